This is an optimization exercise on Yosys and OpenROAD, whose aim is small area, not a production implementation.
At most, simulation tests tie the RTL to the original design; equivalence was not proved.
Order is by start time. A run may have started before the one above it ended, and the first run may already hold edits.
Some runs may be left out. An edit can pass the tests and still lose a function that they never use.
Function not checked in runs 3 to 6: the RTL went through the layout flow alone.

==> flow/run.sh <==
#!/bin/bash
# synth_recipe.tcl (not shown) runs the flow's synth.tcl, then flattens the netlist and writes it again
# the make line also repeats each setting of config.mk as NAME=value (left out here)
make -C /OpenROAD-flow-scripts/flow DESIGN_CONFIG=/design/flow/config.mk WORK_HOME=/design/flow/orfs CLKGATE_MAP_FILE= SYNTH_SCRIPT=/design/flow/synth_recipe.tcl finish
==> flow/constraint.sdc <==
create_clock -name core_clock -period 10.0 [get_ports {clk}]
set_input_delay 2.0000 -clock core_clock [delete_from_list [all_inputs] [get_ports {clk}]]
set_output_delay 2.0000 -clock core_clock [all_outputs]
set_load 0.01 [all_outputs]
==> flow/config.mk <==
export PLATFORM = sky130hd
export DESIGN_NAME = UNPARKING
export DESIGN_NICKNAME = UNPARKING
export VERILOG_FILES = /design/flow/design.v
export SDC_FILE = /design/flow/constraint.sdc
export NUM_CORES = 4
export LEC_CHECK = 0
export CAP_MARGIN = 20
export CORE_MARGIN = 2
export CORE_UTILIZATION = 40
export SLEW_MARGIN = 20
==> flow/design.v <==
`timescale 1ns / 1ps
module LCD_Controller ( 
                        iDATA,iRS,
                        iStart,oDone,
                        iCLK,iRST_N,
                        LCD_DATA,
                        LCD_RW,
                        LCD_EN,
                        LCD_RS
								);
parameter CLK_Divide = 16;
input [7:0] iDATA;
input       iRS,iStart;
input       iCLK,iRST_N;
output reg  oDone;
output [7:0] LCD_DATA;
output reg   LCD_EN;
output       LCD_RW;
output       LCD_RS;
reg [4:0]    Cont;
reg [1:0]    ST;
reg preStart,mStart;
assign LCD_DATA= iDATA;
assign LCD_RW= 1'b0;
assign LCD_RS= iRS;
always@(posedge iCLK)
begin
    if(!iRST_N)
    begin
        oDone   <= 1'b0;
        LCD_EN  <= 1'b0;
        preStart<= 1'b0;
        mStart  <= 1'b0;
        Cont    <= 0;
        ST      <= 0;
    end
    else
    begin
        preStart <= iStart;
        if({preStart,iStart}==2'b01)   
        begin
            mStart   <=    1'b1;
            oDone    <=    1'b0;
        end
        if(mStart)   
        begin
            case(ST)
            0:    ST <= 1;  
            1:    begin
                    LCD_EN <= 1'b1;
                    ST     <= 2;
                end
            2:    begin                   
                    if(Cont<CLK_Divide)
                    Cont  <= Cont+1;
                    else
                    ST    <= 3;
                end
            3:    begin
                    LCD_EN  <=    1'b0;
                    mStart  <=    1'b0;
                    oDone   <=    1'b1;
                    Cont    <=    0;
                    ST      <=    0;
                end
            endcase
        end
    end
end
endmodule 
`timescale 1ns / 1ps
module    LCD_TEST (  
                    iCLK,iRST_N,
                    LCD_DATA,LCD_RW,LCD_EN,LCD_RS,
					 Mostrar_10,
					 Mostrar_11,
					 Mostrar_12,
					 Mostrar_13,
					 Mostrar_14,
					 Mostrar_15,
					 Mostrar_16,
					 Mostrar_17,
					 Mostrar_18,
					 Mostrar_19,
					 Mostrar_110,
					 Mostrar_111,
					 Mostrar_112,
					 Mostrar_113,
					 Mostrar_114,
					 Mostrar_115,
					 Mostrar_20,
					 Mostrar_21,
					  Mostrar_22,
					  Mostrar_23,
					  Mostrar_24,
					  Mostrar_25,
					  Mostrar_26,
					  Mostrar_27,
					  Mostrar_28,
					  Mostrar_29,
					  Mostrar_210,
					  Mostrar_211,
					  Mostrar_212,
					  Mostrar_213,
					  Mostrar_214,
					  Mostrar_215
						  );
input  iCLK,iRST_N;
input [8:0] Mostrar_10;
input [8:0] Mostrar_11;
input [8:0] Mostrar_12;
input [8:0] Mostrar_13;
input [8:0] Mostrar_14;
input [8:0] Mostrar_15;
input [8:0] Mostrar_16;
input [8:0] Mostrar_17;
input [8:0] Mostrar_18;
input [8:0] Mostrar_19;
input [8:0] Mostrar_110;
input [8:0] Mostrar_111;
input [8:0] Mostrar_112;
input [8:0] Mostrar_113;
input [8:0] Mostrar_114;
input [8:0] Mostrar_115;
input [8:0] Mostrar_20;
input [8:0] Mostrar_21;
input [8:0] Mostrar_22;
input [8:0] Mostrar_23;
input [8:0] Mostrar_24;
input [8:0] Mostrar_25;
input [8:0] Mostrar_26;
input [8:0] Mostrar_27;
input [8:0] Mostrar_28;
input [8:0] Mostrar_29;
input [8:0] Mostrar_210;
input [8:0] Mostrar_211;
input [8:0] Mostrar_212;
input [8:0] Mostrar_213;
input [8:0] Mostrar_214;
input [8:0] Mostrar_215;
output [7:0] LCD_DATA;
output LCD_RW,LCD_EN,LCD_RS;
reg [5:0]  LUT_INDEX;
reg [10:0]  LUT_DATA;
reg [5:0]  mLCD_ST;
reg [4:0]  mDLY;
reg        mLCD_Start;
reg [7:0]  mLCD_DATA;
reg        mLCD_RS;
wire       mLCD_Done;
parameter    LCD_INTIAL  = 0;
parameter    LCD_LINE1   = 5;
parameter    LCD_CH_LINE = LCD_LINE1+16;
parameter    LCD_LINE2   = LCD_LINE1+16+1;
parameter    LUT_SIZE    = LCD_LINE1+32+30;
always@(posedge iCLK)
begin
    if(!iRST_N)
    begin
        LUT_INDEX  <= 0;
        mLCD_ST    <= 0;
        mDLY       <= 0;
        mLCD_Start <= 0;
        mLCD_DATA  <= 0;
        mLCD_RS    <= 0;
    end
    else
    begin
        if(LUT_INDEX<LUT_SIZE)
        begin
            case(mLCD_ST)
            0:    begin
                    mLCD_DATA  <= LUT_DATA[7:0];
                    mLCD_RS    <= LUT_DATA[8];
                    mLCD_Start <= 1;
                    mLCD_ST    <= 1;
                end
            1:    begin
                    if(mLCD_Done)
                    begin
                    mLCD_Start <= 0;
                    mLCD_ST    <= 2;                    
                    end
                end
            2:    begin
                    if(mDLY<5'h11)  
                    mDLY <= mDLY+1;
                    else
                    begin
                       mDLY    <= 0;
                       mLCD_ST <= 3;
                    end
                end
            3:    begin
                    LUT_INDEX  <= LUT_INDEX+1;
                    mLCD_ST    <= 0;
                end
            endcase
        end else if (LUT_INDEX>=LUT_SIZE)begin
			LUT_INDEX<= 0;
		  end
    end
end
always@(*)
begin
    case(LUT_INDEX)
    LCD_INTIAL+0:    LUT_DATA    <=    9'h038;  
    LCD_INTIAL+1:    LUT_DATA    <=    9'h00C;  
    LCD_INTIAL+2:    LUT_DATA    <=    9'h001;  
    LCD_INTIAL+3:    LUT_DATA    <=    9'h006;  
    LCD_INTIAL+4:    LUT_DATA    <=    9'h080;  
    LCD_LINE1+0:     LUT_DATA    <=    Mostrar_10; 
    LCD_LINE1+1:     LUT_DATA    <=    Mostrar_11; 
    LCD_LINE1+2:     LUT_DATA    <=    Mostrar_12; 
    LCD_LINE1+3:     LUT_DATA    <=    Mostrar_13; 
    LCD_LINE1+4:     LUT_DATA    <=    Mostrar_14; 
    LCD_LINE1+5:     LUT_DATA    <=    Mostrar_15;  
    LCD_LINE1+6:     LUT_DATA    <=    Mostrar_16; 
    LCD_LINE1+7:     LUT_DATA    <=    Mostrar_17; 
    LCD_LINE1+8:     LUT_DATA    <=    Mostrar_18; 
    LCD_LINE1+9:     LUT_DATA    <=    Mostrar_19; 
    LCD_LINE1+10:    LUT_DATA    <=    Mostrar_110; 
    LCD_LINE1+11:    LUT_DATA    <=    Mostrar_111; 
    LCD_LINE1+12:    LUT_DATA    <=    Mostrar_112; 
    LCD_LINE1+13:    LUT_DATA    <=    Mostrar_113; 
    LCD_LINE1+14:    LUT_DATA    <=    Mostrar_114; 
    LCD_LINE1+15:    LUT_DATA    <=    Mostrar_115; 
    LCD_CH_LINE:     LUT_DATA    <=    9'h0C0;
    LCD_LINE2+0:     LUT_DATA    <=    Mostrar_20; 
    LCD_LINE2+1:     LUT_DATA    <=    Mostrar_21; 
    LCD_LINE2+2:     LUT_DATA    <=    Mostrar_22; 
    LCD_LINE2+3:     LUT_DATA    <=    Mostrar_23; 
    LCD_LINE2+4:     LUT_DATA    <=    Mostrar_24; 
    LCD_LINE2+5:     LUT_DATA    <=    Mostrar_25; 
    LCD_LINE2+6:     LUT_DATA    <=    Mostrar_26; 
    LCD_LINE2+7:     LUT_DATA    <=    Mostrar_27; 
    LCD_LINE2+8:     LUT_DATA    <=    Mostrar_28; 
    LCD_LINE2+9:     LUT_DATA    <=    Mostrar_29; 
    LCD_LINE2+10:    LUT_DATA    <=    Mostrar_210; 
    LCD_LINE2+11:    LUT_DATA    <=    Mostrar_211; 
    LCD_LINE2+12:    LUT_DATA    <=    Mostrar_212; 
    LCD_LINE2+13:    LUT_DATA    <=    Mostrar_213; 
    LCD_LINE2+14:    LUT_DATA    <=    Mostrar_214;
    LCD_LINE2+15:    LUT_DATA    <=    Mostrar_215;
    LCD_LINE2+16:    LUT_DATA    <=     9'h000; 
    LCD_LINE2+17:    LUT_DATA    <=    9'h000; 
    LCD_LINE2+18:    LUT_DATA    <=     9'h000; 
    LCD_LINE2+19:    LUT_DATA    <=     9'h000;
    LCD_LINE2+20:    LUT_DATA    <=    9'h000;
    LCD_LINE2+21:    LUT_DATA    <=     9'h000; 
    LCD_LINE2+22:    LUT_DATA    <=    9'h000; 
    LCD_LINE2+23:    LUT_DATA    <=     9'h000; 
    LCD_LINE2+24:    LUT_DATA    <=     9'h000;
    LCD_LINE2+25:    LUT_DATA    <=     9'h000; 
    LCD_LINE2+26:    LUT_DATA    <=    9'h000; 
    LCD_LINE2+27:    LUT_DATA    <=     9'h000; 
    LCD_LINE2+28:    LUT_DATA    <=     9'h000;
    LCD_LINE2+29:    LUT_DATA    <=    9'h000;
    LCD_LINE2+30:    LUT_DATA    <=     9'h000; 
    LCD_LINE2+31:    LUT_DATA    <=    9'h000; 
    LCD_LINE2+32:    LUT_DATA    <=     9'h000; 
    LCD_LINE2+33:    LUT_DATA    <=     9'h000;
    LCD_LINE2+34:    LUT_DATA    <=     9'h000; 
    LCD_LINE2+35:    LUT_DATA    <=    9'h000; 
    LCD_LINE2+36:    LUT_DATA    <=     9'h000; 
    LCD_LINE2+37:    LUT_DATA    <=     9'h000;
    LCD_LINE2+38:    LUT_DATA    <=    9'h000;
    LCD_LINE2+39:    LUT_DATA    <=     9'h000; 
    default:         LUT_DATA    <=    9'h000;
    endcase
end
LCD_Controller u0 (  
                   .iDATA(mLCD_DATA),
                   .iRS(mLCD_RS),
                   .iStart(mLCD_Start),
                   .oDone(mLCD_Done),
                   .iCLK(iCLK),
                   .iRST_N(iRST_N),
                   .LCD_DATA(LCD_DATA),
                   .LCD_RW(LCD_RW),
                   .LCD_EN(LCD_EN),
                   .LCD_RS(LCD_RS)
						 );
endmodule 
`timescale 1ns / 1ps
module convertidorah(caracter, tecla);
input [3:0]caracter;
output reg [8:0]tecla;
always@(*)begin
case (caracter)
		 4'b0000: tecla = 9'h15f; 
		 4'b0001: tecla = 9'h131; 
		 4'b0010: tecla = 9'h132; 
		 4'b0011: tecla = 9'h133; 
		 4'b0100: tecla = 9'h134; 
		 4'b0101: tecla = 9'h135; 
		 4'b0110: tecla = 9'h136; 
		 4'b0111: tecla = 9'h137; 
		 4'b1000: tecla = 9'h138; 
		 4'b1001: tecla = 9'h139; 
		 4'b1010: tecla = 9'h141; 
		 4'b1011: tecla = 9'h142; 
		 4'b1100: tecla = 9'h143; 
		 4'b1101: tecla = 9'h144; 
		 4'b1110: tecla = 9'h12A; 
		 4'b1111: tecla = 9'h123; 
   endcase
end
endmodule
`timescale 1ns / 1ps
module convertidorahcero(caracter, tecla);
input [3:0]caracter;
output reg [8:0]tecla;
always@(*)begin
case (caracter)
		 4'b0000: tecla = 9'h130; 
		 4'b0001: tecla = 9'h131; 
		 4'b0010: tecla = 9'h132; 
		 4'b0011: tecla = 9'h133; 
		 4'b0100: tecla = 9'h134; 
		 4'b0101: tecla = 9'h135; 
		 4'b0110: tecla = 9'h136; 
		 4'b0111: tecla = 9'h137; 
		 4'b1000: tecla = 9'h138; 
		 4'b1001: tecla = 9'h139; 
		 4'b1010: tecla = 9'h141; 
		 4'b1011: tecla = 9'h142; 
		 4'b1100: tecla = 9'h143; 
		 4'b1101: tecla = 9'h144; 
		 4'b1110: tecla = 9'h12A; 
		 4'b1111: tecla = 9'h123; 
   endcase
end
endmodule
`timescale 1ns / 1ps
module    Reset_Delay(iCLK,rst,oRESET);
input        iCLK;
input        rst;
output reg    oRESET;
reg    [3:0]     Cont;
always@(posedge iCLK)
begin
    if(rst)
    begin
        Cont    <=    0;
        oRESET  <=    1'b0;
    end
    else if(Cont!=4'hF)    
    begin
        Cont    <=    Cont+1;
        oRESET    <=    1'b0;
    end
    else
    oRESET    <=    1'b1;
end
endmodule 
`timescale 1ns / 1ps
module LCD_Top(
                CLOCK_50,   
                rst,
                 LCD_RW,    
                 LCD_EN,    
                 LCD_RS,    
                 LCD_DATA,  
						m,
						PL1,
						PL2,
						PL3,
						PL4,
						PL5,
						PL6,
						pasignado,
						dmin,
						umin,
						dseg,
						useg
					  );
reg [8:0] Mostrar_10;
reg [8:0] Mostrar_11;
reg [8:0] Mostrar_12;
reg [8:0] Mostrar_13;
reg [8:0] Mostrar_14;
reg [8:0] Mostrar_15;
reg [8:0] Mostrar_16;
reg [8:0] Mostrar_17;
reg [8:0] Mostrar_18;
reg [8:0] Mostrar_19;
reg [8:0] Mostrar_110;
reg [8:0] Mostrar_111;
reg [8:0] Mostrar_112;
reg [8:0] Mostrar_113;
reg [8:0] Mostrar_114;
reg [8:0] Mostrar_115;
reg [8:0] Mostrar_20;
reg [8:0] Mostrar_21;
reg [8:0] Mostrar_22;
reg [8:0] Mostrar_23;
reg [8:0] Mostrar_24;
reg [8:0] Mostrar_25;
reg [8:0] Mostrar_26;
reg [8:0] Mostrar_27;
reg [8:0] Mostrar_28;
reg [8:0] Mostrar_29;
reg [8:0] Mostrar_210;
reg [8:0] Mostrar_211;
reg [8:0] Mostrar_212;
reg [8:0] Mostrar_213;
reg [8:0] Mostrar_214;
reg [8:0] Mostrar_215;               
input CLOCK_50;        
input rst;             
output [7:0] LCD_DATA;  
input [3:0]m;
input [3:0]PL1;
input [3:0]PL2;
input [3:0]PL3;
input [3:0]PL4;
input [3:0]PL5;
input [3:0]PL6;
input [8:0]pasignado;
input [3:0]dmin;
input [3:0]umin;
input [3:0]dseg;
input [3:0]useg;
output LCD_RW;         
output LCD_EN;         
output LCD_RS;         
reg [8:0]paga;
reg [8:0]zn;
wire [8:0]D1;
wire [8:0]D2;
wire [8:0]D3;
wire [8:0]D4;
wire [8:0]D5;
wire [8:0]D6;
wire [8:0]pa;
wire [8:0]DM;
wire [8:0]UM;
wire [8:0]DS;
wire [8:0]US;
wire DLY_RST;
Reset_Delay r0 ( .iCLK(CLOCK_50),.rst(rst),.oRESET(DLY_RST)    );
wire LCD_RST_N = DLY_RST & ~rst;
convertidorah d1(PL1, D1);
convertidorah d2(PL2, D2);
convertidorah d3(PL3, D3);
convertidorah d4(PL4, D4);
convertidorah d5(PL5, D5);
convertidorah d6(PL6, D6);
convertidorah Pasig(pasignado, pa);
convertidorahcero dm(dmin, DM);
convertidorahcero um(umin, UM);
convertidorahcero ds(dseg, DS);
convertidorahcero us(useg, US);
always @(*)begin
zn = 9'h130;
Mostrar_10 = 9'h120; Mostrar_11 = 9'h120; Mostrar_12 = 9'h120; Mostrar_13 = 9'h120;
Mostrar_14 = 9'h120; Mostrar_15 = 9'h120; Mostrar_16 = 9'h120; Mostrar_17 = 9'h120;
Mostrar_18 = 9'h120; Mostrar_19 = 9'h120; Mostrar_110 = 9'h120; Mostrar_111 = 9'h120;
Mostrar_112 = 9'h120; Mostrar_113 = 9'h120; Mostrar_114 = 9'h120; Mostrar_115 = 9'h120;
Mostrar_20 = 9'h120; Mostrar_21 = 9'h120; Mostrar_22 = 9'h120; Mostrar_23 = 9'h120;
Mostrar_24 = 9'h120; Mostrar_25 = 9'h120; Mostrar_26 = 9'h120; Mostrar_27 = 9'h120;
Mostrar_28 = 9'h120; Mostrar_29 = 9'h120; Mostrar_210 = 9'h120; Mostrar_211 = 9'h120;
Mostrar_212 = 9'h120; Mostrar_213 = 9'h120; Mostrar_214 = 9'h120; Mostrar_215 = 9'h120;
case(pasignado)
		4'b0000: zn = 9'h130;
		4'b0001: zn = 9'h131;
		4'b0010: zn = 9'h131;
		4'b0011: zn = 9'h132;
		4'b0100: zn = 9'h132;
		4'b0101: zn = 9'h133;
		4'b0110: zn = 9'h133;
endcase
case(m)
	4'b0000:begin 
		Mostrar_10 =9'h120; 
      Mostrar_11 =9'h120; 
      Mostrar_12 =9'h142; 
      Mostrar_13 =9'h149; 
      Mostrar_14 =9'h145; 
      Mostrar_15 =9'h14E; 
      Mostrar_16 =9'h156; 
      Mostrar_17 =9'h145; 
      Mostrar_18 =9'h14E; 
      Mostrar_19 =9'h149; 
      Mostrar_110=9'h144; 
      Mostrar_111=9'h14F; 
      Mostrar_112=9'h153; 
      Mostrar_113=9'h120; 
      Mostrar_114=9'h120; 
      Mostrar_115=9'h120; 
      Mostrar_20 =9'h120; 
      Mostrar_21 =9'h120; 
      Mostrar_22 =9'h120; 
      Mostrar_23 =9'h155; 
      Mostrar_24 =9'h14E; 
      Mostrar_25 =9'h120; 
      Mostrar_26 =9'h150; 
      Mostrar_27 =9'h141; 
      Mostrar_28 =9'h152; 
      Mostrar_29 =9'h14B; 
      Mostrar_210=9'h149; 
      Mostrar_211=9'h14E; 
      Mostrar_212=9'h147; 
      Mostrar_213=9'h120; 
      Mostrar_214=9'h120; 
      Mostrar_215=9'h120; 
		end
	4'b0010:begin 
		Mostrar_10 =9'h149; 
      Mostrar_11 =9'h14E; 
      Mostrar_12 =9'h147; 
      Mostrar_13 =9'h152; 
      Mostrar_14 =9'h145; 
      Mostrar_15 =9'h153; 
      Mostrar_16 =9'h145; 
      Mostrar_17 =9'h120; 
      Mostrar_18 =9'h153; 
      Mostrar_19 =9'h155; 
      Mostrar_110=9'h120; 
      Mostrar_111=9'h150; 
      Mostrar_112=9'h14C; 
      Mostrar_113=9'h141; 
      Mostrar_114=9'h143; 
      Mostrar_115=9'h141; 
      Mostrar_20 =9'h13d; 
      Mostrar_21 =9'h13d; 
      Mostrar_22 =9'h13d; 
      Mostrar_23 =9'h13d; 
      Mostrar_24 =9'h13e; 
      Mostrar_25 =    D1; 
      Mostrar_26 =    D2; 
      Mostrar_27 =    D3; 
      Mostrar_28 =    D4; 
      Mostrar_29 =    D5; 
      Mostrar_210=    D6; 
      Mostrar_211=9'h13c; 
      Mostrar_212=9'h13d; 
      Mostrar_213=9'h13d; 
      Mostrar_214=9'h13d; 
      Mostrar_215=9'h13d; 
		end
	4'b0011:begin 
		Mostrar_10 =9'h120; 
      Mostrar_11 =9'h145; 
      Mostrar_12 =9'h14C; 
      Mostrar_13 =9'h149; 
      Mostrar_14 =9'h14A; 
      Mostrar_15 =9'h141; 
      Mostrar_16 =9'h120; 
      Mostrar_17 =9'h14C; 
      Mostrar_18 =9'h141; 
      Mostrar_19 =9'h120; 
      Mostrar_110=9'h15A; 
      Mostrar_111=9'h14F; 
      Mostrar_112=9'h14E; 
      Mostrar_113=9'h141; 
      Mostrar_114=9'h120; 
      Mostrar_115=9'h120; 
      Mostrar_20 =9'h120; 
      Mostrar_21 =9'h15a; 
      Mostrar_22 =9'h131; 
      Mostrar_23 =9'h13e; 
      Mostrar_24 =9'h131; 
      Mostrar_25 =9'h120; 
      Mostrar_26 =9'h15a; 
      Mostrar_27 =9'h132; 
      Mostrar_28 =9'h13e; 
      Mostrar_29 =9'h132; 
      Mostrar_210=9'h120; 
      Mostrar_211=9'h15a; 
      Mostrar_212=9'h133; 
      Mostrar_213=9'h13e; 
      Mostrar_214=9'h133; 
      Mostrar_215=9'h120; 
		end
	4'b0100:begin 
		Mostrar_10 =9'h120; 
      Mostrar_11 =9'h153; 
      Mostrar_12 =9'h155; 
      Mostrar_13 =9'h120; 
      Mostrar_14 =9'h150; 
      Mostrar_15 =9'h141; 
      Mostrar_16 =9'h152; 
      Mostrar_17 =9'h151; 
      Mostrar_18 =9'h155; 
      Mostrar_19 =9'h145; 
      Mostrar_110=9'h141; 
      Mostrar_111=9'h144; 
      Mostrar_112=9'h145; 
      Mostrar_113=9'h152; 
      Mostrar_114=9'h14F; 
      Mostrar_115=9'h120; 
      Mostrar_20 =9'h141; 
      Mostrar_21 =9'h153; 
      Mostrar_22 =9'h149; 
      Mostrar_23 =9'h147; 
      Mostrar_24 =9'h14E; 
      Mostrar_25 =9'h141; 
      Mostrar_26 =9'h144; 
      Mostrar_27 =9'h14F; 
      Mostrar_28 =9'h13e; 
      Mostrar_29 =9'h13e; 
      Mostrar_210=9'h13e; 
      Mostrar_211=9'h15a; 
      Mostrar_212=    zn; 
      Mostrar_213=9'h12c; 
      Mostrar_214=9'h150; 
      Mostrar_215=    pa; 
	end
	4'b0111:begin
		Mostrar_10 =9'h120; 
      Mostrar_11 =9'h120; 
      Mostrar_12 =9'h147; 
      Mostrar_13 =9'h152; 
      Mostrar_14 =9'h141; 
      Mostrar_15 =9'h143; 
      Mostrar_16 =9'h149; 
      Mostrar_17 =9'h141; 
      Mostrar_18 =9'h153; 
      Mostrar_19 =9'h120; 
      Mostrar_110=9'h150; 
      Mostrar_111=9'h14F; 
      Mostrar_112=9'h152; 
      Mostrar_113=9'h120; 
      Mostrar_114=9'h120; 
      Mostrar_115=9'h120; 
      Mostrar_20 =9'h120; 
      Mostrar_21 =9'h120; 
      Mostrar_22 =9'h120; 
      Mostrar_23 =9'h153; 
      Mostrar_24 =9'h155; 
      Mostrar_25 =9'h120; 
      Mostrar_26 =9'h156; 
      Mostrar_27 =9'h149; 
      Mostrar_28 =9'h153; 
      Mostrar_29 =9'h149; 
      Mostrar_210=9'h154; 
      Mostrar_211=9'h141; 
      Mostrar_212=9'h121; 
      Mostrar_213=9'h120; 
      Mostrar_214=9'h120; 
      Mostrar_215=9'h120; 
	end
	4'b1100:begin 
		Mostrar_10 =9'h120; 
      Mostrar_11 =9'h120; 
      Mostrar_12 =9'h150; 
      Mostrar_13 =9'h141; 
      Mostrar_14 =9'h152; 
      Mostrar_15 =9'h151; 
      Mostrar_16 =9'h155; 
      Mostrar_17 =9'h145; 
      Mostrar_18 =9'h141; 
      Mostrar_19 =9'h144; 
      Mostrar_110=9'h145; 
      Mostrar_111=9'h152; 
      Mostrar_112=9'h14f; 
      Mostrar_113=9'h120; 
      Mostrar_114=9'h120; 
      Mostrar_115=9'h120; 
      Mostrar_20 =9'h120; 
      Mostrar_21 =9'h120; 
      Mostrar_22 =9'h120; 
      Mostrar_23 =9'h120; 
      Mostrar_24 =9'h14f; 
      Mostrar_25 =9'h143; 
      Mostrar_26 =9'h155; 
      Mostrar_27 =9'h150; 
      Mostrar_28 =9'h141; 
      Mostrar_29 =9'h144; 
      Mostrar_210=9'h14f; 
      Mostrar_211=9'h120; 
      Mostrar_212=9'h120; 
      Mostrar_213=9'h120; 
      Mostrar_214=9'h120; 
      Mostrar_215=9'h120; 
	end
	4'b1110:begin 
		Mostrar_10 =9'h120; 
      Mostrar_11 =9'h120; 
      Mostrar_12 =9'h120; 
      Mostrar_13 =9'h120; 
      Mostrar_14 =9'h143; 
      Mostrar_15 =9'h145; 
      Mostrar_16 =9'h152; 
      Mostrar_17 =9'h152; 
      Mostrar_18 =9'h141; 
      Mostrar_19 =9'h14e; 
      Mostrar_110=9'h144; 
      Mostrar_111=9'h14f; 
      Mostrar_112=9'h120; 
      Mostrar_113=9'h120; 
      Mostrar_114=9'h120; 
      Mostrar_115=9'h120; 
      Mostrar_20 =9'h120; 
      Mostrar_21 =9'h120; 
      Mostrar_22 =9'h150; 
      Mostrar_23 =9'h141; 
      Mostrar_24 =9'h152; 
      Mostrar_25 =9'h151; 
      Mostrar_26 =9'h155; 
      Mostrar_27 =9'h145; 
      Mostrar_28 =9'h141; 
      Mostrar_29 =9'h144; 
      Mostrar_210=9'h145; 
      Mostrar_211=9'h152; 
      Mostrar_212=9'h14f; 
      Mostrar_213=9'h120; 
      Mostrar_214=9'h120; 
      Mostrar_215=9'h120; 
	end
4'b1111:begin 
		Mostrar_10 =9'h154; 
      Mostrar_11 =9'h149; 
      Mostrar_12 =9'h145; 
      Mostrar_13 =9'h14D; 
      Mostrar_14 =9'h150; 
      Mostrar_15 =9'h14F; 
      Mostrar_16 =9'h120; 
      Mostrar_17 =9'h13D; 
      Mostrar_18 =9'h13D; 
      Mostrar_19 =9'h13E; 
      Mostrar_110=9'h120; 
      Mostrar_111=    DM; 
      Mostrar_112=    UM; 
      Mostrar_113=9'h14D; 
      Mostrar_114=9'h149; 
      Mostrar_115=9'h14E; 
		Mostrar_20 =9'h154; 
      Mostrar_21 =9'h14F; 
      Mostrar_22 =9'h154; 
      Mostrar_23 =9'h141; 
      Mostrar_24 =9'h14C; 
      Mostrar_25 =9'h120; 
      Mostrar_26 =9'h120; 
      Mostrar_27 =9'h13D; 
      Mostrar_28 =9'h13D; 
      Mostrar_29 =9'h13E; 
      Mostrar_210=9'h120; 
      Mostrar_211=9'h124; 
      Mostrar_212=    DS; 
      Mostrar_213=    US; 
      Mostrar_214=9'h120; 
      Mostrar_215=9'h120; 
	end
endcase
end
LCD_TEST u5 ( 
         .iCLK(CLOCK_50),
         .iRST_N(LCD_RST_N),
         .LCD_DATA(LCD_DATA),
         .LCD_RW(LCD_RW),
         .LCD_EN(LCD_EN),
         .LCD_RS(LCD_RS),   
         .Mostrar_10(Mostrar_10),
		   .Mostrar_11(Mostrar_11),
			.Mostrar_12(Mostrar_12),
			.Mostrar_13(Mostrar_13),
			.Mostrar_14(Mostrar_14),
			.Mostrar_15(Mostrar_15),
			.Mostrar_16(Mostrar_16),
			.Mostrar_17(Mostrar_17),
			.Mostrar_18(Mostrar_18),
			.Mostrar_19(Mostrar_19),
			.Mostrar_110(Mostrar_110),
			.Mostrar_111(Mostrar_111),
			.Mostrar_112(Mostrar_112),
			.Mostrar_113(Mostrar_113),
			.Mostrar_114(Mostrar_114),
			.Mostrar_115(Mostrar_115),
			.Mostrar_20(Mostrar_20),
			.Mostrar_21(Mostrar_21),
			.Mostrar_22(Mostrar_22),
			.Mostrar_23(Mostrar_23),
			.Mostrar_24(Mostrar_24),
			.Mostrar_25(Mostrar_25),
			.Mostrar_26(Mostrar_26),
			.Mostrar_27(Mostrar_27),
			.Mostrar_28(Mostrar_28),
			.Mostrar_29(Mostrar_29),
			.Mostrar_210(Mostrar_210),
			.Mostrar_211(Mostrar_211),
			.Mostrar_212(Mostrar_212),
			.Mostrar_213(Mostrar_213),
			.Mostrar_214(Mostrar_214),
			.Mostrar_215(Mostrar_215)
             );
endmodule
`timescale 1ns / 1ps
module divfreq(clk, rst, tick);
input clk;
input rst;
output tick;
reg clk1hz;
reg clk1hz_d;
reg [1:0] count;
always @ (posedge clk)begin
	if(rst)begin
		count <= 0;
		clk1hz <= 0;
		clk1hz_d <= 0;
	end
	else begin
		clk1hz_d <= clk1hz;
		if(count < 'd3)begin
			count <= count + 1;
			end
		else begin
			count <= 0;
			clk1hz <= !clk1hz;
			end
	end
end
assign tick = clk1hz & !clk1hz_d;
endmodule
`timescale 1ns / 1ps
module barrido(clk, rst, en, filas);
input clk;
input rst;
input en;
output reg [3:0] filas;
reg [1:0] selector;
reg [3:0] filas_n;
reg [1:0] selector_n;
always@(*)begin
	filas_n = filas;
	selector_n = selector;
	selector_n = selector_n + 1;
	case(selector_n)
			2'b00: filas_n = 4'b1000;
			2'b01: filas_n = 4'b0100;
			2'b10: filas_n = 4'b0010;
			2'b11: filas_n = 4'b0001;
	endcase
end
always@(posedge clk)begin
	if(rst)begin
		filas <= 0;
		selector <= 0;
	end
	else if(en)begin
		filas <= filas_n;
		selector <= selector_n;
	end
end
endmodule
`timescale 1ns / 1ps
module comparador(filas, columnas, num);
input [3:0] filas;
input [3:0] columnas;
output reg [3:0] num;
always@(*)begin
		num = 4'b0000;
		if (filas == 4'b1000)begin
				case(columnas)
						4'b1000: num = 4'd0001; 
						4'b0100: num = 4'b0010; 
						4'b0010: num = 4'b0011; 
						4'b0001: num = 4'b1010; 
				default: num = 4'b0000;
				endcase
			end
		if (filas == 4'b0100)begin
				case(columnas)
						4'b1000: num = 4'b0100; 
						4'b0100: num = 4'b0101; 
						4'b0010: num = 4'b0110; 
						4'b0001: num = 4'b1011; 
				default: num = 4'b0000;
				endcase
			end
		if (filas == 4'b0010)begin
				case(columnas)
						4'b1000: num = 4'b0111; 
						4'b0100: num = 4'b1000; 
						4'b0010: num = 4'b1001; 
						4'b0001: num = 4'b1100; 
				default: num = 4'b0000;
				endcase
			end
		if (filas == 4'b0001)begin
				case(columnas)
						4'b1000: num = 4'b1110; 
						4'b0100: num = 4'b0000; 
						4'b0010: num = 4'b1111; 
						4'b0001: num = 4'b1101; 
				default: num = 4'b0000;
				endcase
			end
end
endmodule
`timescale 1ns / 1ps
module lecturateclado (clk, rst, filas, columnas, numer);
input [3:0]columnas;
input clk;
input rst;
output [3:0]filas;
output [3:0]numer;
wire clke;
divfreq F1(clk, rst, clke); 
barrido R1(clk, rst, clke, filas);
comparador C1(filas, columnas, numer);
endmodule
`timescale 1ns / 1ps
module switch(clk, rst, led, pasignado, count, swws);
input clk;
input rst;
input swws;
input [3:0]pasignado;
input [5:0]count;
output reg led;
reg led_n;
always@(*)begin
led_n = 1;
if(swws)begin
if(count[0] == 1 && pasignado == 4'b0001)
	led_n = 0;
if(count[1] == 1 && pasignado == 4'b0010)
	led_n = 0;
if(count[2] == 1 && pasignado == 4'b0011)
	led_n = 0;
if(count[3] == 1 && pasignado == 4'b0100)
	led_n = 0;
if(count[4] == 1 && pasignado == 4'b0101)
	led_n = 0;
if(count[5] == 1 && pasignado == 4'b0110)
	led_n = 0;
end
end
always@(posedge clk)begin
	if(rst)
		led <= 1;
	else
		led <= led_n;
end
endmodule
`timescale 1ns / 1ps
module ledparqueadero(clk, rst, en, led, pasignado, l);
input clk;
input rst;
input en;
input led;
input [3:0]pasignado;
output reg [5:0]l;
reg [9:0]counter3;
reg [5:0]l_n;
reg [9:0]counter3_n;
always@(*)begin
l_n = l;
counter3_n = counter3;
if(led)begin
	if(counter3_n< 4)begin
		case(pasignado)
				4'b0000: l_n = 6'b000000;
				4'b0001: l_n = 6'b000001;
				4'b0010: l_n = 6'b000010;
				4'b0011: l_n = 6'b000100;
				4'b0100: l_n = 6'b001000;
				4'b0101: l_n = 6'b010000;
				4'b0110: l_n = 6'b100000;
				default: ;
		endcase
		counter3_n = counter3_n +1;
	end
	else begin
			counter3_n = 0;
		l_n = 6'b000000;
	end
end
else
	l_n = 6'b000000;
end
always@(posedge clk)begin
	if(rst)begin
		l <= 0;
		counter3 <= 0;
	end
	else if(en)begin
		l <= l_n;
		counter3 <= counter3_n;
	end
end
endmodule
`timescale 1ns / 1ps
module placausada(clk, rst, en, ingplaca, teclado, placa, placafake);
input clk;
input rst;
input en;
input ingplaca;
input [3:0]teclado;
output reg [23:0]placa;
output reg [23:0]placafake;
reg [3:0]d1;
reg [3:0]d2;
reg [3:0]d3;
reg [3:0]d4;
reg [3:0]d5;
reg [3:0]d6;
reg [23:0]placa_n;
reg [23:0]placafake_n;
reg [3:0]d1_n;
reg [3:0]d2_n;
reg [3:0]d3_n;
reg [3:0]d4_n;
reg [3:0]d5_n;
reg [3:0]d6_n;
always @(*)begin
placa_n = placa;
placafake_n = placafake;
d1_n = d1;
d2_n = d2;
d3_n = d3;
d4_n = d4;
d5_n = d5;
d6_n = d6;
if(ingplaca)begin
	if(teclado != 0)begin
			if(d1_n == 0)begin
				d1_n = teclado;
				placafake_n[23:20] = teclado;
				end
			else if(d2_n == 0)begin
				d2_n = teclado;
				placafake_n[19:16] = teclado;
				end
			else if(d3_n == 0)begin
				d3_n = teclado;
				placafake_n[15:12] = teclado;
				end
			else if(d4_n == 0)begin
				d4_n = teclado;
				placafake_n[11:8] = teclado;
				end
			else if(d5_n == 0)begin
				d5_n = teclado;
				placafake_n[7:4] = teclado;
				end
			else if(d6_n == 0)begin
				d6_n = teclado;
				placafake_n[3:0] = teclado;
				end
	end
	if(d1_n != 0 && d2_n != 0 && d3_n != 0 && d4_n != 0 && d5_n != 0 && d6_n != 0)begin
			placa_n[23:20] = d1_n;
			placa_n[19:16] = d2_n;
			placa_n[15:12] = d3_n;
			placa_n[11:8] = d4_n;
			placa_n[7:4] = d5_n;
			placa_n[3:0] = d6_n;
	end
end
else begin
	d1_n = 0;
	d2_n = 0;
	d3_n = 0;
	d4_n = 0;
	d5_n = 0;
	d6_n = 0;
	placa_n = 24'b000000000000000000000000;
	placafake_n = 24'b000000000000000000000000;
end
end
always @(posedge clk)begin
	if(rst)begin
		placa <= 0;
		placafake <= 0;
		d1 <= 0;
		d2 <= 0;
		d3 <= 0;
		d4 <= 0;
		d5 <= 0;
		d6 <= 0;
	end
	else if(en)begin
		placa <= placa_n;
		placafake <= placafake_n;
		d1 <= d1_n;
		d2 <= d2_n;
		d3 <= d3_n;
		d4 <= d4_n;
		d5 <= d5_n;
		d6 <= d6_n;
	end
end
endmodule
`timescale 1ns / 1ps
module asignar(clk, rst, en, ingzona, cancelo, decidir, teclado, placa, pasignado, estaba, ocupado, counterp, carros);
input clk;
input rst;
input en;
input ingzona;
input cancelo;
input decidir;
input [3:0]teclado;
input [23:0]placa;
output reg [3:0]pasignado;
output reg estaba;
output reg ocupado;
output reg [20:0]counterp;
output reg [2:0]carros;
reg [23:0]p1;
reg [23:0]p2;
reg [23:0]p3;
reg [23:0]p4;
reg [23:0]p5;
reg [23:0]p6;
reg pu1;
reg pu2;
reg pu3;
reg pu4;
reg pu5;
reg pu6;
reg [20:0]countp1;
reg [20:0]countp2;
reg [20:0]countp3;
reg [20:0]countp4;
reg [20:0]countp5;
reg [20:0]countp6;
reg counter;
reg [3:0]pasignado_n;
reg estaba_n;
reg ocupado_n;
reg [20:0]counterp_n;
reg [2:0]carros_n;
reg [23:0]p1_n;
reg [23:0]p2_n;
reg [23:0]p3_n;
reg [23:0]p4_n;
reg [23:0]p5_n;
reg [23:0]p6_n;
reg pu1_n;
reg pu2_n;
reg pu3_n;
reg pu4_n;
reg pu5_n;
reg pu6_n;
reg [20:0]countp1_n;
reg [20:0]countp2_n;
reg [20:0]countp3_n;
reg [20:0]countp4_n;
reg [20:0]countp5_n;
reg [20:0]countp6_n;
reg counter_n;
always@(*)begin
pasignado_n = pasignado;
estaba_n = estaba;
ocupado_n = ocupado;
counterp_n = counterp;
carros_n = carros;
p1_n = p1;
p2_n = p2;
p3_n = p3;
p4_n = p4;
p5_n = p5;
p6_n = p6;
pu1_n = pu1;
pu2_n = pu2;
pu3_n = pu3;
pu4_n = pu4;
pu5_n = pu5;
pu6_n = pu6;
countp1_n = countp1;
countp2_n = countp2;
countp3_n = countp3;
countp4_n = countp4;
countp5_n = countp5;
countp6_n = countp6;
counter_n = counter;
if(decidir)begin
	case(placa)
		p1_n: begin estaba_n = 1; counterp_n = countp1_n; end
		p2_n: begin estaba_n = 1; counterp_n = countp2_n; end
		p3_n: begin estaba_n = 1; counterp_n = countp3_n; end
		p4_n: begin estaba_n = 1; counterp_n = countp4_n; end
		p5_n: begin estaba_n = 1; counterp_n = countp5_n; end
		p6_n: begin estaba_n = 1; counterp_n = countp6_n; end
		default begin
			estaba_n = 0;  counterp_n = 0; end
	endcase
end
if(ingzona == 1 && teclado != 0 && teclado <= 4'b0011)begin
case(teclado)
	4'b0001:begin
				if(p1_n==0) begin
						pasignado_n = 4'b0001;
						p1_n = placa;
				end
				else if(p2_n==0) begin
						pasignado_n = 4'b0010;
						p2_n = placa;
				end
				else if(p3_n==0) begin
						pasignado_n = 4'b0011;
						p3_n = placa;
				end
				else if(p4_n==0) begin
						pasignado_n = 4'b0100;
						p4_n = placa;
				end
				else if(p5_n==0) begin
						pasignado_n = 4'b0101;
						p5_n = placa;
				end
				else if(p6_n==0) begin
						pasignado_n = 4'b0110;
						p6_n = placa;
				end
		end
		4'b0010:begin
				if(p3_n==0) begin
						pasignado_n = 4'b0011;
						p3_n = placa;
				end
				else if(p4_n==0) begin
						pasignado_n = 4'b0100;
						p4_n = placa;
				end
				else if(p5_n==0) begin
						pasignado_n = 4'b0101;
						p5_n = placa;
				end
				else if(p6_n==0) begin
						pasignado_n = 4'b0110;
						p6_n = placa;
				end
				else if(p1_n==0) begin
						pasignado_n = 4'b0001;
						p1_n = placa;
				end
				else if(p2_n==0) begin
						pasignado_n = 4'b0010;
						p2_n = placa;
				end
		end
		4'b0011:begin
				if(p5_n==0) begin
						pasignado_n = 4'b0101;
						p5_n = placa;
				end
				else if(p6_n==0) begin
						pasignado_n = 4'b0110;
						p6_n = placa;
				end
				else if(p1_n==0) begin
						pasignado_n = 4'b0001;
						p1_n = placa;
				end
				else if(p2_n==0) begin
						pasignado_n = 4'b0010;
						p2_n = placa;
				end
				else if(p3_n==0) begin
						pasignado_n = 4'b0011;
						p3_n = placa;
				end
				else if(p4_n==0) begin
						pasignado_n = 4'b0100;
						p4_n = placa;
				end
		end
endcase
end
else if(ingzona == 0 && placa == 0)
	pasignado_n = 0;
if(p1_n != 0 && p2_n != 0 && p3_n != 0 && p4_n != 0 && p5_n != 0 && p6_n != 0 && pasignado_n != 0)begin
	if(counter_n < 1)
		counter_n = counter_n + 1;
	else if(counter_n == 1)begin
		ocupado_n = 1;
		counter_n = 0;
	end
end
else if(p1_n == 0 || p2_n == 0 || p3_n == 0 || p4_n == 0 || p5_n == 0 || p6_n == 0)
	ocupado_n = 0;
if(cancelo)begin
	case(placa)
		p1_n: begin p1_n = 0; countp1_n = 0;end
		p2_n: begin p2_n = 0; countp2_n = 0;end
		p3_n: begin p3_n = 0; countp3_n = 0;end
		p4_n: begin p4_n = 0; countp4_n = 0;end
		p5_n: begin p5_n = 0; countp5_n = 0;end
		p6_n: begin p6_n = 0; countp6_n = 0;end
	endcase
end
if(p1_n != 0 && countp1_n != 21'h1FFFFF)
		countp1_n = countp1_n + 1;
if(p2_n != 0 && countp2_n != 21'h1FFFFF)
		countp2_n = countp2_n + 1;
if(p3_n != 0 && countp3_n != 21'h1FFFFF)
		countp3_n = countp3_n + 1;
if(p4_n != 0 && countp4_n != 21'h1FFFFF)
		countp4_n = countp4_n + 1;
if(p5_n != 0 && countp5_n != 21'h1FFFFF)
		countp5_n = countp5_n + 1;
if(p6_n != 0 && countp6_n != 21'h1FFFFF)
		countp6_n = countp6_n + 1;
if(p1_n != 0)
		pu1_n = 1;
else
		pu1_n = 0;
if(p2_n != 0)
		pu2_n = 1;
else
		pu2_n = 0;
if(p3_n != 0)
		pu3_n = 1;
else
		pu3_n = 0;
if(p4_n != 0)
		pu4_n = 1;
else
		pu4_n = 0;
if(p5_n != 0)
		pu5_n = 1;
else
		pu5_n = 0;
if(p6_n != 0)
		pu6_n = 1;
else
		pu6_n = 0;
carros_n = pu1_n + pu2_n + pu3_n + pu4_n + pu5_n + pu6_n;
end
always@(posedge clk)begin
	if(rst)begin
		pasignado <= 0;
		estaba <= 0;
		ocupado <= 0;
		counterp <= 0;
		carros <= 0;
		p1 <= 0;
		p2 <= 0;
		p3 <= 0;
		p4 <= 0;
		p5 <= 0;
		p6 <= 0;
		pu1 <= 0;
		pu2 <= 0;
		pu3 <= 0;
		pu4 <= 0;
		pu5 <= 0;
		pu6 <= 0;
		countp1 <= 0;
		countp2 <= 0;
		countp3 <= 0;
		countp4 <= 0;
		countp5 <= 0;
		countp6 <= 0;
		counter <= 0;
	end
	else if(en)begin
		pasignado <= pasignado_n;
		estaba <= estaba_n;
		ocupado <= ocupado_n;
		counterp <= counterp_n;
		carros <= carros_n;
		p1 <= p1_n;
		p2 <= p2_n;
		p3 <= p3_n;
		p4 <= p4_n;
		p5 <= p5_n;
		p6 <= p6_n;
		pu1 <= pu1_n;
		pu2 <= pu2_n;
		pu3 <= pu3_n;
		pu4 <= pu4_n;
		pu5 <= pu5_n;
		pu6 <= pu6_n;
		countp1 <= countp1_n;
		countp2 <= countp2_n;
		countp3 <= countp3_n;
		countp4 <= countp4_n;
		countp5 <= countp5_n;
		countp6 <= countp6_n;
		counter <= counter_n;
	end
end
endmodule
`timescale 1ns / 1ps
module factura(clk, rst, counterp, dmin, umin, dseg, useg);
input clk;
input rst;
input [20:0]counterp;
output reg[3:0]dmin;
output reg[3:0]umin;
output reg[3:0]dseg;
output reg[3:0]useg;
always@(posedge clk)begin
if(rst)begin
		dmin <= 'd0;
		umin <= 'd0;
		dseg <= 'd0;
		useg <= 'd0;
	end
else if(counterp >= 'd00 && counterp < 'd600)begin
		dmin <= 'd0;
		umin <= 'd0;
		dseg <= 'd0;
		useg <= 'd0;
	end
else if(counterp >= 'd600 && counterp < 'd1200)begin
		dmin <= 'd0;
		umin <= 'd1;
		dseg <= 'd0;
		useg <= 'd2;
	end
else if(counterp >= 'd1200 && counterp < 'd1800)begin
		dmin <= 'd0;
		umin <= 'd2;
		dseg <= 'd0;
		useg <= 'd4;
	end
else if(counterp >= 'd1800 && counterp < 'd2400)begin
		dmin <= 'd0;
		umin <= 'd3;
		dseg <= 'd0;
		useg <= 'd6;
	end
else if(counterp >= 'd2400 && counterp < 'd3000)begin
		dmin <= 'd0;
		umin <= 'd4;
		dseg <= 'd0;
		useg <= 'd8;
	end
else if(counterp >= 'd3000 && counterp < 'd3600)begin
		dmin <= 'd0;
		umin <= 'd5;
		dseg <= 'd1;
		useg <= 'd0;
	end
else if(counterp >= 'd3600 && counterp < 'd4200)begin
		dmin <= 'd0;
		umin <= 'd6;
		dseg <= 'd1;
		useg <= 'd2;
	end
else if(counterp >= 'd4200 && counterp < 'd4800)begin
		dmin <= 'd0;
		umin <= 'd7;
		dseg <= 'd1;
		useg <= 'd4;
	end
else if(counterp >= 'd4800 && counterp < 'd5400)begin
		dmin <= 'd0;
		umin <= 'd8;
		dseg <= 'd1;
		useg <= 'd6;
	end
else if(counterp >= 'd5400 && counterp < 'd6000)begin
		dmin <= 'd0;
		umin <= 'd9;
		dseg <= 'd1;
		useg <= 'd8;
	end
else if(counterp >= 'd6000 && counterp < 'd6600)begin
		dmin <= 'd1;
		umin <= 'd0;
		dseg <= 'd2;
		useg <= 'd0;
	end
else if(counterp >= 'd6600 && counterp < 'd7200)begin
		dmin <= 'd1;
		umin <= 'd1;
		dseg <= 'd2;
		useg <= 'd2;
	end
else if(counterp >= 'd7200 && counterp < 'd7800)begin
		dmin <= 'd1;
		umin <= 'd2;
		dseg <= 'd2;
		useg <= 'd4;
	end
else begin
		dmin <= 4'b0000;
		umin <= 4'b0000;
		dseg <= 4'b0000;
		useg <= 4'b0000;
	end
end
endmodule
`timescale 1ns / 1ps
module UNPARKING( clk,                                 
						rst,                                 
						LCD_RW, LCD_EN, LCD_RS, LCD_DATA,    
						filas,columnas,                      
						count,                               
						s,                                   
						m,                                   
						l,                                   
						c                                    
						);
input clk;
input rst;
output [7:0] LCD_DATA;  
output LCD_RW;         
output LCD_EN;         
output LCD_RS;         
input [5:0]count;
input s;
output reg [1:0]m;
output [5:0]l;
input c;
output [3:0]filas;
input [3:0]columnas;
reg [3:0]status;
reg [10:0]counter;
reg [3:0]message;
reg reset;
reg ingplaca;
reg ingzona;
reg abrir;
reg cerrar;
reg fin;
reg cancelo;
reg decidir;
reg swws;
reg [3:0]status_n;
reg [10:0]counter_n;
reg [3:0]message_n;
reg reset_n;
reg ingplaca_n;
reg ingzona_n;
reg abrir_n;
reg cerrar_n;
reg fin_n;
reg cancelo_n;
reg decidir_n;
reg swws_n;
reg [1:0]m_n;
wire clock;
wire led;
wire ocupado;
wire estaba;
wire [23:0]placa;
wire [23:0]pl;
wire [3:0]pasignado;
wire [3:0]teclado;
wire [20:0]counterp;
wire [3:0]dmin;
wire [3:0]umin;
wire [3:0]dseg;
wire [3:0]useg;
wire [2:0]carros;
parameter   START  = 4'b0000, 
				PLACA  = 4'b0001, 
				DECIDE = 4'b0010, 
				ZONE   = 4'b0011, 
				CANCEL = 4'b0100, 
				OPEN   = 4'b0101, 
				CLOSE  = 4'b0110, 
				ASIGNAR= 4'b0111, 
				LED    = 4'b1000, 
				PARK   = 4'b1001, 
				END    = 4'b1010; 
divfreq DF0(clk, rst, clock);
LCD_Top L0(clk, rst, LCD_RW, LCD_EN, LCD_RS, LCD_DATA, message, pl[23:20], pl[19:16], pl[15:12], pl[11:8], pl[7:4], pl[3:0], {5'b00000, pasignado}, dmin, umin, dseg, useg);
switch S00(clk, rst, led, pasignado, count, swws);
ledparqueadero LP0(clk, rst, clock, led, pasignado, l);
placausada PU0(clk, rst, clock, ingplaca, teclado, placa, pl);
lecturateclado T0(clk, rst, filas, columnas, teclado);
asignar A0(clk, rst, clock, ingzona, cancelo, decidir, teclado, placa, pasignado, estaba, ocupado, counterp, carros);
factura F0(clk, rst, counterp, dmin, umin, dseg, useg);
always@(*)begin
status_n = status;
counter_n = counter;
message_n = message;
reset_n = reset;
ingplaca_n = ingplaca;
ingzona_n = ingzona;
abrir_n = abrir;
cerrar_n = cerrar;
fin_n = fin;
cancelo_n = cancelo;
decidir_n = decidir;
swws_n = swws;
m_n = m;
case(status_n)
		START:begin
					reset_n = 1;
					if(ocupado)
						message_n = 4'b1100;
					else
						message_n = 4'b0000;
					if(s == 0)
						status_n = PLACA;
				end
		PLACA:begin
					message_n = 4'b0010;
					ingplaca_n = 1;
					reset_n = 0;
					if(placa != 0)
						status_n = DECIDE;
						decidir_n = 1;
				end
		DECIDE:begin
					if(estaba)
						status_n = CANCEL;
					else
						status_n = ZONE;
				 end
		ZONE:begin
					decidir_n = 0;
					if(ocupado == 0)begin
						ingzona_n = 1;
						message_n = 4'b0011;
						if(pasignado != 0)
							status_n = ASIGNAR;
					end
					else if(ocupado) begin
						message_n = 4'b1100;
						status_n = END;
					end
			 end
		CANCEL:begin
					ingzona_n = 0;
					decidir_n = 0;
					if(cancelo_n)begin
						status_n = OPEN;
						message_n = 4'b0111;
						fin_n = 1;
						end
					else
						message_n = 4'b1111;
				end
		ASIGNAR:begin
					message_n = 4'b0100;
					status_n = OPEN;
					ingzona_n = 0;
				end
				OPEN:begin
					abrir_n = 1;
				end
		CLOSE:begin
					abrir_n = 0;
					cerrar_n = 1;
				end
		LED:begin
					cerrar_n = 0;
					message_n = 4'b0000;
					swws_n = 1;
						status_n = PARK;
				end
		PARK:begin
					if(led == 0)begin
					   swws_n = 0;
						status_n = END;
					end
				end
		END:begin
					cerrar_n = 0;
					fin_n = 0;
					status_n = START;
				end
endcase
if(abrir_n)begin
	if(counter_n < 'd3)begin
		m_n[0] = 1;
		m_n[1] = 0;
		counter_n = counter_n + 1;
	end
	if(counter_n == 'd3)begin
		m_n[0] = 0;
		if(s)begin
			counter_n = 0;
			status_n = CLOSE;
		end
	end
end
if(cerrar_n)begin
	message_n = 4'b1110;
	if(counter_n < 'd3)begin
		m_n[0] = 0;
		m_n[1] = 1;
		counter_n = counter_n + 1;
	end
	if(counter_n == 'd3)begin
		m_n[1] = 0;
		if(fin_n)begin
			counter_n = 0;
			status_n = END;
		end
		else
			status_n = LED;
	end
end
if(reset_n)begin
ingplaca_n = 0;
counter_n = 0;
end
if(c == 0)
	cancelo_n = 1;
else
	cancelo_n = 0;
end
always@(posedge clk)begin
	if(rst)begin
		status <= 0;
		counter <= 0;
		message <= 0;
		reset <= 0;
		ingplaca <= 0;
		ingzona <= 0;
		abrir <= 0;
		cerrar <= 0;
		fin <= 0;
		cancelo <= 0;
		decidir <= 0;
		swws <= 0;
		m <= 0;
	end
	else if(clock)begin
		status <= status_n;
		counter <= counter_n;
		message <= message_n;
		reset <= reset_n;
		ingplaca <= ingplaca_n;
		ingzona <= ingzona_n;
		abrir <= abrir_n;
		cerrar <= cerrar_n;
		fin <= fin_n;
		cancelo <= cancelo_n;
		decidir <= decidir_n;
		swws <= swws_n;
		m <= m_n;
	end
end
endmodule
==> results.cfg, run 1 <==
[outcome]
outcome = finished clean

[global_route]
grt_overflow_total = 0
first_global_vias = 34603
grt_pass1_wl_um = 222000
globalRouteTotalUtil_pct = 33.1
grt_start_max_net_pins = 168
grt_antenna_before_repair = 4

[yosys]
synth.area.mux_share_pct = 2.51
synth-async-reset-ratio_pct = 0
synth.distinct_cells = 105
synth_compound_area_share_pct = 28.7
number_of_enable_type_register_cells_in_the_synthesized_netlist = 0
synthesis.area_per_instance_sq_um = 7.19
number_of_instances_in_the_synthesized_netlist = 4738
post_synth_xor_area_fraction_pct = 2.11
yosys_register_bits = 525
syn_area_sq_um = 34100
share_of_the_yosys_chip_area_belonging_to_registers_pct = 30.8
synth-simple-area-share_pct = 27.3
mappedNetlistNets = 4827
yosysWarningCount = 16
main_combinational_cell_family_by_area_after_synthesis = compound AO/OA/AOI/OAI gates
post_synth_fa_ha_maj_area_fraction_pct = 2.75
ys_dominant_reg_cell = sky130_fd_sc_hd__dfxtp_1

[clocking]
post_cts_resize_count = 0
postCtsHoldBufs = 0
worst_setup_hold_path_clk_slew_ns = 0.06
cts_root_cell = sky130_fd_sc_hd__clkbuf_16
clock_tree.htree_level_count = 2
clkLatencyLatePin_ns = 0.68
clock_sinks = 525
cts_inserted_buffers = 61
ctsLongestPathBuffers = 3
cts_tree = done
post_cts.repair.setup_buffers = 0

[sta]
final.min_clock_period_ns = 8.73
final_total_negative_setup_slack_ns = 0
fmaxAchievable_ghz = 0.115
rsz0062_at_grt = false
worst_clock_skew_ns = 0.0427
timing.final.max_slew_violations = 0
timing.max_slew.rel_slack_pct = 22.6
final.hold.worst_slack_ns = 0.421
timing_worst_slew_pin_value_ns = 1.13
finalSetupViolCount = 0
hold_viol_final = 0
fin_crit_sh_pct = 87.3

[worst_setup_path]
critical-path-max-stage-delay_ns = 0.74
cp_top_family = compound AO/OA/AOI/OAI gates
cp_max_fo = 21
worst_ep_required_time_ns = 10.57
critical_path_class = primary input to flip-flop
critPathArrivalTime_ns = 9.30
worst_path_most_repeated_cell = sky130_fd_sc_hd__and3_1
end_kind = flip-flop
setup.reg_to_reg.worst_slack_ns = 2.77
cp.buffers_inverters = 2
critical_path.cell_chain = clkdlybuf4s50_1, xor2_1, a211o_1, a211o_1, o21ai_2, buf_4, nand3_1, a21oi_1, nand4_1, a2111oi_0, o211a_1, nand2_1, and2_1, ha_1, and3_1, and3_1, and3_1, and3_1, a41o_1, a211oi_2, nand4_1, or2_2, a21oi_1
r2r-end = A0.countp2[19]
worstReg2RegStart = T0.R1.filas[0]
worst-r2r-cell-count = 20
slowest_stage = sky130_fd_sc_hd__clkdlybuf4s50_1
critPathLaunchType = primary input

[placed_design]
numPortBuffers = 35
dp_hpwl_um = 103000
globalplace.congestion = 1.03

[drt]
detail_route.vias_per_cell = 6.47
number_of_vias_after_detailed_routing = 37542
remaining_drc_errors = 0
detail_route.first_pass.iterations = 9
antenna_left = 0
dr.first_iter.drc_count = 5065
routed_wire_length_per_instance_um = 25.8
route.final.wire_length_um = 150000

[floorplan]
die_w_um = 296
core_footprint_sq_um = 84700
floorplan.initialDensity_pct = 40.2
fp-row-count = 107
ios = 37
dieArea_sq_um = 87600
die_height_um = 296

[worst_hold_path]
worstHoldStart = DF0.count[0]
timing.hold.worst_path_depth = 1
hold_path_class = flip-flop to flip-flop
min_to = DF0.count[0]

[layout]
design.final.nets = 4695
final_common_cell = sky130_fd_sc_hd__nor2_1
layout.cells.most_common_list = 638 x sky130_fd_sc_hd__nor2_1, 522 x sky130_fd_sc_hd__dfxtp_1, 473 x sky130_fd_sc_hd__a21oi_1
syn2layout_area_growth_pct = 10.9
final_layout_size_suffix_gt1_share_pct = 7.58
fillerInstances = 8768
antennaDiodeCount = 0

[flow_run]
maximum_capacitance_violations = 0
routing by layer:
metal,share of wire [%],wire length [um],global-route usage [%]
met1,41,61000,43.5
met2,42,62500,49.6
met3,11,16000,7.91
met4,6.7,10000,18.9
met5,0.039,58,0
cells in the mapped netlist, types with 12 or more instances:
cell type | n | share of area [%]
sky130_fd_sc_hd__a211oi_1 | 67 | 1.5
sky130_fd_sc_hd__and4_1 | 17 | 0.44
sky130_fd_sc_hd__a221oi_1 | 18 | 0.46
sky130_fd_sc_hd__clkbuf_1 | 292 | 3.2
sky130_fd_sc_hd__nand3_1 | 167 | 2.5
sky130_fd_sc_hd__nand2b_1 | 50 | 0.92
sky130_fd_sc_hd__o22ai_1 | 87 | 1.6
sky130_fd_sc_hd__ha_1 | 75 | 2.8
sky130_fd_sc_hd__or3_1 | 50 | 0.92
sky130_fd_sc_hd__inv_1 | 129 | 1.4
sky130_fd_sc_hd__and3_1 | 65 | 1.2
sky130_fd_sc_hd__a41oi_1 | 14 | 0.36
sky130_fd_sc_hd__nor4_1 | 85 | 1.6
sky130_fd_sc_hd__a211o_1 | 13 | 0.33
sky130_fd_sc_hd__nor3_1 | 142 | 2.1
sky130_fd_sc_hd__o21ai_0 | 315 | 4.6
sky130_fd_sc_hd__nand2_1 | 433 | 4.8
sky130_fd_sc_hd__and2_1 | 48 | 0.88
sky130_fd_sc_hd__xor2_1 | 33 | 0.85
sky130_fd_sc_hd__or2_2 | 23 | 0.42
sky130_fd_sc_hd__mux2i_1 | 63 | 1.9
sky130_fd_sc_hd__or4_1 | 26 | 0.57
sky130_fd_sc_hd__buf_1 | 40 | 0.44
sky130_fd_sc_hd__a21oi_1 | 473 | 6.9
sky130_fd_sc_hd__o221ai_1 | 18 | 0.46
sky130_fd_sc_hd__nor2b_1 | 48 | 0.88
sky130_fd_sc_hd__nor2_1 | 641 | 7.1
sky130_fd_sc_hd__o21a_1 | 16 | 0.35
sky130_fd_sc_hd__mux2_2 | 18 | 0.59
sky130_fd_sc_hd__nand4_1 | 74 | 1.4
sky130_fd_sc_hd__a2111oi_0 | 21 | 0.54
sky130_fd_sc_hd__o2111ai_1 | 23 | 0.59
sky130_fd_sc_hd__a21o_1 | 12 | 0.26
sky130_fd_sc_hd__xnor2_1 | 49 | 1.3
sky130_fd_sc_hd__o31ai_1 | 27 | 0.59
sky130_fd_sc_hd__dfxtp_1 | 525 | 31
sky130_fd_sc_hd__a31oi_1 | 114 | 2.1
sky130_fd_sc_hd__buf_2 | 25 | 0.37
sky130_fd_sc_hd__o211ai_1 | 66 | 1.5
sky130_fd_sc_hd__a22oi_1 | 61 | 1.3
sky130_fd_sc_hd__a22o_1 | 32 | 0.82
state kept, by name (all words and copies together) (netlist names), 8 cells and up:
signal and count:
PU0.placa 24, A0.p1 24, A0.p6 24, LP0.counter3 10
A0.countp5 21, PU0.placafake 24, A0.countp3 21, A0.counterp 18
A0.countp4 21, A0.countp1 21, A0.countp6 21, A0.p3 24
A0.countp2 21, counter 11, L0.u5.mLCD_DATA 8, A0.p5 24
A0.p4 24, A0.p2 24
through the flow:
step | cell area, sq um | std cells | util (%) | worst slack [ns]
final | 37800 | 5803 | 44.6 | 1.27
after global routing | 37800 | 5803 | 44.6 | 0.920
after CTS | 37800 | 5803 | 44.6 | 1.45
after detailed placement | 35600 | 5687 | 42.0 | 0.773
after global placement | 35600 | 5687 | 42.0 | 0.861
after floorplan | 34100 | 4738 | - | 2.57
worst register-to-register path, stage by stage (launching register included):
cell,delay (ns)
sky130_fd_sc_hd__dfxtp_1,0.61
sky130_fd_sc_hd__nor4b_2,0.66
sky130_fd_sc_hd__nand3_1,0.52
sky130_fd_sc_hd__a21oi_4,0.71
sky130_fd_sc_hd__nand2_1,0.23
sky130_fd_sc_hd__o211ai_1,0.22
sky130_fd_sc_hd__o211ai_1,0.11
sky130_fd_sc_hd__a2111oi_0,0.59
sky130_fd_sc_hd__o211a_1,0.32
sky130_fd_sc_hd__nand2_1,0.24
sky130_fd_sc_hd__and2_1,0.24
sky130_fd_sc_hd__ha_1,0.20
sky130_fd_sc_hd__and3_1,0.19
sky130_fd_sc_hd__and3_1,0.19
sky130_fd_sc_hd__and3_1,0.23
sky130_fd_sc_hd__and3_1,0.23
sky130_fd_sc_hd__a41o_1,0.29
sky130_fd_sc_hd__a211oi_2,0.72
sky130_fd_sc_hd__nand4_1,0.22
sky130_fd_sc_hd__or2_2,0.31
sky130_fd_sc_hd__a21oi_1,0.13
area by class of cell:
| class | count | area, sq um | share of cell area, % |
|---|---|---|---|
| Multi-Input combinational cell | 3707 | 21700 | 57.5 |
| Sequential cell | 525 | 10500 | 27.8 |
| Clock buffer | 82 | 1740 | 4.59 |
| Timing Repair Buffer | 175 | 1430 | 3.79 |
| Tap cell | 1144 | 1430 | 3.79 |
| Inverter | 136 | 510 | 1.35 |
| Clock inverter | 34 | 443 | 1.17 |
how the worst max path moves through the flow:
stage / depth (start not counted) / end / slack (ns) / start
floorplan: 25 / A0.countp4[7] / 2.57 / columnas[1]
global placement: 24 / A0.countp2[15] / 0.86 / columnas[0]
detailed placement: 23 / A0.countp2[19] / 0.77 / columnas[0]
CTS: 23 / A0.countp2[19] / 1.45 / columnas[0]
global route: 23 / A0.countp2[11] / 0.92 / columnas[1]
finish: 23 / A0.countp2[19] / 1.27 / columnas[1]
logic make-up (layout without fill, tap and decap cells):
| family | count (synthesis) | after routing |
|---|---|---|
| muxes | 82 | 82 |
| buffers and inverters | 506 | 427 |
| adders and majority gates | 75 | 75 |
| AOI/OAI and AO/OA | 1533 | 1533 |
| DFF | 525 | 525 |
| xor gates and xnor gates | 82 | 82 |
| other | 1 | 1 |
| and+or+nand+nor | 1934 | 1934 |
Power of run 1 is not shown: the default activity estimate is doubtful for this run.
==> run 2: changes to the inputs <==
==> flow/design.v (replaced) <==
`timescale 1ns / 1ps
module UNPARKING( clk, rst,
                  LCD_RW, LCD_EN, LCD_RS, LCD_DATA,
                  filas, columnas,
                  count, s, m, l, c );
input clk;
input rst;
output [7:0] LCD_DATA;
output LCD_RW;
output LCD_EN;
output LCD_RS;
input [5:0] count;
input s;
output [1:0] m;
output [5:0] l;
input c;
output [3:0] filas;
input [3:0] columnas;
reg [4:0] u;
always @(posedge clk)
	if (rst) u <= 5'd3;
	else     u <= u + 5'd1;
wire tick = (u[2:0] == 3'd7);
reg [4:0] p;
reg [1:0] ist;
reg [5:0] idx;
reg [7:0] dreg;
reg       rsreg;
wire p_end = (p == 5'd20);
always @(posedge clk)
	if (rst) begin
		p <= 5'd4;
		ist <= 2'd0;
	end else begin
		p <= p_end ? 5'd0 : p + 5'd1;
		if (p_end && ist != 2'd3) ist <= ist + 2'd1;
	end
assign LCD_EN = (p >= 5'd3) & ist[0];
assign LCD_RW = 1'b0;
assign LCD_DATA = dreg;
assign LCD_RS = rsreg;
wire started = ~((ist == 2'd0) & (p <= 5'd8));
reg [3:0] filas_w;
always @(*) begin
	case (u[4:3])
		2'd0: filas_w = 4'b1000;
		2'd1: filas_w = 4'b0100;
		2'd2: filas_w = 4'b0010;
		default: filas_w = 4'b0001;
	endcase
	if (!started) filas_w = 4'b0000;
end
assign filas = filas_w;
reg [3:0] teclado;
always @(*) begin
	teclado = 4'd0;
	case (filas)
		4'b1000: case (columnas)
			4'b1000: teclado = 4'd1;
			4'b0100: teclado = 4'd2;
			4'b0010: teclado = 4'd3;
			4'b0001: teclado = 4'd10;
			default: teclado = 4'd0;
		endcase
		4'b0100: case (columnas)
			4'b1000: teclado = 4'd4;
			4'b0100: teclado = 4'd5;
			4'b0010: teclado = 4'd6;
			4'b0001: teclado = 4'd11;
			default: teclado = 4'd0;
		endcase
		4'b0010: case (columnas)
			4'b1000: teclado = 4'd7;
			4'b0100: teclado = 4'd8;
			4'b0010: teclado = 4'd9;
			4'b0001: teclado = 4'd12;
			default: teclado = 4'd0;
		endcase
		4'b0001: case (columnas)
			4'b1000: teclado = 4'd14;
			4'b0010: teclado = 4'd15;
			4'b0001: teclado = 4'd13;
			default: teclado = 4'd0;
		endcase
		default: teclado = 4'd0;
	endcase
end
localparam START=4'd0, PLACA=4'd1, DECIDE=4'd2, ZONE=4'd3, CANCEL=4'd4,
           OPEN=4'd5, CLOSE=4'd6, ASIGNAR=4'd7, LED=4'd8, PARK=4'd9, END=4'd10;
localparam M_BIEN=3'd0, M_PLACA=3'd1, M_ZONA=3'd2, M_ASIG=3'd3,
           M_GRAC=3'd4, M_OCUP=3'd5, M_CERR=3'd6, M_TIEM=3'd7;
reg [3:0] status;
reg [1:0] cnt;
reg [2:0] msg;
reg ingplaca, decidir, ingzona, cancelo, fin;
reg led;
reg [23:0] pf;
wire full = (pf[3:0] != 4'd0);
wire [23:0] placa = full ? pf : 24'd0;
reg [2:0] pasignado;
reg estaba, ocupado, acnt;
reg [3:0] cpb;       
reg [5:0] valid;     
wire [5:0] eq;       
wire [5:0] sat;      
wire [13:0] cval0, cval1, cval2, cval3, cval4, cval5;
wire swws = (status == PARK);
assign m = { (status == CLOSE) & (cnt == 2'd1 || cnt == 2'd2),
             (status == OPEN)  & (cnt == 2'd1 || cnt == 2'd2) };
reg [3:0] status_n;
reg [1:0] cnt_n;
reg [2:0] msg_n;
reg ingplaca_n, decidir_n, ingzona_n, fin_n;
always @(*) begin
	status_n = status;
	cnt_n = 2'd0;
	msg_n = msg;
	ingplaca_n = ingplaca;
	decidir_n = decidir;
	ingzona_n = ingzona;
	fin_n = fin;
	case (status)
		START: begin
			msg_n = ocupado ? M_OCUP : M_BIEN;
			ingplaca_n = 1'b0;
			if (!s) status_n = PLACA;
		end
		PLACA: begin
			msg_n = M_PLACA;
			ingplaca_n = 1'b1;
			decidir_n = 1'b1;
			if (placa != 24'd0) status_n = DECIDE;
		end
		DECIDE: status_n = estaba ? CANCEL : ZONE;
		ZONE: begin
			decidir_n = 1'b0;
			if (!ocupado) begin
				ingzona_n = 1'b1;
				msg_n = M_ZONA;
				if (pasignado != 3'd0) status_n = ASIGNAR;
			end else begin
				msg_n = M_OCUP;
				status_n = END;
			end
		end
		CANCEL: begin
			ingzona_n = 1'b0;
			decidir_n = 1'b0;
			if (cancelo) begin
				status_n = OPEN;
				msg_n = M_GRAC;
				fin_n = 1'b1;
			end else
				msg_n = M_TIEM;
		end
		ASIGNAR: begin
			msg_n = M_ASIG;
			status_n = OPEN;
			ingzona_n = 1'b0;
		end
		OPEN: begin
			cnt_n = (cnt == 2'd3) ? 2'd3 : cnt + 2'd1;
			if (cnt_n == 2'd3 && s) begin
				cnt_n = 2'd0;
				status_n = CLOSE;
			end
		end
		CLOSE: begin
			msg_n = M_CERR;
			cnt_n = cnt + 2'd1;
			if (cnt_n == 2'd3) begin
				cnt_n = 2'd0;
				status_n = fin ? END : LED;
			end
		end
		LED: begin
			msg_n = M_BIEN;
			status_n = PARK;
		end
		PARK: if (!led) status_n = END;
		END: begin
			fin_n = 1'b0;
			status_n = START;
		end
		default: ;
	endcase
end
always @(posedge clk)
	if (rst) begin
		status <= START;
		cnt <= 2'd0;
		msg <= M_BIEN;
		ingplaca <= 1'b0;
		decidir <= 1'b0;
		ingzona <= 1'b0;
		cancelo <= 1'b0;
		fin <= 1'b0;
	end else if (tick) begin
		status <= status_n;
		cnt <= cnt_n;
		msg <= msg_n;
		ingplaca <= ingplaca_n;
		decidir <= decidir_n;
		ingzona <= ingzona_n;
		cancelo <= ~c;
		fin <= fin_n;
	end
reg [23:0] pf_n;
always @(*) begin
	pf_n = pf;
	if (ingplaca) begin
		if (teclado != 4'd0) begin
			if      (pf[23:20] == 4'd0) pf_n[23:20] = teclado;
			else if (pf[19:16] == 4'd0) pf_n[19:16] = teclado;
			else if (pf[15:12] == 4'd0) pf_n[15:12] = teclado;
			else if (pf[11:8]  == 4'd0) pf_n[11:8]  = teclado;
			else if (pf[7:4]   == 4'd0) pf_n[7:4]   = teclado;
			else if (pf[3:0]   == 4'd0) pf_n[3:0]   = teclado;
		end
	end else
		pf_n = 24'd0;
end
always @(posedge clk)
	if (rst) pf <= 24'd0;
	else if (tick) pf <= pf_n;
wire placa_nz = full;
wire [5:0] eqp = placa_nz ? eq : ~valid;    
wire [5:0] first = eqp & ~{eqp[4:0], 1'b0} & ~{eqp[3:0], 2'b0} & ~{eqp[2:0], 3'b0}
                       & ~{eqp[1:0], 4'b0} & ~{eqp[0], 5'b0};
reg [5:0] asg;      
reg [2:0] asg_num;
wire zone_key = ingzona && teclado != 4'd0 && teclado <= 4'd3;
wire [5:0] fr = ~valid;
always @(*) begin
	asg = 6'd0;
	asg_num = 3'd0;
	if (zone_key) begin
		case (teclado[1:0])
			2'd1: begin
				if      (fr[0]) begin asg = 6'b000001; asg_num = 3'd1; end
				else if (fr[1]) begin asg = 6'b000010; asg_num = 3'd2; end
				else if (fr[2]) begin asg = 6'b000100; asg_num = 3'd3; end
				else if (fr[3]) begin asg = 6'b001000; asg_num = 3'd4; end
				else if (fr[4]) begin asg = 6'b010000; asg_num = 3'd5; end
				else if (fr[5]) begin asg = 6'b100000; asg_num = 3'd6; end
			end
			2'd2: begin
				if      (fr[2]) begin asg = 6'b000100; asg_num = 3'd3; end
				else if (fr[3]) begin asg = 6'b001000; asg_num = 3'd4; end
				else if (fr[4]) begin asg = 6'b010000; asg_num = 3'd5; end
				else if (fr[5]) begin asg = 6'b100000; asg_num = 3'd6; end
				else if (fr[0]) begin asg = 6'b000001; asg_num = 3'd1; end
				else if (fr[1]) begin asg = 6'b000010; asg_num = 3'd2; end
			end
			default: begin
				if      (fr[4]) begin asg = 6'b010000; asg_num = 3'd5; end
				else if (fr[5]) begin asg = 6'b100000; asg_num = 3'd6; end
				else if (fr[0]) begin asg = 6'b000001; asg_num = 3'd1; end
				else if (fr[1]) begin asg = 6'b000010; asg_num = 3'd2; end
				else if (fr[2]) begin asg = 6'b000100; asg_num = 3'd3; end
				else if (fr[3]) begin asg = 6'b001000; asg_num = 3'd4; end
			end
		endcase
	end
end
wire [5:0] load = asg & {6{placa_nz}};        
wire [5:0] v1 = valid | load;                 
wire allfull = &v1;
wire [5:0] cm = (eq | load) & {6{placa_nz & cancelo}};
wire [5:0] clr = cm & ~{cm[4:0], 1'b0} & ~{cm[3:0], 2'b0} & ~{cm[2:0], 3'b0}
                    & ~{cm[1:0], 4'b0} & ~{cm[0], 5'b0};
wire [5:0] valid_n = v1 & ~clr;
reg [2:0] pasignado_n;
reg ocupado_n, acnt_n;
always @(*) begin
	pasignado_n = pasignado;
	if (zone_key) begin
		if (asg != 6'd0) pasignado_n = asg_num;
	end else if (!ingzona && !placa_nz)
		pasignado_n = 3'd0;
	ocupado_n = ocupado;
	acnt_n = acnt;
	if (allfull && pasignado_n != 3'd0) begin
		if (!acnt) acnt_n = 1'b1;
		else begin ocupado_n = 1'b1; acnt_n = 1'b0; end
	end else if (!allfull)
		ocupado_n = 1'b0;
end
wire [13:0] csel = ({14{first[0]}} & cval0) | ({14{first[1]}} & cval1) |
                   ({14{first[2]}} & cval2) | ({14{first[3]}} & cval3) |
                   ({14{first[4]}} & cval4) | ({14{first[5]}} & cval5);
reg [3:0] bstep;
always @(*) begin
	if      (csel < 14'd600)  bstep = 4'd0;
	else if (csel < 14'd1200) bstep = 4'd1;
	else if (csel < 14'd1800) bstep = 4'd2;
	else if (csel < 14'd2400) bstep = 4'd3;
	else if (csel < 14'd3000) bstep = 4'd4;
	else if (csel < 14'd3600) bstep = 4'd5;
	else if (csel < 14'd4200) bstep = 4'd6;
	else if (csel < 14'd4800) bstep = 4'd7;
	else if (csel < 14'd5400) bstep = 4'd8;
	else if (csel < 14'd6000) bstep = 4'd9;
	else if (csel < 14'd6600) bstep = 4'd10;
	else if (csel < 14'd7200) bstep = 4'd11;
	else if (csel < 14'd7800) bstep = 4'd12;
	else                      bstep = 4'd0;
end
wire [3:0] cpb_n = decidir ? ((placa_nz & (eq != 6'd0)) ? bstep : 4'd0) : cpb;
always @(posedge clk)
	if (rst) begin
		pasignado <= 3'd0;
		estaba <= 1'b0;
		ocupado <= 1'b0;
		acnt <= 1'b0;
		cpb <= 4'd0;
		valid <= 6'd0;
	end else if (tick) begin
		pasignado <= pasignado_n;
		if (decidir) estaba <= (eqp != 6'd0);
		ocupado <= ocupado_n;
		acnt <= acnt_n;
		cpb <= cpb_n;
		valid <= valid_n;
	end
wire [2:0] rsl = ~u[2:0];
reg [2:0] rslice;
always @(*) begin
	case (rsl)
		3'd0: rslice = placa[2:0];
		3'd1: rslice = placa[5:3];
		3'd2: rslice = placa[8:6];
		3'd3: rslice = placa[11:9];
		3'd4: rslice = placa[14:12];
		3'd5: rslice = placa[17:15];
		3'd6: rslice = placa[20:18];
		default: rslice = placa[23:21];
	endcase
end
reg [3:0] dig;
always @(posedge clk)
	if (rst) dig <= 4'd0;
	else dig <= cpb;
genvar gi;
generate for (gi = 0; gi < 6; gi = gi + 1) begin : bay
	reg [23:0] pr;         
	reg mm;                
	wire dif = (pr[2:0] != rslice);
	assign eq[gi] = valid[gi] & ~mm & ~dif;
	always @(posedge clk) begin
		if (tick && load[gi]) pr <= {placa[20:0], placa[23:21]};
		else pr <= {pr[20:0], pr[23:21]};
		mm <= tick ? 1'b0 : (mm | dif);
	end
	reg [15:0] cr;         
	reg cy;
	wire keep = tick ? valid_n[gi] : valid[gi];
	wire ci = tick ? (valid_n[gi] & ~cr[13]) : cy;
	wire [1:0] g7 = cr[1:0];
	wire [1:0] sum = g7 + {1'b0, ci};
	always @(posedge clk) begin
		cr <= {keep ? sum : 2'b00, cr[15:2]};
		cy <= ci & (g7 == 2'b11);
	end
	wire [15:0] cv = cr;
	assign sat[gi] = cv[13];
end endgenerate
assign cval0 = bay[0].cv[13:0];
assign cval1 = bay[1].cv[13:0];
assign cval2 = bay[2].cv[13:0];
assign cval3 = bay[3].cv[13:0];
assign cval4 = bay[4].cv[13:0];
assign cval5 = bay[5].cv[13:0];
reg [2:0] lp;
reg [2:0] c3;
always @(posedge clk)
	if (rst) led <= 1'b1;
	else led <= ~(swws & (
		(count[0] & pasignado == 3'd1) | (count[1] & pasignado == 3'd2) |
		(count[2] & pasignado == 3'd3) | (count[3] & pasignado == 3'd4) |
		(count[4] & pasignado == 3'd5) | (count[5] & pasignado == 3'd6)));
always @(posedge clk)
	if (rst) begin
		lp <= 3'd0;
		c3 <= 3'd0;
	end else if (tick) begin
		if (led) begin
			if (c3 < 3'd4) begin
				lp <= pasignado;
				c3 <= c3 + 3'd1;
			end else begin
				lp <= 3'd0;
				c3 <= 3'd0;
			end
		end else
			lp <= 3'd0;
	end
assign l = { lp == 3'd6, lp == 3'd5, lp == 3'd4, lp == 3'd3, lp == 3'd2, lp == 3'd1 };
function [7:0] hexch;   
	input [3:0] d;
	case (d)
		4'h0: hexch = 8'h5f;
		4'ha: hexch = 8'h41; 4'hb: hexch = 8'h42; 4'hc: hexch = 8'h43;
		4'hd: hexch = 8'h44; 4'he: hexch = 8'h2a; 4'hf: hexch = 8'h23;
		default: hexch = {4'h3, d};
	endcase
endfunction
wire [3:0] dmin = (dig >= 4'd10) ? 4'd1 : 4'd0;
wire [3:0] umin = (dig >= 4'd10) ? dig - 4'd10 : dig;
wire [4:0] dbl  = {dig, 1'b0};
wire [3:0] dseg = (dbl >= 5'd20) ? 4'd2 : (dbl >= 5'd10) ? 4'd1 : 4'd0;
wire [3:0] useg = (dbl >= 5'd20) ? dbl - 5'd20 : (dbl >= 5'd10) ? dbl - 5'd10 : dbl[3:0];
reg [7:0] zn;
always @(*)
	case (pasignado)
		3'd0: zn = 8'h30;
		3'd1, 3'd2: zn = 8'h31;
		3'd3, 3'd4: zn = 8'h32;
		default: zn = 8'h33;
	endcase
reg [7:0] ch;    
wire [4:0] pos = (idx <= 6'd20) ? {1'b0, idx[3:0] - 4'd5} : {1'b1, idx[3:0] - 4'd6};
reg [8*32-1:0] txt;
always @(*) begin
	case (msg)
		M_BIEN:  txt = "  BIENVENIDOS      UN PARKING   ";
		M_PLACA: txt = "INGRESE SU PLACA====>??????<====";
		M_ZONA:  txt = " ELIJA LA ZONA   Z1>1 Z2>2 Z3>3 ";
		M_ASIG:  txt = " SU PARQUEADERO ASIGNADO>>>Z?,P?";
		M_GRAC:  txt = "  GRACIAS POR      SU VISITA!   ";
		M_OCUP:  txt = "  PARQUEADERO       OCUPADO     ";
		M_CERR:  txt = "    CERRANDO      PARQUEADERO   ";
		default: txt = "TIEMPO ==> ??MINTOTAL  ==> $??  ";
	endcase
end
always @(*) begin
	ch = 8'h20;
	ch = txt[8*(31-pos) +: 8];
	case (msg)
		M_PLACA: case (pos)
			5'd21: ch = hexch(pf[23:20]);
			5'd22: ch = hexch(pf[19:16]);
			5'd23: ch = hexch(pf[15:12]);
			5'd24: ch = hexch(pf[11:8]);
			5'd25: ch = hexch(pf[7:4]);
			5'd26: ch = hexch(pf[3:0]);
			default: ;
		endcase
		M_ASIG: case (pos)
			5'd28: ch = zn;
			5'd31: ch = hexch({1'b0, pasignado});
			default: ;
		endcase
		M_TIEM: case (pos)
			5'd11: ch = {4'h3, dmin};
			5'd12: ch = {4'h3, umin};
			5'd28: ch = {4'h3, dseg};
			5'd29: ch = {4'h3, useg};
			default: ;
		endcase
		default: ;
	endcase
end
reg [8:0] lut;
always @(*) begin
	case (idx)
		6'd0: lut = 9'h038;
		6'd1: lut = 9'h00C;
		6'd2: lut = 9'h001;
		6'd3: lut = 9'h006;
		6'd4: lut = 9'h080;
		6'd21: lut = 9'h0C0;
		default: lut = (idx >= 6'd5 && idx <= 6'd37) ? {1'b1, ch} : 9'h000;
	endcase
end
always @(posedge clk)
	if (rst) begin
		idx <= 6'd0;
		dreg <= 8'd0;
		rsreg <= 1'b0;
	end else if (p_end && ist != 2'd1) begin
		idx <= idx + 6'd1;
		dreg <= lut[7:0];
		rsreg <= lut[8];
	end
endmodule
==> run 2 against run 1 <==
  * Synthesized area fell by 47%
  * Hold slack got worse by 0.098 ns
  * Non-clock buffer count fell by 97
==> results.cfg, run 2 <==
[outcome]
outcome = finished clean

[yosys]
synth-simple-area-share_pct = 17.6
yosys_register_bits = 344
syn_area_sq_um = 18000
main_combinational_cell_family_by_area_after_synthesis = compound AO/OA/AOI/OAI gates
synth_compound_area_share_pct = 23.5
synth.area.mux_share_pct = 10.4
mappedNetlistNets = 2163
number_of_enable_type_register_cells_in_the_synthesized_netlist = 0
synth.distinct_cells = 98
post_synth_fa_ha_maj_area_fraction_pct = 3.16
post-synth-top-area-cell = sky130_fd_sc_hd__dfxtp_1
post_synth_main_area_contributors = sky130_fd_sc_hd__dfxtp_1 38%, sky130_fd_sc_hd__mux2_2 8.5%, sky130_fd_sc_hd__nor2_1 4.2%
yosysWarningCount = 1
synth_top_cells_by_count = 344 x sky130_fd_sc_hd__dfxtp_1, 202 x sky130_fd_sc_hd__nor2_1, 182 x sky130_fd_sc_hd__nand2_1
synth.top_cell.area_share_pct = 38.4
number_of_instances_in_the_synthesized_netlist = 2106
post_synth_xor_area_fraction_pct = 2.10
synth-async-reset-ratio_pct = 0
share_of_the_yosys_chip_area_belonging_to_registers_pct = 38.4
yosysMostFrequentCell = sky130_fd_sc_hd__dfxtp_1
ys_dominant_reg_cell = sky130_fd_sc_hd__dfxtp_1
synthesis.area_per_instance_sq_um = 8.52

[clocking]
ctsLongestPathBuffers = 3
clkLatencyLatePin_ns = 0.56
cts_tree = done
cts_root_cell = sky130_fd_sc_hd__clkbuf_16
cts_inserted_buffers = 36
clock_tree.htree_level_count = 2
post_cts.repair.setup_buffers = 0
worst_setup_hold_path_clk_slew_ns = 0.06
postCtsHoldBufs = 0
post_cts_resize_count = 0
clock_sinks = 344

[drt]
number_of_vias_after_detailed_routing = 15854
detail_route.vias_per_cell = 5.93
dr.first_iter.drc_count = 1765
remaining_drc_errors = 0
antenna_left = 0
route.final.wire_length_um = 52900
detail_route.first_pass.iterations = 8
routed_wire_length_per_instance_um = 19.8

[sta]
hold_viol_final = 0
fin_crit_sh_pct = 60.1
final.hold.worst_slack_ns = 0.323
rsz0062_at_grt = false
worst_clock_skew_ns = 0.0262
finalSetupViolCount = 0
timing.max_slew.rel_slack_pct = 23.6
fmaxAchievable_ghz = 0.166
final.min_clock_period_ns = 6.01
timing_worst_slew_pin_value_ns = 1.14
timing.final.max_slew_violations = 0
setup_ws_ns = 3.99
final_total_negative_setup_slack_ns = 0

[placed_design]
post-place-ws_ns = 3.68
dp_hpwl_um = 35500
numPortBuffers = 35
globalplace.congestion = 0.934

[worst_setup_path]
worstReg2RegStart = u[0]
r2r-end = cpb[1]
cp_max_fo = 21
worst_ep_required_time_ns = 10.49
worst-r2r-cell-count = 16
end_kind = flip-flop
critical_path_class = flip-flop to flip-flop
setup.reg_to_reg.worst_slack_ns = 3.99
critPathArrivalTime_ns = 6.50
critPathLaunchType = flip-flop

[layout]
combined_area_of_the_multi_input_logic_cells_sq_um = 10200
register_name_with_the_most_flops = bay.pr
layout.cells.most_common_list = 341 x sky130_fd_sc_hd__dfxtp_1, 201 x sky130_fd_sc_hd__nor2_1, 182 x sky130_fd_sc_hd__nand2_1
final_layout_size_suffix_gt1_share_pct = 14.2
final-seq-area_sq_um = 6890
biggestRegsByFlops = bay.pr (144), bay.cr (96), pf (24)
antennaDiodeCount = 0
largest_reg_flops = 144
syn2layout_area_growth_pct = 11.5
postLayoutCoreUtil_pct = 45.3
final_common_cell = sky130_fd_sc_hd__dfxtp_1
fillerInstances = 4255
design.final.nets = 2115

[floorplan]
core_footprint_sq_um = 44200
floorplan.initialDensity_pct = 40.6
ios = 37
die_w_um = 216
dieArea_sq_um = 46600
die_height_um = 216
fp-row-count = 77

[global_route]
grt_antenna_before_repair = 1
fraction_of_met2_tracks_used_by_global_routing_pct = 34.1
grt_overflow_total = 0
first_global_vias = 14872
grt_start_max_net_pins = 77
global_route.usage.met1_pct = 30.8
met3_usage_pct = 3.48
top_usage_layer = met2
globalRouteTotalUtil_pct = 22.3
grt_pass1_wl_um = 83500

[worst_hold_path]
min_to = bay[5].cr[13]
worstHoldStart = bay[5].cr[15]
hold_path_class = flip-flop to flip-flop
timing.hold.worst_path_depth = 0

[flow_run]
maximum_capacitance_violations = 0
## run 2: cell count changes after synthesis, moves of 60 or more
cell                       previous run  this run
sky130_fd_sc_hd__nand4_1             74        14
sky130_fd_sc_hd__nor3_1             142        51
sky130_fd_sc_hd__clkbuf_1           292       139
sky130_fd_sc_hd__a31oi_1            114        30
sky130_fd_sc_hd__nor2_1             641       202
sky130_fd_sc_hd__dfxtp_1            525       344
sky130_fd_sc_hd__inv_1              129        51
sky130_fd_sc_hd__o21ai_0            315       145
sky130_fd_sc_hd__nor4_1              85        20
sky130_fd_sc_hd__mux2_2              18       135
sky130_fd_sc_hd__nand2_1            433       182
sky130_fd_sc_hd__a21oi_1            473       146
sky130_fd_sc_hd__nand3_1            167        41
## run 2: logic make-up (layout without fill, tap and decap cells)
logic type	after synthesis	count (layout)
mux	168	168
buf+inv	222	198
fa+ha+maj	43	43
simple gates	661	661
compound gates	624	624
xor+xnor	43	43
other cells	1	1
flops	344	344
## run 2: worst max path at each step
stage           startpoint            end  slack [ns]  cells after the start
2_1_floorplan  columnas[3]  bay[0].pr[10]        4.49                     14
3_3_place_gp   columnas[1]           acnt        3.79                     20
3_5_place_dp   columnas[1]           acnt        3.68                     20
4_1_cts               u[0]         cpb[1]        4.04                     16
5_1_grt               u[0]         cpb[0]        3.42                     16
6_report              u[0]         cpb[1]        3.99                     16
## run 2: metrics by stage
stage / cells / cell area, sq um
6_report: 2674 / 20000
5_1_grt: 2674 / 20000
4_1_cts: 2673 / 20000
3_5_place_dp: 2611 / 18700
3_3_place_gp: 2611 / 18700
2_1_floorplan: 2106 / 18000
## run 2: critical path: stages, from the launching register on
cell and delay (ns):
sky130_fd_sc_hd__dfxtp_1 0.44, sky130_fd_sc_hd__ha_1 0.25, sky130_fd_sc_hd__ha_1 0.71, sky130_fd_sc_hd__nor2_1 0.16
sky130_fd_sc_hd__a22oi_1 0.44, sky130_fd_sc_hd__a21oi_2 0.14, sky130_fd_sc_hd__or3_1 0.37, sky130_fd_sc_hd__a2111o_1 0.48
sky130_fd_sc_hd__o21ai_2 0.50, sky130_fd_sc_hd__or4b_1 0.45, sky130_fd_sc_hd__o2bb2ai_1 0.12, sky130_fd_sc_hd__a211oi_1 0.60
sky130_fd_sc_hd__a2111oi_0 0.24, sky130_fd_sc_hd__o41ai_1 0.58, sky130_fd_sc_hd__a211oi_1 0.09, sky130_fd_sc_hd__o21ai_0 0.22
sky130_fd_sc_hd__a22o_1 0.15
## run 2: area by class of cell
cell class              instances  area share [%]
clock buffers                  44            4.96
clock inverters                18            1.44
inverters                      58            1.09
multi-input cells            1540            51.0
flip-flops and latches        344            34.4
well taps                     592            3.70
repair buffers                 78            3.34
## run 2: per-layer routing
layer  vias to the layer above  wire (um)
met5                         -          0
met4                         0       2030
met3                       123       3620
met2                       639      22900
met1                      7542      24400
li1                       7550          -
Power of run 2 is not shown: the default activity estimate is doubtful for this run.
==> run 3: changes to the inputs <==
--- a/flow/design.v
+++ b/flow/design.v
@@ -87,16 +87,16 @@
 end
 localparam START=4'd0, PLACA=4'd1, DECIDE=4'd2, ZONE=4'd3, CANCEL=4'd4,
            OPEN=4'd5, CLOSE=4'd6, ASIGNAR=4'd7, LED=4'd8, PARK=4'd9, END=4'd10;
-localparam M_BIEN=3'd0, M_PLACA=3'd1, M_ZONA=3'd2, M_ASIG=3'd3,
-           M_GRAC=3'd4, M_OCUP=3'd5, M_CERR=3'd6, M_TIEM=3'd7;
+localparam M_CERR=3'd0, M_PLACA=3'd1, M_ASIG=3'd2, M_ZONA=3'd3,
+           M_GRAC=3'd4, M_OCUP=3'd5, M_BIEN=3'd6, M_TIEM=3'd7;
 reg [3:0] status;
 reg [1:0] cnt;
 reg [2:0] msg;
 reg ingplaca, decidir, ingzona, cancelo, fin;
 reg led;
 reg [23:0] pf;
-wire full = (pf[3:0] != 4'd0);
-wire [23:0] placa = full ? pf : 24'd0;
+reg pfz;
+wire full = ~pfz & (pf[3:0] != 4'd0);
 reg [2:0] pasignado;
 reg estaba, ocupado, acnt;
 reg [3:0] cpb;       
@@ -129,7 +129,7 @@
 			msg_n = M_PLACA;
 			ingplaca_n = 1'b1;
 			decidir_n = 1'b1;
-			if (placa != 24'd0) status_n = DECIDE;
+			if (full) status_n = DECIDE;
 		end
 		DECIDE: status_n = estaba ? CANCEL : ZONE;
 		ZONE: begin
@@ -205,25 +205,23 @@
 		cancelo <= ~c;
 		fin <= fin_n;
 	end
-reg [23:0] pf_n;
-always @(*) begin
-	pf_n = pf;
-	if (ingplaca) begin
-		if (teclado != 4'd0) begin
-			if      (pf[23:20] == 4'd0) pf_n[23:20] = teclado;
-			else if (pf[19:16] == 4'd0) pf_n[19:16] = teclado;
-			else if (pf[15:12] == 4'd0) pf_n[15:12] = teclado;
-			else if (pf[11:8]  == 4'd0) pf_n[11:8]  = teclado;
-			else if (pf[7:4]   == 4'd0) pf_n[7:4]   = teclado;
-			else if (pf[3:0]   == 4'd0) pf_n[3:0]   = teclado;
-		end
-	end else
-		pf_n = 24'd0;
+wire [5:0] dz = {pf[23:20] == 4'd0, pf[19:16] == 4'd0, pf[15:12] == 4'd0,
+                 pf[11:8] == 4'd0, pf[7:4] == 4'd0, pf[3:0] == 4'd0} | {6{pfz}};
+wire wr = ingplaca & (teclado != 4'd0);
+wire [5:0] wsel = {dz[5], dz[4] & ~dz[5], dz[3] & ~dz[4], dz[2] & ~dz[3],
+                   dz[1] & ~dz[2], dz[0] & ~dz[1]} & {6{wr}};
+wire kz = ~(ingplaca & pfz);
+wire [23:0] pf_n = (pf & {24{kz}}) |
+                   ({{4{wsel[5]}}, {4{wsel[4]}}, {4{wsel[3]}}, {4{wsel[2]}}, {4{wsel[1]}}, {4{wsel[0]}}} &
+                    {6{teclado}});
+always @(posedge clk) begin
+	if (tick) pf <= {pf_n[20:0], pf_n[23:21]};
+	else      pf <= {pf[20:0], pf[23:21]};
+	if (rst) pfz <= 1'b1;
+	else if (tick) pfz <= ~ingplaca;
 end
-always @(posedge clk)
-	if (rst) pf <= 24'd0;
-	else if (tick) pf <= pf_n;
 wire placa_nz = full;
+reg loadf;
 wire [5:0] eqp = placa_nz ? eq : ~valid;    
 wire [5:0] first = eqp & ~{eqp[4:0], 1'b0} & ~{eqp[3:0], 2'b0} & ~{eqp[2:0], 3'b0}
                        & ~{eqp[1:0], 4'b0} & ~{eqp[0], 5'b0};
@@ -315,7 +313,9 @@
 		acnt <= 1'b0;
 		cpb <= 4'd0;
 		valid <= 6'd0;
+		loadf <= 1'b0;
 	end else if (tick) begin
+		loadf <= (load != 6'd0);
 		pasignado <= pasignado_n;
 		if (decidir) estaba <= (eqp != 6'd0);
 		ocupado <= ocupado_n;
@@ -323,33 +323,20 @@
 		cpb <= cpb_n;
 		valid <= valid_n;
 	end
-wire [2:0] rsl = ~u[2:0];
-reg [2:0] rslice;
-always @(*) begin
-	case (rsl)
-		3'd0: rslice = placa[2:0];
-		3'd1: rslice = placa[5:3];
-		3'd2: rslice = placa[8:6];
-		3'd3: rslice = placa[11:9];
-		3'd4: rslice = placa[14:12];
-		3'd5: rslice = placa[17:15];
-		3'd6: rslice = placa[20:18];
-		default: rslice = placa[23:21];
-	endcase
-end
 reg [3:0] dig;
 always @(posedge clk)
 	if (rst) dig <= 4'd0;
 	else dig <= cpb;
 genvar gi;
 generate for (gi = 0; gi < 6; gi = gi + 1) begin : bay
-	reg [23:0] pr;         
+	reg [23:0] pr;
 	reg mm;                
-	wire dif = (pr[2:0] != rslice);
-	assign eq[gi] = valid[gi] & ~mm & ~dif;
+	wire dif = (pr[2:0] != pf[2:0]);
+	wire lding = loadf & (pasignado == gi + 1);
+	wire sel = tick ? load[gi] : lding;
+	assign eq[gi] = valid[gi] & (lding | (~mm & ~dif));
 	always @(posedge clk) begin
-		if (tick && load[gi]) pr <= {placa[20:0], placa[23:21]};
-		else pr <= {pr[20:0], pr[23:21]};
+		pr <= {pr[20:0], sel ? pf[23:21] : pr[23:21]};
 		mm <= tick ? 1'b0 : (mm | dif);
 	end
 	reg [15:0] cr;         
@@ -410,14 +397,34 @@
 wire [4:0] dbl  = {dig, 1'b0};
 wire [3:0] dseg = (dbl >= 5'd20) ? 4'd2 : (dbl >= 5'd10) ? 4'd1 : 4'd0;
 wire [3:0] useg = (dbl >= 5'd20) ? dbl - 5'd20 : (dbl >= 5'd10) ? dbl - 5'd10 : dbl[3:0];
-reg [7:0] zn;
-always @(*)
-	case (pasignado)
-		3'd0: zn = 8'h30;
-		3'd1, 3'd2: zn = 8'h31;
-		3'd3, 3'd4: zn = 8'h32;
-		default: zn = 8'h33;
+reg [3:0] pnib;
+always @(*) begin
+	case (idx)
+		6'd27: pnib = {pf[23], pf[22], pf[21], pf[20]};
+		6'd28: pnib = {pf[10], pf[9], pf[8], pf[7]};
+		6'd29: pnib = {pf[21], pf[20], pf[19], pf[18]};
+		6'd30: pnib = {pf[8], pf[7], pf[6], pf[5]};
+		6'd31: pnib = {pf[19], pf[18], pf[17], pf[16]};
+		6'd32: pnib = {pf[6], pf[5], pf[4], pf[3]};
+		default: pnib = 4'd0;
 	endcase
+end
+wire [3:0] nib = (msg == M_PLACA) ? (pnib & {4{~pfz}}) : {1'b0, pasignado};
+wire [7:0] hch = hexch(nib);
+reg [3:0] ddig;    
+always @(*) begin
+	case (idx)
+		6'd16: ddig = dmin;
+		6'd17: ddig = umin;
+		6'd35: ddig = useg;
+		default: ddig = (msg == M_TIEM) ? dseg :
+		                (pasignado == 3'd0) ? 4'd0 : (pasignado <= 3'd2) ? 4'd1 :
+		                (pasignado <= 3'd4) ? 4'd2 : 4'd3;
+	endcase
+end
+wire is_hex = ((msg == M_PLACA) & (idx >= 6'd27) & (idx <= 6'd32)) | ((msg == M_ASIG) & (idx == 6'd37));
+wire is_dig = ((msg == M_TIEM) & (idx == 6'd16 || idx == 6'd17 || idx == 6'd34 || idx == 6'd35)) |
+              ((msg == M_ASIG) & (idx == 6'd34));
 reg [7:0] ch;    
 wire [4:0] pos = (idx <= 6'd20) ? {1'b0, idx[3:0] - 4'd5} : {1'b1, idx[3:0] - 4'd6};
 reg [8*32-1:0] txt;
@@ -434,32 +441,9 @@
 	endcase
 end
 always @(*) begin
-	ch = 8'h20;
 	ch = txt[8*(31-pos) +: 8];
-	case (msg)
-		M_PLACA: case (pos)
-			5'd21: ch = hexch(pf[23:20]);
-			5'd22: ch = hexch(pf[19:16]);
-			5'd23: ch = hexch(pf[15:12]);
-			5'd24: ch = hexch(pf[11:8]);
-			5'd25: ch = hexch(pf[7:4]);
-			5'd26: ch = hexch(pf[3:0]);
-			default: ;
-		endcase
-		M_ASIG: case (pos)
-			5'd28: ch = zn;
-			5'd31: ch = hexch({1'b0, pasignado});
-			default: ;
-		endcase
-		M_TIEM: case (pos)
-			5'd11: ch = {4'h3, dmin};
-			5'd12: ch = {4'h3, umin};
-			5'd28: ch = {4'h3, dseg};
-			5'd29: ch = {4'h3, useg};
-			default: ;
-		endcase
-		default: ;
-	endcase
+	if (is_hex) ch = hch;
+	if (is_dig) ch = {4'h3, ddig};
 end
 reg [8:0] lut;
 always @(*) begin
--- a/flow/config.mk
+++ b/flow/config.mk
@@ -5,7 +5,9 @@
 export SDC_FILE = /design/flow/constraint.sdc
 export NUM_CORES = 4
 export LEC_CHECK = 0
+export ABC_AREA = 1
 export CAP_MARGIN = 20
 export CORE_MARGIN = 2
 export CORE_UTILIZATION = 40
+export CTS_BUF_LIST = sky130_fd_sc_hd__clkbuf_4
 export SLEW_MARGIN = 20
==> run 3 against run 2 <==
  * Still clean on timing, DRC and antenna
  * Clock skew is 0.045 ns higher
  * Non-clock buffer count is 33 lower
  * Final cell count is 0.49% higher
  * Synthesized area is 15% lower
  * Wire length is 14% lower
  * Fmax is 12% higher
  * Register-to-register slack better by 0.63 ns
  * Count of clock-buffer cells in the layout is 86 higher
  * Via count is 10% lower
  * Critical endpoint is now dreg[1]
==> results.cfg, run 3 <==
[outcome]
outcome = finished clean

[worst_setup_path]
critPathArrivalTime_ns = 5.98
slowest_stage = sky130_fd_sc_hd__inv_1
critical_path.cell_chain = inv_1, ha_1, nand4_1, nand2_1, inv_1, nand2_1, nand2_2, buf_4, inv_1, buf_4, nor2_1, inv_1, o22ai_1, o311ai_1, nand3_1, o21ai_0, o21ai_0, o21ai_0, o21ai_0, a21oi_1
critPathLaunchType = flip-flop
critical-path-max-stage-delay_ns = 0.55
cp_max_fo = 42
critical_path_class = flip-flop to flip-flop
end_kind = flip-flop
worst_ep_required_time_ns = 10.59

[layout]
design.final.nets = 2160
final_common_cell = sky130_fd_sc_hd__nand2_1
register_name_with_the_most_flops = bay.pr
final_layout_size_suffix_gt1_share_pct = 10.8
syn2layout_area_growth_pct = 12.2
layout.cells.most_common_list = 389 x sky130_fd_sc_hd__nand2_1, 346 x sky130_fd_sc_hd__dfxtp_1, 249 x sky130_fd_sc_hd__nor2_1
postLayoutCoreUtil_pct = 45.5
biggestRegsByFlops = bay.pr (144), bay.cr (96), pf (24)
largest_reg_flops = 144

[clocking]
worst_setup_hold_path_clk_slew_ns = 0.06
cts_tree = done
postCtsHoldBufs = 0
ctsLongestPathBuffers = 3
cts_root_cell = sky130_fd_sc_hd__clkbuf_4
clkLatencyLatePin_ns = 0.78
clock_tree.htree_level_count = 3
cts_inserted_buffers = 86
post_cts.repair.setup_buffers = 0
post_cts_resize_count = 0
clock_sinks = 346

[sta]
fmaxAchievable_ghz = 0.186
fin_crit_sh_pct = 53.9
worst_clock_skew_ns = 0.0712
hold_viol_final = 0
timing_worst_slew_pin_value_ns = 0.980
timing.max_slew.rel_slack_pct = 34.4
finalSetupViolCount = 0
rsz0062_at_grt = false
timing.final.max_slew_violations = 0
final.min_clock_period_ns = 5.39
final_total_negative_setup_slack_ns = 0
setup_ws_ns = 4.61

[drt]
route.final.wire_length_um = 45500
number_of_vias_after_detailed_routing = 14213
detail_route.vias_per_cell = 5.29
detail_route.first_pass.iterations = 6
remaining_drc_errors = 0
antenna_left = 0
routed_wire_length_per_instance_um = 17.0
dr.first_iter.drc_count = 1145

[yosys]
syn_area_sq_um = 15300
synthesis.area_per_instance_sq_um = 7.52
yosys_register_bits = 346
synth.distinct_cells = 60
number_of_instances_in_the_synthesized_netlist = 2033
ys_dominant_reg_cell = sky130_fd_sc_hd__dfxtp_1
mappedNetlistNets = 2088
synth.top_cell.area_share_pct = 45.3
number_of_enable_type_register_cells_in_the_synthesized_netlist = 0
yosysWarningCount = 1
post-synth-top-area-cell = sky130_fd_sc_hd__dfxtp_1
synth_top_cells_by_count = 389 x sky130_fd_sc_hd__nand2_1, 346 x sky130_fd_sc_hd__dfxtp_1, 249 x sky130_fd_sc_hd__nor2_1
synth-async-reset-ratio_pct = 0
post_synth_main_area_contributors = sky130_fd_sc_hd__dfxtp_1 45%, sky130_fd_sc_hd__nand2_1 9.5%, sky130_fd_sc_hd__nor2_1 6.1%
yosysMostFrequentCell = sky130_fd_sc_hd__nand2_1
share_of_the_yosys_chip_area_belonging_to_registers_pct = 45.3

[global_route]
grt_start_max_net_pins = 54
first_global_vias = 13595
grt_overflow_total = 0
grt_antenna_before_repair = 2
globalRouteTotalUtil_pct = 23.2
grt_pass1_wl_um = 71800

[floorplan]
die_w_um = 200
core_footprint_sq_um = 37700
fp-row-count = 71
ios = 37
die_height_um = 200
dieArea_sq_um = 39800
floorplan.initialDensity_pct = 40.6

[worst_hold_path]
hold_path_class = flip-flop to flip-flop

[placed_design]
post-place-ws_ns = 4.08
dp_hpwl_um = 33100
numPortBuffers = 35
globalplace.congestion = 0.957

[flow_run]
maximum_capacitance_violations = 0
run 3: changes by cell type in the layout (fill, tap and decap cells not counted), sizes merged, moves of 46 or more:
cell / before / now
a21oi: 148 / 102
clkbuf: 45 / 130
inv: 54 / 264
mux2: 135 / 0
nand2: 183 / 406
nand3: 42 / 123
nor2: 202 / 265
run 3: path summary, 6_finish.rpt:
kind | endpoint | cells past startpoint | from | slack [ns]
worst max-delay path | dreg[1] | 20 | idx[0] | 4.61
worst min-delay path | bay[4].cr[0] | 0 | bay[4].cr[2] | 0.29
worst max register to register | dreg[1] | 20 | idx[0] | 4.61
worst min register to register | bay[4].cr[0] | 0 | bay[4].cr[2] | 0.29
run 3: kinds of logic after synthesis:
group / after synthesis / synth area share (%)
AND/OR/NAND/NOR: 892 / 25.5
AO/OA/AOI/OAI: 423 / 16.7
flip-flops: 346 / 45.3
buffers and inverters: 323 / 8.55
adder cells (fa/ha/maj): 41 / 3.50
XOR/XNOR: 7 / 0.450
other: 1 / 0.0245
run 3: critical path: cells and delay by family, from the launching register on:
| kind | cells | cell delay (ns) |
|---|---|---|
| adders and majority gates | 1 | 0.30 |
| AOI/OAI and AO/OA | 7 | 1.33 |
| DFF | 1 | 0.43 |
| and+or+nand+nor | 6 | 1.17 |
| buffers and inverters | 6 | 1.98 |
run 3: cell type report:
type	instances	area, sq um
Fill cell	3878	20500
Multi-Input combinational cell	1364	7060
Sequential cell	346	6930
Inverter	262	988
Clock buffer	130	976
Tap cell	511	639
Timing Repair Buffer	45	425
Clock inverter	25	125
Antenna cell	4	10.0
run 3: per-layer routing:
metal	global-route usage (%)	vias up	share of wire, %
li1	-	6994	-
met1	30.9	6573	46
met2	35.8	531	44
met3	4.91	115	6.9
met4	10.8	0	3.4
met5	0	-	0
run 3: stage by stage:
stage	area, sq um	hold slack, ns	std cells
after floorplan	15300	0.310	2033
after global placement	16000	0.310	2528
after detailed placement	16000	0.312	2528
after CTS	17100	0.303	2683
after global routing	17200	0.320	2687
final	17200	0.293	2687
Power of run 3 is not shown: the default activity estimate is doubtful for this run.
==> run 4: changes to the inputs <==
--- a/flow/config.mk
+++ b/flow/config.mk
@@ -8,6 +8,6 @@
 export ABC_AREA = 1
 export CAP_MARGIN = 20
 export CORE_MARGIN = 2
-export CORE_UTILIZATION = 40
-export CTS_BUF_LIST = sky130_fd_sc_hd__clkbuf_4
+export CORE_UTILIZATION = 60
+export CTS_BUF_LIST = sky130_fd_sc_hd__clkbuf_8
 export SLEW_MARGIN = 20
==> run 4 against run 3 <==
  * Still clean on timing, DRC and antenna
  * Via count up 1.5%
  * Register-to-register slack better by 0.11 ns
  * Non-clock buffer count down 1
  * Count of clock-buffer cells in the layout is 67 lower
  * Fmax rose by 1.5%
  * Sequential share of layout area grew 0.61 points
  * Critical path type is now primary input to flip-flop
  * Critical endpoint is now bay[4].cr[15]
  * Largest cell class unchanged
==> results.cfg, run 4 <==
[outcome]
outcome = finished clean

[worst_setup_path]
worst_ep_required_time_ns = 10.48
critical_path_class = primary input to flip-flop
cp_max_fo = 5
critPathArrivalTime_ns = 5.80
setup.reg_to_reg.worst_slack_ns = 4.72
critPathLaunchType = primary input
startpoint = columnas[2]
worstReg2RegStart = idx[0]
end_kind = flip-flop

[floorplan]
ios = 37
die_height_um = 164
floorplan.initialDensity_pct = 60.9
fp-row-count = 58
core_footprint_sq_um = 25100
dieArea_sq_um = 26800
die_w_um = 164

[sta]
timing.final.max_slew_violations = 0
final.min_clock_period_ns = 5.31
fmaxAchievable_ghz = 0.188
worst_clock_skew_ns = 0.0302
rsz0062_at_grt = false
fin_crit_sh_pct = 53.1
finalSetupViolCount = 0
timing_worst_slew_pin_value_ns = 1.06
hold_viol_final = 0
final_total_negative_setup_slack_ns = 0
timing.max_slew.rel_slack_pct = 29.1

[layout]
register_name_with_the_most_flops = bay.pr
largest_reg_flops = 144
layout.cells.most_common_list = 389 x sky130_fd_sc_hd__nand2_1, 346 x sky130_fd_sc_hd__dfxtp_1, 253 x sky130_fd_sc_hd__inv_1
combined_area_of_the_multi_input_logic_cells_sq_um = 7060
syn2layout_area_growth_pct = 10.5
final_layout_size_suffix_gt1_share_pct = 8.00
final-seq-area_sq_um = 6930
fillerInstances = 2088
design.final.nets = 2125
final_common_cell = sky130_fd_sc_hd__nand2_1
antennaDiodeCount = 0
stdcell_area_sq_um = 16900
biggestRegsByFlops = bay.pr (144), bay.cr (96), pf (24)

[clocking]
worst_setup_hold_path_clk_slew_ns = 0.07
postCtsHoldBufs = 0
cts_root_cell = sky130_fd_sc_hd__clkbuf_8
clock_tree.htree_level_count = 2
post_cts_resize_count = 0
post_cts.repair.setup_buffers = 0
clkLatencyLatePin_ns = 0.60
clock_sinks = 346
cts_inserted_buffers = 52
ctsLongestPathBuffers = 3
cts_tree = done

[yosys]
yosysWarningCount = 1
share_of_the_yosys_chip_area_belonging_to_registers_pct = 45.3
synth_top_cells_by_count = 389 x sky130_fd_sc_hd__nand2_1, 346 x sky130_fd_sc_hd__dfxtp_1, 249 x sky130_fd_sc_hd__nor2_1
post_synth_main_area_contributors = sky130_fd_sc_hd__dfxtp_1 45%, sky130_fd_sc_hd__nand2_1 9.5%, sky130_fd_sc_hd__nor2_1 6.1%
synth.top_cell.area_share_pct = 45.3
number_of_instances_in_the_synthesized_netlist = 2033
synth.distinct_cells = 60
yosys_register_bits = 346
yosysMostFrequentCell = sky130_fd_sc_hd__nand2_1
ys_dominant_reg_cell = sky130_fd_sc_hd__dfxtp_1
post-synth-top-area-cell = sky130_fd_sc_hd__dfxtp_1
synthesis.area_per_instance_sq_um = 7.52
mappedNetlistNets = 2088
syn_area_sq_um = 15300
synth-async-reset-ratio_pct = 0
number_of_enable_type_register_cells_in_the_synthesized_netlist = 0

[drt]
route.final.wire_length_um = 45200
detail_route.vias_per_cell = 5.91
antenna_left = 0
dr.first_iter.drc_count = 1751
detail_route.first_pass.iterations = 6
remaining_drc_errors = 0
number_of_vias_after_detailed_routing = 14427
routed_wire_length_per_instance_um = 18.5

[global_route]
grt_overflow_total = 0
grt_start_max_net_pins = 43
globalRouteTotalUtil_pct = 33.7
grt_pass1_wl_um = 71700
first_global_vias = 13850
grt_antenna_before_repair = 0

[placed_design]
globalplace.congestion = 0.990
dp_hpwl_um = 32600
place_area_sq_um = 15800
numPortBuffers = 35

[worst_hold_path]
hold_path_class = flip-flop to flip-flop
worstHoldStart = bay[1].pr[3]

[flow_run]
maximum_capacitance_violations = 0
## run 4: cell types whose count changed in the layout (fill, tap and decap cells not counted), sizes merged
cell / before / now
clkinvlp: 0 / 2
clkinv: 22 / 9
inv: 264 / 282
diode: 4 / 0
buf: 10 / 9
bufinv: 1 / 2
clkbuf: 130 / 63
## run 4: worst max-delay path, cell delays in order
cell,delay (ns)
sky130_fd_sc_hd__clkdlybuf4s50_1,0.49
sky130_fd_sc_hd__inv_1,0.06
sky130_fd_sc_hd__nand2_1,0.08
sky130_fd_sc_hd__nor3_1,0.09
sky130_fd_sc_hd__nor2_1,0.22
sky130_fd_sc_hd__nand2_1,0.11
sky130_fd_sc_hd__nand2_1,0.08
sky130_fd_sc_hd__o21ai_0,0.07
sky130_fd_sc_hd__a21oi_1,0.24
sky130_fd_sc_hd__ha_1,0.25
sky130_fd_sc_hd__nand2_1,0.08
sky130_fd_sc_hd__o21ai_0,0.34
sky130_fd_sc_hd__a21oi_1,0.14
sky130_fd_sc_hd__nor3_1,0.33
sky130_fd_sc_hd__nand2_1,0.16
sky130_fd_sc_hd__a21oi_1,0.21
sky130_fd_sc_hd__nand3_1,0.09
sky130_fd_sc_hd__o211ai_1,0.22
sky130_fd_sc_hd__o21ai_1,0.11
sky130_fd_sc_hd__ha_1,0.20
sky130_fd_sc_hd__xnor2_1,0.16
sky130_fd_sc_hd__nor2_1,0.07
## run 4: stage by stage
stage / setup slack, ns / utilization [%] / std cells / hold slack (ns)
2_1_floorplan: 5.19 / - / 2033 / 0.310
3_3_place_gp: 4.35 / 63.0 / 2346 / 0.310
3_5_place_dp: 4.21 / 63.0 / 2346 / 0.312
4_1_cts: 4.83 / 67.3 / 2442 / 0.318
5_1_grt: 4.25 / 67.3 / 2442 / 0.323
6_report: 4.69 / 67.3 / 2442 / 0.317
## run 4: path summary, 6_finish.rpt
| path | to | depth (start not counted) |
|---|---|---|
| setup / recovery | bay[4].cr[15] | 22 |
| hold / removal | bay[1].pr[6] | 0 |
| setup reg to reg | dreg[1] | 19 |
| hold reg to reg | bay[1].pr[6] | 0 |
## run 4: layout make-up
| class | instances | area share, % |
|---|---|---|
| Timing Repair Buffer | 44 | 2.47 |
| Inverter | 262 | 5.85 |
| Tap cell | 330 | 2.44 |
| Multi-Input combinational cell | 1364 | 41.8 |
| Clock inverter | 33 | 1.31 |
| Clock buffer | 63 | 5.13 |
| Sequential cell | 346 | 41.0 |
## run 4: layer usage
layer	routed length, um	GRT usage (%)	vias to the layer above	share of wire, %
li1	-	-	6840	-
met1	18200	42.7	6619	40
met2	21500	57.3	812	48
met3	3600	4.77	156	8.0
met4	1920	14.6	0	4.2
met5	0	0	-	0
## run 4: cell families after synthesis
family                   Yosys count  share of synthesized area (%)
buffers and inverters            323                           8.55
other                              1                         0.0245
AO/OA/AOI/OAI                    423                           16.7
XOR/XNOR                           7                          0.450
flip-flops                       346                           45.3
AND/OR/NAND/NOR                  892                           25.5
adder cells (fa/ha/maj)           41                           3.50
Power of run 4 is not shown: the default activity estimate is doubtful for this run.
## Run 5: large edit since run 4, in outline
flow/design.v: 470 -> 4653 lines; modules unchanged: 0
  UNPARKING: edited, 469 -> 4652 lines, shown in part
==> module UNPARKING, changes in run 5, first 75 of 5110 lines <==
@@ -1,469 +1,4652 @@
-module UNPARKING( clk, rst,
-                  LCD_RW, LCD_EN, LCD_RS, LCD_DATA,
-                  filas, columnas,
-                  count, s, m, l, c );
+module UNPARKING(clk, rst, LCD_RW, LCD_EN, LCD_RS, LCD_DATA, filas, columnas, count, s, m, l, c);
 input clk;
 input rst;
-output [7:0] LCD_DATA;
+input [3:0] columnas;
+input [5:0] count;
+input s;
+input c;
 output LCD_RW;
 output LCD_EN;
 output LCD_RS;
-input [5:0] count;
-input s;
+output [7:0] LCD_DATA;
+output [3:0] filas;
 output [1:0] m;
 output [5:0] l;
-input c;
-output [3:0] filas;
-input [3:0] columnas;
-reg [4:0] u;
-always @(posedge clk)
-	if (rst) u <= 5'd3;
-	else     u <= u + 5'd1;
-wire tick = (u[2:0] == 3'd7);
-reg [4:0] p;
-reg [1:0] ist;
-reg [5:0] idx;
-reg [7:0] dreg;
-reg       rsreg;
-wire p_end = (p == 5'd20);
-always @(posedge clk)
-	if (rst) begin
-		p <= 5'd4;
-		ist <= 2'd0;
-	end else begin
-		p <= p_end ? 5'd0 : p + 5'd1;
-		if (p_end && ist != 2'd3) ist <= ist + 2'd1;
-	end
-assign LCD_EN = (p >= 5'd3) & ist[0];
-assign LCD_RW = 1'b0;
-assign LCD_DATA = dreg;
-assign LCD_RS = rsreg;
-wire started = ~((ist == 2'd0) & (p <= 5'd8));
-reg [3:0] filas_w;
-always @(*) begin
-	case (u[4:3])
-		2'd0: filas_w = 4'b1000;
-		2'd1: filas_w = 4'b0100;
-		2'd2: filas_w = 4'b0010;
-		default: filas_w = 4'b0001;
-	endcase
-	if (!started) filas_w = 4'b0000;
-end
-assign filas = filas_w;
-reg [3:0] teclado;
-always @(*) begin
-	teclado = 4'd0;
-	case (filas)
-		4'b1000: case (columnas)
-			4'b1000: teclado = 4'd1;
-			4'b0100: teclado = 4'd2;
-			4'b0010: teclado = 4'd3;
-			4'b0001: teclado = 4'd10;
-			default: teclado = 4'd0;
-		endcase
-		4'b0100: case (columnas)
-			4'b1000: teclado = 4'd4;
-			4'b0100: teclado = 4'd5;
-			4'b0010: teclado = 4'd6;
--- a/flow/config.mk
+++ b/flow/config.mk
@@ -9,5 +9,7 @@
 export CAP_MARGIN = 20
 export CORE_MARGIN = 2
 export CORE_UTILIZATION = 60
-export CTS_BUF_LIST = sky130_fd_sc_hd__clkbuf_8
+export CTS_BUF_LIST = sky130_fd_sc_hd__clkbuf_16
+export CTS_CLUSTER_DIAMETER = 80
+export CTS_CLUSTER_SIZE = 25
 export SLEW_MARGIN = 20
==> run 5 against run 4 <==
  * Sequential share of layout area up 5.2 points
  * Sequential cell count down 3
  * Synthesized cell count down 13%
  * Via count down 13%
  * Synthesized area down 9.6%
  * Register-to-register slack better by 0.94 ns
  * Setup slack better by 0.82 ns
  * Clock skew down 0.0029 ns
  * Non-clock buffer count down 4
  * First-iteration DRC count down 23%
  * Count of clock-buffer cells in the layout down 44
  * Core utilization down 1.6 points
==> results.cfg, run 5 <==
[outcome]
outcome = finished clean

[drt]
routed_wire_length_per_instance_um = 20.6
number_of_vias_after_detailed_routing = 12569
detail_route.first_pass.iterations = 6
antenna_left = 0
remaining_drc_errors = 0
detail_route.vias_per_cell = 6.11
dr.first_iter.drc_count = 1355
route.final.wire_length_um = 42300

[yosys]
syn_area_sq_um = 13800
mappedNetlistNets = 1797
yosysWarningCount = 1
number_of_instances_in_the_synthesized_netlist = 1761
share_of_the_yosys_chip_area_belonging_to_registers_pct = 49.7
post_synth_main_area_contributors = sky130_fd_sc_hd__dfxtp_1 50%, sky130_fd_sc_hd__nand2_1 8.8%, sky130_fd_sc_hd__inv_1 5.8%
number_of_enable_type_register_cells_in_the_synthesized_netlist = 0
post-synth-top-area-cell = sky130_fd_sc_hd__dfxtp_1
synth_top_cells_by_count = 343 x sky130_fd_sc_hd__dfxtp_1, 324 x sky130_fd_sc_hd__nand2_1, 215 x sky130_fd_sc_hd__inv_1
ys_dominant_reg_cell = sky130_fd_sc_hd__dfxtp_1
yosysMostFrequentCell = sky130_fd_sc_hd__dfxtp_1
synthesis.area_per_instance_sq_um = 7.85
synth.top_cell.area_share_pct = 49.7
synth-async-reset-ratio_pct = 0
synth.distinct_cells = 62
yosys_register_bits = 343

[sta]
timing.final.max_slew_violations = 0
worst_clock_skew_ns = 0.0273
finalSetupViolCount = 0
timing.max_slew.rel_slack_pct = 28.6
final_total_negative_setup_slack_ns = 0
fmaxAchievable_ghz = 0.223
setup_ws_ns = 5.51
timing_worst_slew_pin_value_ns = 1.07
final.min_clock_period_ns = 4.49
fin_crit_sh_pct = 44.9
rsz0062_at_grt = false
hold_viol_final = 0

[floorplan]
floorplan.initialDensity_pct = 61.0
ios = 37
die_w_um = 156
dieArea_sq_um = 24300
die_height_um = 156
core_footprint_sq_um = 22600
fp-row-count = 55

[worst_setup_path]
cp.buffers_inverters = 4
critPathArrivalTime_ns = 4.95
worst_ep_required_time_ns = 10.45
cp_max_fo = 6
end_kind = flip-flop
worst-r2r-cell-count = 18
cp_top_family = compound AO/OA/AOI/OAI gates
r2r-end = dreg_6_
critPathLaunchType = primary input
critical_path.cell_chain = clkdlybuf4s50_1, inv_1, nand2_1, nand3_1, nand2_1, inv_1, a21oi_1, nand3_1, o21ai_2, or2_2, nand4_1, inv_1, nand2_1, o31ai_1, nor2_1, a21oi_1
slowest_stage = sky130_fd_sc_hd__o31ai_1
setup.reg_to_reg.worst_slack_ns = 5.66
worstReg2RegStart = idx_2_
critical_path_class = primary input to flip-flop
critical-path-max-stage-delay_ns = 0.78

[placed_design]
globalplace.congestion = 1.06
dp_hpwl_um = 31300
place_area_sq_um = 14300
numPortBuffers = 35
post-place-ws_ns = 5.04

[flow_run]
maximum_capacitance_violations = 0

[clocking]
worst_setup_hold_path_clk_slew_ns = 0.10
clkLatencyLatePin_ns = 0.53
post_cts.repair.setup_buffers = 0
postCtsHoldBufs = 0
cts_inserted_buffers = 19
cts_tree = done
clock_tree.htree_level_count = 1
ctsLongestPathBuffers = 3
cts_root_cell = sky130_fd_sc_hd__clkbuf_16
clock_sinks = 343
post_cts_resize_count = 0

[layout]
final_layout_size_suffix_gt1_share_pct = 5.25
final-seq-area_sq_um = 6870
combined_area_of_the_multi_input_logic_cells_sq_um = 5830
stdcell_area_sq_um = 14900
syn2layout_area_growth_pct = 7.68
final_common_cell = sky130_fd_sc_hd__dfxtp_1
antennaDiodeCount = 0
postLayoutCoreUtil_pct = 65.7
layout.cells.most_common_list = 343 x sky130_fd_sc_hd__dfxtp_1, 324 x sky130_fd_sc_hd__nand2_1, 215 x sky130_fd_sc_hd__inv_1
fillerInstances = 1866
design.final.nets = 1806

[global_route]
globalRouteTotalUtil_pct = 34.4
grt_pass1_wl_um = 65200
grt_overflow_total = 0
first_global_vias = 12295
grt_start_max_net_pins = 32
grt_antenna_before_repair = 1

[worst_hold_path]
worstHoldStart = bay_0__cr_15_
min_to = bay_0__cr_13_
timing.hold.worst_path_depth = 0
hold_path_class = flip-flop to flip-flop
[run 5: how the worst max path moves through the flow]
stage / start / endpoint / depth (start not counted)
floorplan: columnas[3] / bay_4__cr_15_ / 22
CTS: columnas[1] / acnt / 21
detailed placement: columnas[1] / acnt / 21
global route: columnas[1] / bay_5__pr_1_ / 16
finish: columnas[1] / bay_5__pr_0_ / 16
global placement: columnas[1] / ocupado / 16
[run 5: cell type report]
cell class / instances / area share [%]
Multi-Input combinational cell: 1131 / 39.2
Sequential cell: 343 / 46.1
Tap cell: 285 / 2.40
Inverter: 235 / 5.93
Clock buffer: 19 / 3.20
Clock inverter: 4 / 0.572
Timing Repair Buffer: 40 / 2.61
[run 5: routing by layer]
layer / share of wire, % / GRT usage [%]
met1: 40 / 42.6
met4: 5.5 / 18.4
met3: 8.4 / 5.64
met5: 0 / 0
met2: 46 / 57.6
[run 5: stage by stage]
stage / hold WS, ns / std cells
after floorplan: 0.310 / 1761
after global placement: 0.310 / 2034
after detailed placement: 0.312 / 2034
after CTS: 0.326 / 2057
after global routing: 0.329 / 2057
final: 0.325 / 2057
[run 5: kinds of logic after synthesis]
logic type	Yosys count	share of synthesized area [%]
other	1	0.0271
XOR/XNOR	5	0.317
AO/OA/AOI/OAI	357	15.7
flip-flops	343	49.7
buffers and inverters	287	8.23
AND/OR/NAND/NOR	746	24.1
adder cells (fa/ha/maj)	22	1.99
[run 5: worst reg2reg max path: cells and delay by family, from the launching register on]
kind                       cells  cell delay [ns]
AOI/OAI and AO/OA              1             0.22
adders and majority gates      1             0.38
buffers and inverters          4             0.98
DFF                            1             0.83
and+or+nand+nor               12             1.85
Power of run 5 is not shown: the default activity estimate is doubtful for this run.
==> run 6: too many edits to list; what changed since run 5 <==
flow/design.v: 4653 -> 4595 lines; modules unchanged: 0
  UNPARKING: edited, 4652 -> 4594 lines, shown in part
==> module UNPARKING, changes in run 6, first 95 of 6096 lines <==
@@ -305,125 +305,124 @@
 reg msg_0_;
 reg msg_1_;
 reg msg_2_;
-wire n1000_li208;
-wire n1004_li209;
-wire n1008_li210;
-wire n1012_li211;
-wire n1016_li212;
+wire n1002_li209;
+wire n1006_li210;
+wire n1010_li211;
+wire n1014_li212;
+wire n1018_li213;
 wire n101_li005;
-wire n1020_li213;
-wire n1024_li214;
-wire n1028_li215;
-wire n1032_li216;
-wire n1036_li217;
-wire n1040_li218;
-wire n1045_li219;
-wire n1050_li220;
-wire n1055_li221;
-wire n1060_li222;
-wire n1064_li223;
-wire n1068_li224;
+wire n1022_li214;
+wire n1026_li215;
+wire n1030_li216;
+wire n1034_li217;
+wire n1038_li218;
+wire n1042_li219;
+wire n1046_li220;
+wire n1050_li221;
+wire n1054_li222;
+wire n1058_li223;
+wire n1062_li224;
+wire n1066_li225;
 wire n106_li006;
-wire n1072_li225;
-wire n1076_li226;
-wire n1080_li227;
-wire n1084_li228;
-wire n1088_li229;
-wire n1092_li230;
-wire n1096_li231;
-wire n1100_li232;
-wire n1104_li233;
-wire n1108_li234;
-wire n1112_li235;
-wire n1116_li236;
+wire n1070_li226;
+wire n1074_li227;
+wire n1078_li228;
+wire n1082_li229;
+wire n1086_li230;
+wire n1091_li231;
+wire n1096_li232;
+wire n1101_li233;
+wire n1105_li234;
+wire n1109_li235;
+wire n1113_li236;
+wire n1117_li237;
 wire n111_li007;
-wire n1120_li237;
-wire n1124_li238;
-wire n1128_li239;
-wire n1132_li240;
-wire n1136_li241;
-wire n1140_li242;
-wire n1144_li243;
-wire n1149_li244;
-wire n1154_li245;
-wire n1159_li246;
-wire n1164_li247;
-wire n1168_li248;
+wire n1121_li238;
+wire n1125_li239;
+wire n1129_li240;
+wire n1133_li241;
+wire n1137_li242;
+wire n1141_li243;
+wire n1145_li244;
+wire n1149_li245;
+wire n1153_li246;
+wire n1157_li247;
+wire n1162_li248;
+wire n1167_li249;
 wire n116_li008;
-wire n1172_li249;
-wire n1176_li250;
-wire n1180_li251;
-wire n1184_li252;
-wire n1188_li253;
--- a/flow/config.mk
+++ b/flow/config.mk
@@ -10,6 +10,6 @@
 export CORE_MARGIN = 2
 export CORE_UTILIZATION = 60
 export CTS_BUF_LIST = sky130_fd_sc_hd__clkbuf_16
-export CTS_CLUSTER_DIAMETER = 80
-export CTS_CLUSTER_SIZE = 25
+export CTS_CLUSTER_DIAMETER = 100
+export CTS_CLUSTER_SIZE = 30
 export SLEW_MARGIN = 20
==> run 6 against run 5 <==
  * Wire length fell by 6.3%
  * Cell area fell by 2.6%
  * Count of clock-buffer cells in the layout fell by 4
  * Hold slack improved by 0.00081 ns
  * Still clean
  * Critical path type is now flip-flop to flip-flop
  * Core utilization fell by 1.3 points
  * Clock skew fell by 0.0048 ns
  * Fmax fell by 4.6%
  * Non-clock buffer count rose by 1
  * Final cell count fell by 2.2%
  * Sequential share of layout area rose by 0.38 points
  * Global-route usage fell by 1.6 points
==> results.cfg, run 6 <==
[layout]
final_common_cell = sky130_fd_sc_hd__dfxtp_1
final_layout_size_suffix_gt1_share_pct = 5.79
antennaDiodeCount = 0
design.final.nets = 1766
fillerInstances = 1912
syn2layout_area_growth_pct = 6.37
layout.cells.most_common_list = 337 x sky130_fd_sc_hd__dfxtp_1, 316 x sky130_fd_sc_hd__nand2_1, 194 x sky130_fd_sc_hd__inv_1

[worst_setup_path]
worstReg2RegStart = idx_2_
r2r-end = dreg_6_
end_kind = flip-flop
critical_path.cell_chain = clkinv_1, ha_1, nand2_1, inv_1, nor2_1, nand2_1, nand2_1, and2_1, clkinv_1, o31ai_1, nand3_1, o2111ai_1, nand2_1, a22o_1
critPathArrivalTime_ns = 5.10
worst-r2r-cell-count = 14
cp_max_fo = 15
critPathLaunchType = flip-flop
critical_path_class = flip-flop to flip-flop
worst_ep_required_time_ns = 10.40
slowest_stage = sky130_fd_sc_hd__dfxtp_1
cp.buffers_inverters = 3
setup.reg_to_reg.worst_slack_ns = 5.29
critical-path-max-stage-delay_ns = 0.84
cp_top_family = simple AND/OR/NAND/NOR gates
worst_path_most_repeated_cell = sky130_fd_sc_hd__nand2_1
path_length_in_cells_of_the_critical_path = 14

[sta]
fmaxAchievable_ghz = 0.212
hold_viol_final = 0
fin_crit_sh_pct = 47.1
worst_clock_skew_ns = 0.0225
rsz0062_at_grt = false
final.min_clock_period_ns = 4.71
final_total_negative_setup_slack_ns = 0
timing.final.max_slew_violations = 0
finalSetupViolCount = 0
timing_worst_slew_pin_value_ns = 0.839
timing.max_slew.rel_slack_pct = 44.0

[global_route]
first_global_vias = 11564
grt_pass1_wl_um = 62100
grt_antenna_before_repair = 0
grt_overflow_total = 0
grt_start_max_net_pins = 34
globalRouteTotalUtil_pct = 32.7

[drt]
detail_route.vias_per_cell = 5.99
number_of_vias_after_detailed_routing = 12042
dr.first_iter.drc_count = 1288
routed_wire_length_per_instance_um = 19.7
antenna_left = 0
detail_route.first_pass.iterations = 6
route.final.wire_length_um = 39700
remaining_drc_errors = 0

[floorplan]
die_height_um = 155
ios = 37
die_w_um = 155
dieArea_sq_um = 23900
fp-row-count = 55
core_footprint_sq_um = 22500
floorplan.initialDensity_pct = 60.6

[outcome]
outcome = finished clean

[clocking]
post_cts_resize_count = 0
cts_root_cell = sky130_fd_sc_hd__clkbuf_16
cts_inserted_buffers = 15
postCtsHoldBufs = 0
worst_setup_hold_path_clk_slew_ns = 0.11
clock_tree.htree_level_count = 1
post_cts.repair.setup_buffers = 0
clock_sinks = 337
clkLatencyLatePin_ns = 0.50
cts_tree = done
ctsLongestPathBuffers = 3

[yosys]
post_synth_main_area_contributors = sky130_fd_sc_hd__dfxtp_1 49%, sky130_fd_sc_hd__nand2_1 8.7%, sky130_fd_sc_hd__inv_1 5.4%
synth.top_cell.area_share_pct = 49.5
synth_top_cells_by_count = 337 x sky130_fd_sc_hd__dfxtp_1, 316 x sky130_fd_sc_hd__nand2_1, 195 x sky130_fd_sc_hd__inv_1
ys_dominant_reg_cell = sky130_fd_sc_hd__dfxtp_1
synth-async-reset-ratio_pct = 0
yosysMostFrequentCell = sky130_fd_sc_hd__dfxtp_1
mappedNetlistNets = 1760
yosysWarningCount = 1
share_of_the_yosys_chip_area_belonging_to_registers_pct = 49.5
synth.distinct_cells = 64
yosys_register_bits = 337
synthesis.area_per_instance_sq_um = 7.92
number_of_instances_in_the_synthesized_netlist = 1720
post-synth-top-area-cell = sky130_fd_sc_hd__dfxtp_1
syn_area_sq_um = 13600
number_of_enable_type_register_cells_in_the_synthesized_netlist = 0

[worst_hold_path]
min_to = bay_4__cr_1_
timing.hold.worst_path_depth = 0
worstHoldStart = bay_4__cr_3_
hold_path_class = flip-flop to flip-flop

[flow_run]
maximum_capacitance_violations = 0

[placed_design]
dp_hpwl_um = 29000
numPortBuffers = 35
globalplace.congestion = 1.03
run 6: changes by cell type after synthesis, moves of 9 or more:
cell	delta
sky130_fd_sc_hd__nand4_1	+14
sky130_fd_sc_hd__inv_1	-20
sky130_fd_sc_hd__nor2_2	+9
sky130_fd_sc_hd__a21oi_1	-10
run 6: worst max path at each step:
stage	startpoint	end	slack, ns
after global routing	columnas[2]	bay_5__cr_15_	4.87
after detailed placement	columnas[2]	bay_5__cr_15_	4.85
after CTS	columnas[2]	bay_5__cr_15_	5.36
after floorplan	columnas[3]	bay_5__cr_15_	5.77
after global placement	columnas[2]	bay_5__cr_15_	4.90
final	idx_2_	dreg_6_	5.29
run 6: kinds of logic (layout without fill, tap and decap cells):
logic type	Yosys count	count (layout)	synth area share [%]
buffers and inverters	268	274	8.17
adders and majority gates	26	26	2.39
other	1	1	0.0275
AOI/OAI and AO/OA	333	333	14.9
and+or+nand+nor	754	754	24.9
xor gates and xnor gates	1	1	0.0643
DFF	337	337	49.5
run 6: through the flow:
stage | cells | hold WS [ns] | setup slack, ns | instance area, sq um | utilization (%)
finish | 2011 | 0.326 | 5.29 | 14500 | 64.4
global placement | 1994 | 0.310 | 4.90 | 14100 | 62.6
detailed placement | 1994 | 0.312 | 4.85 | 14100 | 62.6
CTS | 2011 | 0.325 | 5.36 | 14500 | 64.4
global route | 2011 | 0.329 | 4.87 | 14500 | 64.4
floorplan | 1720 | 0.310 | 5.77 | 13600 | -
run 6: layout make-up:
type	instances	area, sq um	share of cell area, %
inverters	216	816	5.63
multi-input cells	1115	5780	39.9
repair buffers	41	395	2.73
clock inverters	2	27.5	0.190
clock buffers	15	375	2.59
flip-flops and latches	337	6750	46.5
well taps	285	357	2.46
run 6: per-layer routing:
layer | part of all wire, % | global-route usage, %
met5 | 0 | 0
met4 | 4.0 | 11.4
met3 | 8.3 | 5.44
met2 | 45 | 54.1
met1 | 42 | 43.7
Power of run 6 is not shown: the default activity estimate is doubtful for this run.
==> run 7: too many edits to list; what changed since run 6 <==
flow/design.v: 4595 -> 4445 lines; modules unchanged: 0
  UNPARKING: edited, 4594 -> 4444 lines, shown in part
==> module UNPARKING, changes in run 7, first 103 of 4361 lines <==
@@ -653,7 +653,7 @@
 wire new_n1059;
 wire new_n1060;
 wire new_n1061;
-wire new_n1064;
+wire new_n1063;
 wire new_n1067;
 wire new_n1068;
 wire new_n1069;
@@ -661,11 +661,11 @@
 wire new_n1071;
 wire new_n1072;
 wire new_n1074;
+wire new_n1075;
 wire new_n1076;
 wire new_n1078;
 wire new_n1080;
-wire new_n1082;
-wire new_n1086;
+wire new_n1083;
 wire new_n1087;
 wire new_n1088;
 wire new_n1089;
@@ -679,7 +679,7 @@
 wire new_n1097;
 wire new_n1098;
 wire new_n1099;
-wire new_n1101;
+wire new_n1100;
 wire new_n1102;
 wire new_n1103;
 wire new_n1104;
@@ -687,23 +687,19 @@
 wire new_n1106;
 wire new_n1107;
 wire new_n1108;
-wire new_n1109;
 wire new_n1110;
+wire new_n1111;
 wire new_n1112;
-wire new_n1114;
+wire new_n1113;
 wire new_n1115;
 wire new_n1116;
-wire new_n1117;
 wire new_n1118;
 wire new_n1119;
 wire new_n1120;
-wire new_n1121;
 wire new_n1122;
 wire new_n1123;
-wire new_n1124;
 wire new_n1125;
 wire new_n1126;
-wire new_n1127;
 wire new_n1128;
 wire new_n1129;
 wire new_n1130;
@@ -726,10 +722,8 @@
 wire new_n1147;
 wire new_n1148;
 wire new_n1149;
-wire new_n1150;
 wire new_n1151;
 wire new_n1152;
-wire new_n1153;
 wire new_n1154;
 wire new_n1155;
 wire new_n1156;
@@ -742,7 +736,6 @@
 wire new_n1163;
 wire new_n1164;
 wire new_n1165;
-wire new_n1166;
 wire new_n1167;
 wire new_n1168;
 wire new_n1169;
@@ -788,7 +781,6 @@
 wire new_n1209;
 wire new_n1210;
 wire new_n1211;
-wire new_n1212;
 wire new_n1213;
 wire new_n1214;
 wire new_n1215;
@@ -986,6 +978,7 @@
 wire new_n1407;
 wire new_n1408;
 wire new_n1409;
+wire new_n1410;
 wire new_n1411;
 wire new_n1412;
 wire new_n1413;
@@ -1018,6 +1011,7 @@
 wire new_n1440;
 wire new_n1441;
 wire new_n1442;
+wire new_n1443;
 wire new_n1444;
 wire new_n1445;
 wire new_n1446;
@@ -1025,6 +1019,7 @@
 wire new_n1448;
==> run 7 against run 6 <==
  * Final cell count shrank 2.1%
  * Sequential share of layout area increased by 0.62 points
  * Critical endpoint is now bay_2__cr_15_
  * Largest cell class unchanged
  * Still clean
  * Die area is 2.1% lower
  * First-iteration DRC count up 14%
  * Critical path depth is 3 lower
  * Fmax down 7.2%
  * Register-to-register slack gained 0.86 ns
  * Core utilization grew 1.1 points
  * Sequential cell count stayed put
  * Global-route usage is 2.8 points higher
==> results.cfg, run 7 <==
[outcome]
outcome = finished clean

[global_route]
grt_antenna_before_repair = 0
first_global_vias = 11456
grt_overflow_total = 0
grt_start_max_net_pins = 31
globalRouteTotalUtil_pct = 35.6
grt_pass1_wl_um = 65600

[floorplan]
dieArea_sq_um = 23400
core_footprint_sq_um = 21800
fp-row-count = 54
ios = 37
die_w_um = 153
die_height_um = 153
floorplan.initialDensity_pct = 61.1

[drt]
routed_wire_length_per_instance_um = 21.5
route.final.wire_length_um = 42300
remaining_drc_errors = 0
number_of_vias_after_detailed_routing = 12082
antenna_left = 0
detail_route.vias_per_cell = 6.14
detail_route.first_pass.iterations = 5
dr.first_iter.drc_count = 1467

[worst_hold_path]
min_to = bay_1__pr_20_
timing.hold.worst_path_depth = 0
worstHoldStart = bay_1__pr_17_
hold_path_class = flip-flop to flip-flop

[yosys]
synthesis.area_per_instance_sq_um = 8.00
synth-async-reset-ratio_pct = 0
syn_area_sq_um = 13300
synth_top_cells_by_count = 337 x sky130_fd_sc_hd__dfxtp_1, 303 x sky130_fd_sc_hd__nand2_1, 207 x sky130_fd_sc_hd__inv_1
yosysWarningCount = 1
yosysMostFrequentCell = sky130_fd_sc_hd__dfxtp_1
post-synth-top-area-cell = sky130_fd_sc_hd__dfxtp_1
number_of_enable_type_register_cells_in_the_synthesized_netlist = 0
synth.distinct_cells = 54
ys_dominant_reg_cell = sky130_fd_sc_hd__dfxtp_1
number_of_instances_in_the_synthesized_netlist = 1668
mappedNetlistNets = 1720
yosys_register_bits = 337
post_synth_main_area_contributors = sky130_fd_sc_hd__dfxtp_1 51%, sky130_fd_sc_hd__nand2_1 8.5%, sky130_fd_sc_hd__inv_1 5.8%
synth.top_cell.area_share_pct = 50.6
share_of_the_yosys_chip_area_belonging_to_registers_pct = 50.6

[sta]
fin_crit_sh_pct = 50.7
finalSetupViolCount = 0
setup_ws_ns = 4.93
final.hold.worst_slack_ns = 0.331
worst_clock_skew_ns = 0.0348
timing.max_slew.rel_slack_pct = 35.0
timing.final.max_slew_violations = 0
final.min_clock_period_ns = 5.07
timing_worst_slew_pin_value_ns = 0.966
final_total_negative_setup_slack_ns = 0
rsz0062_at_grt = false
hold_viol_final = 0
fmaxAchievable_ghz = 0.197

[placed_design]
globalplace.congestion = 1.06
dp_hpwl_um = 31600
numPortBuffers = 35
post-place-ws_ns = 4.56

[worst_setup_path]
cp_max_fo = 9
critPathArrivalTime_ns = 5.48
critical_path_class = primary input to flip-flop
setup.reg_to_reg.worst_slack_ns = 6.15
worst-r2r-cell-count = 16
r2r-end = dreg_6_
critPathLaunchType = primary input
worst_ep_required_time_ns = 10.41
worstReg2RegStart = idx_2_
end_kind = flip-flop

[clocking]
cts_root_cell = sky130_fd_sc_hd__clkbuf_16
postCtsHoldBufs = 0
cts_tree = done
clock_tree.htree_level_count = 1
post_cts_resize_count = 0
ctsLongestPathBuffers = 3
cts_inserted_buffers = 15
clock_sinks = 337
post_cts.repair.setup_buffers = 0
clkLatencyLatePin_ns = 0.52
worst_setup_hold_path_clk_slew_ns = 0.12

[layout]
design.final.nets = 1739
syn2layout_area_growth_pct = 7.22
final_layout_size_suffix_gt1_share_pct = 5.86
antennaDiodeCount = 0
final_common_cell = sky130_fd_sc_hd__dfxtp_1
layout.cells.most_common_list = 337 x sky130_fd_sc_hd__dfxtp_1, 303 x sky130_fd_sc_hd__nand2_1, 207 x sky130_fd_sc_hd__inv_1

[flow_run]
maximum_capacitance_violations = 0
## run 7: metrics by stage
step	util, %	cell area (sq um)	instances
floorplan	-	13300	1668
global placement	63.7	13900	1950
detailed placement	63.7	13900	1950
CTS	65.5	14300	1968
global route	65.6	14300	1968
finish	65.6	14300	1968
## run 7: cells by family (layout without fill, tap and decap cells)
kind of cell | Yosys count | after routing | share of synthesized area (%)
and+or+nand+nor | 704 | 704 | 23.6
buffers and inverters | 270 | 290 | 8.05
adders and majority gates | 38 | 38 | 3.56
xor gates and xnor gates | 1 | 1 | 0.0656
AOI/OAI and AO/OA | 317 | 317 | 14.1
DFF | 337 | 337 | 50.6
other | 1 | 1 | 0.0281
## run 7: metal layers
| metal | part of all wire, % | vias to the layer above | global-route usage [%] |
|---|---|---|---|
| met5 | 0 | - | 0 |
| met4 | 4.0 | 0 | 12.8 |
| met3 | 9.2 | 118 | 5.56 |
| met2 | 46 | 735 | 58.2 |
| met1 | 41 | 5690 | 47.9 |
| li1 | - | 5539 | - |
## run 7: final cells by class
| cell class | count | area, sq um |
|---|---|---|
| Clock buffer | 15 | 375 |
| Timing Repair Buffer | 42 | 403 |
| Clock inverter | 3 | 33.8 |
| Tap cell | 280 | 350 |
| Multi-Input combinational cell | 1061 | 5540 |
| Fill cell | 1789 | 7520 |
| Inverter | 230 | 863 |
| Sequential cell | 337 | 6750 |
## run 7: worst max-delay path, cell delays in order
cell	delay (ns)
sky130_fd_sc_hd__clkdlybuf4s50_1	0.50
sky130_fd_sc_hd__or2_2	0.33
sky130_fd_sc_hd__ha_1	0.28
sky130_fd_sc_hd__or2_2	0.35
sky130_fd_sc_hd__nor4_1	0.85
sky130_fd_sc_hd__nand2_1	0.13
sky130_fd_sc_hd__o21ai_1	0.40
sky130_fd_sc_hd__nor3_1	0.13
sky130_fd_sc_hd__nand2_1	0.10
sky130_fd_sc_hd__o21ai_0	0.11
sky130_fd_sc_hd__ha_1	0.30
## run 7: how the worst max path moves through the flow
| stage | startpoint | end | slack, ns |
|---|---|---|---|
| detailed placement | columnas[3] | bay_2__cr_15_ | 4.56 |
| global placement | columnas[3] | bay_4__cr_15_ | 4.62 |
| CTS | columnas[3] | bay_2__cr_15_ | 5.07 |
| finish | columnas[3] | bay_2__cr_15_ | 4.93 |
| global route | columnas[3] | bay_2__cr_15_ | 4.86 |
| floorplan | columnas[3] | bay_4__cr_15_ | 5.59 |
Power of run 7 is not shown: the default activity estimate is doubtful for this run.
==> run 8: changes to the inputs <==
--- a/flow/config.mk
+++ b/flow/config.mk
@@ -9,7 +9,7 @@
 export CAP_MARGIN = 20
 export CORE_MARGIN = 2
 export CORE_UTILIZATION = 60
-export CTS_BUF_LIST = sky130_fd_sc_hd__clkbuf_16
-export CTS_CLUSTER_DIAMETER = 100
-export CTS_CLUSTER_SIZE = 30
+export CTS_BUF_LIST = sky130_fd_sc_hd__clkbuf_8
+export CTS_CLUSTER_DIAMETER = 60
+export CTS_CLUSTER_SIZE = 18
 export SLEW_MARGIN = 20
==> run 8 against run 7 <==
  * Setup slack gained 0.13 ns
  * Still clean on timing, DRC and antenna
  * Fmax increased by 2.7%
  * Critical path type unchanged
  * Critical path depth up 3
==> results.cfg, run 8 <==
[worst_setup_path]
r2r-end = dreg_6_
critPathArrivalTime_ns = 5.43
end_kind = flip-flop
worst_ep_required_time_ns = 10.49
worst-r2r-cell-count = 16
critPathLaunchType = primary input
setup.reg_to_reg.worst_slack_ns = 6.16
cp_max_fo = 6
critical_path_class = primary input to flip-flop
worstReg2RegStart = idx_2_

[worst_hold_path]
hold_path_class = flip-flop to flip-flop
timing.hold.worst_path_depth = 0
worstHoldStart = bay_1__pr_16_
min_to = bay_1__pr_19_

[flow_run]
maximum_capacitance_violations = 0

[clocking]
ctsLongestPathBuffers = 3
cts_inserted_buffers = 26
cts_tree = done
postCtsHoldBufs = 0
worst_setup_hold_path_clk_slew_ns = 0.10
clock_tree.htree_level_count = 1
cts_root_cell = sky130_fd_sc_hd__clkbuf_8
clock_sinks = 337
post_cts_resize_count = 0
clkLatencyLatePin_ns = 0.60
post_cts.repair.setup_buffers = 0

[sta]
finalSetupViolCount = 0
timing.max_slew.rel_slack_pct = 35.9
final_total_negative_setup_slack_ns = 0
fmaxAchievable_ghz = 0.202
final.min_clock_period_ns = 4.94
rsz0062_at_grt = false
timing.final.max_slew_violations = 0
timing_worst_slew_pin_value_ns = 0.952
worst_clock_skew_ns = 0.0525
hold_viol_final = 0
fin_crit_sh_pct = 49.4

[placed_design]
globalplace.congestion = 1.06
place.detailed.instances = 1950
numPortBuffers = 35
dp_hpwl_um = 31600

[yosys]
number_of_instances_in_the_synthesized_netlist = 1668
yosysMostFrequentCell = sky130_fd_sc_hd__dfxtp_1
mappedNetlistNets = 1720
yosysWarningCount = 1
syn_area_sq_um = 13300
share_of_the_yosys_chip_area_belonging_to_registers_pct = 50.6
post-synth-top-area-cell = sky130_fd_sc_hd__dfxtp_1
synthesis.area_per_instance_sq_um = 8.00
ys_dominant_reg_cell = sky130_fd_sc_hd__dfxtp_1
yosys_register_bits = 337
synth-async-reset-ratio_pct = 0
post_synth_main_area_contributors = sky130_fd_sc_hd__dfxtp_1 51%, sky130_fd_sc_hd__nand2_1 8.5%, sky130_fd_sc_hd__inv_1 5.8%
synth.distinct_cells = 54
number_of_enable_type_register_cells_in_the_synthesized_netlist = 0
synth_top_cells_by_count = 337 x sky130_fd_sc_hd__dfxtp_1, 303 x sky130_fd_sc_hd__nand2_1, 207 x sky130_fd_sc_hd__inv_1
synth.top_cell.area_share_pct = 50.6

[floorplan]
dieArea_sq_um = 23400
fp-row-count = 54
die_w_um = 153
floorplan.initialDensity_pct = 61.1
die_height_um = 153
ios = 37
core_footprint_sq_um = 21800

[drt]
detail_route.vias_per_cell = 6.08
number_of_vias_after_detailed_routing = 12090
remaining_drc_errors = 0
detail_route.first_pass.iterations = 6
dr.first_iter.drc_count = 1369
antenna_left = 0
routed_wire_length_per_instance_um = 21.1
route.final.wire_length_um = 42000

[outcome]
outcome = finished clean

[global_route]
globalRouteTotalUtil_pct = 35.2
grt_pass1_wl_um = 65100
grt_start_max_net_pins = 24
grt_antenna_before_repair = 0
grt_overflow_total = 0
first_global_vias = 11574

[layout]
combined_area_of_the_multi_input_logic_cells_sq_um = 5540
design.final.nets = 1750
antennaDiodeCount = 0
final_layout_size_suffix_gt1_share_pct = 6.85
layout.cells.most_common_list = 337 x sky130_fd_sc_hd__dfxtp_1, 303 x sky130_fd_sc_hd__nand2_1, 208 x sky130_fd_sc_hd__inv_1
fillerInstances = 1787
final_common_cell = sky130_fd_sc_hd__dfxtp_1
syn2layout_area_growth_pct = 7.80
final-instance-count-excl-fill = 1987
final-seq-area_sq_um = 6750
==> run 8: through the flow <==
step / utilization [%] / setup WS (ns) / hold WS, ns / instance area [sq um]
final: 65.9 / 5.06 / 0.327 / 14400
after global routing: 65.9 / 5.01 / 0.337 / 14400
after CTS: 65.9 / 5.18 / 0.333 / 14400
after detailed placement: 63.7 / 4.56 / 0.312 / 13900
after global placement: 63.7 / 4.62 / 0.310 / 13900
after floorplan: - / 5.59 / 0.310 / 13300
==> run 8: per-layer routing <==
layer  routed length [um]  GRT usage, %
met1                16800          47.5
met2                19000          56.3
met3                 4280          6.15
met4                 1960          14.3
met5                    0             0
==> run 8: worst max-delay path, stage by stage <==
cell                              delay [ns]
sky130_fd_sc_hd__clkdlybuf4s50_1        0.49
sky130_fd_sc_hd__or2_2                  0.33
sky130_fd_sc_hd__ha_1                   0.28
sky130_fd_sc_hd__or2_2                  0.34
sky130_fd_sc_hd__nor4_1                 0.84
sky130_fd_sc_hd__or2_2                  0.27
sky130_fd_sc_hd__nor2_1                 0.06
sky130_fd_sc_hd__nand2_1                0.06
sky130_fd_sc_hd__nand2_1                0.05
sky130_fd_sc_hd__nand2_1                0.06
sky130_fd_sc_hd__nand2_1                0.07
sky130_fd_sc_hd__a21oi_1                0.18
sky130_fd_sc_hd__o21bai_1               0.14
sky130_fd_sc_hd__ha_1                   0.26
==> run 8: cells by family after synthesis <==
kind of cell | count (synthesis) | share of synthesized area (%)
DFF | 337 | 50.6
and+or+nand+nor | 704 | 23.6
xor gates and xnor gates | 1 | 0.0656
AOI/OAI and AO/OA | 317 | 14.1
adders and majority gates | 38 | 3.56
other | 1 | 0.0281
buffers and inverters | 270 | 8.05
==> run 8: layout make-up <==
| type | count | area share, % |
|---|---|---|
| inverter | 230 | 6.00 |
| timing repair buffer | 42 | 2.80 |
| sequential | 337 | 46.9 |
| multi-input combinational | 1061 | 38.5 |
| tap | 280 | 2.44 |
| clock buffer | 27 | 2.58 |
| clock inverter | 10 | 0.800 |
==> run 8: how the worst max path moves through the flow <==
stage,start,end,cells past startpoint
floorplan,columnas[3],bay_4__cr_15_,13
global placement,columnas[3],bay_4__cr_15_,14
detailed placement,columnas[3],bay_2__cr_15_,11
CTS,columnas[3],bay_2__cr_15_,11
global route,columnas[3],bay_2__cr_15_,11
finish,columnas[3],bay_4__cr_15_,14
Power of run 8 is not shown: the default activity estimate is doubtful for this run.
==> run 9: changes to the inputs <==
--- a/flow/config.mk
+++ b/flow/config.mk
@@ -9,7 +9,7 @@
 export CAP_MARGIN = 20
 export CORE_MARGIN = 2
 export CORE_UTILIZATION = 60
-export CTS_BUF_LIST = sky130_fd_sc_hd__clkbuf_8
+export CTS_BUF_LIST = sky130_fd_sc_hd__clkbuf_8 sky130_fd_sc_hd__clkbuf_16
 export CTS_CLUSTER_DIAMETER = 60
-export CTS_CLUSTER_SIZE = 18
+export CTS_CLUSTER_SIZE = 22
 export SLEW_MARGIN = 20
==> run 9 against run 8 <==
  * Cell area increased by 2.1%
  * Global-route usage increased by 1.2 points
  * Still clean on timing, DRC and antenna
  * Sequential share of layout area decreased by 0.94 points
  * Largest cell class unchanged
  * Wire length increased by 3.4%
==> results.cfg, run 9 <==
[outcome]
outcome = finished clean

[worst_setup_path]
critical_path_class = primary input to flip-flop
setup.reg_to_reg.worst_slack_ns = 6.17
worst-r2r-cell-count = 16
worst_ep_required_time_ns = 10.43
cp_max_fo = 9
worstReg2RegStart = idx_2_
critPathArrivalTime_ns = 5.44
end_kind = flip-flop
critPathLaunchType = primary input
r2r-end = dreg_6_

[yosys]
synth_compound_area_share_pct = 14.1
synthesis.area_per_instance_sq_um = 8.00
synth-simple-area-share_pct = 23.6
post_synth_main_area_contributors = sky130_fd_sc_hd__dfxtp_1 51%, sky130_fd_sc_hd__nand2_1 8.5%, sky130_fd_sc_hd__inv_1 5.8%
main_combinational_cell_family_by_area_after_synthesis = simple AND/OR/NAND/NOR gates
synth.area.mux_share_pct = 0
synth-async-reset-ratio_pct = 0
synth.distinct_cells = 54
post_synth_fa_ha_maj_area_fraction_pct = 3.56
synth.top_cell.area_share_pct = 50.6
ys_dominant_reg_cell = sky130_fd_sc_hd__dfxtp_1
yosysWarningCount = 1
number_of_instances_in_the_synthesized_netlist = 1668
synth_top_cells_by_count = 337 x sky130_fd_sc_hd__dfxtp_1, 303 x sky130_fd_sc_hd__nand2_1, 207 x sky130_fd_sc_hd__inv_1
post_synth_xor_area_fraction_pct = 0.0656
mappedNetlistNets = 1720
syn_area_sq_um = 13300
yosys_register_bits = 337
number_of_enable_type_register_cells_in_the_synthesized_netlist = 0
share_of_the_yosys_chip_area_belonging_to_registers_pct = 50.6
yosysMostFrequentCell = sky130_fd_sc_hd__dfxtp_1
post-synth-top-area-cell = sky130_fd_sc_hd__dfxtp_1

[sta]
timing.final.max_slew_violations = 0
final_total_negative_setup_slack_ns = 0
timing_worst_slew_pin_value_ns = 0.912
setup_ws_ns = 4.99
worst_clock_skew_ns = 0.0352
fin_crit_sh_pct = 50.1
rsz0062_at_grt = false
finalSetupViolCount = 0
final.min_clock_period_ns = 5.01
fmaxAchievable_ghz = 0.200
timing.max_slew.rel_slack_pct = 38.6
hold_viol_final = 0

[drt]
routed_wire_length_per_instance_um = 21.8
number_of_vias_after_detailed_routing = 12276
antenna_left = 0
remaining_drc_errors = 0
dr.first_iter.drc_count = 1514
detail_route.vias_per_cell = 6.18
detail_route.first_pass.iterations = 7
route.final.wire_length_um = 43400

[clocking]
cts_tree = done
clkLatencyLatePin_ns = 0.55
cts_root_cell = sky130_fd_sc_hd__clkbuf_16
clock_sinks = 337
clock_tree.htree_level_count = 1
cts_inserted_buffers = 24
postCtsHoldBufs = 0
worst_setup_hold_path_clk_slew_ns = 0.08
post_cts.repair.setup_buffers = 0
ctsLongestPathBuffers = 3
post_cts_resize_count = 0

[floorplan]
dieArea_sq_um = 23400
core_footprint_sq_um = 21800
die_height_um = 153
floorplan.initialDensity_pct = 61.1
die_w_um = 153
fp-row-count = 54
ios = 37

[global_route]
globalRouteTotalUtil_pct = 36.4
grt_start_max_net_pins = 24
first_global_vias = 11725
grt_pass1_wl_um = 67100
grt_antenna_before_repair = 1
grt_overflow_total = 0

[worst_hold_path]
hold_path_class = flip-flop to flip-flop
min_to = bay_2__pr_12_
worstHoldStart = bay_2__pr_9_
timing.hold.worst_path_depth = 0

[layout]
syn2layout_area_growth_pct = 10.0
design.final.nets = 1748
antennaDiodeCount = 0
layout.cells.most_common_list = 337 x sky130_fd_sc_hd__dfxtp_1, 303 x sky130_fd_sc_hd__nand2_1, 208 x sky130_fd_sc_hd__inv_1
final_common_cell = sky130_fd_sc_hd__dfxtp_1
final_layout_size_suffix_gt1_share_pct = 6.91

[placed_design]
post-place-ws_ns = 4.56
numPortBuffers = 35
dp_hpwl_um = 31600
globalplace.congestion = 1.06

[flow_run]
maximum_capacitance_violations = 0
## run 9: cell counts after synthesis
No cell type changed its count.
## run 9: worst max path at each step
stage | depth (start not counted) | slack (ns) | start | endpoint
global route | 11 | 4.83 | columnas[3] | bay_2__cr_15_
global placement | 14 | 4.62 | columnas[3] | bay_4__cr_15_
CTS | 11 | 5.09 | columnas[3] | bay_2__cr_15_
floorplan | 13 | 5.59 | columnas[3] | bay_4__cr_15_
detailed placement | 11 | 4.56 | columnas[3] | bay_2__cr_15_
finish | 11 | 4.99 | columnas[3] | bay_2__cr_15_
## run 9: area by class of cell
type	instances	area, sq um
fillers	1721	7140
flip-flops and latches	337	6750
multi-input cells	1061	5540
inverters	230	863
clock buffers	25	614
repair buffers	42	403
well taps	280	350
clock inverters	13	168
## run 9: worst max-delay path, stage by stage
cell and delay, ns:
sky130_fd_sc_hd__clkdlybuf4s50_1 0.50, sky130_fd_sc_hd__or2_2 0.33, sky130_fd_sc_hd__ha_1 0.28, sky130_fd_sc_hd__or2_2 0.34, sky130_fd_sc_hd__nor4_1 0.81, sky130_fd_sc_hd__nand2_1 0.13, sky130_fd_sc_hd__o21ai_1 0.39, sky130_fd_sc_hd__nor3_1 0.15
sky130_fd_sc_hd__nand2_1 0.09, sky130_fd_sc_hd__o21ai_0 0.11, sky130_fd_sc_hd__ha_1 0.31
## run 9: cells by family after synthesis
| logic type | count (synthesis) |
|---|---|
| buffers and inverters | 270 |
| xor gates and xnor gates | 1 |
| and+or+nand+nor | 704 |
| other | 1 |
| DFF | 337 |
| AOI/OAI and AO/OA | 317 |
| adders and majority gates | 38 |
## run 9: through the flow
| step | utilization [%] | instances | hold slack, ns | instance area (sq um) |
|---|---|---|---|---|
| floorplan | - | 1668 | 0.310 | 13300 |
| global placement | 63.7 | 1950 | 0.310 | 13900 |
| detailed placement | 63.7 | 1950 | 0.312 | 13900 |
| CTS | 67.2 | 1988 | 0.328 | 14700 |
| global route | 67.3 | 1988 | 0.332 | 14700 |
| finish | 67.3 | 1988 | 0.326 | 14700 |
## run 9: metal layers
metal | share of wire (%) | GRT usage (%)
met5 | 0 | 0
met4 | 4.6 | 15.1
met3 | 9.7 | 6.04
met2 | 46 | 59.1
met1 | 40 | 48.4
Power of run 9 is not shown: the default activity estimate is doubtful for this run.
--- run 10: outline of the changes from run 9 ---
flow/design.v: 4445 -> 4389 lines; modules unchanged: 0
  UNPARKING: edited, 4444 -> 4388 lines, shown in part
==> module UNPARKING, changes in run 10, first 104 of 4083 lines <==
@@ -654,17 +654,17 @@
 wire new_n1060;
 wire new_n1061;
 wire new_n1063;
-wire new_n1067;
+wire new_n1065;
 wire new_n1068;
 wire new_n1069;
 wire new_n1070;
 wire new_n1071;
 wire new_n1072;
-wire new_n1074;
+wire new_n1073;
 wire new_n1075;
-wire new_n1076;
-wire new_n1078;
-wire new_n1080;
+wire new_n1077;
+wire new_n1079;
+wire new_n1081;
 wire new_n1083;
 wire new_n1087;
 wire new_n1088;
@@ -675,22 +675,22 @@
 wire new_n1093;
 wire new_n1094;
 wire new_n1095;
-wire new_n1096;
 wire new_n1097;
 wire new_n1098;
 wire new_n1099;
 wire new_n1100;
 wire new_n1102;
 wire new_n1103;
-wire new_n1104;
 wire new_n1105;
 wire new_n1106;
 wire new_n1107;
 wire new_n1108;
+wire new_n1109;
 wire new_n1110;
 wire new_n1111;
 wire new_n1112;
 wire new_n1113;
+wire new_n1114;
 wire new_n1115;
 wire new_n1116;
 wire new_n1118;
@@ -736,6 +736,7 @@
 wire new_n1163;
 wire new_n1164;
 wire new_n1165;
+wire new_n1166;
 wire new_n1167;
 wire new_n1168;
 wire new_n1169;
@@ -768,7 +769,6 @@
 wire new_n1196;
 wire new_n1197;
 wire new_n1198;
-wire new_n1199;
 wire new_n1200;
 wire new_n1201;
 wire new_n1202;
@@ -781,6 +781,7 @@
 wire new_n1209;
 wire new_n1210;
 wire new_n1211;
+wire new_n1212;
 wire new_n1213;
 wire new_n1214;
 wire new_n1215;
@@ -1081,33 +1082,33 @@
 wire new_n1510;
 wire new_n1511;
 wire new_n1512;
-wire new_n1513;
 wire new_n1514;
 wire new_n1515;
 wire new_n1516;
 wire new_n1517;
 wire new_n1518;
-wire new_n1519;
 wire new_n1520;
 wire new_n1521;
 wire new_n1522;
+wire new_n1523;
 wire new_n1524;
 wire new_n1525;
 wire new_n1526;
-wire new_n1527;
 wire new_n1528;
+wire new_n1529;
 wire new_n1530;
 wire new_n1531;
-wire new_n1532;
 wire new_n1533;
 wire new_n1534;
 wire new_n1535;
 wire new_n1536;
 wire new_n1537;
 wire new_n1538;
+wire new_n1539;
 wire new_n1540;
--- a/flow/config.mk
+++ b/flow/config.mk
@@ -9,7 +9,7 @@
 export CAP_MARGIN = 20
 export CORE_MARGIN = 2
 export CORE_UTILIZATION = 60
-export CTS_BUF_LIST = sky130_fd_sc_hd__clkbuf_8 sky130_fd_sc_hd__clkbuf_16
-export CTS_CLUSTER_DIAMETER = 60
-export CTS_CLUSTER_SIZE = 22
+export CTS_BUF_LIST = sky130_fd_sc_hd__clkbuf_16
+export CTS_CLUSTER_DIAMETER = 100
+export CTS_CLUSTER_SIZE = 30
 export SLEW_MARGIN = 20
==> run 10 against run 9 <==
  * Synthesized area decreased by 2.2%
  * Still clean
  * Core utilization decreased by 1.3 points
  * Synthesized cell count decreased by 1.6%
  * Final cell count decreased by 2.8%
  * Die area decreased by 2.1%
  * Largest cell class unchanged
  * Critical path depth increased by 3
  * Hold slack improved by 0.0017 ns
  * Sequential cell count unchanged
  * Count of clock-buffer cells in the layout decreased by 10
  * Register-to-register slack got worse by 0.16 ns
  * Non-clock buffer count increased by 1
  * Clock skew decreased by 0.0036 ns
==> results.cfg, run 10 <==
[layout]
final_layout_size_suffix_gt1_share_pct = 4.70
antennaDiodeCount = 0
final-instance-count-excl-fill = 1933
postLayoutCoreUtil_pct = 66.0
final_common_cell = sky130_fd_sc_hd__dfxtp_1
layout.cells.most_common_list = 337 x sky130_fd_sc_hd__dfxtp_1, 324 x sky130_fd_sc_hd__nand2_1, 184 x sky130_fd_sc_hd__inv_1
design.final.nets = 1692
syn2layout_area_growth_pct = 6.96

[clocking]
clkLatencyLatePin_ns = 0.51
clock_sinks = 337
cts_root_cell = sky130_fd_sc_hd__clkbuf_16
postCtsHoldBufs = 0
post_cts.repair.setup_buffers = 0
cts_tree = done
clock_tree.htree_level_count = 1
post_cts_resize_count = 0
ctsLongestPathBuffers = 3
worst_setup_hold_path_clk_slew_ns = 0.12
cts_inserted_buffers = 15

[sta]
final.hold.worst_slack_ns = 0.328
timing.final.max_slew_violations = 0
worst_clock_skew_ns = 0.0315
hold_viol_final = 0
fin_crit_sh_pct = 43.8
final_total_negative_setup_slack_ns = 0
fmaxAchievable_ghz = 0.228
final.min_clock_period_ns = 4.38
rsz0062_at_grt = false
finalSetupViolCount = 0
timing_worst_slew_pin_value_ns = 0.904
timing.max_slew.rel_slack_pct = 39.6

[placed_design]
numPortBuffers = 35
place.detailed.instances = 1916
globalplace.congestion = 0.994
dp_hpwl_um = 29800

[yosys]
post-synth-top-area-cell = sky130_fd_sc_hd__dfxtp_1
number_of_instances_in_the_synthesized_netlist = 1642
yosysMostFrequentCell = sky130_fd_sc_hd__dfxtp_1
ys_dominant_reg_cell = sky130_fd_sc_hd__dfxtp_1
yosysWarningCount = 1
synth.top_cell.area_share_pct = 51.7
syn_area_sq_um = 13100
number_of_enable_type_register_cells_in_the_synthesized_netlist = 0
share_of_the_yosys_chip_area_belonging_to_registers_pct = 51.7
post_synth_main_area_contributors = sky130_fd_sc_hd__dfxtp_1 52%, sky130_fd_sc_hd__nand2_1 9.3%, sky130_fd_sc_hd__inv_1 5.3%
mappedNetlistNets = 1676
synth-async-reset-ratio_pct = 0
synthesis.area_per_instance_sq_um = 7.95
yosys_register_bits = 337
synth.distinct_cells = 60
synth_top_cells_by_count = 337 x sky130_fd_sc_hd__dfxtp_1, 324 x sky130_fd_sc_hd__nand2_1, 184 x sky130_fd_sc_hd__inv_1

[worst_setup_path]
cp_max_fo = 9
critPathLaunchType = primary input
critical_path_class = primary input to flip-flop
end_kind = flip-flop
critPathArrivalTime_ns = 4.78
worst_ep_required_time_ns = 10.40

[drt]
detail_route.vias_per_cell = 6.10
dr.first_iter.drc_count = 1303
routed_wire_length_per_instance_um = 20.5
detail_route.first_pass.iterations = 9
number_of_vias_after_detailed_routing = 11786
antenna_left = 0
route.final.wire_length_um = 39700
remaining_drc_errors = 0

[global_route]
first_global_vias = 11171
grt_start_max_net_pins = 31
grt_antenna_before_repair = 0
globalRouteTotalUtil_pct = 34.7
grt_pass1_wl_um = 61000
grt_overflow_total = 0

[outcome]
outcome = finished clean

[floorplan]
dieArea_sq_um = 23000
die_w_um = 151
fp-row-count = 53
ios = 37
core_footprint_sq_um = 21200
die_height_um = 151
floorplan.initialDensity_pct = 61.7

[flow_run]
maximum_capacitance_violations = 0

[worst_hold_path]
hold_path_class = flip-flop to flip-flop
run 10: cell types whose count changed in the layout (fill, tap and decap cells not counted), moves of 8 or more:
cell                        before  now
sky130_fd_sc_hd__nand2_1       303  324
sky130_fd_sc_hd__nor4_1         17    9
sky130_fd_sc_hd__o21ai_0       103  121
sky130_fd_sc_hd__nor2_1        196  171
sky130_fd_sc_hd__ha_1           38   20
sky130_fd_sc_hd__clkbuf_16      24   15
sky130_fd_sc_hd__inv_2          20   12
sky130_fd_sc_hd__nand3_1        73  108
sky130_fd_sc_hd__o22ai_1        45   24
sky130_fd_sc_hd__a31oi_1        10   19
sky130_fd_sc_hd__inv_1         208  184
run 10: path summary, 6_finish.rpt:
kind	from	end	slack (ns)	cells past startpoint
max	columnas[3]	bay_4__cr_15_	5.62	14
max reg2reg	msg_2_	dreg_6_	6.01	15
min	bay_3__pr_3_	bay_3__pr_6_	0.33	0
min reg2reg	bay_3__pr_3_	bay_3__pr_6_	0.33	0
run 10: critical path: stages:
cell and delay [ns]:
sky130_fd_sc_hd__clkdlybuf4s50_1 0.51, sky130_fd_sc_hd__nor2_1 0.17, sky130_fd_sc_hd__nand2_1 0.06, sky130_fd_sc_hd__nor2_1 0.19, sky130_fd_sc_hd__nand2_1 0.08, sky130_fd_sc_hd__nand2_1 0.08
sky130_fd_sc_hd__nand3_1 0.16, sky130_fd_sc_hd__inv_1 0.13, sky130_fd_sc_hd__nand3_1 0.16, sky130_fd_sc_hd__o22ai_1 0.61, sky130_fd_sc_hd__nor3_1 0.14, sky130_fd_sc_hd__nand2_1 0.09
sky130_fd_sc_hd__o21ai_0 0.09, sky130_fd_sc_hd__ha_1 0.31
run 10: layout make-up:
type	count	area [sq um]
inverters	200	753
well taps	275	344
multi-input cells	1061	5310
clock buffers	15	375
clock inverters	2	25.0
flip-flops and latches	337	6750
fillers	1769	7190
repair buffers	43	410
run 10: routing by layer:
layer / vias to the layer above / track usage [%] / part of all wire (%)
met3: 134 / 6.26 / 10
met4: 0 / 12.0 / 4.1
met5: - / 0 / 0
li1: 5464 / - / -
met2: 706 / 56.1 / 45
met1: 5482 / 47.1 / 40
run 10: cells by family after synthesis:
| group | share of synthesized area [%] |
|---|---|
| AOI/OAI and AO/OA | 15.3 |
| xor gates and xnor gates | 0.134 |
| adders and majority gates | 1.92 |
| buffers and inverters | 7.67 |
| DFF | 51.7 |
| other | 0.0287 |
| and+or+nand+nor | 23.3 |
run 10: per-stage QoR:
step | setup slack (ns) | area (sq um)
2_1_floorplan | 6.23 | 13100
3_3_place_gp | 5.30 | 13600
3_5_place_dp | 5.17 | 13600
4_1_cts | 5.66 | 14000
5_1_grt | 5.32 | 14000
6_report | 5.62 | 14000
Power of run 10 is not shown: the default activity estimate is doubtful for this run.
==> run 11: changes to the inputs <==
--- a/flow/config.mk
+++ b/flow/config.mk
@@ -11,5 +11,5 @@
 export CORE_UTILIZATION = 60
 export CTS_BUF_LIST = sky130_fd_sc_hd__clkbuf_16
 export CTS_CLUSTER_DIAMETER = 100
-export CTS_CLUSTER_SIZE = 30
+export CTS_CLUSTER_SIZE = 34
 export SLEW_MARGIN = 20
==> run 11 against run 10 <==
  * Still clean on timing, DRC and antenna
  * Fmax is 0.21% higher
  * Count of clock-buffer cells in the layout is the same
  * Critical path depth unchanged
  * First-iteration DRC count grew 9.7%
  * Clock skew up 0.0021 ns
  * Highest routed layer unchanged
==> results.cfg, run 11 <==
[drt]
number_of_vias_after_detailed_routing = 11703
detail_route.vias_per_cell = 6.05
detail_route.first_pass.iterations = 6
dr.first_iter.drc_count = 1429
route.final.wire_length_um = 39600
remaining_drc_errors = 0
routed_wire_length_per_instance_um = 20.5
antenna_left = 0

[yosys]
synth-async-reset-ratio_pct = 0
synth.top_cell.area_share_pct = 51.7
ys_dominant_reg_cell = sky130_fd_sc_hd__dfxtp_1
number_of_enable_type_register_cells_in_the_synthesized_netlist = 0
yosys_register_bits = 337
post_synth_main_area_contributors = sky130_fd_sc_hd__dfxtp_1 52%, sky130_fd_sc_hd__nand2_1 9.3%, sky130_fd_sc_hd__inv_1 5.3%
synthesis.area_per_instance_sq_um = 7.95
yosysMostFrequentCell = sky130_fd_sc_hd__dfxtp_1
mappedNetlistNets = 1676
post-synth-top-area-cell = sky130_fd_sc_hd__dfxtp_1
synth_top_cells_by_count = 337 x sky130_fd_sc_hd__dfxtp_1, 324 x sky130_fd_sc_hd__nand2_1, 184 x sky130_fd_sc_hd__inv_1
yosysWarningCount = 1
syn_area_sq_um = 13100
number_of_instances_in_the_synthesized_netlist = 1642
share_of_the_yosys_chip_area_belonging_to_registers_pct = 51.7
synth.distinct_cells = 60

[layout]
combined_area_of_the_multi_input_logic_cells_sq_um = 5310
final_common_cell = sky130_fd_sc_hd__dfxtp_1
syn2layout_area_growth_pct = 7.08
antennaDiodeCount = 0
final-seq-area_sq_um = 6750
layout.cells.most_common_list = 337 x sky130_fd_sc_hd__dfxtp_1, 324 x sky130_fd_sc_hd__nand2_1, 184 x sky130_fd_sc_hd__inv_1
design.final.nets = 1691
final_layout_size_suffix_gt1_share_pct = 4.70
fillerInstances = 1759

[floorplan]
fp-row-count = 53
ios = 37
core_footprint_sq_um = 21200
floorplan.initialDensity_pct = 61.7
die_height_um = 151
dieArea_sq_um = 23000
die_w_um = 151

[sta]
finalSetupViolCount = 0
fin_crit_sh_pct = 43.7
hold_viol_final = 0
final.min_clock_period_ns = 4.37
fmaxAchievable_ghz = 0.229
final_total_negative_setup_slack_ns = 0
worst_clock_skew_ns = 0.0336
timing.max_slew.rel_slack_pct = 38.1
timing_worst_slew_pin_value_ns = 0.927
timing.final.max_slew_violations = 0
rsz0062_at_grt = false

[global_route]
globalRouteTotalUtil_pct = 34.6
first_global_vias = 11100
grt_overflow_total = 0
grt_pass1_wl_um = 60800
grt_antenna_before_repair = 0
grt_start_max_net_pins = 35

[clocking]
cts_root_cell = sky130_fd_sc_hd__clkbuf_16
postCtsHoldBufs = 0
post_cts_resize_count = 0
ctsLongestPathBuffers = 3
post_cts.repair.setup_buffers = 0
clock_tree.htree_level_count = 1
worst_setup_hold_path_clk_slew_ns = 0.12
clkLatencyLatePin_ns = 0.52
cts_inserted_buffers = 14
clock_sinks = 337
cts_tree = done

[worst_setup_path]
cp_max_fo = 9
worst-r2r-cell-count = 15
end_kind = flip-flop
critPathArrivalTime_ns = 4.78
critical_path_class = primary input to flip-flop
worst_ep_required_time_ns = 10.41
critPathLaunchType = primary input

[worst_hold_path]
hold_path_class = flip-flop to flip-flop
timing.hold.worst_path_depth = 0

[placed_design]
globalplace.congestion = 0.994
dp_hpwl_um = 29800
numPortBuffers = 35

[outcome]
outcome = finished clean

[flow_run]
maximum_capacitance_violations = 0
## run 11: cell counts after synthesis
No cell type changed its count.
## run 11: through the flow
step	instance area, sq um	hold WS (ns)	instances	utilization [%]	setup WS [ns]
after CTS	14000	0.319	1933	66.1	5.63
after global routing	14000	0.333	1933	66.1	5.35
after global placement	13600	0.310	1916	64.1	5.30
final	14000	0.328	1933	66.1	5.63
after floorplan	13100	0.310	1642	-	6.23
after detailed placement	13600	0.312	1916	64.1	5.17
## run 11: cells by family (layout without fill, tap and decap cells)
logic type                 count (synthesis)  in the layout  synth area share, %
AOI/OAI and AO/OA                        332            332                 15.3
DFF                                      337            337                 51.7
buffers and inverters                    244            260                 7.67
other                                      1              1               0.0287
adders and majority gates                 20             20                 1.92
xor gates and xnor gates                   2              2                0.134
and+or+nand+nor                          706            706                 23.3
## run 11: worst max-delay path: stages
cell and delay [ns]:
sky130_fd_sc_hd__clkdlybuf4s50_1 0.52, sky130_fd_sc_hd__nor2_1 0.18, sky130_fd_sc_hd__nand2_1 0.06, sky130_fd_sc_hd__nor2_1 0.19, sky130_fd_sc_hd__nand2_1 0.08, sky130_fd_sc_hd__nand2_1 0.08
sky130_fd_sc_hd__nand3_1 0.15, sky130_fd_sc_hd__inv_1 0.13, sky130_fd_sc_hd__nand3_1 0.17, sky130_fd_sc_hd__o22ai_1 0.61, sky130_fd_sc_hd__nor3_1 0.14, sky130_fd_sc_hd__nand2_1 0.09
sky130_fd_sc_hd__o21ai_0 0.09, sky130_fd_sc_hd__ha_1 0.31
## run 11: area by class of cell
cell class                      instances  area share [%]
Sequential cell                       337            48.3
Clock buffer                           15            2.69
Tap cell                              275            2.46
Clock inverter                          2           0.295
Multi-Input combinational cell       1061            38.0
Inverter                              200            5.39
Timing Repair Buffer                   43            2.94
## run 11: path summary, 6_finish.rpt
| kind | from | endpoint | slack, ns |
|---|---|---|---|
| min | bay_3__pr_3_ | bay_3__pr_6_ | 0.33 |
| max | columnas[3] | bay_4__cr_15_ | 5.63 |
| max reg2reg | msg_2_ | dreg_6_ | 6.04 |
| min reg2reg | bay_3__pr_3_ | bay_3__pr_6_ | 0.33 |
## run 11: routing by layer
| layer | wire length (um) | track usage (%) | up-vias |
|---|---|---|---|
| li1 | - | - | 5454 |
| met1 | 16400 | 47.4 | 5413 |
| met2 | 17800 | 55.2 | 709 |
| met3 | 3790 | 6.47 | 127 |
| met4 | 1510 | 12.4 | 0 |
| met5 | 0 | 0 | - |
Power of run 11 is not shown: the default activity estimate is doubtful for this run.
==> run 12: changes to the inputs <==
--- a/flow/config.mk
+++ b/flow/config.mk
@@ -8,8 +8,8 @@
 export ABC_AREA = 1
 export CAP_MARGIN = 20
 export CORE_MARGIN = 2
-export CORE_UTILIZATION = 60
+export CORE_UTILIZATION = 68
 export CTS_BUF_LIST = sky130_fd_sc_hd__clkbuf_16
 export CTS_CLUSTER_DIAMETER = 100
-export CTS_CLUSTER_SIZE = 34
+export CTS_CLUSTER_SIZE = 30
 export SLEW_MARGIN = 20
==> run 12 against run 11 <==
  * Still clean
  * Core utilization rose by 8.1 points
  * Sequential cell count is the same
  * Wire length up 4.3%
  * Global-route usage up 5.4 points
  * Critical path depth unchanged
  * First-iteration DRC count grew 15%
  * Clock skew is 0.019 ns lower
  * Sequential share of layout area up 0.17 points
  * Largest cell class unchanged
==> results.cfg, run 12 <==
[outcome]
outcome = finished clean

[yosys]
synthesis.area_per_instance_sq_um = 7.95
synth.distinct_cells = 60
post-synth-top-area-cell = sky130_fd_sc_hd__dfxtp_1
ys_dominant_reg_cell = sky130_fd_sc_hd__dfxtp_1
post_synth_main_area_contributors = sky130_fd_sc_hd__dfxtp_1 52%, sky130_fd_sc_hd__nand2_1 9.3%, sky130_fd_sc_hd__inv_1 5.3%
share_of_the_yosys_chip_area_belonging_to_registers_pct = 51.7
number_of_instances_in_the_synthesized_netlist = 1642
synth.top_cell.area_share_pct = 51.7
synth-async-reset-ratio_pct = 0
synth_top_cells_by_count = 337 x sky130_fd_sc_hd__dfxtp_1, 324 x sky130_fd_sc_hd__nand2_1, 184 x sky130_fd_sc_hd__inv_1
syn_area_sq_um = 13100
yosys_register_bits = 337
yosysMostFrequentCell = sky130_fd_sc_hd__dfxtp_1
mappedNetlistNets = 1676
yosysWarningCount = 1
number_of_enable_type_register_cells_in_the_synthesized_netlist = 0

[sta]
final_total_negative_setup_slack_ns = 0
worst_clock_skew_ns = 0.0144
fmaxAchievable_ghz = 0.229
timing_worst_slew_pin_value_ns = 0.892
hold_viol_final = 0
finalSetupViolCount = 0
timing.final.max_slew_violations = 0
final.min_clock_period_ns = 4.36
timing.max_slew.rel_slack_pct = 39.9
fin_crit_sh_pct = 43.6
rsz0062_at_grt = false

[worst_setup_path]
slowest_stage = sky130_fd_sc_hd__o22ai_1
critical-path-max-stage-delay_ns = 0.66
critPathLaunchType = primary input
cp.buffers_inverters = 2
r2r-end = cpb_0_
setup.reg_to_reg.worst_slack_ns = 6.12
critPathArrivalTime_ns = 4.76
startpoint = columnas[3]
end_kind = flip-flop
worstReg2RegStart = pf_0_
worst_path_most_repeated_cell = sky130_fd_sc_hd__nand2_1
critical_path_class = primary input to flip-flop
worst_ep_required_time_ns = 10.40
critical_path.cell_chain = clkdlybuf4s50_1, nor2_1, nand2_1, nor2_1, nand2_1, nand2_1, nand3_1, nor2_1, nand2_1, inv_1, nand2_1, o22ai_1, nor2_1, ha_1
critical_path.endpoint = bay_1__cr_15_
cp_max_fo = 7
worst-r2r-cell-count = 22
cp_top_family = simple AND/OR/NAND/NOR gates
path_length_in_cells_of_the_critical_path = 14

[floorplan]
ios = 37
die_w_um = 143
fp-row-count = 50
floorplan.initialDensity_pct = 69.5
dieArea_sq_um = 20300
core_footprint_sq_um = 18800
die_height_um = 143

[layout]
syn2layout_area_growth_pct = 6.70
final_layout_size_suffix_gt1_share_pct = 4.82
antennaDiodeCount = 0
design.final.nets = 1693
layout.cells.most_common_list = 337 x sky130_fd_sc_hd__dfxtp_1, 324 x sky130_fd_sc_hd__nand2_1, 184 x sky130_fd_sc_hd__inv_1
fillerInstances = 1291
final_common_cell = sky130_fd_sc_hd__dfxtp_1

[clocking]
cts_inserted_buffers = 15
worst_setup_hold_path_clk_slew_ns = 0.11
post_cts_resize_count = 0
clock_sinks = 337
cts_root_cell = sky130_fd_sc_hd__clkbuf_16
clkLatencyLatePin_ns = 0.51
clock_tree.htree_level_count = 1
cts_tree = done
postCtsHoldBufs = 0
ctsLongestPathBuffers = 3
post_cts.repair.setup_buffers = 0

[drt]
remaining_drc_errors = 0
route.final.wire_length_um = 41300
number_of_vias_after_detailed_routing = 12240
routed_wire_length_per_instance_um = 21.8
dr.first_iter.drc_count = 1640
antenna_left = 0
detail_route.vias_per_cell = 6.46
detail_route.first_pass.iterations = 11

[global_route]
globalRouteTotalUtil_pct = 40.1
first_global_vias = 11796
grt_start_max_net_pins = 31
grt_pass1_wl_um = 63100
grt_overflow_total = 0
grt_antenna_before_repair = 0

[placed_design]
globalplace.congestion = 1.06
numPortBuffers = 35
dp_hpwl_um = 30200

[flow_run]
maximum_capacitance_violations = 0

[worst_hold_path]
hold_path_class = flip-flop to flip-flop
==> run 12: area by class of cell <==
class | count | area (sq um) | share of cell area [%]
inverters | 200 | 753 | 5.41
clock inverters | 3 | 36.3 | 0.261
flip-flops and latches | 337 | 6750 | 48.4
multi-input cells | 1061 | 5310 | 38.1
well taps | 234 | 293 | 2.10
clock buffers | 15 | 375 | 2.70
repair buffers | 44 | 418 | 3.00
==> run 12: logic make-up after synthesis <==
logic type | synth area share (%)
simple gates | 23.3
flops | 51.7
compound gates | 15.3
buf+inv | 7.67
fa+ha+maj | 1.92
xor+xnor | 0.134
other cells | 0.0287
==> run 12: per-layer routing <==
layer | vias to the layer above | track usage [%] | wire, um
li1 | 5454 | - | -
met1 | 5621 | 51.2 | 15400
met2 | 953 | 64.9 | 18700
met3 | 212 | 8.65 | 4920
met4 | 0 | 19.2 | 2270
met5 | - | 0 | 0
==> run 12: stage by stage <==
step | util [%] | setup WS [ns] | instance area [sq um] | hold WS (ns) | instances
6_report | 74.2 | 5.64 | 13900 | 0.333 | 1894
5_1_grt | 74.2 | 5.40 | 13900 | 0.340 | 1894
4_1_cts | 74.2 | 5.75 | 13900 | 0.333 | 1894
3_5_place_dp | 72.0 | 5.23 | 13500 | 0.312 | 1876
3_3_place_gp | 72.0 | 5.40 | 13500 | 0.310 | 1876
2_1_floorplan | - | 6.23 | 13100 | 0.310 | 1642
==> run 12: worst min path at each step <==
stage | endpoint | slack [ns] | from | cells past startpoint
2_1_floorplan | bay_0__cr_0_ | 0.31 | bay_0__cr_2_ | 0
6_report | bay_3__pr_12_ | 0.33 | bay_3__pr_9_ | 0
3_5_place_dp | bay_1__pr_10_ | 0.31 | bay_1__pr_7_ | 0
5_1_grt | bay_2__pr_19_ | 0.34 | bay_2__pr_16_ | 0
3_3_place_gp | bay_2__pr_12_ | 0.31 | bay_2__pr_9_ | 0
4_1_cts | bay_2__pr_19_ | 0.33 | bay_2__pr_16_ | 0
Power of run 12 is not shown: the default activity estimate is doubtful for this run.
--- run 13: outline of the changes from run 12 ---
flow/design.v: 4389 -> 4263 lines; modules unchanged: 0
  UNPARKING: edited, 4388 -> 4262 lines, shown in part
==> module UNPARKING, changes in run 13, first 104 of 4069 lines <==
@@ -654,20 +654,19 @@
 wire new_n1060;
 wire new_n1061;
 wire new_n1063;
-wire new_n1065;
+wire new_n1067;
 wire new_n1068;
 wire new_n1069;
 wire new_n1070;
 wire new_n1071;
 wire new_n1072;
-wire new_n1073;
-wire new_n1075;
-wire new_n1077;
-wire new_n1079;
+wire new_n1074;
+wire new_n1076;
+wire new_n1078;
 wire new_n1081;
-wire new_n1083;
+wire new_n1085;
+wire new_n1086;
 wire new_n1087;
-wire new_n1088;
 wire new_n1089;
 wire new_n1090;
 wire new_n1091;
@@ -675,17 +674,18 @@
 wire new_n1093;
 wire new_n1094;
 wire new_n1095;
+wire new_n1096;
 wire new_n1097;
 wire new_n1098;
 wire new_n1099;
 wire new_n1100;
+wire new_n1101;
 wire new_n1102;
-wire new_n1103;
+wire new_n1104;
 wire new_n1105;
 wire new_n1106;
 wire new_n1107;
 wire new_n1108;
-wire new_n1109;
 wire new_n1110;
 wire new_n1111;
 wire new_n1112;
@@ -693,13 +693,17 @@
 wire new_n1114;
 wire new_n1115;
 wire new_n1116;
+wire new_n1117;
 wire new_n1118;
 wire new_n1119;
 wire new_n1120;
+wire new_n1121;
 wire new_n1122;
 wire new_n1123;
+wire new_n1124;
 wire new_n1125;
 wire new_n1126;
+wire new_n1127;
 wire new_n1128;
 wire new_n1129;
 wire new_n1130;
@@ -721,13 +725,13 @@
 wire new_n1146;
 wire new_n1147;
 wire new_n1148;
-wire new_n1149;
+wire new_n1150;
 wire new_n1151;
 wire new_n1152;
+wire new_n1153;
 wire new_n1154;
 wire new_n1155;
 wire new_n1156;
-wire new_n1157;
 wire new_n1158;
 wire new_n1159;
 wire new_n1160;
@@ -735,15 +739,12 @@
 wire new_n1162;
 wire new_n1163;
 wire new_n1164;
-wire new_n1165;
 wire new_n1166;
 wire new_n1167;
 wire new_n1168;
-wire new_n1169;
 wire new_n1170;
 wire new_n1171;
 wire new_n1172;
-wire new_n1173;
 wire new_n1174;
 wire new_n1175;
 wire new_n1176;
@@ -756,7 +757,6 @@
 wire new_n1183;
 wire new_n1184;
 wire new_n1185;
-wire new_n1186;
 wire new_n1187;
--- a/flow/config.mk
+++ b/flow/config.mk
@@ -8,7 +8,7 @@
 export ABC_AREA = 1
 export CAP_MARGIN = 20
 export CORE_MARGIN = 2
-export CORE_UTILIZATION = 68
+export CORE_UTILIZATION = 60
 export CTS_BUF_LIST = sky130_fd_sc_hd__clkbuf_16
 export CTS_CLUSTER_DIAMETER = 100
 export CTS_CLUSTER_SIZE = 30
==> run 13 against run 12 <==
  * Critical path depth shrank 8
  * Setup slack lost 0.27 ns
  * Global-route usage shrank 9.2 points
  * Fmax shrank 5.8%
  * Core utilization shrank 8.4 points
  * Wire length shrank 15%
  * Final cell count shrank 0.11%
  * Die area grew 13%
  * Synthesized area shrank 0.19%
  * Largest cell class unchanged
  * Register-to-register slack lost 0.31 ns
  * Hold slack lost 0.014 ns
  * Via count shrank 9.8%
==> results.cfg, run 13 <==
[outcome]
outcome = finished clean

[yosys]
ys_dominant_reg_cell = sky130_fd_sc_hd__dfxtp_1
post_synth_main_area_contributors = sky130_fd_sc_hd__dfxtp_1 52%, sky130_fd_sc_hd__nand2_1 7.7%, sky130_fd_sc_hd__nor2_1 5.9%
number_of_enable_type_register_cells_in_the_synthesized_netlist = 0
synth.top_cell.area_share_pct = 51.8
synth-async-reset-ratio_pct = 0
yosysWarningCount = 1
number_of_instances_in_the_synthesized_netlist = 1604
synth.distinct_cells = 64
yosysMostFrequentCell = sky130_fd_sc_hd__dfxtp_1
synth_top_cells_by_count = 337 x sky130_fd_sc_hd__dfxtp_1, 266 x sky130_fd_sc_hd__nand2_1, 206 x sky130_fd_sc_hd__nor2_1
synthesis.area_per_instance_sq_um = 8.12
syn_area_sq_um = 13000
yosys_register_bits = 337
mappedNetlistNets = 1641
post-synth-top-area-cell = sky130_fd_sc_hd__dfxtp_1
share_of_the_yosys_chip_area_belonging_to_registers_pct = 51.8

[clocking]
post_cts_resize_count = 0
clock_tree.htree_level_count = 1
cts_tree = done
ctsLongestPathBuffers = 3
post_cts.repair.setup_buffers = 0
clkLatencyLatePin_ns = 0.50
postCtsHoldBufs = 0
worst_setup_hold_path_clk_slew_ns = 0.11
clock_sinks = 337
cts_inserted_buffers = 15
cts_root_cell = sky130_fd_sc_hd__clkbuf_16

[drt]
number_of_vias_after_detailed_routing = 11037
remaining_drc_errors = 0
detail_route.vias_per_cell = 5.83
routed_wire_length_per_instance_um = 18.6
route.final.wire_length_um = 35100
dr.first_iter.drc_count = 1058
detail_route.first_pass.iterations = 8
antenna_left = 0

[worst_hold_path]
hold_path_class = flip-flop to flip-flop
worstHoldStart = bay_0__cr_3_

[sta]
timing_worst_slew_pin_value_ns = 0.920
timing.final.max_slew_violations = 0
fin_crit_sh_pct = 46.3
rsz0062_at_grt = false
final.min_clock_period_ns = 4.63
fmaxAchievable_ghz = 0.216
timing.max_slew.rel_slack_pct = 38.1
worst_clock_skew_ns = 0.0237
final_total_negative_setup_slack_ns = 0
hold_viol_final = 0
finalSetupViolCount = 0

[floorplan]
die_height_um = 151
fp-row-count = 53
die_w_um = 151
core_footprint_sq_um = 21200
dieArea_sq_um = 22900
ios = 37
floorplan.initialDensity_pct = 61.6

[worst_setup_path]
critical_path_class = flip-flop to primary output
critPathArrivalTime_ns = 2.63
startpoint = p_0_
end_kind = primary output
worst_ep_required_time_ns = 8.00
critPathLaunchType = flip-flop
worstReg2RegStart = idx_2_
cp_max_fo = 8

[flow_run]
maximum_capacitance_violations = 0

[layout]
syn2layout_area_growth_pct = 6.91
final_common_cell = sky130_fd_sc_hd__dfxtp_1
layout.cells.most_common_list = 337 x sky130_fd_sc_hd__dfxtp_1, 266 x sky130_fd_sc_hd__nand2_1, 206 x sky130_fd_sc_hd__nor2_1
design.final.nets = 1654
antennaDiodeCount = 0
final_layout_size_suffix_gt1_share_pct = 6.31

[global_route]
first_global_vias = 10499
grt_antenna_before_repair = 0
grt_overflow_total = 0
grt_pass1_wl_um = 55000
grt_start_max_net_pins = 31
globalRouteTotalUtil_pct = 30.9

[placed_design]
numPortBuffers = 35
dp_hpwl_um = 26000
globalplace.congestion = 0.989
[run 13: changes by cell type in the layout (fill, tap and decap cells not counted), moves of 6 or more]
cell,before,now
sky130_fd_sc_hd__a21oi_1,81,64
sky130_fd_sc_hd__a31oi_1,19,12
sky130_fd_sc_hd__buf_4,9,3
sky130_fd_sc_hd__inv_1,184,172
sky130_fd_sc_hd__inv_2,12,19
sky130_fd_sc_hd__nand2_1,324,266
sky130_fd_sc_hd__nand3_1,108,86
sky130_fd_sc_hd__nand3_2,4,14
sky130_fd_sc_hd__nor2_1,171,206
sky130_fd_sc_hd__o211ai_1,8,14
sky130_fd_sc_hd__o21ai_1,7,14
[run 13: critical path, stage by stage (launching register included)]
cell and delay (ns):
sky130_fd_sc_hd__dfxtp_1 0.36, sky130_fd_sc_hd__or2_1 0.15, sky130_fd_sc_hd__o21ai_1 0.08, sky130_fd_sc_hd__nand2_2 0.24, sky130_fd_sc_hd__inv_1 0.16, sky130_fd_sc_hd__nor3_1 0.46, sky130_fd_sc_hd__clkdlybuf4s50_1 0.66
[run 13: cells by family after synthesis]
group	synth area share [%]
flops	51.8
fa+ha+maj	2.21
buf+inv	7.40
xor+xnor	0.0672
simple gates	23.7
compound gates	14.8
other cells	0.0288
[run 13: worst paths after layout]
path | to | slack, ns | cells after the start
worst max-delay path | filas[2] | 5.37 | 6
worst min-delay path | bay_0__cr_1_ | 0.32 | 0
worst max register to register | dreg_1_ | 5.81 | 20
worst min register to register | bay_0__cr_1_ | 0.32 | 0
[run 13: final cells by class]
class	count	area (sq um)
inverters	198	746
repair buffers	38	373
fillers	1745	7230
clock buffers	15	375
multi-input cells	1027	5320
clock inverters	2	25.0
flip-flops and latches	337	6750
well taps	275	344
[run 13: metal layers]
| metal | vias to the layer above | share of wire [%] | GRT usage, % |
|---|---|---|---|
| met5 | - | 0 | 0 |
| met4 | 0 | 3.9 | 11.2 |
| met3 | 110 | 7.2 | 3.83 |
| met2 | 507 | 45 | 50.9 |
| met1 | 5101 | 43 | 41.7 |
| li1 | 5319 | - | - |
[run 13: metrics by stage]
step | cell area (sq um) | cells | util, % | setup slack [ns] | hold WS, ns
after floorplan | 13000 | 1604 | - | 5.85 | 0.310
after global placement | 13500 | 1875 | 63.9 | 5.01 | 0.310
after detailed placement | 13500 | 1875 | 63.9 | 4.97 | 0.312
after CTS | 13900 | 1892 | 65.8 | 5.41 | 0.324
after global routing | 13900 | 1892 | 65.8 | 5.12 | 0.325
final | 13900 | 1892 | 65.8 | 5.37 | 0.319
Power of run 13 is not shown: the default activity estimate is doubtful for this run.
--- run 14: outline of the changes from run 13 ---
flow/design.v: 4263 -> 4297 lines; modules unchanged: 0
  UNPARKING: edited, 4262 -> 4296 lines, shown in part
==> module UNPARKING, changes in run 14, first 104 of 3827 lines <==
@@ -661,15 +661,15 @@
 wire new_n1071;
 wire new_n1072;
 wire new_n1074;
+wire new_n1075;
 wire new_n1076;
 wire new_n1078;
-wire new_n1081;
-wire new_n1085;
-wire new_n1086;
-wire new_n1087;
+wire new_n1080;
+wire new_n1082;
+wire new_n1084;
+wire new_n1088;
 wire new_n1089;
 wire new_n1090;
-wire new_n1091;
 wire new_n1092;
 wire new_n1093;
 wire new_n1094;
@@ -685,7 +685,7 @@
 wire new_n1105;
 wire new_n1106;
 wire new_n1107;
-wire new_n1108;
+wire new_n1109;
 wire new_n1110;
 wire new_n1111;
 wire new_n1112;
@@ -725,26 +725,26 @@
 wire new_n1146;
 wire new_n1147;
 wire new_n1148;
+wire new_n1149;
 wire new_n1150;
-wire new_n1151;
 wire new_n1152;
 wire new_n1153;
 wire new_n1154;
 wire new_n1155;
 wire new_n1156;
-wire new_n1158;
+wire new_n1157;
 wire new_n1159;
 wire new_n1160;
 wire new_n1161;
-wire new_n1162;
 wire new_n1163;
 wire new_n1164;
+wire new_n1165;
 wire new_n1166;
-wire new_n1167;
 wire new_n1168;
-wire new_n1170;
+wire new_n1169;
 wire new_n1171;
 wire new_n1172;
+wire new_n1173;
 wire new_n1174;
 wire new_n1175;
 wire new_n1176;
@@ -754,9 +754,9 @@
 wire new_n1180;
 wire new_n1181;
 wire new_n1182;
-wire new_n1183;
 wire new_n1184;
 wire new_n1185;
+wire new_n1186;
 wire new_n1187;
 wire new_n1188;
 wire new_n1189;
@@ -789,6 +789,7 @@
 wire new_n1216;
 wire new_n1217;
 wire new_n1218;
+wire new_n1219;
 wire new_n1220;
 wire new_n1221;
 wire new_n1222;
@@ -797,7 +798,6 @@
 wire new_n1225;
 wire new_n1226;
 wire new_n1227;
-wire new_n1228;
 wire new_n1229;
 wire new_n1230;
 wire new_n1231;
@@ -1106,14 +1106,15 @@
 wire new_n1534;
 wire new_n1535;
 wire new_n1536;
+wire new_n1537;
 wire new_n1538;
 wire new_n1539;
 wire new_n1540;
 wire new_n1541;
 wire new_n1542;
 wire new_n1543;
+wire new_n1544;
 wire new_n1545;
-wire new_n1546;
 wire new_n1547;
==> run 14 against run 13 <==
  * Core utilization shrank 0.14 points
  * Sequential share of layout area grew 0.18 points
  * Die area barely moved
  * Clock skew fell by 0.0018 ns
  * Global-route usage rose by 1.3 points
  * Via count rose by 1.5%
  * Critical endpoint is now bay_3__cr_15_
  * Sequential cell count unchanged
  * Synthesized cell count increased by 0.69%
==> results.cfg, run 14 <==
[flow_run]
maximum_capacitance_violations = 0

[yosys]
synth_compound_area_share_pct = 15.2
yosysWarningCount = 1
post-synth-top-area-cell = sky130_fd_sc_hd__dfxtp_1
ys_dominant_reg_cell = sky130_fd_sc_hd__dfxtp_1
post_synth_main_area_contributors = sky130_fd_sc_hd__dfxtp_1 52%, sky130_fd_sc_hd__nand2_1 8.3%, sky130_fd_sc_hd__inv_1 5.5%
synth.distinct_cells = 59
number_of_instances_in_the_synthesized_netlist = 1615
number_of_enable_type_register_cells_in_the_synthesized_netlist = 1
post_synth_xor_area_fraction_pct = 0.0672
synth.top_cell.area_share_pct = 51.6
mappedNetlistNets = 1657
share_of_the_yosys_chip_area_belonging_to_registers_pct = 51.8
main_combinational_cell_family_by_area_after_synthesis = simple AND/OR/NAND/NOR gates
yosysMostFrequentCell = sky130_fd_sc_hd__dfxtp_1
synthesis.area_per_instance_sq_um = 8.07
synth-async-reset-ratio_pct = 0
yosys_register_bits = 337
post_synth_fa_ha_maj_area_fraction_pct = 2.69
synth.area.mux_share_pct = 0
synth-simple-area-share_pct = 22.0
synth_top_cells_by_count = 336 x sky130_fd_sc_hd__dfxtp_1, 289 x sky130_fd_sc_hd__nand2_1, 190 x sky130_fd_sc_hd__inv_1
syn_area_sq_um = 13000

[drt]
route.final.wire_length_um = 37000
detail_route.vias_per_cell = 5.89
number_of_vias_after_detailed_routing = 11204
antenna_left = 0
routed_wire_length_per_instance_um = 19.4
remaining_drc_errors = 0
detail_route.first_pass.iterations = 6
dr.first_iter.drc_count = 1281

[sta]
timing.final.max_slew_violations = 0
worst_clock_skew_ns = 0.0219
rsz0062_at_grt = false
fin_crit_sh_pct = 45.9
fmaxAchievable_ghz = 0.218
hold_viol_final = 0
final.min_clock_period_ns = 4.59
timing.max_slew.rel_slack_pct = 28.1
final_total_negative_setup_slack_ns = 0
final.hold.worst_slack_ns = 0.318
finalSetupViolCount = 0
timing_worst_slew_pin_value_ns = 1.05

[worst_setup_path]
cp.buffers_inverters = 4
critical_path_class = primary input to flip-flop
cp_top_family = simple AND/OR/NAND/NOR gates
critPathArrivalTime_ns = 5.00
critical-path-max-stage-delay_ns = 0.51
slowest_stage = sky130_fd_sc_hd__nor4_1
critPathLaunchType = primary input
cp_max_fo = 5
worst_path_most_repeated_cell = sky130_fd_sc_hd__nand2_1
end_kind = flip-flop
critical_path.cell_chain = clkdlybuf4s50_1, inv_1, ha_1, inv_1, a21oi_1, nand2_1, nor4_1, nand2_1, inv_1, nand2_1, nand2_1, nor2_1, nand2_1, nor2_1, o31ai_1, o22ai_1, ha_1
worst_ep_required_time_ns = 10.41
setup.reg_to_reg.worst_slack_ns = 6.30

[outcome]
outcome = finished clean

[clocking]
clock_sinks = 337
cts_tree = done
ctsLongestPathBuffers = 3
post_cts_resize_count = 0
clkLatencyLatePin_ns = 0.51
clock_tree.htree_level_count = 1
worst_setup_hold_path_clk_slew_ns = 0.11
post_cts.repair.setup_buffers = 0
postCtsHoldBufs = 0
cts_root_cell = sky130_fd_sc_hd__clkbuf_16
cts_inserted_buffers = 15

[layout]
layout.cells.most_common_list = 336 x sky130_fd_sc_hd__dfxtp_1, 289 x sky130_fd_sc_hd__nand2_1, 191 x sky130_fd_sc_hd__inv_1
final_common_cell = sky130_fd_sc_hd__dfxtp_1
final_layout_size_suffix_gt1_share_pct = 5.41
stdcell_area_sq_um = 13900
syn2layout_area_growth_pct = 6.61
antennaDiodeCount = 0
design.final.nets = 1669
fillerInstances = 1761
postLayoutCoreUtil_pct = 65.7

[placed_design]
globalplace.congestion = 1.01
numPortBuffers = 35
place_area_sq_um = 13500
dp_hpwl_um = 27800

[global_route]
first_global_vias = 10607
grt_antenna_before_repair = 2
grt_start_max_net_pins = 32
grt_overflow_total = 0
grt_pass1_wl_um = 56400
globalRouteTotalUtil_pct = 32.2

[floorplan]
fp-row-count = 53
core_footprint_sq_um = 21200
die_height_um = 151
die_w_um = 151
dieArea_sq_um = 22900
ios = 37
floorplan.initialDensity_pct = 61.6

[worst_hold_path]
hold_path_class = flip-flop to flip-flop
==> run 14: changes by cell type in the layout (fill, tap and decap cells not counted), sizes merged, moves of 7 or more <==
cell	change
a22o	-7
nor3	-10
a21oi	+24
inv	+16
nor2	-34
nand2	+22
==> run 14: worst reg2reg max path, cell delays in order (launching register included) <==
cell,delay [ns]
sky130_fd_sc_hd__dfxtp_1,0.82
sky130_fd_sc_hd__inv_1,0.45
sky130_fd_sc_hd__ha_1,0.44
sky130_fd_sc_hd__nand2_1,0.16
sky130_fd_sc_hd__inv_1,0.08
sky130_fd_sc_hd__a21oi_1,0.30
sky130_fd_sc_hd__nor3_1,0.11
sky130_fd_sc_hd__nor3_1,0.19
sky130_fd_sc_hd__o311ai_0,0.28
sky130_fd_sc_hd__o31ai_1,0.15
sky130_fd_sc_hd__nand2_1,0.09
sky130_fd_sc_hd__o211ai_1,0.11
sky130_fd_sc_hd__nand3_1,0.15
sky130_fd_sc_hd__a22oi_1,0.16
sky130_fd_sc_hd__o21ai_0,0.10
==> run 14: worst paths after layout <==
path                   end         start  cells after the start
max          bay_3__cr_15_   columnas[1]                     17
min          bay_5__pr_11_  bay_5__pr_8_                      0
max reg2reg        dreg_6_        idx_1_                     14
min reg2reg  bay_5__pr_11_  bay_5__pr_8_                      0
==> run 14: layer usage <==
metal  track usage (%)  vias up  share of wire, %
met5                 0        -             0.030
met2              51.3      525                45
met4              13.9        2               4.6
met3              6.99      122               8.3
met1              42.3     5198                43
li1                  -     5357                 -
==> run 14: cell type report <==
class,count,area [sq um],share of cell area [%]
clock buffer,15,375,2.70
clock inverter,3,31.3,0.225
inverter,212,801,5.76
multi-input combinational,1021,5200,37.4
sequential,337,6760,48.6
tap,275,344,2.48
timing repair buffer,40,388,2.79
==> run 14: logic make-up after synthesis <==
logic type / after synthesis
AO/OA/AOI/OAI: 338
XOR/XNOR: 1
buffers and inverters: 257
adder cells (fa/ha/maj): 28
flip-flops: 337
other: 1
AND/OR/NAND/NOR: 653
==> run 14: metrics by stage <==
stage / setup slack (ns) / std cells
floorplan: 5.88 / 1615
CTS: 5.50 / 1903
finish: 5.41 / 1903
global placement: 5.09 / 1885
global route: 5.08 / 1903
detailed placement: 4.96 / 1885
Power of run 14 is not shown: the default activity estimate is doubtful for this run.

## what the ideal ports hide
In the flow no input, the clock included, has a driving cell. The finished layouts below were timed again as built, in two steps. Step 1 assumes that a clkbuf_16 drives the clock port and a buf_2 every other input. Step 2 adds t to the input delays and takes it off the output delays; t is the mean of the earliest and latest rising clock arrival at the registers after step 1. Input paths then give back, and output paths get back, about the clock's delay inside the block. Slacks: ideal / step 1 / step 2; pairs: ideal / step 1.
run	t, ns	setup WS [ns]	latest minus earliest clock arrival (ns)	worst slew at a driven data input, ns	pins driven straight from the clock port
run 1	0.732	1.269 / 1.313 / 0.582	0.043 / 0.043	0.07	1
run 2	0.599	3.987 / 3.987 / 3.576	0.027 / 0.026	0.04	1
run 3	0.788	4.612 / 4.612 / 4.000	0.078 / 0.079	0.04	1
run 4	0.631	4.689 / 4.703 / 4.071	0.036 / 0.037	0.04	1
run 5	0.567	5.509 / 5.533 / 4.967	0.029 / 0.029	0.06	1
run 6	0.538	5.293 / 5.293 / 4.813	0.029 / 0.029	0.04	1
run 7	0.556	4.925 / 4.958 / 4.402	0.042 / 0.041	0.04	1
run 8	0.617	5.060 / 5.084 / 4.467	0.053 / 0.053	0.04	1
run 9	0.579	4.989 / 5.017 / 4.438	0.036 / 0.036	0.04	1
run 10	0.546	5.620 / 5.598 / 5.103	0.034 / 0.035	0.06	1
run 11	0.552	5.630 / 5.605 / 5.108	0.034 / 0.034	0.05	1
run 12	0.550	5.638 / 5.653 / 5.103	0.018 / 0.018	0.05	1
run 13	0.540	5.367 / 5.317 / 4.951	0.028 / 0.029	0.04	1
run 14	0.546	5.407 / 5.433 / 4.887	0.028 / 0.028	0.04	1
After both steps setup and hold are still met in every run listed. The setup slack of run 1, which loses most, moves by +0.044 ns with the drivers and by -0.687 ns with both steps.
